What follows belongs to an exercise in optimizing a design on an open flow for small area and a short achievable clock period; a production flow would make more cautious choices. RTL that was checked went through simulation tests only; none was proved equivalent to the original. Order is by start time. A run may have started before the one above it ended, and the first run may already hold edits. The series may have gaps, and a smaller design here may also do less where the tests do not look. No functional check of the RTL was part of run 1.

$ cat flow/constraint.sdc
create_clock -name core_clock -period 92.0 [get_ports {clk}]
set_input_delay 18.4000 -clock core_clock [delete_from_list [all_inputs] [get_ports {clk}]]
set_output_delay 18.4000 -clock core_clock [all_outputs]
set_load 0.01 [all_outputs]
$ cat flow/design.v
module alu (
    data1,
    data2,
    data3,
    data4,
    shift_amount,
    alu_select,
    result,
    result2
);
    input [31:0] data1;
    input [31:0] data2;
    input [31:0] data3;
    input [31:0] data4;
    input [4:0] shift_amount;
    input [5:0] alu_select;
    output reg [31:0] result;
    output reg [31:0] result2;
    wire signed [31:0] signed_data1;
    wire signed [31:0] signed_data2;
    wire signed [31:0] signed_data3;
    wire signed [31:0] signed_data4;
    assign signed_data1 = data1;
    assign signed_data2 = data2;
    assign signed_data3 = data3;
    assign signed_data4 = data4;
    always @(*) begin
        result = 0;
        result2 = 0;
        case(alu_select)
            6'b000000 : result = data1 ^ data2;                        
            6'b000001 : result = data1 | data2;                        
            6'b000010 : result = ~(data1 | data2);                      
            6'b000011 : result = data1 & data2;                        
            6'b000100 : result = signed_data1 + signed_data2;          
            6'b000101 : result = signed_data1 - signed_data2;          
            6'b000110 : result = data2 + data1;                        
            6'b000111 : result = data1 - data2;                        
            6'b001000 : result = signed_data1 * signed_data2;          
            6'b001001 : begin                                        
                if (data2 == 32'b0)
                    result = 32'b0;
                else if (data1 == 32'h80000000 && data2 == 32'hffffffff)
                    result = 32'h80000000;
                else
                    result = signed_data1 / signed_data2;
            end
            6'b001010 : result = data2 << shift_amount;                
            6'b001011 : result = data2 << data1;                       
            6'b001100 : result = data2 >> shift_amount;                
            6'b001101 : result = data2 >> data1;                       
            6'b001110 : result = signed_data2 >>> shift_amount;                      
            6'b001111 : result = {31'b0, signed_data1 < signed_data2};                        
            6'b010000 : result = 1;                                    
            6'b010001 : result = 1;                                    
            6'b010010 : result = {31'b0, signed_data1 < signed_data2};                    
            6'b010011 : result = data2 << 16;                        
            6'b010100 : result = 32'b0;                                  
            6'b010101 : result = data1;                              
            default: ;
        endcase
    end
endmodule
module alu_ctrl (
    funct,
    alu_op,
    alu_select
);
    input [5:0] funct;
    input [4:0] alu_op;
    output reg [5:0] alu_select;
    always @(*) begin
        case(alu_op)
        5'b00000 : begin
            case(funct)
                6'b100110 : alu_select = 6'b000000;  
                6'b100101 : alu_select = 6'b000001;  
                6'b100111 : alu_select = 6'b000010;  
                6'b100100 : alu_select = 6'b000011;  
                6'b100000 : alu_select = 6'b000100;  
                6'b100010 : alu_select = 6'b000101;  
                6'b100001 : alu_select = 6'b000110;  
                6'b100011 : alu_select = 6'b000111;  
                6'b011000 : alu_select = 6'b001000;  
                6'b011010 : alu_select = 6'b001001;  
                6'b000000 : alu_select = 6'b001010;  
                6'b000100 : alu_select = 6'b001011;  
                6'b000010 : alu_select = 6'b001100;  
                6'b000110 : alu_select = 6'b001101;  
                6'b000011 : alu_select = 6'b001110;  
                6'b101010 : alu_select = 6'b001111;  
                6'b001100 : alu_select = 6'b010000;  
                6'b001000 : alu_select = 6'b010001;  
                default : alu_select = 6'b000000;
            endcase
        end
        5'b00001 : alu_select = 6'b000100;  
        5'b00010 : alu_select = 6'b000110;  
        5'b00011 : alu_select = 6'b000011;  
        5'b00100 : alu_select = 6'b000000;  
        5'b00101 : alu_select = 6'b000001;  
        5'b00110 : alu_select = 6'b010110;  
        5'b00111 : alu_select = 6'b010111;  
        5'b01000 : alu_select = 6'b011000;  
        5'b01001 : alu_select = 6'b011001;  
        5'b01010 : alu_select = 6'b011010;  
        5'b01011 : alu_select = 6'b000100;  
        5'b01100 : alu_select = 6'b000100;  
        5'b01101 : alu_select = 6'b000100;  
        5'b01110 : alu_select = 6'b000100;  
        5'b01111 : alu_select = 6'b010010;  
        5'b10000 : alu_select = 6'b010011;  
        5'b10001 : alu_select = 6'b010100;  
        5'b10010 : alu_select = 6'b010101;  
        5'b10011 : alu_select = 6'b010110;  
        5'b10100 : alu_select = 6'b010111;  
        5'b10101 : alu_select = 6'b011000;  
        5'b10110 : alu_select = 6'b011001;  
        5'b10111 : alu_select = 6'b011010;  
        5'b11000 : alu_select = 6'b011011;  
        5'b11001 : alu_select = 6'b011100;  
        5'b11010 : alu_select = 6'b011101;  
        5'b11011 : alu_select = 6'b011110;  
        5'b11100 : alu_select = 6'b010110;  
        5'b11101 : alu_select = 6'b010110;  
        5'b11110 : alu_select = 6'b010110;  
        default : alu_select = 6'b000000;
        endcase
    end
endmodule
module comparison_control (
    compare_op,
    compare_select
);
    input [4:0] compare_op;
    output reg [5:0] compare_select;
    always @(*) begin
        case(compare_op)
            5'b00110 : compare_select = 6'b010110;  
            5'b00111 : compare_select = 6'b010111;  
            5'b01000 : compare_select = 6'b011000;  
            5'b01001 : compare_select = 6'b011001;  
            5'b01010 : compare_select = 6'b011010;  
            default : compare_select = 6'b000000;
        endcase
    end
endmodule
module comparison_unit (
    compare_select,
    data1,
    data2,
    zero
);
    input [5:0] compare_select;
    input [31:0] data1, data2;
    output reg zero;
    wire signed [31:0] signed_data1;
    wire signed [31:0] signed_data2;
    assign signed_data1 = data1;
    assign signed_data2 = data2;
    always @(*) begin
        zero = 1'b0;
        case(compare_select)
            6'b010110 : zero = (signed_data1 == signed_data2);       
            6'b010111 : zero = (signed_data1 != signed_data2);       
            6'b011000 : zero = (signed_data1 <= 0);                  
            6'b011001 : zero = (signed_data1 > 0);                   
            6'b011010 : zero = (signed_data1 >= 0);                  
            default: ;
        endcase
    end
endmodule
module control_unit(
    is_hazard_detected,
    opcode,
    funct,
    reg_write_en,
    reg_dst,
    alu_src,
    alu_op,
    mem_write_en,
    mem_read_en,
    mem_to_reg,
    branch,
    halted,
    jr,
    jal,
    b,
    jump,
    unsign,
    load,
    cache_en,
    complex,
    reg_write_en_C,
    forwarding_en,
    complex_forwarding_en,
    complex_reg_dst,
    alu_src_C,
    mem_write_en_C,
    mem_to_reg_C
);
    input is_hazard_detected;
    input [5:0] opcode;
    input [5:0] funct;
    output reg reg_write_en;
    output reg [1:0] reg_dst;
    output reg alu_src;
    output reg [4:0] alu_op;
    output reg mem_write_en;
    output reg mem_read_en;
    output reg mem_to_reg;
    output reg branch;
    output reg halted;
    output reg b;
    output reg jr;
    output reg jal;
    output reg jump;
    output reg unsign;
    output reg load;
    output reg cache_en;
    output reg complex;
    output reg reg_write_en_C;
    output reg forwarding_en;
    output reg complex_forwarding_en;
    output reg complex_reg_dst;
    output reg alu_src_C;
    output reg mem_write_en_C;
    output reg mem_to_reg_C;
    always @(*) begin
        reg_write_en = 1'b0;
        reg_dst = 2'b00; 
        alu_src = 1'b0;
        alu_op = 5'b00000;
        mem_write_en = 1'b0;
        mem_read_en = 1'b0;
        mem_to_reg = 1'b0;
        branch = 1'b0;
        halted = 1'b0;
        b = 1'b0;
        jr = 1'b0;
        jal = 1'b0;
        jump = 1'b0;
        unsign = 1'b0;
        load = 1'b0;
        cache_en = 1'b0;
        complex = 1'b0;
        reg_write_en_C = 1'b0;
        complex_forwarding_en = 1'b0;
        forwarding_en = 1'b1;
        alu_src_C = 1'b0;
        mem_write_en_C = 1'b0;
        mem_to_reg_C = 1'b0;
        complex_reg_dst = 1'b0;
        if (is_hazard_detected == 1'b0) begin
            case(opcode)
                6'b000000 :  
                    case(funct)
                        6'b001100 :  
                            begin
                                reg_dst = 2'b01;
                                halted = 1'b1;
                            end
                        6'b001000 :  
                            begin
                                jr = 1'b1;
                            end
                        default : 
                            begin 
                                reg_write_en = 1'b1;
                                reg_dst = 2'b01;
                            end
                    endcase
                6'b001000 :  
                begin
                    reg_write_en = 1'b1;
                    alu_src = 1'b1;
                    alu_op = 5'b00001;
                end
                6'b001001 :  
                begin 
                    reg_write_en = 1'b1;
                    alu_src = 1'b1;
                    alu_op = 5'b00010;
                    unsign = 1'b1;
                end
                6'b001100 :  
                begin
                    reg_write_en = 1'b1;
                    alu_src = 1'b1;
                    alu_op = 5'b00011;
                end
                6'b001110 :  
                begin
                    reg_write_en = 1'b1;
                    alu_src = 1'b1;
                    alu_op = 5'b00100;
                end
                6'b001101 :  
                begin
                    reg_write_en = 1'b1;
                    alu_src = 1'b1;
                    alu_op = 5'b00101;
                    unsign = 1'b1;
                end
                6'b000100 :  
                begin
                    alu_src = 1'b0;
                    alu_op = 5'b00110;        
                    branch = 1'b1;
                end
                6'b000101 :  
                begin
                    alu_src = 1'b0;
                    alu_op = 5'b00111;        
                    branch = 1'b1;
                end
                6'b000110 :  
                begin
                    alu_src = 1'b1;
                    alu_op = 5'b01000;        
                    branch = 1'b1;
                end
                6'b000111 :  
                begin
                    alu_src = 1'b1;
                    alu_op = 5'b01001;        
                    branch = 1'b1;
                end
                6'b000001 :  
                begin
                    alu_src = 1'b1;
                    alu_op = 5'b01010;        
                    branch = 1'b1;
                end
                6'b100011 :  
                begin
                    reg_write_en = 1'b1;
                    reg_dst = 2'b00;
                    alu_src = 1'b1;
                    alu_op = 5'b01011;
                    mem_read_en = 1'b1;
                    mem_to_reg = 1'b1;
                    load = 1'b1;
                    cache_en = 1'b1;
                end
                6'b101011 :  
                begin
                    alu_src = 1'b1;
                    alu_op = 5'b01100;
                    cache_en = 1'b1;
                end
                6'b100000 :  
                begin
                    reg_write_en = 1'b1;
                    alu_src = 1'b1;
                    alu_op = 5'b01101;
                    mem_read_en = 1'b1;
                    mem_to_reg = 1'b1;
                    b = 1'b1;
                    load = 1'b1;
                    cache_en = 1'b1;
                end
                6'b101000 :  
                begin
                    alu_src = 1'b1;
                    alu_op = 5'b01110;
                    b = 1'b1;
                    cache_en = 1'b1;
                end
                6'b001010 :  
                begin
                    reg_write_en = 1'b1;
                    alu_src = 1'b1;
                    alu_op = 5'b01111;
                end
                6'b001111 :  
                begin
                    reg_write_en = 1'b1;
                    alu_src = 1'b1;
                    alu_op = 5'b10000;
                end
                6'b000010 :  
                begin
                    alu_src = 1'b1;
                    jump = 1'b1;
                end
                6'b000011 :  
                begin
                    reg_write_en = 1'b1;
                    reg_dst = 2'b10; 
                    alu_op = 5'b10010;
                    jal = 1'b1;
                    jump = 1'b1;
                end
                default : ;
            endcase
        end
    end
endmodule
module hazard_detection (
    src1_ID,
    src2_ID,
    write_reg_EXE,
    write_reg_MEM,
    reg_write_en_EXE,
    reg_write_en_MEM,
    mem_to_reg_EXE,
    opcode_ID,
    opcode_EXE,
    funct,
    is_hazard_detected
);
    input [4:0] src1_ID, src2_ID;
    input [4:0] write_reg_EXE, write_reg_MEM;
    input reg_write_en_EXE, reg_write_en_MEM, mem_to_reg_EXE;
    input [5:0] opcode_ID, funct, opcode_EXE;
    output is_hazard_detected;
    wire src1_is_valid, src2_is_valid, exe_has_hazard, mem_has_hazard, hazard, inst_is_branch, inst_is_store_or_beq_or_bne;
    assign inst_is_store_or_beq_or_bne = (opcode_ID == 6'b000100) || (opcode_ID == 6'b000101) ||  
    (opcode_ID == 6'b101011) || (opcode_ID == 6'b101000);  
    assign src2_is_valid = inst_is_store_or_beq_or_bne ||
    ((opcode_ID == 6'b000000) && (funct != 6'b001100) && (funct != 6'b001000));
    assign src1_is_valid = (opcode_ID != 6'b000010) && (opcode_ID != 6'b000011) && 
    ((opcode_ID == 6'b000000) && (funct != 6'b001100));
    assign inst_is_branch = (opcode_ID == 6'b000100) || (opcode_ID == 6'b000101) || 
    (opcode_ID == 6'b000110) || (opcode_ID == 6'b000111) || (opcode_ID == 6'b000001);
    assign exe_has_hazard = reg_write_en_EXE && write_reg_EXE != 5'b00000 && ((src1_is_valid && (src1_ID == write_reg_EXE)) || (src2_is_valid && (src2_ID == write_reg_EXE)));
    assign mem_has_hazard = reg_write_en_MEM && write_reg_MEM != 5'b00000 && ((src1_is_valid && (src1_ID == write_reg_MEM)) || (src2_is_valid && (src2_ID == write_reg_MEM)));
    assign hazard = exe_has_hazard || mem_has_hazard;
    assign is_hazard_detected = (inst_is_branch && hazard) || (mem_to_reg_EXE && mem_has_hazard);
endmodule
module Forwarding_EXE (
    src1_EXE,
    src2_EXE,
    store_src_EXE,
    write_reg_MEM,
    write_reg_WB,
    reg_write_en_MEM,
    reg_write_en_WB,
    alu_input1_sel,
    alu_input2_sel,
    store_val_sel
);
    input [4:0] src1_EXE, src2_EXE, store_src_EXE;
    input [4:0] write_reg_MEM, write_reg_WB;
    input reg_write_en_MEM, reg_write_en_WB;
    output reg [1:0] alu_input1_sel, alu_input2_sel, store_val_sel;
    always @(*) begin
        {alu_input1_sel, alu_input2_sel, store_val_sel} = 0;
        if ((store_src_EXE != 5'b00000) && reg_write_en_MEM && (store_src_EXE == write_reg_MEM)) begin
            store_val_sel = 2'b01;
        end
        else if ((store_src_EXE != 5'b00000) && reg_write_en_WB && (store_src_EXE == write_reg_WB)) begin
            store_val_sel = 2'b10;
        end
        if ((src1_EXE != 5'b00000) && reg_write_en_MEM && (src1_EXE == write_reg_MEM)) begin
            alu_input1_sel = 2'b01;
        end
        else if ((src1_EXE != 5'b00000) && reg_write_en_WB && (src1_EXE == write_reg_WB)) begin
            alu_input1_sel = 2'b10;
        end
        if ((src2_EXE != 5'b00000) && reg_write_en_MEM && (src2_EXE == write_reg_MEM)) begin
            alu_input2_sel = 2'b01;
        end
        else if ((src2_EXE != 5'b00000) && reg_write_en_WB && (src2_EXE == write_reg_WB)) begin
            alu_input2_sel = 2'b10;
        end
    end
endmodule
module complex_forwarding_EXE (
    src1_EXE,
    src2_EXE,
    src3_EXE,
    src4_EXE,
    store_src_EXE,
    store_src2_EXE,
    write_reg_MEM,
    write_reg2_MEM,
    write_reg_WB,
    write_reg2_WB,
    reg_write_en_MEM,
    reg_write_en_WB,
    alu_input1_sel,
    alu_input2_sel,
    alu_input3_sel,
    alu_input4_sel,
    store_val_sel,
    store_val2_sel  
);
    input [3:0] src1_EXE, src2_EXE, src3_EXE, src4_EXE, store_src_EXE, store_src2_EXE;
    input [3:0] write_reg_MEM, write_reg2_MEM, write_reg_WB, write_reg2_WB;
    input reg_write_en_MEM, reg_write_en_WB;
    output reg [2:0] alu_input1_sel, alu_input2_sel, alu_input3_sel, alu_input4_sel, store_val_sel, store_val2_sel;
    always @(*) begin
        {alu_input1_sel, alu_input2_sel, alu_input3_sel, alu_input4_sel, store_val_sel, store_val2_sel} = 0;
        if ((store_src_EXE != 4'b0000) && reg_write_en_MEM && (store_src_EXE == write_reg_MEM)) begin
            store_val_sel = 3'b001;
        end
        else if ((store_src_EXE != 4'b0000) && reg_write_en_WB && (store_src_EXE == write_reg_WB)) begin
            store_val_sel = 3'b010;
        end 
        if ((store_src2_EXE != 4'b0000) && reg_write_en_MEM && (store_src2_EXE == write_reg_MEM)) begin
            store_val2_sel = 3'b001;
        end
        else if ((store_src2_EXE != 4'b0000) && reg_write_en_WB && (store_src2_EXE == write_reg_WB)) begin
            store_val2_sel = 3'b010;
        end 
        if ((store_src_EXE != 4'b0000) && reg_write_en_MEM && (store_src_EXE == write_reg2_MEM)) begin
            store_val_sel = 3'b011;
        end
        else if ((store_src_EXE != 4'b0000) && reg_write_en_WB && (store_src_EXE == write_reg2_WB)) begin
            store_val_sel = 3'b100;
        end 
        if ((store_src2_EXE != 4'b0000) && reg_write_en_MEM && (store_src2_EXE == write_reg2_MEM)) begin
            store_val2_sel = 3'b011;
        end
        else if ((store_src2_EXE != 4'b0000) && reg_write_en_WB && (store_src2_EXE == write_reg2_WB)) begin
            store_val2_sel = 3'b100;
        end
        if ((src1_EXE != 4'b0000) && reg_write_en_MEM && (src1_EXE == write_reg_MEM)) begin
            alu_input1_sel = 3'b001;
        end
        else if ((src1_EXE != 4'b0000) && reg_write_en_WB && (src1_EXE == write_reg_WB)) begin
            alu_input1_sel = 3'b010;
        end 
        if ((src2_EXE != 4'b0000) && reg_write_en_MEM && (src2_EXE == write_reg_MEM)) begin
            alu_input2_sel = 3'b001;
        end
        else if ((src2_EXE != 4'b0000) && reg_write_en_WB && (src2_EXE == write_reg_WB)) begin
            alu_input2_sel = 3'b010;
        end 
        if ((src1_EXE != 4'b0000) && reg_write_en_MEM && (src1_EXE == write_reg2_MEM)) begin
            alu_input1_sel = 3'b011;
        end
        else if ((src1_EXE != 4'b0000) && reg_write_en_WB && (src1_EXE == write_reg2_WB)) begin
            alu_input1_sel = 3'b100;
        end 
        if ((src2_EXE != 4'b0000) && reg_write_en_MEM && (src2_EXE == write_reg2_MEM)) begin
            alu_input2_sel = 3'b011;
        end
        else if ((src2_EXE != 4'b0000) && reg_write_en_WB && (src2_EXE == write_reg2_WB)) begin
            alu_input2_sel = 3'b100;
        end
        if ((src3_EXE != 4'b0000) && reg_write_en_MEM && (src3_EXE == write_reg_MEM)) begin
            alu_input3_sel = 3'b001;
        end
        else if ((src3_EXE != 4'b0000) && reg_write_en_WB && (src3_EXE == write_reg_WB)) begin
            alu_input3_sel = 3'b010;
        end 
        if ((src4_EXE != 4'b0000) && reg_write_en_MEM && (src4_EXE == write_reg_MEM)) begin
            alu_input4_sel = 3'b001;
        end
        else if ((src4_EXE != 4'b0000) && reg_write_en_WB && (src4_EXE == write_reg_WB)) begin
            alu_input4_sel = 3'b010;
        end 
        if ((src3_EXE != 4'b0000) && reg_write_en_MEM && (src3_EXE == write_reg2_MEM)) begin
            alu_input3_sel = 3'b011;
        end
        else if ((src3_EXE != 4'b0000) && reg_write_en_WB && (src3_EXE == write_reg2_WB)) begin
            alu_input3_sel = 3'b100;
        end 
        if ((src4_EXE != 4'b0000) && reg_write_en_MEM && (src4_EXE == write_reg2_MEM)) begin
            alu_input4_sel = 3'b011;
        end
        else if ((src4_EXE != 4'b0000) && reg_write_en_WB && (src4_EXE == write_reg2_WB)) begin
            alu_input4_sel = 3'b100;
        end
    end
endmodule
module regfile(
    rs_data,
    rt_data,
    rs_num,
    rt_num,
    rd_num,
    rd_data,
    rd_we,
    clk,
    rst_b,
    halted
);
    parameter XLEN=32, size=32;
    output [XLEN-1:0] rs_data;
    output [XLEN-1:0] rt_data;
    input       [4:0] rs_num;
    input       [4:0] rt_num;
    input       [4:0] rd_num;
    input  [XLEN-1:0] rd_data;
    input             rd_we;
    input             clk;
    input             rst_b;
    input             halted;
    reg [XLEN-1:0] data[0:size-1];
    assign rs_data = data[rs_num];
    assign rt_data = data[rt_num];
    always_ff @(posedge clk, negedge rst_b) begin
        if (rst_b == 0) begin
            integer i;
            for (i = 0; i < size; i++)
                data[i] <= 0;
        end else begin
            if (rd_we && (rd_num != 0))
                data[rd_num] <= rd_data;
        end
    end
endmodule
module cache(
    clk,
    rst_b,
    hit,
    cache_addr,
    cache_data_out,
    cache_data_in,
    mem_write_en,
    mem_addr,
    mem_data_in,
    mem_data_out,
    load,
    cache_en
);
    input clk;
    input rst_b;
    output hit;
    input [31:0] cache_addr;
    output reg [31:0] cache_data_out;
    input [31:0] cache_data_in;
    output mem_write_en;
    output reg [31:0] mem_addr;
    output reg [31:0] mem_data_in;
    input [31:0] mem_data_out;
    input load;
    input cache_en;
    reg [31:0] cache_memory[0:15];
    reg [25:0] tag_array[0:15];
    reg valid_array[0:15];
    reg dirty_array[0:15];
    reg [3:0] cycle;
    wire [25:0] address_tag;
    wire [3:0] address_block;
    wire [1:0] address_byte;
    reg temp_hit;
    reg temp_write_en;
    assign address_tag = cache_addr[31:6];
    assign address_block = cache_addr[5:2];
    assign address_byte = cache_addr[1:0];
    assign hit = (address_tag == tag_array[address_block]) && valid_array[address_block] || temp_hit;
    assign mem_write_en = temp_write_en;
    integer j;
    always @(posedge clk, negedge rst_b) begin
        if (!rst_b) begin
            cycle <= 4'b0;
            temp_hit <= 1'b0;
            temp_write_en <= 1'b0;
            cache_data_out <= 32'b0;
            mem_addr <= 32'b0;
            mem_data_in <= 32'b0;
            for (j = 0; j < 16; j = j + 1) begin
                cache_memory[j] <= 32'b0;
                tag_array[j] <= 26'b0;
                valid_array[j] <= 1'b0;
                dirty_array[j] <= 1'b0;
            end
        end 
        else begin
            if (cache_en) begin
                case(cycle)
                    4'b0: begin
                        temp_hit <= 1'b0;
                        if (hit) begin
                            if (load) 
                                cache_data_out <= cache_memory[address_block];
                            else begin
                                cache_memory[address_block] <= cache_data_in;
                                dirty_array[address_block] <= 1'b1;
                            end 
                        end 
                        else
                            cycle <= 4'b0001;
                    end
                    4'b0001: begin
                        if (address_tag != tag_array[address_block] && valid_array[address_block]) begin
                            if (dirty_array[address_block]) begin
                                mem_data_in <= cache_memory[address_block];
                                mem_addr <= {tag_array[address_block], address_block, 2'b0};
                                temp_write_en <= 1'b1;
                                cycle <= 4'b0010;  
                            end
                            else
                                cycle <= 4'b0101;
                        end
                        else cycle <= 4'b0101;
                    end
                    4'b0010: cycle <= 4'b0011;
                    4'b0011: cycle <= 4'b0100;
                    4'b0100: cycle <= 4'b0101;
                    4'b0101: begin  
                        temp_hit <= 1'b1;
                        if (load) begin
                            temp_write_en <= 1'b0;
                            mem_addr <= cache_addr;
                            cycle <= 4'b0110;  
                        end
                        else begin
                            cache_memory[address_block] <= cache_data_in;
                            tag_array[address_block] <= address_tag;
                            valid_array[address_block] <= 1'b1;
                            dirty_array[address_block] <= 1'b1;
                            cycle <= 4'b1010;
                        end
                    end
                    4'b0110: cycle <= 4'b0111;
                    4'b0111: cycle <= 4'b1000;
                    4'b1000: cycle <= 4'b1001;
                    4'b1001: begin
                        cache_memory[address_block] <= mem_data_out;
                        valid_array[address_block] <= 1'b1;
                        tag_array[address_block] <= address_tag;
                        cycle <= 4'b1010;
                    end
                    4'b1010: begin
                        temp_hit <= 1'b0;
                        cycle <= 4'b0;
                    end
                default: cycle <= 4'b0;
                endcase
            end
        end
    end 
endmodule
module IFStage (
    clk,
    rst_b,
    is_hazard_detected,
    is_cache_missed,
    new_PC,
    PC
);
    input clk, rst_b, is_hazard_detected, is_cache_missed;
    input [31:0] new_PC;
    output reg [31:0] PC;
    always @(posedge clk, negedge rst_b) begin
        if (rst_b == 1'b0)
            PC <= 32'b0;
        else if (is_hazard_detected)
            PC <= PC;
        else
            PC <= new_PC;
    end
endmodule
module IF2ID (
    clk,
    rst_b,
    freeze,
    flush,
    PC_in,
    inst_in,
    inst,
    PC
);
    input clk, rst_b, freeze, flush;
    input [31:0] PC_in, inst_in;
    output reg [31:0] inst, PC;
    always @(posedge clk, negedge rst_b) begin
        if (rst_b == 1'b0) begin
            PC <= 32'b0;
            inst <= 32'b0;
        end
        else if (freeze == 1'b0) begin
            if (flush) begin
                PC <= PC_in - 4;
                inst <= 32'b0;
            end
            else begin
                PC <= PC_in;
                inst <= inst_in;
            end
        end
        else begin
            PC <= PC;
            inst <= inst;
        end
    end
endmodule
module IDStage (
    is_hazard_detected,
    inst,
    PC,
    rs_data,
    rt_data,
    rs1_data_C, 
    rs2_data_C, 
    rt1_data_C, 
    rt2_data_C,
    halted,
    mem_read_en,
    mem_to_reg,
    reg_write_en,
    b,
    jal,
    is_load,
    cache_en,
    program_flow_change_taken,
    alu_op,
    rs_num,
    rt_num,
    src2_forwarding,
    opcode,
    val1,
    val2,
    new_PC,
    write_register,
    shift_amount,
    func,
    rs1_num_C, 
    rs2_num_C, 
    rt1_num_C, 
    rt2_num_C, 
    rd1_num_C, 
    rd2_num_C,
    complex_write_register,
    complex_write_register2,
    complex,
    complex_forwarding_en,
    forwarding_en,
    reg_write_en_C,
    mem_write_en_C,
    mem_to_reg_C,
    val3,
    val4,
    src3_forwarding_C,
    src4_forwarding_C,
    input_format_C,
    output_format_C
);
    input is_hazard_detected;
    input [31:0] inst, PC, rs_data, rt_data;
    output reg halted;
    output mem_read_en, mem_to_reg, reg_write_en, b, jal, is_load, cache_en, program_flow_change_taken;
    output [4:0] alu_op;
    output [5:0] opcode, func;
    output [31:0] new_PC;
    output [4:0] shift_amount;
    output [4:0] rs_num, rt_num, src2_forwarding;
    output reg [4:0] write_register;
    output reg [31:0] val1, val2;
    input [31:0] rs1_data_C, rs2_data_C, rt1_data_C, rt2_data_C;
    output [3:0] rs1_num_C, rs2_num_C, rt1_num_C, rt2_num_C, rd1_num_C, rd2_num_C;
    output reg [3:0] complex_write_register, complex_write_register2;
    output complex, forwarding_en, complex_forwarding_en, reg_write_en_C;
    output mem_write_en_C, mem_to_reg_C;
    output reg [31:0] val3,val4;
    output [3:0] src3_forwarding_C, src4_forwarding_C;
    output input_format_C, output_format_C;
    assign rs1_num_C = inst[25:22];
    assign rs2_num_C = inst[21:18];
    assign rt1_num_C = inst[17:14];
    assign rt2_num_C = inst[13:10];
    assign rd1_num_C = inst[9:6];
    assign rd2_num_C = inst[5:2];
    assign signed_extend_immediate_C = {{28{inst[9]}}, inst[9:6]};
    assign signed_extend2_immediate_C = {{28{inst[5]}}, inst[5:2]};
    assign src3_forwarding_C = alu_src_C == 1'b0 ? rt1_num_C : 4'b0000;
    assign src4_forwarding_C = alu_src_C == 1'b0 ? rt2_num_C : 4'b0000;
    assign input_format_C = 1'b0;
    assign output_format_C = 1'b0;
    wire [4:0] rd_num;
    wire [15:0] immediate;
    wire [31:0] signed_extend_immediate;
    wire [31:0] zero_extend_immediate;
    wire [31:0] shifted_immediate;
    wire [27:0] jump_shifted;
    wire [31:0] jump_address;
    wire [31:0] PC_add_4;
    wire [31:0] PC_4_immediate;
    wire [31:0] extended_immediate;
    assign opcode = inst[31:26];
    assign rs_num = inst[25:21];
    assign rt_num = inst[20:16];
    assign rd_num = inst[15:11];
    assign shift_amount = inst[10:6];
    assign func = inst[5:0];
    assign immediate = inst[15:0];
    assign signed_extend_immediate = {{16{inst[15]}}, inst[15:0]};
    assign zero_extend_immediate = {16'b0, inst[15:0]};
    assign extended_immediate = unsign ? zero_extend_immediate : signed_extend_immediate;
    assign shifted_immediate = signed_extend_immediate << 2;
    assign PC_add_4 = PC + 4;
    assign PC_4_immediate = PC_add_4 + shifted_immediate;
    assign jump_shifted = {inst[25:0], 2'b0};
    assign jump_address = {PC_add_4[31:28], jump_shifted};
    assign program_flow_change_taken = (branch && zero) || jump || jr;
    wire branch;
    wire alu_src;
    wire jr;
    wire jump;
    wire unsign;
    wire mem_write_en;
    wire [1:0] reg_dst;
    wire complex_reg_dst;
    wire [5:0] compare_select;
    wire zero;
    wire [31:0] PC_temp1, PC_temp2;
    wire [31:0] signed_extend_immediate_C;
    wire [31:0] signed_extend2_immediate_C;
    wire alu_src_C;
    control_unit controlUnit(
        .is_hazard_detected(is_hazard_detected),
        .opcode(opcode),
        .funct(func),
        .reg_write_en(reg_write_en),
        .reg_dst(reg_dst),
        .alu_src(alu_src),
        .alu_op(alu_op),
        .mem_write_en(mem_write_en),
        .mem_read_en(mem_read_en),
        .mem_to_reg(mem_to_reg),
        .branch(branch),
        .halted(halted),
        .b(b),
        .jr(jr),
        .jal(jal),
        .jump(jump),
        .unsign(unsign),
        .load(is_load),
        .cache_en(cache_en),
        .complex(complex),
        .forwarding_en(forwarding_en),
        .complex_forwarding_en(complex_forwarding_en),
        .complex_reg_dst(complex_reg_dst),
        .reg_write_en_C(reg_write_en_C),
        .alu_src_C(alu_src_C),
        .mem_write_en_C(mem_write_en_C),
        .mem_to_reg_C(mem_to_reg_C)
    );
    comparison_control compare_ctrl(
        .compare_op(alu_op),
        .compare_select(compare_select)
    );
    comparison_unit compare_unit(
        .compare_select(compare_select),
        .data1(rs_data),
        .data2(rt_data),
        .zero(zero)
    );
    assign PC_temp1 = (branch && zero) ? PC_4_immediate : PC_add_4;
    assign PC_temp2 = (jump) ? jump_address : PC_temp1;
    assign new_PC = (jr) ? rs_data : PC_temp2;
    always @(*) begin
        if (complex)
            write_register = 5'b0;
        else begin
            case (reg_dst) 
                2'b0 : write_register = rt_num;
                2'b01 : write_register = rd_num;
                2'b10 : write_register = 5'b11111;
                default : write_register = 5'b00000;
            endcase
            end
    end
    always @(*) begin
        if (~complex) begin
            complex_write_register = 4'b0;
            complex_write_register2 = 4'b0;
        end
        else if (complex_reg_dst == 1'b0) begin
            complex_write_register = rt1_num_C;
            complex_write_register2 = rt2_num_C;
        end
        else begin
            complex_write_register = rd1_num_C;
            complex_write_register2 = rd2_num_C;
        end
    end
    always @(*) begin
        if(~complex) begin
            val3 = 32'b0;
            val4 = 32'b0;
        end
        else if(alu_src_C == 1'b0) begin
            val3 = rt1_data_C;
            val4 = rt2_data_C;
        end 
        else begin
            val3 = signed_extend_immediate_C;
            val4 = signed_extend2_immediate_C;
        end
    end
    always @(*) begin
        if(~complex) begin
            val1 = rs_data;
            if (alu_src == 1'b0)
                val2 = rt_data;
            else 
                val2 = extended_immediate;
        end
        else begin
            val1 = rs1_data_C;
            val2 = rs2_data_C;
        end 
    end
    assign src2_forwarding = ((alu_src == 1'b0) || (opcode == 6'b101011) || (opcode == 6'b101000)) ? rt_num : 5'b00000;
endmodule
module ID2EXE (
    clk,
    rst_b,
    mem_read_en_in,
    mem_to_reg_in,
    reg_write_en_in,
    write_register_in,
    val1_in,
    val2_in,
    val3_in,
    val4_in,
    store_val_in,
    store_val2_in,
    rt_data_in,
    inst_func_in,
    shift_amount_in,
    jal_in,
    b_in,
    alu_op_in,
    PC_in,
    is_load_in,
    cache_en_in,
    src1_in,
    src2_in,
    halted_in,
    complex_in,
    forwarding_en_in,
    complex_forwarding_en_in,
    complex_write_register_in,
    complex_write_register2_in,
    reg_write_en_C_in,
    src1_C_in,
    src2_C_in,
    src3_C_in,
    src4_C_in,
    mem_to_reg_C_in,
    mem_write_en_C_in,
    output_format_C_in,
    input_format_C_in,
    mem_read_en,
    mem_to_reg,
    reg_write_en,
    write_register,
    val1_out,
    val2_out,
    val3_out,
    val4_out,
    store_value,
    store_value2,
    rt_data,
    inst_func,
    shift_amount,
    jal,
    b,
    alu_op,
    PC,
    is_load,
    cache_en,
    src1_out,
    src2_out,
    halted,
    complex,
    forwarding_en,
    complex_forwarding_en,
    complex_write_register,
    complex_write_register2,
    reg_write_en_C,
    src1_C_out,
    src2_C_out,
    src3_C_out,
    src4_C_out,
    mem_to_reg_C,
    mem_write_en_C,
    output_format_C,
    input_format_C
);
    input clk, rst_b, mem_read_en_in, mem_to_reg_in, reg_write_en_in, jal_in, b_in, is_load_in, cache_en_in, halted_in;
    input [4:0] write_register_in, alu_op_in, src1_in, src2_in, shift_amount_in;
    input [5:0] inst_func_in;
    input [31:0] val1_in, val2_in, val3_in, val4_in, store_val_in, store_val2_in, rt_data_in, PC_in;
    input complex_in;
    input forwarding_en_in;
    input complex_forwarding_en_in;
    input [3:0] complex_write_register_in, complex_write_register2_in;
    input reg_write_en_C_in;
    input [3:0] src1_C_in, src2_C_in, src3_C_in, src4_C_in;
    input mem_to_reg_C_in, mem_write_en_C_in;
    input output_format_C_in, input_format_C_in;
    output reg mem_read_en, mem_to_reg, reg_write_en, jal, b, is_load, cache_en, halted;
    output reg [4:0] write_register, alu_op, src1_out, src2_out, shift_amount;
    output reg [5:0] inst_func;
    output reg [31:0] val1_out, val2_out, val3_out, val4_out, store_value, store_value2, rt_data, PC;
    output reg complex;
    output reg forwarding_en;
    output reg complex_forwarding_en;
    output reg [3:0] complex_write_register, complex_write_register2;
    output reg reg_write_en_C;
    output reg [3:0] src1_C_out, src2_C_out, src3_C_out, src4_C_out;
    output reg mem_to_reg_C, mem_write_en_C;
    output reg output_format_C, input_format_C;
    always @(posedge clk, negedge rst_b) begin
        if (rst_b == 1'b0) begin
            {mem_read_en, mem_to_reg, reg_write_en, jal, b, is_load, cache_en, write_register, alu_op, inst_func,
             src1_out, src2_out, shift_amount, val1_out, val2_out, val3_out, val4_out, 
             store_value, store_value2, rt_data, PC, halted, complex, forwarding_en, complex_forwarding_en, complex_write_register,
             complex_write_register2, reg_write_en_C, src1_C_out, src2_C_out, src3_C_out, src4_C_out,
             mem_to_reg_C, mem_write_en_C, output_format_C, input_format_C} <= 0;
        end
        else begin
            mem_read_en <= mem_read_en_in;
            mem_to_reg <= mem_to_reg_in;
            reg_write_en <= reg_write_en_in;
            jal <= jal_in;
            b <= b_in;
            is_load <= is_load_in;
            cache_en <= cache_en_in;
            write_register <= write_register_in;
            alu_op <= alu_op_in;
            inst_func <= inst_func_in;
            val1_out <= val1_in;
            val2_out <= val2_in;
            val3_out <= val3_in;
            val4_out <= val4_in;
            store_value <= store_val_in;
            store_value2 <= store_val2_in;
            PC <= PC_in;
            src1_out <= src1_in;
            src2_out <= src2_in;
            shift_amount <= shift_amount_in;
            rt_data <= rt_data_in;
            halted <= halted_in;
            complex <= complex_in;
            forwarding_en <= forwarding_en_in;
            complex_forwarding_en <= complex_forwarding_en_in;
            complex_write_register <= complex_write_register_in;
            complex_write_register2 <= complex_write_register2_in;
            reg_write_en_C <= reg_write_en_C_in;
            src1_C_out <= src1_C_in;
            src2_C_out <= src2_C_in;
            src3_C_out <= src3_C_in;
            src4_C_out <= src4_C_in;
            mem_to_reg_C <= mem_to_reg_C_in;
            mem_write_en_C <= mem_write_en_C_in;
            output_format_C <= output_format_C_in;
            input_format_C <= input_format_C_in;
        end
    end
endmodule
module EXEStage (
    val1,
    val2,
    val3,
    val4,
    alu_result_MEM,
    alu_result2_MEM,
    rd_data_WB,
    store_val_in,
    store_val2_in,
    rd_data_forwarding_C_WB,
    rd_data2_forwarding_C_WB,
    alu_input1_sel,
    alu_input2_sel,
    alu_input3_sel_C,
    alu_input4_sel_C,
    store_val_sel,
    store_val2_sel,
    alu_op,
    func,
    shift_amount,
    alu_result,
    alu_result2,
    store_val_out,
    store_val2_out,
    alu_input1_sel_C,
    alu_input2_sel_C,
    complex,
    store_val_sel_C
);
    input [31:0] val1, val2, val3, val4, alu_result_MEM, alu_result2_MEM, rd_data_WB, rd_data2_forwarding_C_WB, store_val_in, store_val2_in;
    input [1:0] alu_input1_sel, alu_input2_sel, store_val_sel;
    input [2:0] alu_input3_sel_C, alu_input4_sel_C, store_val2_sel;
    input [4:0] alu_op, shift_amount;
    input [5:0] func;
    input [2:0] alu_input1_sel_C, alu_input2_sel_C, store_val_sel_C;
    input complex;
    input [31:0] rd_data_forwarding_C_WB;
    output [31:0] alu_result, alu_result2;
    output reg [31:0] store_val_out, store_val2_out;
    wire [5:0] alu_select;
    reg [31:0] alu_input1, alu_input2, alu_input3, alu_input4;
    always @(*) begin
        if(~complex) begin
            case(alu_input1_sel)
            2'b00: alu_input1 = val1;
            2'b01: alu_input1 = alu_result_MEM;
            2'b10: alu_input1 = rd_data_WB;
            default: alu_input1 = 32'b0;
        endcase
        end     
        else begin
            case(alu_input1_sel_C)
            3'b000: alu_input1 = val1;
            3'b001: alu_input1 = alu_result_MEM;
            3'b010: alu_input1 = rd_data_forwarding_C_WB;
            3'b011: alu_input1 = alu_result2_MEM;
            3'b100: alu_input1 = rd_data2_forwarding_C_WB;
            default: alu_input1 = 32'b0;
            endcase
        end
    end
    always @(*) begin
        if(~complex) begin
            case(alu_input2_sel)
            2'b00: alu_input2 = val2;
            2'b01: alu_input2 = alu_result_MEM;
            2'b10: alu_input2 = rd_data_WB;
            default: alu_input2 = 32'b0;
        endcase
        end     
        else begin
            case(alu_input2_sel_C)
            3'b000: alu_input2 = val2;
            3'b001: alu_input2 = alu_result_MEM;
            3'b010: alu_input2 = rd_data_forwarding_C_WB;
            3'b011: alu_input2 = alu_result2_MEM;
            3'b100: alu_input2 = rd_data2_forwarding_C_WB;
            default: alu_input2 = 32'b0;
            endcase
        end
    end
    always @(*) begin
        case(alu_input3_sel_C)
            3'b000: alu_input3 = val3;
            3'b001: alu_input3 = alu_result_MEM;
            3'b010: alu_input3 = rd_data_forwarding_C_WB;
            3'b011: alu_input3 = alu_result2_MEM;
            3'b100: alu_input3 = rd_data2_forwarding_C_WB;
            default: alu_input3 = 32'b0;
        endcase
    end
    always @(*) begin
        case(alu_input4_sel_C)
            3'b000: alu_input4 = val4;
            3'b001: alu_input4 = alu_result_MEM;
            3'b010: alu_input4 = rd_data_forwarding_C_WB;
            3'b011: alu_input4 = alu_result2_MEM;
            3'b100: alu_input4 = rd_data2_forwarding_C_WB;
            default: alu_input4 = 32'b0;
        endcase
    end
    always @(*) begin
        if (~complex) begin
            case(store_val_sel)
            2'b00: store_val_out = store_val_in;
            2'b01: store_val_out = alu_result_MEM;
            2'b10: store_val_out = rd_data_WB;
            default: store_val_out = 32'b0;
            endcase
        end
        else begin
            case(store_val_sel_C)
            3'b000: store_val_out = store_val_in;
            3'b001: store_val_out = alu_result_MEM;
            3'b010: store_val_out = rd_data_forwarding_C_WB;
            3'b011: store_val_out = alu_result2_MEM;
            3'b100: store_val_out = rd_data2_forwarding_C_WB;
            default: store_val_out = 32'b0;
            endcase
        end  
    end
    always @(*) begin
        case(store_val2_sel)
            3'b000: store_val2_out = store_val2_in;
            3'b001: store_val2_out = alu_result_MEM;
            3'b010: store_val2_out = rd_data_forwarding_C_WB;
            3'b011: store_val2_out = alu_result2_MEM;
            3'b100: store_val2_out = rd_data2_forwarding_C_WB;
            default: store_val2_out = 32'b0;
        endcase
    end
    alu_ctrl aluControl(
        .funct(func),
        .alu_op(alu_op),
        .alu_select(alu_select)
    );
    alu alu(
        .data1(alu_input1),
        .data2(alu_input2),
        .data3(alu_input3),
        .data4(alu_input4),
        .shift_amount(shift_amount),
        .alu_select(alu_select),
        .result(alu_result),
        .result2(alu_result2)
    );
endmodule
module EXE2MEM (
    clk,
    rst_b,
    mem_to_reg_in,
    mem_read_en_in,
    reg_write_en_in,
    is_load_in,
    cache_en_in,
    jal_in,
    b_in,
    write_register_in,
    store_val_in,
    store_val2_in,
    rt_data_in,
    PC_in,
    alu_result_in,
    alu_result2_in,
    halted_in,
    complex_in,
    forwarding_en_in,
    complex_forwarding_en_in,
    complex_write_register_in,
    complex_write_register2_in,
    reg_write_en_C_in,
    mem_to_reg_C_in,
    mem_write_en_C_in,
    output_format_C_in,
    input_format_C_in,
    mem_to_reg,
    mem_read_en,
    reg_write_en,
    is_load,
    cache_en,
    jal,
    b,
    write_register,
    store_val,
    store_val2,
    rt_data,
    PC,
    alu_result,
    alu_result2,
    halted,
    complex,
    forwarding_en,
    complex_forwarding_en,
    reg_write_en_C,
    complex_write_register,
    complex_write_register2,
    mem_to_reg_C,
    mem_write_en_C,
    output_format_C,
    input_format_C
);
    input clk, rst_b, mem_to_reg_in, mem_read_en_in, reg_write_en_in, is_load_in, cache_en_in, jal_in, b_in, halted_in;
    input [4:0] write_register_in;
    input [31:0] store_val_in, PC_in, alu_result_in, alu_result2_in, rt_data_in;
    input complex_in, forwarding_en_in, complex_forwarding_en_in, reg_write_en_C_in;
    input [3:0] complex_write_register_in, complex_write_register2_in;
    input [31:0] store_val2_in;
    input mem_to_reg_C_in, mem_write_en_C_in;
    input output_format_C_in, input_format_C_in;
    output reg mem_to_reg, mem_read_en, reg_write_en, is_load, cache_en, jal, b, halted;
    output reg [4:0] write_register;
    output reg [31:0] store_val, PC, alu_result, alu_result2, rt_data;
    output reg complex, forwarding_en, complex_forwarding_en, reg_write_en_C;
    output reg [3:0] complex_write_register, complex_write_register2;
    output reg [31:0] store_val2;
    output reg mem_to_reg_C, mem_write_en_C;
    output reg output_format_C, input_format_C;
    always @(posedge clk, negedge rst_b) begin
        if (rst_b == 1'b0) begin
            {mem_to_reg, mem_read_en, reg_write_en, is_load, cache_en, jal, b, 
            write_register, store_val, PC, alu_result, alu_result2, rt_data, halted,
            complex, forwarding_en, complex_forwarding_en, reg_write_en_C,
            complex_write_register, complex_write_register2, store_val2,
            mem_to_reg_C, mem_write_en_C, output_format_C, input_format_C} <= 0;
        end
        else begin
            mem_to_reg <= mem_to_reg_in;
            mem_read_en <= mem_read_en_in;
            reg_write_en <= reg_write_en_in;
            is_load <= is_load_in;
            cache_en <= cache_en_in;
            jal <= jal_in;
            b <= b_in;
            write_register <= write_register_in;
            store_val <= store_val_in;
            PC <= PC_in;
            alu_result <= alu_result_in;
            alu_result2 <= alu_result2_in;
            rt_data <= rt_data_in;
            halted <= halted_in;
            complex <= complex_in;
            forwarding_en <= forwarding_en_in;
            complex_forwarding_en <= complex_forwarding_en_in;
            reg_write_en_C <= reg_write_en_C_in;
            complex_write_register <= complex_write_register_in;
            complex_write_register2 <= complex_write_register2_in;
            store_val2 <= store_val2_in;
            mem_to_reg_C <= mem_to_reg_C_in;
            mem_write_en_C <= mem_write_en_C_in;
            output_format_C <= output_format_C_in;
            input_format_C <= input_format_C_in;
        end
    end
endmodule
module MEMStage (
    clk,
    rst_b,
    cache_addr,
    store_val,
    cache_en,
    is_load,
    mem_write_en,
    b,
    mem_data_out,
    mem_addr,
    hit,
    cache_data_out,
    mem_data_in
);
    input clk, rst_b, cache_en, is_load, b;
    input [31:0] cache_addr, store_val;
    input [31:0] mem_data_out;
    output [31:0] mem_data_in;
    output [31:0] mem_addr, cache_data_out;
    output hit, mem_write_en;
    wire [31:0] cache_data_in;
    assign cache_data_in[7:0] = b ? (cache_addr % 4 == 3 ? store_val[7:0] : cache_data_out[7:0]) : store_val[7:0];
    assign cache_data_in[15:8] = b ? (cache_addr % 4 == 2 ? store_val[7:0] : cache_data_out[15:8]) : store_val[15:8];
    assign cache_data_in[23:16] = b ? (cache_addr % 4 == 1 ? store_val[7:0] : cache_data_out[23:16]) : store_val[23:16];
    assign cache_data_in[31:24] = b ? (cache_addr % 4 == 0 ? store_val[7:0] : cache_data_out[31:24]) : store_val[31:24];
    cache cache_memory(
        .clk(clk),
        .rst_b(rst_b),
        .hit(hit),
        .cache_addr(cache_addr),
        .cache_data_out(cache_data_out),
        .cache_data_in(cache_data_in),
        .mem_write_en(mem_write_en),
        .mem_addr(mem_addr),
        .mem_data_in(mem_data_in),
        .mem_data_out(mem_data_out),
        .load(is_load),
        .cache_en(cache_en)
    );
endmodule
module MEM2WB (
    clk,
    rst_b,
    mem_to_reg_in,
    reg_write_en_in,
    b_in,
    jal_in,
    write_register_in,
    cache_data_out_in,
    alu_result_in,
    rt_data_in,
    PC_in,
    reg_write_en_C_in,
    complex_write_register_in,
    complex_write_register2_in,
    mem_data1_out_C_in,
    mem_data2_out_C_in,
    mem_to_reg_C_in,
    alu_result2_in,
    complex_in,
    output_format_C_in,
    input_format_C_in,
    mem_to_reg,
    reg_write_en,
    b,
    jal,
    write_register,
    cache_data_out,
    alu_result,
    rt_data,
    PC,
    reg_write_en_C,
    complex_write_register,
    complex_write_register2,
    mem_data1_out_C,
    mem_data2_out_C,
    mem_to_reg_C,
    alu_result2,
    complex,
    output_format_C,
    input_format_C
);
    input clk, rst_b, mem_to_reg_in, b_in, jal_in, reg_write_en_in;
    input [4:0] write_register_in;
    input [31:0] cache_data_out_in, alu_result_in, rt_data_in, PC_in;
    input reg_write_en_C_in;
    input [3:0] complex_write_register_in, complex_write_register2_in;
    input [31:0] mem_data1_out_C_in, mem_data2_out_C_in;
    input mem_to_reg_C_in, complex_in;
    input [31:0] alu_result2_in;
    input output_format_C_in, input_format_C_in;
    output reg mem_to_reg, b, jal, reg_write_en;
    output reg [4:0] write_register;
    output reg [31:0] cache_data_out, alu_result, rt_data, PC;
    output reg reg_write_en_C;
    output reg [3:0] complex_write_register, complex_write_register2;
    output reg [31:0] mem_data1_out_C, mem_data2_out_C;
    output reg mem_to_reg_C, complex;
    output reg [31:0] alu_result2;
    output reg output_format_C, input_format_C;
    always @(posedge clk, negedge rst_b) begin
        if (rst_b == 1'b0) begin
            {mem_to_reg, b, jal, reg_write_en, write_register, cache_data_out, alu_result, 
            rt_data, PC, reg_write_en_C, complex_write_register, complex_write_register2,
            mem_data1_out_C, mem_data2_out_C, mem_to_reg_C, alu_result2, complex, output_format_C,
            input_format_C} <= 0;
        end
        else begin
            mem_to_reg <= mem_to_reg_in;
            b <= b_in;
            jal <= jal_in;
            reg_write_en <= reg_write_en_in;
            write_register <= write_register_in;
            cache_data_out <= cache_data_out_in;
            alu_result <= alu_result_in;
            rt_data <= rt_data_in;
            PC <= PC_in;
            reg_write_en_C <= reg_write_en_C_in;
            complex_write_register <= complex_write_register_in;
            complex_write_register2 <= complex_write_register2_in;
            mem_data1_out_C <= mem_data1_out_C_in;
            mem_data2_out_C <= mem_data2_out_C_in;
            mem_to_reg_C <= mem_to_reg_C_in;
            alu_result2 <= alu_result2_in;
            complex <= complex_in;
            output_format_C <= output_format_C_in;
            input_format_C <= input_format_C_in;
        end
    end
endmodule
module WBStage (
    mem_to_reg,
    b,
    jal,
    cache_data_out,
    alu_result,
    PC,
    rt_data,
    mem_to_reg_C,
    complex,
    mem_data1_out_C,
    mem_data2_out_C,
    alu_result2,
    output_format_C,
    rd_data,
    rd_data2,
    rd_data_forwarding_C,
    rd_data2_forwarding_C
);
    input mem_to_reg, b, jal;
    input [31:0] cache_data_out, alu_result, PC, rt_data;
    input mem_to_reg_C, complex;
    input [31:0] mem_data1_out_C, mem_data2_out_C, alu_result2;
    input output_format_C;
    output reg [31:0] rd_data, rd_data2;
    output reg [31:0] rd_data_forwarding_C, rd_data2_forwarding_C;
    reg [31:0] byte_word;
    reg [31:0] bw_result;
    wire signed [31:0] signed_alu_result, signed_alu_result2;
    assign signed_alu_result = alu_result;
    assign signed_alu_result2 = alu_result2;
    always @(*) begin
        if(~complex) begin
            rd_data_forwarding_C = 32'b0;
            rd_data2_forwarding_C = 32'b0;
        end
        else if(mem_to_reg_C) begin
            rd_data_forwarding_C = mem_data1_out_C; 
            rd_data2_forwarding_C = mem_data2_out_C;
        end
        else begin
            rd_data_forwarding_C = alu_result;
            rd_data2_forwarding_C = alu_result2;
        end
    end
    always @(*) begin
        if (~complex) begin
            if (mem_to_reg) begin
                byte_word = cache_data_out;
                if (b) begin
                    case (alu_result % 4)
                        0: byte_word[7:0] = cache_data_out[31:24];
                        1: byte_word[7:0] = cache_data_out[23:16];
                        2: byte_word[7:0] = cache_data_out[15:8];
                        3: byte_word[7:0] = cache_data_out[7:0];
                    endcase
                end
            end
            else begin
                byte_word = alu_result;
            end
            bw_result[7:0] = byte_word[7:0];
            bw_result[31:8] = b ? rt_data[31:8] : byte_word[31:8];
            rd_data = jal ? PC : bw_result;
            rd_data2 = 32'b0;
        end
        else begin
            if (mem_to_reg_C) begin
                rd_data = mem_data1_out_C;
                rd_data2 = mem_data2_out_C;
            end
            else begin
                rd_data = alu_result;
                rd_data2 = alu_result2;
            end
        end
    end
endmodule
module mips_core(
    inst_addr,
    inst,
    mem_addr,
    mem_data_out,
    mem_data_in,
    mem_write_en,
    halted,
    clk,
    rst_b
);
    output  [31:0] inst_addr;
    input   [31:0] inst;
    output  [31:0] mem_addr;
    input   [31:0] mem_data_out;
    output  [31:0] mem_data_in;
    output         mem_write_en;
    output         halted;
    input          clk;
    input          rst_b;
    wire [5:0] opcode;
    wire [4:0] rd_num;
    wire [4:0] shift_amount;
    wire [5:0] func;
    wire [15:0] immediate;
    wire [31:0] signed_extend_immediate;
    wire [31:0] zero_extend_immediate;
    wire [31:0] alu_input2_immediate;
    wire [31:0] shifted_immediate;
    wire [27:0] jump_shifted;
    wire [31:0] jump_address;
    wire [31:0] byte_number;
    wire reg_write_en;
    wire [1:0] reg_dst;
    wire alu_src;
    wire [4:0] alu_op;
    wire mem_read_en;
    wire mem_to_reg;
    wire branch;
    wire b;
    wire jr;
    wire jal;
    wire jump;
    wire unsign;
    wire [31:0] bw_result;
    wire [5:0] alu_select;
    wire zero;
    wire [31:0] alu_result;
    reg [31:0] PC;
    reg [31:0] alu_input2;
    wire [31:0] byte_word;
    wire [31:0] PC_add_4;
    wire [31:0] PC_4_immediate;
    reg [31:0] PC_4_immediate_branch;
    reg [31:0] PC_jump;
    reg [31:0] PC_next;
    wire hit;
    reg [31:0] cache_addr;
    wire [31:0] cache_data_in;
    wire load;
    wire cache_en;
    assign rd_num = inst[15:11];
    assign shift_amount = inst[10:6];
    assign func = inst[5:0];
    assign immediate = inst[15:0];
    assign signed_extend_immediate = {{16{inst[15]}}, inst[15:0]};
    assign zero_extend_immediate = {16'b0, inst[15:0]};
    assign alu_input2_immediate = unsign ? zero_extend_immediate : signed_extend_immediate;
    assign shifted_immediate = signed_extend_immediate << 2;
    assign jump_shifted = {inst[25:0], 2'b0};
    assign PC_add_4 = PC + 4;
    assign PC_4_immediate = PC_add_4 + shifted_immediate;
    assign jump_address = {PC_add_4[31:28], jump_shifted};
    wire is_hazard_detected;
    wire [31:0] PC_IF, PC_ID, new_PC_ID, PC_EXE, PC_MEM, PC_WB;
    assign inst_addr = PC_IF;
    wire [31:0] inst_IF, inst_ID;
    wire prog_fl_chg_tkn_ID, flush_IF;
    wire mem_read_en_ID, mem_read_en_EXE, mem_read_en_MEM;
    wire mem_to_reg_ID, mem_to_reg_EXE, mem_to_reg_MEM, mem_to_reg_WB;
    wire reg_write_en_ID, reg_write_en_EXE, reg_write_en_MEM, reg_write_en_WB;
    wire b_ID, b_EXE, b_MEM, b_WB;
    wire jal_ID, jal_EXE, jal_MEM, jal_WB;
    wire is_load_ID, is_load_EXE, is_load_MEM;
    wire cache_en_ID, cache_en_EXE, cache_en_MEM;
    wire [4:0] alu_op_ID, alu_op_EXE;
    wire [4:0] rs_num_ID, rt_num_ID, src2_forwarding_ID, src1_forwarding_EXE, src2_forwarding_EXE;
    wire [5:0] opcode_ID;
    wire [5:0] opcode_EXE = 6'b0;
    wire [31:0] val1_ID, val1_EXE;
    wire [31:0] val2_ID, val2_EXE;
    wire [31:0] rs_data_ID;
    wire [31:0] rt_data_ID, rt_data_EXE, rt_data_MEM, rt_data_WB;
    wire [4:0] write_register_ID, write_register_EXE, write_register_MEM, write_register_WB;
    wire [5:0] inst_func_ID, inst_func_EXE;
    wire [31:0] alu_result_EXE, alu_result_MEM, alu_result_WB;
    wire [31:0] alu_result2_EXE, alu_result2_MEM, alu_result2_WB;
    wire [31:0] rd_data_WB;
    wire [31:0] store_val_MEM;
    wire [31:0] store_val_EXE, store_val_EXE2MEM;
    wire [1:0] alu_input1_sel, alu_input2_sel, store_val_sel;
    wire [4:0] shift_amount_ID, shift_amount_EXE;
    wire [31:0] cache_data_out_MEM, cache_data_out_WB;
    wire halted_ID, halted_EXE, halted_MEM;
    reg [31:0] store_val_ID;
    wire [31:0] rs1_data_C_ID, rs2_data_C_ID;
    wire [31:0] rt1_data_C_ID, rt2_data_C_ID;
    wire [31:0] rd_data2_WB;
    wire [31:0] store_val2_EXE, store_val2_EXE2MEM;
    wire [31:0] store_val2_MEM;
    wire [31:0] val3_ID, val3_EXE;
    wire [31:0] val4_ID, val4_EXE;
    wire [3:0] complex_write_register_ID, complex_write_register_EXE, complex_write_register_MEM, complex_write_register_WB;
    wire [3:0] complex_write_register2_ID, complex_write_register2_EXE, complex_write_register2_MEM, complex_write_register2_WB;
    wire [3:0] rs1_num_C_ID, rs2_num_C_ID, rt1_num_C_ID, rt2_num_C_ID;
    wire [3:0] rd1_num_C_ID, rd2_num_C_ID;
    wire [2:0] store_val2_sel = 3'b0;
    wire mem_write_en_C_ID, mem_write_en_C_EXE, mem_write_en_C_MEM;
    wire complex_ID, complex_EXE, complex_MEM, complex_WB;
    wire forwarding_en_ID, forwarding_en_EXE, forwarding_en_MEM;
    wire complex_forwarding_en_ID, complex_forwarding_en_EXE, complex_forwarding_en_MEM;
    wire reg_write_en_C_ID, reg_write_en_C_EXE, reg_write_en_C_MEM, reg_write_en_C_WB;
    wire [3:0] src3_forwarding_C_ID, src3_forwarding_C_EXE;
    wire [3:0] src4_forwarding_C_ID, src4_forwarding_C_EXE;
    wire [3:0] src1_forwarding_C_EXE, src2_forwarding_C_EXE;
    wire [2:0] alu_input1_sel_C_EXE, alu_input2_sel_C_EXE, alu_input3_sel_C_EXE, alu_input4_sel_C_EXE;
    wire [2:0] store_val_sel_C_EXE, store_val2_sel_C_EXE;
    wire [31:0] mem_data1_out_C_MEM = 32'b0;
    wire [31:0] mem_data2_out_C_MEM = 32'b0;
    wire [31:0] mem_data1_out_C_WB, mem_data2_out_C_WB;
    wire mem_to_reg_C_ID, mem_to_reg_C_EXE, mem_to_reg_C_MEM, mem_to_reg_C_WB;
    wire input_format_C_ID, input_format_C_EXE, input_format_C_MEM, input_format_C_WB;
    wire output_format_C_ID, output_format_C_EXE, output_format_C_MEM, output_format_C_WB;
    wire [31:0] rd_data_forwarding_C_WB, rd_data2_forwarding_C_WB;
    wire [31:0] mem_data1_out_C_P_WB, mem_data2_out_C_P_WB;
    reg [31:0] store_val2_ID;
    assign mem_data1_out_C_P_WB = mem_data1_out_C_WB;
    assign mem_data2_out_C_P_WB = mem_data2_out_C_WB;
    assign rs1_data_C_ID = 32'b0;
    assign rs2_data_C_ID = 32'b0;
    assign rt1_data_C_ID = 32'b0;
    assign rt2_data_C_ID = 32'b0;
    always @(*) begin
        store_val_ID = rt_data_ID;
        store_val2_ID = 32'b0;
    end
    IFStage ifstage(
        .clk(clk),
        .rst_b(rst_b),
        .is_hazard_detected(is_hazard_detected),
        .is_cache_missed(~hit),
        .new_PC(new_PC_ID),
        .PC(PC_IF)
    );
    assign flush_IF = prog_fl_chg_tkn_ID;
    assign inst_IF = inst;
    IF2ID if2id(
        .clk(clk),
        .rst_b(rst_b),
        .freeze(is_hazard_detected),
        .flush(flush_IF),
        .PC_in(PC_IF),
        .inst_in(inst_IF),
        .inst(inst_ID),
        .PC(PC_ID)
    );
    IDStage idstage(
        .is_hazard_detected(is_hazard_detected),
        .inst(inst_ID),
        .PC(PC_ID),
        .rs_data(rs_data_ID),
        .rt_data(rt_data_ID),
        .rs1_data_C(rs1_data_C_ID), 
        .rs2_data_C(rs2_data_C_ID), 
        .rt1_data_C(rt1_data_C_ID), 
        .rt2_data_C(rt2_data_C_ID),
        .halted(halted_ID),
        .mem_read_en(mem_read_en_ID),
        .mem_to_reg(mem_to_reg_ID),
        .reg_write_en(reg_write_en_ID),
        .b(b_ID),
        .jal(jal_ID),
        .is_load(is_load_ID),
        .cache_en(cache_en_ID),
        .program_flow_change_taken(prog_fl_chg_tkn_ID),
        .alu_op(alu_op_ID),
        .rs_num(rs_num_ID),
        .rt_num(rt_num_ID),
        .src2_forwarding(src2_forwarding_ID),
        .opcode(opcode_ID),
        .val1(val1_ID),
        .val2(val2_ID),
        .new_PC(new_PC_ID),
        .write_register(write_register_ID),
        .shift_amount(shift_amount_ID),
        .func(inst_func_ID),
        .rs1_num_C(rs1_num_C_ID), 
        .rs2_num_C(rs2_num_C_ID), 
        .rt1_num_C(rt1_num_C_ID), 
        .rt2_num_C(rt2_num_C_ID), 
        .rd1_num_C(rd1_num_C_ID), 
        .rd2_num_C(rd2_num_C_ID),
        .complex_write_register(complex_write_register_ID),
        .complex_write_register2(complex_write_register2_ID),
        .complex(complex_ID),
        .complex_forwarding_en(complex_forwarding_en_ID),
        .forwarding_en(forwarding_en_ID),
        .reg_write_en_C(reg_write_en_C_ID),
        .val3(val3_ID),
        .val4(val4_ID),
        .src3_forwarding_C(src3_forwarding_C_ID),
        .src4_forwarding_C(src4_forwarding_C_ID),
        .mem_to_reg_C(mem_to_reg_C_ID),
        .mem_write_en_C(mem_write_en_C_ID),
        .input_format_C(input_format_C_ID),
        .output_format_C(output_format_C_ID)
    );
    ID2EXE id2exe(
        .clk(clk),
        .rst_b(rst_b),
        .mem_read_en_in(mem_read_en_ID),
        .mem_to_reg_in(mem_to_reg_ID),
        .reg_write_en_in(reg_write_en_ID),
        .write_register_in(write_register_ID),
        .val1_in(val1_ID),
        .val2_in(val2_ID),
        .val3_in(val3_ID),
        .val4_in(val4_ID),
        .store_val_in(store_val_ID),
        .store_val2_in(store_val2_ID),
        .rt_data_in(rt_data_ID),
        .inst_func_in(inst_func_ID),
        .jal_in(jal_ID),
        .b_in(b_ID),
        .alu_op_in(alu_op_ID),
        .PC_in(new_PC_ID),
        .is_load_in(is_load_ID),
        .cache_en_in(cache_en_ID),
        .src1_in(rs_num_ID),
        .src2_in(src2_forwarding_ID),
        .shift_amount_in(shift_amount_ID),
        .halted_in(halted_ID),
        .complex_in(complex_ID),
        .complex_forwarding_en_in(complex_forwarding_en_ID),
        .forwarding_en_in(forwarding_en_ID),
        .complex_write_register_in(complex_write_register_ID),
        .complex_write_register2_in(complex_write_register2_ID),
        .reg_write_en_C_in(reg_write_en_C_ID),
        .src1_C_in(rs1_num_C_ID),
        .src2_C_in(rs2_num_C_ID),
        .src3_C_in(src3_forwarding_C_ID),
        .src4_C_in(src4_forwarding_C_ID),
        .mem_to_reg_C_in(mem_to_reg_C_ID),
        .mem_write_en_C_in(mem_write_en_C_ID),
        .output_format_C_in(output_format_C_ID),
        .input_format_C_in(input_format_C_ID),
        .mem_read_en(mem_read_en_EXE),
        .mem_to_reg(mem_to_reg_EXE),
        .reg_write_en(reg_write_en_EXE),
        .write_register(write_register_EXE),
        .val1_out(val1_EXE),
        .val2_out(val2_EXE),
        .val3_out(val3_EXE),
        .val4_out(val4_EXE),
        .store_value(store_val_EXE),
        .store_value2(store_val2_EXE),
        .rt_data(rt_data_EXE),
        .inst_func(inst_func_EXE),
        .jal(jal_EXE),
        .b(b_EXE),
        .alu_op(alu_op_EXE),
        .PC(PC_EXE),
        .is_load(is_load_EXE),
        .cache_en(cache_en_EXE),
        .src1_out(src1_forwarding_EXE),
        .src2_out(src2_forwarding_EXE),
        .shift_amount(shift_amount_EXE),
        .halted(halted_EXE),
        .complex(complex_EXE),
        .complex_forwarding_en(complex_forwarding_en_EXE),
        .forwarding_en(forwarding_en_EXE),
        .complex_write_register(complex_write_register_EXE),
        .complex_write_register2(complex_write_register2_EXE),
        .reg_write_en_C(reg_write_en_C_EXE),
        .src1_C_out(src1_forwarding_C_EXE),
        .src2_C_out(src2_forwarding_C_EXE),
        .src3_C_out(src3_forwarding_C_EXE),
        .src4_C_out(src4_forwarding_C_EXE),
        .mem_to_reg_C(mem_to_reg_C_EXE),
        .mem_write_en_C(mem_write_en_C_EXE),
        .output_format_C(output_format_C_EXE),
        .input_format_C(input_format_C_EXE)
    );
    EXEStage exestage(
        .val1(val1_EXE),
        .val2(val2_EXE),
        .val3(val3_EXE),
        .val4(val4_EXE),
        .alu_result_MEM(alu_result_MEM),
        .alu_result2_MEM(alu_result2_MEM),
        .rd_data_WB(rd_data_WB),
        .rd_data_forwarding_C_WB(rd_data_forwarding_C_WB),
        .rd_data2_forwarding_C_WB(rd_data2_forwarding_C_WB),
        .store_val_in(store_val_EXE),
        .store_val2_in(store_val2_EXE),
        .alu_input1_sel(alu_input1_sel),
        .alu_input2_sel(alu_input2_sel),
        .store_val_sel(store_val_sel),
        .store_val2_sel(store_val2_sel),
        .alu_op(alu_op_EXE),
        .func(inst_func_EXE),
        .shift_amount(shift_amount_EXE),
        .alu_input1_sel_C(alu_input1_sel_C_EXE),
        .alu_input2_sel_C(alu_input2_sel_C_EXE),
        .alu_input3_sel_C(alu_input3_sel_C_EXE),
        .alu_input4_sel_C(alu_input4_sel_C_EXE),
        .complex(complex_EXE),
        .store_val_sel_C(store_val_sel_C_EXE),
        .alu_result(alu_result_EXE),
        .alu_result2(alu_result2_EXE),
        .store_val_out(store_val_EXE2MEM),
        .store_val2_out(store_val2_EXE2MEM)
    );
    EXE2MEM exe2mem(
        .clk(clk),
        .rst_b(rst_b),
        .mem_to_reg_in(mem_to_reg_EXE),
        .mem_read_en_in(mem_read_en_EXE),
        .reg_write_en_in(reg_write_en_EXE),
        .is_load_in(is_load_EXE),
        .cache_en_in(cache_en_EXE),
        .jal_in(jal_EXE),
        .b_in(b_EXE),
        .write_register_in(write_register_EXE),
        .store_val_in(store_val_EXE2MEM),
        .store_val2_in(store_val2_EXE2MEM),
        .rt_data_in(rt_data_EXE),
        .PC_in(PC_EXE),
        .alu_result_in(alu_result_EXE),
        .alu_result2_in(alu_result2_EXE),
        .halted_in(halted_EXE),
        .complex_in(complex_EXE),
        .complex_forwarding_en_in(complex_forwarding_en_EXE),
        .forwarding_en_in(forwarding_en_EXE),
        .reg_write_en_C_in(reg_write_en_C_EXE),
        .complex_write_register_in(complex_write_register_EXE),
        .complex_write_register2_in(complex_write_register2_EXE),
        .mem_to_reg_C_in(mem_to_reg_C_EXE),
        .mem_write_en_C_in(mem_write_en_C_EXE),
        .output_format_C_in(output_format_C_EXE),
        .input_format_C_in(input_format_C_EXE),
        .mem_to_reg(mem_to_reg_MEM),
        .mem_read_en(mem_read_en_MEM),
        .reg_write_en(reg_write_en_MEM),
        .is_load(is_load_MEM),
        .cache_en(cache_en_MEM),
        .jal(jal_MEM),
        .b(b_MEM),
        .write_register(write_register_MEM),
        .store_val(store_val_MEM),
        .store_val2(store_val2_MEM),
        .rt_data(rt_data_MEM),
        .PC(PC_MEM),
        .alu_result(alu_result_MEM),
        .alu_result2(alu_result2_MEM),
        .halted(halted),
        .complex(complex_MEM),
        .complex_forwarding_en(complex_forwarding_en_MEM),
        .forwarding_en(forwarding_en_MEM),
        .reg_write_en_C(reg_write_en_C_MEM),
        .complex_write_register(complex_write_register_MEM),
        .complex_write_register2(complex_write_register2_MEM),
        .mem_to_reg_C(mem_to_reg_C_MEM),
        .mem_write_en_C(mem_write_en_C_MEM),
        .output_format_C(output_format_C_MEM),
        .input_format_C(input_format_C_MEM)
    );
    MEMStage memstage(
        .clk(clk),
        .rst_b(rst_b),
        .cache_addr(alu_result_MEM),
        .store_val(store_val_MEM),
        .cache_en(cache_en_MEM),
        .is_load(is_load_MEM),
        .b(b_MEM),
        .mem_data_out(mem_data_out),
        .mem_addr(mem_addr),
        .hit(hit),
        .mem_write_en(mem_write_en),
        .cache_data_out(cache_data_out_MEM),
        .mem_data_in(mem_data_in)
    );
    MEM2WB mem2wb(
        .clk(clk),
        .rst_b(rst_b),
        .mem_to_reg_in(mem_to_reg_MEM),
        .reg_write_en_in(reg_write_en_MEM),
        .b_in(b_MEM),
        .jal_in(jal_MEM),
        .write_register_in(write_register_MEM),
        .cache_data_out_in(cache_data_out_MEM),
        .alu_result_in(alu_result_MEM),
        .rt_data_in(rt_data_MEM),
        .PC_in(PC_MEM),
        .reg_write_en_C_in(reg_write_en_C_MEM),
        .complex_write_register_in(complex_write_register_MEM),
        .complex_write_register2_in(complex_write_register2_MEM),
        .mem_data1_out_C_in(mem_data1_out_C_MEM),
        .mem_data2_out_C_in(mem_data2_out_C_MEM),
        .mem_to_reg_C_in(mem_to_reg_C_MEM),
        .complex_in(complex_MEM),
        .alu_result2_in(alu_result2_MEM),
        .output_format_C_in(output_format_C_MEM),
        .input_format_C_in(input_format_C_MEM),
        .mem_to_reg(mem_to_reg_WB),
        .reg_write_en(reg_write_en_WB),
        .b(b_WB),
        .jal(jal_WB),
        .write_register(write_register_WB),
        .cache_data_out(cache_data_out_WB),
        .alu_result(alu_result_WB),
        .rt_data(rt_data_WB),
        .PC(PC_WB),
        .reg_write_en_C(reg_write_en_C_WB),
        .complex_write_register(complex_write_register_WB),
        .complex_write_register2(complex_write_register2_WB),
        .mem_data1_out_C(mem_data1_out_C_WB),
        .mem_data2_out_C(mem_data2_out_C_WB),
        .mem_to_reg_C(mem_to_reg_C_WB),
        .complex(complex_WB),
        .alu_result2(alu_result2_WB),
        .output_format_C(output_format_C_WB),
        .input_format_C(input_format_C_WB)
    );
    WBStage wbstage(
        .mem_to_reg(mem_to_reg_WB),
        .b(b_WB),
        .jal(jal_WB),
        .cache_data_out(cache_data_out_WB),
        .alu_result(alu_result_WB),
        .PC(PC_WB),
        .rt_data(rt_data_WB),
        .complex(complex_WB),
        .mem_to_reg_C(mem_to_reg_C_WB),
        .mem_data1_out_C(mem_data1_out_C_P_WB),
        .mem_data2_out_C(mem_data2_out_C_P_WB),
        .alu_result2(alu_result2_WB),
        .output_format_C(output_format_C_WB),
        .rd_data(rd_data_WB),
        .rd_data2(rd_data2_WB),
        .rd_data_forwarding_C(rd_data_forwarding_C_WB),
        .rd_data2_forwarding_C(rd_data2_forwarding_C_WB)
    );
    regfile RegisterFile(
        .rs_data(rs_data_ID),
        .rt_data(rt_data_ID),
        .rs_num(rs_num_ID),
        .rt_num(rt_num_ID),
        .rd_num(write_register_WB),
        .rd_data(rd_data_WB),
        .rd_we(reg_write_en_WB),
        .clk(clk),
        .rst_b(rst_b),
        .halted(halted)
    );
    Forwarding_EXE forwarding_EXE(
        .src1_EXE(src1_forwarding_EXE),
        .src2_EXE(src2_forwarding_EXE),
        .store_src_EXE(write_register_EXE),
        .write_reg_MEM(write_register_MEM),
        .write_reg_WB(write_register_WB),
        .reg_write_en_MEM(reg_write_en_MEM),
        .reg_write_en_WB(reg_write_en_WB),
        .alu_input1_sel(alu_input1_sel),
        .alu_input2_sel(alu_input2_sel),
        .store_val_sel(store_val_sel)
    );
    hazard_detection hazard_detection_unit(
        .src1_ID(rs_num_ID),
        .src2_ID(rt_num_ID),
        .write_reg_EXE(write_register_EXE),
        .write_reg_MEM(write_register_MEM),
        .reg_write_en_EXE(reg_write_en_EXE),
        .reg_write_en_MEM(reg_write_en_MEM),
        .mem_to_reg_EXE(mem_to_reg_EXE),
        .opcode_ID(opcode_ID),
        .opcode_EXE(opcode_EXE),
        .funct(inst_func_ID),
        .is_hazard_detected(is_hazard_detected)
    );
    complex_forwarding_EXE C_forwarding_EXE(
        .src1_EXE(src1_forwarding_C_EXE),
        .src2_EXE(src2_forwarding_C_EXE),
        .src3_EXE(src3_forwarding_C_EXE),
        .src4_EXE(src4_forwarding_C_EXE),
        .store_src_EXE(complex_write_register_EXE),
        .store_src2_EXE(complex_write_register2_EXE),
        .write_reg_MEM(complex_write_register_MEM),
        .write_reg2_MEM(complex_write_register2_MEM),
        .write_reg_WB(complex_write_register_WB),
        .write_reg2_WB(complex_write_register2_WB),
        .reg_write_en_MEM(reg_write_en_C_MEM),
        .reg_write_en_WB(reg_write_en_C_WB),
        .alu_input1_sel(alu_input1_sel_C_EXE),
        .alu_input2_sel(alu_input2_sel_C_EXE),
        .alu_input3_sel(alu_input3_sel_C_EXE),
        .alu_input4_sel(alu_input4_sel_C_EXE),
        .store_val_sel(store_val_sel_C_EXE),
        .store_val2_sel (store_val2_sel_C_EXE)
    );
endmodule
$ cat flow/run.sh
#!/bin/bash
# synth_recipe.tcl (not shown) runs the flow's synth.tcl, then flattens the netlist and writes it again
# the make line also repeats each setting of config.mk as NAME=value (left out here)
make -C /OpenROAD-flow-scripts/flow DESIGN_CONFIG=/design/flow/config.mk WORK_HOME=/design/flow/orfs CLKGATE_MAP_FILE= SYNTH_SCRIPT=/design/flow/synth_recipe.tcl finish
$ cat flow/config.mk
export PLATFORM = sky130hd
export DESIGN_NAME = mips_core
export DESIGN_NICKNAME = mips_core
export VERILOG_FILES = /design/flow/design.v
export SDC_FILE = /design/flow/constraint.sdc
export NUM_CORES = 4
export LEC_CHECK = 0
export CAP_MARGIN = 20
export CORE_MARGIN = 2
export CORE_UTILIZATION = 40
export PLACE_DENSITY = 0.6
export SLEW_MARGIN = 20
==> results.txt, run 1 <==
- Least-Margin Pin Slew: 1.349 ns
- Hpwl dp: 590.2 mm
- Post-synthesis compound-gate area fraction: 22.87%
- RePlAce Congestion: 1.098
- Flop-to-flop setup slack: 5.26 ns
- Largest net degree at the start of global routing: 182
- Hold-fix buffers, CTS: 0
- Port bufs: 163
- Die area: 435800 µm²
- Share of flip-flops with an asynchronous set or reset: 100.0%
- Proportion of synthesized area in mux cells: 5.266%
- Number of buffers created by CTS: 293
- Most used DFF post-synth: dfrtp_1
- Worst setup SP type: flop
- Largest family of logic cells by synthesized area: compound AO/OA/AOI/OAI gates
- Die height: 660.2 µm
- FF-to-FF End: exe2mem.alu_result[19]
- Reg clk slew, reported paths: 0.06 ns
- Tcrit/Tclk final: 94.29%
- Final instance area: 194900 µm²
- Setup WS pre-CTS: -0.4983 ns
- Clock Sinks: 2607
- Worst Slack Setup Final: 5.257 ns
- Total GRT Usage: 39.02%
- Syn Std Cell Area: 172200 µm²
- Setup CP Type: flop to flop
- Cells after Synth: 19380
- Total Wirelength: 874.8 mm
- Setup TNS: 0 ns
- Maxcap violations: 0
- Via count: 164600
- Final core occ: 45.55%
- Gr ovfl total: 0
- Hold Crit Depth: 0
- NumNets Final: 20640
- Register area share after synthesis: 37.88%
- CTS tree: yes
- CP Buf/Inv Count: 15
- H-tree levels: 5
- Crit-path max FO: 30
- Initial antenna violation count: 62
- Biggest regs: RegisterFile.data x1024, memstage.cache_memory.cache_memory x512, memstage.cache_memory.tag_array x416
- Max Slew Vio Count: 0
- First-pass DRT Iterations: 12
- Worst setup path start: mem2wb.alu_result[1]
- Root Buffer: clkbuf_16
- Vias/cell: 6.513
- Post-synth top cells: dfrtp_1, nand2_1, nor2_1
- Fmax achieved: 11.53 MHz
- Number of flip-flops under the largest register name: 1024
- Post-DRT Antenna Nets: 0
- Area Overhead vs Synth: 13.18%
- Top-area cell type share of the netlist area: 37.88%
- Slew headroom: 9.092%
- First-pass GRT wire length: 1216 mm
- EDFF count, synth: 0
- Share of cells above drive strength 1: 13.03%
- Critical Path Sink Type: flop
- Fill count: 41290
- Max incr delay on CP: 0.71 ns
- Worst r2r src: mem2wb.alu_result[1]
- Critical path's top delay family: compound AO/OA/AOI/OAI gates
- Synth warn: 23
- Area after DPL: 183900 µm²
- Top cells by area, synth: dfrtp_1, ha_1, a21oi_1, fa_1, nand2_1
- Worst hold start: exe2mem.PC[12]
- Rows: 240
- I/O pins: 164
- Core Footprint: 427900 µm²
- Hold Fails Final Rpt: 0
- Max stage delay cell, worst path: nor4_1
- Post-Synth Adder-Cell Area: 10.91%
- Count leader, synth: dfrtp_1
- Worst-Skew Late Latency: 0.98 ns
- Final setup violating endpoints: 0
- Clock buffer depth: 4
- Post-Synth XOR/XNOR Area: 3.301%
- Post-Syn Area per Cell: 8.888 µm²
- Initial Utilization: 40.25%
- Outcome: finished clean
- Chip width: 660.2 µm
- CP Data Required Time: 92.77 ns
- Synth area leader: dfrtp_1
- Data arrival, critical path: 87.51 ns
- Syn nets: 20700
- Most used cell, CP: o21a_1
- Drt wl/cell: 34.62 µm
- Biggest register: RegisterFile.data
- DR iter-0 viols: 22520
- Worst Hold End: mem2wb.PC[12]
- Post-layout min period: 86.74 ns
- Worst R2R Path Depth: 430
- Residual DRC count: 0
- Synth Register Bits: 2607
- Hold Path Class: flop to flop
- Vias in the first global route: 156300
- Worst Skew: 0.07712 ns
- Simple-gate area share of the yosys netlist: 14.66%
- Library cells used by synthesis: 122
## area by class of cell
cell class / count / area, µm² / share of cell area, %
Multi-Input combinational cell: 14470 / 100600 / 51.63
Sequential cell: 2607 / 65250 / 33.48
Timing Repair Buffer: 1078 / 8851 / 4.541
Clock buffer: 412 / 8454 / 4.337
Tap cell: 5687 / 7116 / 3.651
Inverter: 868 / 3263 / 1.674
Clock inverter: 100 / 1237 / 0.6348
Antenna cell: 45 / 112.6 / 0.05777
Timing Repair inverter: 1 / 5.005 / 0.002568
## through the flow
stage	hold WS (ns)	instances
after floorplan	0.3312	19380
after CTS	0.3235	25180
after global placement	0.3320	24660
after global routing	0.3342	25230
after detailed placement	0.3347	24660
final	0.3234	25270
## worst register-to-register path, delay by kind of cell (launching register included)
kind | cells | cell delay, ns
buffers and inverters | 15 | 2.60
adders and majority gates | 32 | 9.41
muxes | 6 | 1.74
AOI/OAI and AO/OA | 284 | 54.80
DFF | 1 | 0.54
and+or+nand+nor | 93 | 17.47
## worst max-delay path by stage
| stage | to | depth (start not counted) |
|---|---|---|
| global placement | exe2mem.alu_result[26] | 423 |
| floorplan | exe2mem.alu_result[26] | 452 |
| detailed placement | exe2mem.alu_result[26] | 425 |
| finish | exe2mem.alu_result[19] | 430 |
| CTS | exe2mem.alu_result[26] | 435 |
| global route | exe2mem.alu_result[26] | 443 |
## cells by family after synthesis
group           Yosys count
flops                  2607
compound gates         6039
buf+inv                2303
simple gates           5715
mux                     808
xor+xnor                649
fa+ha+maj              1255
## repair_timing
item                       in CTS  in global routing
setup endpoints to repair      20                 32
gates cloned                    0                  3
resized for setup               5                196
pin swaps                       2                 43
buffers inserted                4                 36
## metal layers
metal / track usage [%] / vias to the layer above / wire length [µm]
li1: - / 69360 / -
met1: 49.22 / 80910 / 333900
met4: 26.40 / 52 / 74860
met3: 13.04 / 3377 / 104300
met5: 0.3435 / - / 1029
met2: 56.46 / 10860 / 360700
## placed cells by master (no fill, tap or decap), types with 373 or more instances in the layout
cell      instances
xnor2_1         469
inv_1           834
a221oi_1        413
nor2_1         1890
ha_1            842
nand2_1        2003
buf_4           885
dfrtp_1        2599
fa_1            412
a22o_1          373
a22oi_1         681
a21oi_1        1671
o21ai_0        1316
mux2_2          584
Power of run 1 is not shown: default switching activity piles up to over one toggle a cycle in this logic, so the estimate is an artifact.
==> run 2, diff against run 1 <==
--- a/flow/design.v
+++ b/flow/design.v
@@ -24,6 +24,8 @@
     assign signed_data2 = data2;
     assign signed_data3 = data3;
     assign signed_data4 = data4;
+    wire [31:0] quotient;
+    rdiv divider(.a(data1), .b(data2), .q(quotient));
     always @(*) begin
         result = 0;
         result2 = 0;
@@ -37,14 +39,7 @@
             6'b000110 : result = data2 + data1;                        
             6'b000111 : result = data1 - data2;                        
             6'b001000 : result = signed_data1 * signed_data2;          
-            6'b001001 : begin                                        
-                if (data2 == 32'b0)
-                    result = 32'b0;
-                else if (data1 == 32'h80000000 && data2 == 32'hffffffff)
-                    result = 32'h80000000;
-                else
-                    result = signed_data1 / signed_data2;
-            end
+            6'b001001 : result = quotient;                          
             6'b001010 : result = data2 << shift_amount;                
             6'b001011 : result = data2 << data1;                       
             6'b001100 : result = data2 >> shift_amount;                
@@ -61,6 +56,51 @@
         endcase
     end
 endmodule
+module rdiv (
+    input  [31:0] a,
+    input  [31:0] b,
+    output [31:0] q
+);
+    wire an = a[31], bn = b[31];
+    wire [31:0] ua = an ? -a : a;
+    wire [31:0] ub = bn ? -b : b;
+    wire [33:0] D1 = {2'b0, ub};
+    wire [33:0] D2 = {1'b0, ub, 1'b0};
+    wire [33:0] D3 = D1 + D2;
+    wire [31:0] uq;
+    genvar j;
+    generate
+        for (j = 15; j >= 0; j = j - 1) begin : st
+            localparam integer WR = 32 - 2 * j;            
+            wire [WR-1:0] R4;
+            wire [WR-1:0] rn;                             
+            if (j == 15) begin : f
+                assign R4 = ua[31:30];
+            end else begin : n
+                assign R4 = {st[j+1].rn, ua[2*j+1:2*j]};
+            end
+            wire f1, f2, f3;
+            if (WR >= 34) begin : wide
+                assign f1 = 1'b1; assign f2 = 1'b1; assign f3 = 1'b1;
+            end else begin : narrow
+                assign f1 = (D1[33:WR] == 0);
+                assign f2 = (D2[33:WR] == 0);
+                assign f3 = (D3[33:WR] == 0);
+            end
+            wire [WR:0] d1 = {1'b0, R4} - {1'b0, D1[WR-1:0]};
+            wire [WR:0] d2 = {1'b0, R4} - {1'b0, D2[WR-1:0]};
+            wire [WR:0] d3 = {1'b0, R4} - {1'b0, D3[WR-1:0]};
+            wire c1 = f1 & ~d1[WR];
+            wire c2 = f2 & ~d2[WR];
+            wire c3 = f3 & ~d3[WR];
+            assign rn = c3 ? d3[WR-1:0] : c2 ? d2[WR-1:0] : c1 ? d1[WR-1:0] : R4;
+            assign uq[2*j+1] = c2;
+            assign uq[2*j] = c3 | (c1 & ~c2);
+        end
+    endgenerate
+    wire bz = (b == 32'b0);
+    assign q = bz ? 32'b0 : (an ^ bn) ? -uq : uq;
+endmodule
 module alu_ctrl (
     funct,
     alu_op,
==> results.txt, run 2 <==
- Share of flip-flops with an asynchronous set or reset: 100.0% (unchanged)
- Count leader, synth: dfrtp_1
- Worst r2r src: mem2wb.write_register[1]
- Gr ovfl total: 0 (unchanged)
- First-pass DRT Iterations: 10 (-2)
- Fmax achieved: 13.92 MHz (+21%)
- Worst setup SP type: flop
- Worst R2R Path Depth: 281 (-35%)
- Hold Path Class: flop to flop
- Flop-to-flop setup slack: 20.17 ns (+14.92 ns)
- Number of flip-flops under the largest register name: 1024 (unchanged)
- Core Footprint: 460200 µm² (+7.5%)
- CTS tree: yes
- Register area share after synthesis: 35.26% (-2.6 points)
- Initial antenna violation count: 99 (+60%)
- Synth area leader: dfrtp_1
- CP Data Required Time: 92.83 ns (+0.06 ns)
- Post-DRT Antenna Nets: 0 (unchanged)
- Maxcap violations: 0 (unchanged)
- Die height: 684.1 µm (+3.6%)
- Most used DFF post-synth: dfrtp_1
- Syn nets: 22740 (+9.9%)
- Biggest regs: RegisterFile.data x1024, memstage.cache_memory.cache_memory x512, memstage.cache_memory.tag_array x416
- Max incr delay on CP: 0.95 ns (+0.24 ns)
- Worst-Skew Late Latency: 0.97 ns (about the same)
- Initial Utilization: 40.20% (-0.042 points)
- Tcrit/Tclk final: 78.07% (-16 points)
- Synth Register Bits: 2607 (unchanged)
- Biggest register: RegisterFile.data
- Post-Syn Area per Cell: 8.767 µm² (-1.4%)
- Cells after Synth: 21100 (+8.9%)
- First-pass GRT wire length: 1268 mm (+4.3%)
- Top-area cell type share of the netlist area: 35.26% (-2.6 points)
- RePlAce Congestion: 1.064 (-3.1%)
- Max stage delay cell, worst path: a2111oi_0
- Share of cells above drive strength 1: 10.21% (-2.8 points)
- Post-synth top cells: dfrtp_1, nand2_1, nor2_1
- Critical Path Sink Type: flop
- Vias/cell: 6.512 (about the same)
- End of the critical path: exe2mem.alu_result[23]
- Setup CP Type: flop to flop
- DR iter-0 viols: 24190 (+7.4%)
- Via count: 177300 (+7.7%)
- Hold Fails Final Rpt: 0 (unchanged)
- Die area: 468000 µm² (+7.4%)
- Leading cell types in the layout, fill and taps excluded: dfrtp_1, nand2_1, a21oi_1
- Slew headroom: 9.456% (+0.36 points)
- Chip width: 684.1 µm (+3.6%)
- Final setup violating endpoints: 0 (unchanged)
- Fill count: 44950 (+8.9%)
- Post-layout min period: 71.83 ns (-14.92 ns)
- Hpwl dp: 605.4 mm (+2.6%)
- Port bufs: 163 (unchanged)
- RSZ-0062 raised after global routing: false
- Setup TNS: 0 ns (unchanged)
- Area Overhead vs Synth: 11.05%
- H-tree levels: 5 (unchanged)
- Largest net degree at the start of global routing: 146 (-20%)
- Number of buffers created by CTS: 285 (-2.7%)
- Rows: 249 (+3.8%)
- Syn Std Cell Area: 185000 µm² (+7.4%)
- Most common cell after layout, fill and taps aside: dfrtp_1
- Total Wirelength: 904.5 mm (+3.4%)
- Total GRT Usage: 37.38% (-1.6 points)
- Clock buffer depth: 4 (unchanged)
- Drt wl/cell: 33.23 µm (-4.0%)
- Data arrival, critical path: 72.65 ns (-14.86 ns)
- Post-CTS resize count: 0 (-5)
- Worst setup path start: mem2wb.write_register[1]
- Max Slew Vio Count: 0 (unchanged)
- EDFF count, synth: 0 (unchanged)
- Clock Sinks: 2607 (unchanged)
- FF-to-FF End: exe2mem.alu_result[23]
- Synth warn: 23 (unchanged)
- Reg clk slew, reported paths: 0.06 ns (about the same)
- Crit-path max FO: 43 (+43%)
- Post-CTS setup buffers: 0 (-4)
- NumNets Final: 22410 (+8.6%)
- Hold-fix buffers, CTS: 0 (unchanged)
- Vias in the first global route: 167600 (+7.2%)
- Worst Skew: 0.08504 ns (+0.007922 ns)
- I/O pins: 164 (unchanged)
- Most used cell, CP: o21ai_0
- Residual DRC count: 0 (unchanged)
- Outcome: finished clean
- Top cells by area, synth: dfrtp_1, ha_1, a21oi_1, fa_1, nand2_1
- Library cells used by synthesis: 128 (+4.9%)
- Least-Margin Pin Slew: 1.344 ns (-0.005408 ns)
- Root Buffer: clkbuf_16
-- run 2: changes by cell type after synthesis, moves of 121 or more --
cell / delta
a21oi_1: +278
a21o_1: +150
xnor2_1: +155
inv_1: +173
nand2_1: +158
nor3_1: -140
o21a_1: -121
o21ai_0: +187
ha_1: +275
-- run 2: final cells by class --
cell class | instances | area (µm²) | area share, %
Inverter | 1063 | 3990 | 1.942
Sequential cell | 2607 | 65240 | 31.76
Clock inverter | 103 | 1483 | 0.7217
Timing Repair Buffer | 831 | 6802 | 3.311
Tap cell | 6149 | 7694 | 3.745
Clock buffer | 395 | 8203 | 3.993
Antenna cell | 93 | 232.7 | 0.1133
Multi-Input combinational cell | 15980 | 111800 | 54.42
-- run 2: kinds of logic (layout without fill, tap and decap cells) --
group / Yosys count / in the layout / synth area share, %
compound gates: 6895 / 6895 / 24.23
buf+inv: 2516 / 2392 / 5.260
fa+ha+maj: 1577 / 1577 / 12.52
xor+xnor: 881 / 881 / 4.215
mux: 735 / 735 / 4.412
other cells: 0 / 93 / 0
simple gates: 5892 / 5892 / 14.10
flops: 2607 / 2607 / 35.26
-- run 2: through the flow --
| stage | std cells | hold WS (ns) | util [%] | cell area (µm²) | setup slack, ns |
|---|---|---|---|---|---|
| global placement | 26620 | 0.3322 | 42.43 | 195200 | 22.79 |
| detailed placement | 26620 | 0.3347 | 42.44 | 195300 | 22.05 |
| finish | 27220 | 0.3320 | 44.65 | 205400 | 20.17 |
| CTS | 27120 | 0.2955 | 44.55 | 205000 | 21.66 |
| global route | 27160 | 0.3169 | 44.61 | 205300 | 14.28 |
| floorplan | 21100 | 0.3312 | - | 185000 | 33.97 |
-- run 2: critical path: cells and delay by family, from the launching register on --
| kind | cells | cell delay [ns] |
|---|---|---|
| and+or+nand+nor | 58 | 14.09 |
| AOI/OAI and AO/OA | 172 | 39.68 |
| xor gates and xnor gates | 4 | 0.50 |
| muxes | 10 | 5.37 |
| DFF | 1 | 0.72 |
| adders and majority gates | 17 | 5.75 |
| buffers and inverters | 20 | 5.31 |
-- run 2: metal layers --
metal	vias to the layer above	wire, µm	track usage [%]
met2	12130	378700	55.11
met4	40	90010	29.64
met3	4004	102900	11.37
met5	-	469	0.1327
met1	86210	332400	45.36
li1	74890	-	-
-- run 2: worst min-delay path by stage --
stage | startpoint | end | cells past startpoint
after floorplan | id2exe.PC[0] | exe2mem.PC[0] | 0
after global placement | exe2mem.rt_data[9] | mem2wb.rt_data[9] | 0
after detailed placement | id2exe.PC[25] | exe2mem.PC[25] | 0
after CTS | exe2mem.rt_data[24] | mem2wb.rt_data[24] | 0
after global routing | exe2mem.rt_data[24] | mem2wb.rt_data[24] | 0
final | exe2mem.rt_data[14] | mem2wb.rt_data[14] | 0
Power of run 2 is left out for the same reason.
==> run 3, diff against run 2 <==
==> flow/design.v (replaced) <==
module alu (
    data1,
    data2,
    shift_amount,
    alu_select,
    result
);
    input [31:0] data1;
    input [31:0] data2;
    input [4:0] shift_amount;
    input [5:0] alu_select;
    output reg [31:0] result;
    wire signed [31:0] signed_data1 = data1;
    wire signed [31:0] signed_data2 = data2;
    wire [31:0] quotient;
    rdiv divider(.a(data1), .b(data2), .q(quotient));
    always @(*) begin
        result = 0;
        case(alu_select)
            6'b000000 : result = data1 ^ data2;                        
            6'b000001 : result = data1 | data2;                        
            6'b000010 : result = ~(data1 | data2);                      
            6'b000011 : result = data1 & data2;                        
            6'b000100 : result = signed_data1 + signed_data2;          
            6'b000101 : result = signed_data1 - signed_data2;          
            6'b000110 : result = data2 + data1;                        
            6'b000111 : result = data1 - data2;                        
            6'b001000 : result = signed_data1 * signed_data2;          
            6'b001001 : result = quotient;                          
            6'b001010 : result = data2 << shift_amount;                
            6'b001011 : result = data2 << data1;                       
            6'b001100 : result = data2 >> shift_amount;                
            6'b001101 : result = data2 >> data1;                       
            6'b001110 : result = signed_data2 >>> shift_amount;                      
            6'b001111 : result = {31'b0, signed_data1 < signed_data2};                        
            6'b010000 : result = 1;                                    
            6'b010001 : result = 1;                                    
            6'b010010 : result = {31'b0, signed_data1 < signed_data2};                    
            6'b010011 : result = data2 << 16;                        
            6'b010100 : result = 32'b0;                                  
            6'b010101 : result = data1;                              
            default: ;
        endcase
    end
endmodule
module rdiv (
    input  [31:0] a,
    input  [31:0] b,
    output [31:0] q
);
    wire an = a[31], bn = b[31];
    wire [31:0] ua = an ? -a : a;
    wire [31:0] ub = bn ? -b : b;
    wire [33:0] D1 = {2'b0, ub};
    wire [33:0] D2 = {1'b0, ub, 1'b0};
    wire [33:0] D3 = D1 + D2;
    wire [31:0] uq;
    genvar j;
    generate
        for (j = 15; j >= 0; j = j - 1) begin : st
            localparam integer WR = 32 - 2 * j;            
            wire [WR-1:0] R4;
            wire [WR-1:0] rn;                             
            if (j == 15) begin : f
                assign R4 = ua[31:30];
            end else begin : n
                assign R4 = {st[j+1].rn, ua[2*j+1:2*j]};
            end
            wire f1, f2, f3;
            if (WR >= 34) begin : wide
                assign f1 = 1'b1; assign f2 = 1'b1; assign f3 = 1'b1;
            end else begin : narrow
                assign f1 = (ub < (34'd1 << WR));
                assign f2 = (ub < (34'd1 << (WR - 1)));
                assign f3 = (ub < ((34'd1 << WR) + 34'd2) / 3);
            end
            wire [WR:0] d1 = {1'b0, R4} - {1'b0, D1[WR-1:0]};
            wire [WR:0] d2 = {1'b0, R4} - {1'b0, D2[WR-1:0]};
            wire [WR:0] d3 = {1'b0, R4} - {1'b0, D3[WR-1:0]};
            wire c1 = f1 & ~d1[WR];
            wire c2 = f2 & ~d2[WR];
            wire c3 = f3 & ~d3[WR];
            assign rn = c3 ? d3[WR-1:0] : c2 ? d2[WR-1:0] : c1 ? d1[WR-1:0] : R4;
            assign uq[2*j+1] = c2;
            assign uq[2*j] = c3 | (c1 & ~c2);
        end
    endgenerate
    wire [29:0] nhi = -uq[31:2];
    wire [1:0] m = uq[1:0];
    wire [31:0] nq = (m == 2'd0) ? {nhi, 2'b00} : {~uq[31:2], 2'd0 - m};
    wire bz = (b == 32'b0);
    assign q = bz ? 32'b0 : (an ^ bn) ? nq : uq;
endmodule
module alu_ctrl (
    funct,
    alu_op,
    alu_select
);
    input [5:0] funct;
    input [4:0] alu_op;
    output reg [5:0] alu_select;
    always @(*) begin
        case(alu_op)
        5'b00000 : begin
            case(funct)
                6'b100110 : alu_select = 6'b000000;  
                6'b100101 : alu_select = 6'b000001;  
                6'b100111 : alu_select = 6'b000010;  
                6'b100100 : alu_select = 6'b000011;  
                6'b100000 : alu_select = 6'b000100;  
                6'b100010 : alu_select = 6'b000101;  
                6'b100001 : alu_select = 6'b000110;  
                6'b100011 : alu_select = 6'b000111;  
                6'b011000 : alu_select = 6'b001000;  
                6'b011010 : alu_select = 6'b001001;  
                6'b000000 : alu_select = 6'b001010;  
                6'b000100 : alu_select = 6'b001011;  
                6'b000010 : alu_select = 6'b001100;  
                6'b000110 : alu_select = 6'b001101;  
                6'b000011 : alu_select = 6'b001110;  
                6'b101010 : alu_select = 6'b001111;  
                6'b001100 : alu_select = 6'b010000;  
                6'b001000 : alu_select = 6'b010001;  
                default : alu_select = 6'b000000;
            endcase
        end
        5'b00001 : alu_select = 6'b000100;  
        5'b00010 : alu_select = 6'b000110;  
        5'b00011 : alu_select = 6'b000011;  
        5'b00100 : alu_select = 6'b000000;  
        5'b00101 : alu_select = 6'b000001;  
        5'b00110 : alu_select = 6'b010110;  
        5'b00111 : alu_select = 6'b010111;  
        5'b01000 : alu_select = 6'b011000;  
        5'b01001 : alu_select = 6'b011001;  
        5'b01010 : alu_select = 6'b011010;  
        5'b01011 : alu_select = 6'b000100;  
        5'b01100 : alu_select = 6'b000100;  
        5'b01101 : alu_select = 6'b000100;  
        5'b01110 : alu_select = 6'b000100;  
        5'b01111 : alu_select = 6'b010010;  
        5'b10000 : alu_select = 6'b010011;  
        5'b10001 : alu_select = 6'b010100;  
        5'b10010 : alu_select = 6'b010101;  
        5'b10011 : alu_select = 6'b010110;  
        5'b10100 : alu_select = 6'b010111;  
        5'b10101 : alu_select = 6'b011000;  
        5'b10110 : alu_select = 6'b011001;  
        5'b10111 : alu_select = 6'b011010;  
        5'b11000 : alu_select = 6'b011011;  
        5'b11001 : alu_select = 6'b011100;  
        5'b11010 : alu_select = 6'b011101;  
        5'b11011 : alu_select = 6'b011110;  
        5'b11100 : alu_select = 6'b010110;  
        5'b11101 : alu_select = 6'b010110;  
        5'b11110 : alu_select = 6'b010110;  
        default : alu_select = 6'b000000;
        endcase
    end
endmodule
module comparison_control (
    compare_op,
    compare_select
);
    input [4:0] compare_op;
    output reg [5:0] compare_select;
    always @(*) begin
        case(compare_op)
            5'b00110 : compare_select = 6'b010110;  
            5'b00111 : compare_select = 6'b010111;  
            5'b01000 : compare_select = 6'b011000;  
            5'b01001 : compare_select = 6'b011001;  
            5'b01010 : compare_select = 6'b011010;  
            default : compare_select = 6'b000000;
        endcase
    end
endmodule
module comparison_unit (
    compare_select,
    data1,
    data2,
    zero
);
    input [5:0] compare_select;
    input [31:0] data1, data2;
    output reg zero;
    wire signed [31:0] signed_data1;
    wire signed [31:0] signed_data2;
    assign signed_data1 = data1;
    assign signed_data2 = data2;
    always @(*) begin
        zero = 1'b0;
        case(compare_select)
            6'b010110 : zero = (signed_data1 == signed_data2);       
            6'b010111 : zero = (signed_data1 != signed_data2);       
            6'b011000 : zero = (signed_data1 <= 0);                  
            6'b011001 : zero = (signed_data1 > 0);                   
            6'b011010 : zero = (signed_data1 >= 0);                  
            default: ;
        endcase
    end
endmodule
module control_unit(
    is_hazard_detected,
    opcode,
    funct,
    reg_write_en,
    reg_dst,
    alu_src,
    alu_op,
    mem_write_en,
    mem_read_en,
    mem_to_reg,
    branch,
    halted,
    jr,
    jal,
    b,
    jump,
    unsign,
    load,
    cache_en
);
    input is_hazard_detected;
    input [5:0] opcode;
    input [5:0] funct;
    output reg reg_write_en;
    output reg [1:0] reg_dst;
    output reg alu_src;
    output reg [4:0] alu_op;
    output reg mem_write_en;
    output reg mem_read_en;
    output reg mem_to_reg;
    output reg branch;
    output reg halted;
    output reg b;
    output reg jr;
    output reg jal;
    output reg jump;
    output reg unsign;
    output reg load;
    output reg cache_en;
    always @(*) begin
        reg_write_en = 1'b0;
        reg_dst = 2'b00; 
        alu_src = 1'b0;
        alu_op = 5'b00000;
        mem_write_en = 1'b0;
        mem_read_en = 1'b0;
        mem_to_reg = 1'b0;
        branch = 1'b0;
        halted = 1'b0;
        b = 1'b0;
        jr = 1'b0;
        jal = 1'b0;
        jump = 1'b0;
        unsign = 1'b0;
        load = 1'b0;
        cache_en = 1'b0;
        if (is_hazard_detected == 1'b0) begin
            case(opcode)
                6'b000000 :  
                    case(funct)
                        6'b001100 :  
                            begin
                                reg_dst = 2'b01;
                                halted = 1'b1;
                            end
                        6'b001000 :  
                            begin
                                jr = 1'b1;
                            end
                        default : 
                            begin 
                                reg_write_en = 1'b1;
                                reg_dst = 2'b01;
                            end
                    endcase
                6'b001000 :  
                begin
                    reg_write_en = 1'b1;
                    alu_src = 1'b1;
                    alu_op = 5'b00001;
                end
                6'b001001 :  
                begin 
                    reg_write_en = 1'b1;
                    alu_src = 1'b1;
                    alu_op = 5'b00010;
                    unsign = 1'b1;
                end
                6'b001100 :  
                begin
                    reg_write_en = 1'b1;
                    alu_src = 1'b1;
                    alu_op = 5'b00011;
                end
                6'b001110 :  
                begin
                    reg_write_en = 1'b1;
                    alu_src = 1'b1;
                    alu_op = 5'b00100;
                end
                6'b001101 :  
                begin
                    reg_write_en = 1'b1;
                    alu_src = 1'b1;
                    alu_op = 5'b00101;
                    unsign = 1'b1;
                end
                6'b000100 :  
                begin
                    alu_src = 1'b0;
                    alu_op = 5'b00110;        
                    branch = 1'b1;
                end
                6'b000101 :  
                begin
                    alu_src = 1'b0;
                    alu_op = 5'b00111;        
                    branch = 1'b1;
                end
                6'b000110 :  
                begin
                    alu_src = 1'b1;
                    alu_op = 5'b01000;        
                    branch = 1'b1;
                end
                6'b000111 :  
                begin
                    alu_src = 1'b1;
                    alu_op = 5'b01001;        
                    branch = 1'b1;
                end
                6'b000001 :  
                begin
                    alu_src = 1'b1;
                    alu_op = 5'b01010;        
                    branch = 1'b1;
                end
                6'b100011 :  
                begin
                    reg_write_en = 1'b1;
                    reg_dst = 2'b00;
                    alu_src = 1'b1;
                    alu_op = 5'b01011;
                    mem_read_en = 1'b1;
                    mem_to_reg = 1'b1;
                    load = 1'b1;
                    cache_en = 1'b1;
                end
                6'b101011 :  
                begin
                    alu_src = 1'b1;
                    alu_op = 5'b01100;
                    cache_en = 1'b1;
                end
                6'b100000 :  
                begin
                    reg_write_en = 1'b1;
                    alu_src = 1'b1;
                    alu_op = 5'b01101;
                    mem_read_en = 1'b1;
                    mem_to_reg = 1'b1;
                    b = 1'b1;
                    load = 1'b1;
                    cache_en = 1'b1;
                end
                6'b101000 :  
                begin
                    alu_src = 1'b1;
                    alu_op = 5'b01110;
                    b = 1'b1;
                    cache_en = 1'b1;
                end
                6'b001010 :  
                begin
                    reg_write_en = 1'b1;
                    alu_src = 1'b1;
                    alu_op = 5'b01111;
                end
                6'b001111 :  
                begin
                    reg_write_en = 1'b1;
                    alu_src = 1'b1;
                    alu_op = 5'b10000;
                end
                6'b000010 :  
                begin
                    alu_src = 1'b1;
                    jump = 1'b1;
                end
                6'b000011 :  
                begin
                    reg_write_en = 1'b1;
                    reg_dst = 2'b10; 
                    alu_op = 5'b10010;
                    jal = 1'b1;
                    jump = 1'b1;
                end
                default : ;
            endcase
        end
    end
endmodule
module hazard_detection (
    src1_ID,
    src2_ID,
    write_reg_EXE,
    write_reg_MEM,
    reg_write_en_EXE,
    reg_write_en_MEM,
    mem_to_reg_EXE,
    opcode_ID,
    opcode_EXE,
    funct,
    is_hazard_detected
);
    input [4:0] src1_ID, src2_ID;
    input [4:0] write_reg_EXE, write_reg_MEM;
    input reg_write_en_EXE, reg_write_en_MEM, mem_to_reg_EXE;
    input [5:0] opcode_ID, funct, opcode_EXE;
    output is_hazard_detected;
    wire src1_is_valid, src2_is_valid, exe_has_hazard, mem_has_hazard, hazard, inst_is_branch, inst_is_store_or_beq_or_bne;
    assign inst_is_store_or_beq_or_bne = (opcode_ID == 6'b000100) || (opcode_ID == 6'b000101) ||  
    (opcode_ID == 6'b101011) || (opcode_ID == 6'b101000);  
    assign src2_is_valid = inst_is_store_or_beq_or_bne ||
    ((opcode_ID == 6'b000000) && (funct != 6'b001100) && (funct != 6'b001000));
    assign src1_is_valid = (opcode_ID != 6'b000010) && (opcode_ID != 6'b000011) && 
    ((opcode_ID == 6'b000000) && (funct != 6'b001100));
    assign inst_is_branch = (opcode_ID == 6'b000100) || (opcode_ID == 6'b000101) || 
    (opcode_ID == 6'b000110) || (opcode_ID == 6'b000111) || (opcode_ID == 6'b000001);
    assign exe_has_hazard = reg_write_en_EXE && write_reg_EXE != 5'b00000 && ((src1_is_valid && (src1_ID == write_reg_EXE)) || (src2_is_valid && (src2_ID == write_reg_EXE)));
    assign mem_has_hazard = reg_write_en_MEM && write_reg_MEM != 5'b00000 && ((src1_is_valid && (src1_ID == write_reg_MEM)) || (src2_is_valid && (src2_ID == write_reg_MEM)));
    assign hazard = exe_has_hazard || mem_has_hazard;
    assign is_hazard_detected = (inst_is_branch && hazard) || (mem_to_reg_EXE && mem_has_hazard);
endmodule
module Forwarding_EXE (
    src1_EXE,
    src2_EXE,
    store_src_EXE,
    write_reg_MEM,
    write_reg_WB,
    reg_write_en_MEM,
    reg_write_en_WB,
    alu_input1_sel,
    alu_input2_sel,
    store_val_sel
);
    input [4:0] src1_EXE, src2_EXE, store_src_EXE;
    input [4:0] write_reg_MEM, write_reg_WB;
    input reg_write_en_MEM, reg_write_en_WB;
    output reg [1:0] alu_input1_sel, alu_input2_sel, store_val_sel;
    always @(*) begin
        {alu_input1_sel, alu_input2_sel, store_val_sel} = 0;
        if ((store_src_EXE != 5'b00000) && reg_write_en_MEM && (store_src_EXE == write_reg_MEM)) begin
            store_val_sel = 2'b01;
        end
        else if ((store_src_EXE != 5'b00000) && reg_write_en_WB && (store_src_EXE == write_reg_WB)) begin
            store_val_sel = 2'b10;
        end
        if ((src1_EXE != 5'b00000) && reg_write_en_MEM && (src1_EXE == write_reg_MEM)) begin
            alu_input1_sel = 2'b01;
        end
        else if ((src1_EXE != 5'b00000) && reg_write_en_WB && (src1_EXE == write_reg_WB)) begin
            alu_input1_sel = 2'b10;
        end
        if ((src2_EXE != 5'b00000) && reg_write_en_MEM && (src2_EXE == write_reg_MEM)) begin
            alu_input2_sel = 2'b01;
        end
        else if ((src2_EXE != 5'b00000) && reg_write_en_WB && (src2_EXE == write_reg_WB)) begin
            alu_input2_sel = 2'b10;
        end
    end
endmodule
module complex_forwarding_EXE (
    src1_EXE,
    src2_EXE,
    src3_EXE,
    src4_EXE,
    store_src_EXE,
    store_src2_EXE,
    write_reg_MEM,
    write_reg2_MEM,
    write_reg_WB,
    write_reg2_WB,
    reg_write_en_MEM,
    reg_write_en_WB,
    alu_input1_sel,
    alu_input2_sel,
    alu_input3_sel,
    alu_input4_sel,
    store_val_sel,
    store_val2_sel  
);
    input [3:0] src1_EXE, src2_EXE, src3_EXE, src4_EXE, store_src_EXE, store_src2_EXE;
    input [3:0] write_reg_MEM, write_reg2_MEM, write_reg_WB, write_reg2_WB;
    input reg_write_en_MEM, reg_write_en_WB;
    output reg [2:0] alu_input1_sel, alu_input2_sel, alu_input3_sel, alu_input4_sel, store_val_sel, store_val2_sel;
    always @(*) begin
        {alu_input1_sel, alu_input2_sel, alu_input3_sel, alu_input4_sel, store_val_sel, store_val2_sel} = 0;
        if ((store_src_EXE != 4'b0000) && reg_write_en_MEM && (store_src_EXE == write_reg_MEM)) begin
            store_val_sel = 3'b001;
        end
        else if ((store_src_EXE != 4'b0000) && reg_write_en_WB && (store_src_EXE == write_reg_WB)) begin
            store_val_sel = 3'b010;
        end 
        if ((store_src2_EXE != 4'b0000) && reg_write_en_MEM && (store_src2_EXE == write_reg_MEM)) begin
            store_val2_sel = 3'b001;
        end
        else if ((store_src2_EXE != 4'b0000) && reg_write_en_WB && (store_src2_EXE == write_reg_WB)) begin
            store_val2_sel = 3'b010;
        end 
        if ((store_src_EXE != 4'b0000) && reg_write_en_MEM && (store_src_EXE == write_reg2_MEM)) begin
            store_val_sel = 3'b011;
        end
        else if ((store_src_EXE != 4'b0000) && reg_write_en_WB && (store_src_EXE == write_reg2_WB)) begin
            store_val_sel = 3'b100;
        end 
        if ((store_src2_EXE != 4'b0000) && reg_write_en_MEM && (store_src2_EXE == write_reg2_MEM)) begin
            store_val2_sel = 3'b011;
        end
        else if ((store_src2_EXE != 4'b0000) && reg_write_en_WB && (store_src2_EXE == write_reg2_WB)) begin
            store_val2_sel = 3'b100;
        end
        if ((src1_EXE != 4'b0000) && reg_write_en_MEM && (src1_EXE == write_reg_MEM)) begin
            alu_input1_sel = 3'b001;
        end
        else if ((src1_EXE != 4'b0000) && reg_write_en_WB && (src1_EXE == write_reg_WB)) begin
            alu_input1_sel = 3'b010;
        end 
        if ((src2_EXE != 4'b0000) && reg_write_en_MEM && (src2_EXE == write_reg_MEM)) begin
            alu_input2_sel = 3'b001;
        end
        else if ((src2_EXE != 4'b0000) && reg_write_en_WB && (src2_EXE == write_reg_WB)) begin
            alu_input2_sel = 3'b010;
        end 
        if ((src1_EXE != 4'b0000) && reg_write_en_MEM && (src1_EXE == write_reg2_MEM)) begin
            alu_input1_sel = 3'b011;
        end
        else if ((src1_EXE != 4'b0000) && reg_write_en_WB && (src1_EXE == write_reg2_WB)) begin
            alu_input1_sel = 3'b100;
        end 
        if ((src2_EXE != 4'b0000) && reg_write_en_MEM && (src2_EXE == write_reg2_MEM)) begin
            alu_input2_sel = 3'b011;
        end
        else if ((src2_EXE != 4'b0000) && reg_write_en_WB && (src2_EXE == write_reg2_WB)) begin
            alu_input2_sel = 3'b100;
        end
        if ((src3_EXE != 4'b0000) && reg_write_en_MEM && (src3_EXE == write_reg_MEM)) begin
            alu_input3_sel = 3'b001;
        end
        else if ((src3_EXE != 4'b0000) && reg_write_en_WB && (src3_EXE == write_reg_WB)) begin
            alu_input3_sel = 3'b010;
        end 
        if ((src4_EXE != 4'b0000) && reg_write_en_MEM && (src4_EXE == write_reg_MEM)) begin
            alu_input4_sel = 3'b001;
        end
        else if ((src4_EXE != 4'b0000) && reg_write_en_WB && (src4_EXE == write_reg_WB)) begin
            alu_input4_sel = 3'b010;
        end 
        if ((src3_EXE != 4'b0000) && reg_write_en_MEM && (src3_EXE == write_reg2_MEM)) begin
            alu_input3_sel = 3'b011;
        end
        else if ((src3_EXE != 4'b0000) && reg_write_en_WB && (src3_EXE == write_reg2_WB)) begin
            alu_input3_sel = 3'b100;
        end 
        if ((src4_EXE != 4'b0000) && reg_write_en_MEM && (src4_EXE == write_reg2_MEM)) begin
            alu_input4_sel = 3'b011;
        end
        else if ((src4_EXE != 4'b0000) && reg_write_en_WB && (src4_EXE == write_reg2_WB)) begin
            alu_input4_sel = 3'b100;
        end
    end
endmodule
module regfile(
    rs_data,
    rt_data,
    rs_num,
    rt_num,
    rd_num,
    rd_data,
    rd_we,
    clk,
    rst_b
);
    parameter XLEN=32, size=32;
    output [XLEN-1:0] rs_data;
    output [XLEN-1:0] rt_data;
    input       [4:0] rs_num;
    input       [4:0] rt_num;
    input       [4:0] rd_num;
    input  [XLEN-1:0] rd_data;
    input             rd_we;
    input             clk;
    input             rst_b;
    reg [XLEN-1:0] data[1:size-1];
    reg [size-1:1] valid;
    assign rs_data = (rs_num != 0 && valid[rs_num]) ? data[rs_num] : {XLEN{1'b0}};
    assign rt_data = (rt_num != 0 && valid[rt_num]) ? data[rt_num] : {XLEN{1'b0}};
    always @(posedge clk, negedge rst_b) begin
        if (rst_b == 0)
            valid <= 0;
        else if (rd_we && (rd_num != 0))
            valid[rd_num] <= 1'b1;
    end
    always @(posedge clk) begin
        if (rd_we && (rd_num != 0))
            data[rd_num] <= rd_data;
    end
endmodule
module cache(
    clk,
    rst_b,
    cache_addr,
    cache_data_out,
    cache_data_in,
    mem_write_en,
    mem_addr,
    mem_data_in,
    mem_data_out,
    load,
    cache_en
);
    input clk;
    input rst_b;
    input [31:0] cache_addr;
    output reg [31:0] cache_data_out;
    input [31:0] cache_data_in;
    output reg mem_write_en;
    output reg [31:0] mem_addr;
    output reg [31:0] mem_data_in;
    input [31:0] mem_data_out;
    input load;
    input cache_en;
    reg [31:0] cache_memory[0:15];
    reg [25:0] tag_array[0:15];
    reg [15:0] valid_array;
    reg [15:0] dirty_array;
    reg [3:0] cycle;
    wire [25:0] address_tag = cache_addr[31:6];
    wire [3:0] address_block = cache_addr[5:2];
    wire [25:0] line_tag = tag_array[address_block];
    wire line_valid = valid_array[address_block];
    wire tag_match = (address_tag == line_tag);
    wire hit = tag_match && line_valid;
    wire st0 = (cycle == 4'd0);
    wire st1 = (cycle == 4'd1);
    wire st5 = (cycle == 4'd5);
    wire st9 = (cycle == 4'd9);
    wire wr_data = cache_en && ((st0 && hit && !load) || (st5 && !load) || st9);
    wire [31:0] wdata = st9 ? mem_data_out : cache_data_in;
    wire wr_tag = cache_en && ((st5 && !load) || st9);
    wire set_dirty = cache_en && ((st0 && hit && !load) || (st5 && !load));
    always @(posedge clk) begin
        if (wr_data)
            cache_memory[address_block] <= wdata;
        if (wr_tag)
            tag_array[address_block] <= address_tag;
    end
    always @(posedge clk, negedge rst_b) begin
        if (!rst_b) begin
            valid_array <= 16'b0;
            dirty_array <= 16'b0;
        end else begin
            if (wr_tag)
                valid_array[address_block] <= 1'b1;
            if (set_dirty)
                dirty_array[address_block] <= 1'b1;
        end
    end
    always @(posedge clk, negedge rst_b) begin
        if (!rst_b) begin
            cycle <= 4'b0;
            mem_write_en <= 1'b0;
            cache_data_out <= 32'b0;
            mem_addr <= 32'b0;
            mem_data_in <= 32'b0;
        end
        else begin
            if (cache_en) begin
                case(cycle)
                    4'b0: begin
                        if (hit) begin
                            if (load)
                                cache_data_out <= cache_memory[address_block];
                        end
                        else
                            cycle <= 4'b0001;
                    end
                    4'b0001: begin
                        if (!tag_match && line_valid) begin
                            if (dirty_array[address_block]) begin
                                mem_data_in <= cache_memory[address_block];
                                mem_addr <= {line_tag, address_block, 2'b0};
                                mem_write_en <= 1'b1;
                                cycle <= 4'b0010;  
                            end
                            else
                                cycle <= 4'b0101;
                        end
                        else cycle <= 4'b0101;
                    end
                    4'b0010: cycle <= 4'b0011;
                    4'b0011: cycle <= 4'b0100;
                    4'b0100: cycle <= 4'b0101;
                    4'b0101: begin
                        if (load) begin
                            mem_write_en <= 1'b0;
                            mem_addr <= cache_addr;
                            cycle <= 4'b0110;
                        end
                        else
                            cycle <= 4'b1010;
                    end
                    4'b0110: cycle <= 4'b0111;
                    4'b0111: cycle <= 4'b1000;
                    4'b1000: cycle <= 4'b1001;
                    4'b1001: cycle <= 4'b1010;
                    4'b1010: cycle <= 4'b0;
                    default: cycle <= 4'b0;
                endcase
            end
        end
    end
endmodule
module IFStage (
    clk,
    rst_b,
    is_hazard_detected,
    new_PC,
    PC
);
    input clk, rst_b, is_hazard_detected;
    input [31:0] new_PC;
    output reg [31:0] PC;
    always @(posedge clk, negedge rst_b) begin
        if (rst_b == 1'b0)
            PC <= 32'b0;
        else if (is_hazard_detected)
            PC <= PC;
        else
            PC <= new_PC;
    end
endmodule
module IF2ID (
    clk,
    rst_b,
    freeze,
    flush,
    PC_in,
    inst_in,
    inst,
    PC
);
    input clk, rst_b, freeze, flush;
    input [31:0] PC_in, inst_in;
    output reg [31:0] inst, PC;
    always @(posedge clk, negedge rst_b) begin
        if (rst_b == 1'b0) begin
            PC <= 32'b0;
            inst <= 32'b0;
        end
        else if (freeze == 1'b0) begin
            if (flush) begin
                PC <= PC_in - 4;
                inst <= 32'b0;
            end
            else begin
                PC <= PC_in;
                inst <= inst_in;
            end
        end
        else begin
            PC <= PC;
            inst <= inst;
        end
    end
endmodule
module IDStage (
    is_hazard_detected,
    inst,
    PC,
    rs_data,
    rt_data,
    halted,
    mem_to_reg,
    reg_write_en,
    b,
    jal,
    is_load,
    cache_en,
    program_flow_change_taken,
    alu_select,
    rs_num,
    rt_num,
    src2_forwarding,
    opcode,
    val1,
    val2,
    new_PC,
    write_register,
    shift_amount,
    func
);
    input is_hazard_detected;
    input [31:0] inst, PC, rs_data, rt_data;
    output halted;
    output mem_to_reg, reg_write_en, b, jal, is_load, cache_en, program_flow_change_taken;
    output [5:0] alu_select;
    output [5:0] opcode, func;
    output [31:0] new_PC;
    output [4:0] shift_amount;
    output [4:0] rs_num, rt_num, src2_forwarding;
    output reg [4:0] write_register;
    output [31:0] val1;
    output [31:0] val2;
    wire [4:0] rd_num;
    wire [31:0] signed_extend_immediate;
    wire [31:0] zero_extend_immediate;
    wire [31:0] shifted_immediate;
    wire [27:0] jump_shifted;
    wire [31:0] jump_address;
    wire [31:0] PC_add_4;
    wire [31:0] PC_4_immediate;
    wire [31:0] extended_immediate;
    assign opcode = inst[31:26];
    assign rs_num = inst[25:21];
    assign rt_num = inst[20:16];
    assign rd_num = inst[15:11];
    assign shift_amount = inst[10:6];
    assign func = inst[5:0];
    assign signed_extend_immediate = {{16{inst[15]}}, inst[15:0]};
    assign zero_extend_immediate = {16'b0, inst[15:0]};
    assign extended_immediate = unsign ? zero_extend_immediate : signed_extend_immediate;
    assign shifted_immediate = signed_extend_immediate << 2;
    assign PC_add_4 = PC + 4;
    assign PC_4_immediate = PC_add_4 + shifted_immediate;
    assign jump_shifted = {inst[25:0], 2'b0};
    assign jump_address = {PC_add_4[31:28], jump_shifted};
    assign program_flow_change_taken = (branch && zero) || jump || jr;
    wire branch;
    wire alu_src;
    wire jr;
    wire jump;
    wire unsign;
    wire mem_write_en;
    wire mem_read_en;
    wire [1:0] reg_dst;
    wire [4:0] alu_op;
    wire [5:0] compare_select;
    wire zero;
    wire [31:0] PC_temp1, PC_temp2;
    control_unit controlUnit(
        .is_hazard_detected(is_hazard_detected),
        .opcode(opcode),
        .funct(func),
        .reg_write_en(reg_write_en),
        .reg_dst(reg_dst),
        .alu_src(alu_src),
        .alu_op(alu_op),
        .mem_write_en(mem_write_en),
        .mem_read_en(mem_read_en),
        .mem_to_reg(mem_to_reg),
        .branch(branch),
        .halted(halted),
        .b(b),
        .jr(jr),
        .jal(jal),
        .jump(jump),
        .unsign(unsign),
        .load(is_load),
        .cache_en(cache_en)
    );
    alu_ctrl aluControl(
        .funct(func),
        .alu_op(alu_op),
        .alu_select(alu_select)
    );
    comparison_control compare_ctrl(
        .compare_op(alu_op),
        .compare_select(compare_select)
    );
    comparison_unit compare_unit(
        .compare_select(compare_select),
        .data1(rs_data),
        .data2(rt_data),
        .zero(zero)
    );
    assign PC_temp1 = (branch && zero) ? PC_4_immediate : PC_add_4;
    assign PC_temp2 = (jump) ? jump_address : PC_temp1;
    assign new_PC = (jr) ? rs_data : PC_temp2;
    always @(*) begin
        case (reg_dst) 
            2'b0 : write_register = rt_num;
            2'b01 : write_register = rd_num;
            2'b10 : write_register = 5'b11111;
            default : write_register = 5'b00000;
        endcase
    end
    assign val1 = rs_data;
    assign val2 = jal ? new_PC : (alu_src ? extended_immediate : rt_data);
    assign src2_forwarding = ((alu_src == 1'b0) || (opcode == 6'b101011) || (opcode == 6'b101000)) ? rt_num : 5'b00000;
endmodule
module ID2EXE (
    clk,
    rst_b,
    mem_to_reg_in,
    reg_write_en_in,
    write_register_in,
    val1_in,
    val2_in,
    rt_data_in,
    alu_select_in,
    shift_amount_in,
    jal_in,
    b_in,
    is_load_in,
    cache_en_in,
    halted_in,
    fwd1_in,
    fwd2_in,
    fwds_in,
    mem_to_reg,
    reg_write_en,
    write_register,
    val1_out,
    val2_out,
    rt_data,
    alu_select,
    shift_amount,
    jal,
    b,
    is_load,
    cache_en,
    halted,
    fwd1,
    fwd2,
    fwds
);
    input clk, rst_b, mem_to_reg_in, reg_write_en_in, jal_in, b_in, is_load_in, cache_en_in, halted_in;
    input [4:0] write_register_in, shift_amount_in;
    input [5:0] alu_select_in;
    input [31:0] val1_in, val2_in, rt_data_in;
    input [1:0] fwd1_in, fwd2_in, fwds_in;
    output reg mem_to_reg, reg_write_en, jal, b, is_load, cache_en, halted;
    output reg [4:0] write_register, shift_amount;
    output reg [5:0] alu_select;
    output reg [31:0] val1_out, val2_out, rt_data;
    output reg [1:0] fwd1, fwd2, fwds;
    always @(posedge clk, negedge rst_b) begin
        if (rst_b == 1'b0) begin
            {mem_to_reg, reg_write_en, jal, b, is_load, cache_en, halted, write_register, shift_amount,
             alu_select, val1_out, val2_out, rt_data, fwd1, fwd2, fwds} <= 0;
        end
        else begin
            mem_to_reg <= mem_to_reg_in;
            reg_write_en <= reg_write_en_in;
            jal <= jal_in;
            b <= b_in;
            is_load <= is_load_in;
            cache_en <= cache_en_in;
            halted <= halted_in;
            write_register <= write_register_in;
            shift_amount <= shift_amount_in;
            alu_select <= alu_select_in;
            val1_out <= val1_in;
            val2_out <= val2_in;
            rt_data <= rt_data_in;
            fwd1 <= fwd1_in;
            fwd2 <= fwd2_in;
            fwds <= fwds_in;
        end
    end
endmodule
module EXEStage (
    val1,
    val2,
    rt_data,
    alu_result_MEM,
    rd_data_WB,
    fwd1,
    fwd2,
    fwds,
    jal,
    is_load,
    alu_select,
    shift_amount,
    alu_result,
    aux
);
    input [31:0] val1, val2, rt_data, alu_result_MEM, rd_data_WB;
    input [1:0] fwd1, fwd2, fwds;
    input jal, is_load;
    input [5:0] alu_select;
    input [4:0] shift_amount;
    output [31:0] alu_result;
    output [31:0] aux;
    reg [31:0] alu_input1, alu_input2, store_val;
    always @(*) begin
        case (fwd1)
            2'b01: alu_input1 = alu_result_MEM;
            2'b10: alu_input1 = rd_data_WB;
            default: alu_input1 = val1;
        endcase
        case (fwd2)
            2'b01: alu_input2 = alu_result_MEM;
            2'b10: alu_input2 = rd_data_WB;
            default: alu_input2 = val2;
        endcase
        case (fwds)
            2'b01: store_val = alu_result_MEM;
            2'b10: store_val = rd_data_WB;
            default: store_val = rt_data;
        endcase
    end
    assign aux = jal ? val2 : (is_load ? rt_data : store_val);
    alu alu(
        .data1(alu_input1),
        .data2(alu_input2),
        .shift_amount(shift_amount),
        .alu_select(alu_select),
        .result(alu_result)
    );
endmodule
module EXE2MEM (
    clk,
    rst_b,
    mem_to_reg_in,
    reg_write_en_in,
    is_load_in,
    cache_en_in,
    jal_in,
    b_in,
    write_register_in,
    aux_in,
    alu_result_in,
    halted_in,
    mem_to_reg,
    reg_write_en,
    is_load,
    cache_en,
    jal,
    b,
    write_register,
    aux,
    alu_result,
    halted
);
    input clk, rst_b, mem_to_reg_in, reg_write_en_in, is_load_in, cache_en_in, jal_in, b_in, halted_in;
    input [4:0] write_register_in;
    input [31:0] aux_in, alu_result_in;
    output reg mem_to_reg, reg_write_en, is_load, cache_en, jal, b, halted;
    output reg [4:0] write_register;
    output reg [31:0] aux, alu_result;
    always @(posedge clk, negedge rst_b) begin
        if (rst_b == 1'b0) begin
            {mem_to_reg, reg_write_en, is_load, cache_en, jal, b, halted, write_register, aux, alu_result} <= 0;
        end
        else begin
            mem_to_reg <= mem_to_reg_in;
            reg_write_en <= reg_write_en_in;
            is_load <= is_load_in;
            cache_en <= cache_en_in;
            jal <= jal_in;
            b <= b_in;
            halted <= halted_in;
            write_register <= write_register_in;
            aux <= aux_in;
            alu_result <= alu_result_in;
        end
    end
endmodule
module MEMStage (
    clk,
    rst_b,
    cache_addr,
    store_val,
    cache_en,
    is_load,
    mem_write_en,
    b,
    mem_data_out,
    mem_addr,
    cache_data_out,
    mem_data_in
);
    input clk, rst_b, cache_en, is_load, b;
    input [31:0] cache_addr, store_val;
    input [31:0] mem_data_out;
    output [31:0] mem_data_in;
    output [31:0] mem_addr, cache_data_out;
    output mem_write_en;
    wire [31:0] cache_data_in;
    assign cache_data_in[7:0] = b ? (cache_addr[1:0] == 2'd3 ? store_val[7:0] : cache_data_out[7:0]) : store_val[7:0];
    assign cache_data_in[15:8] = b ? (cache_addr[1:0] == 2'd2 ? store_val[7:0] : cache_data_out[15:8]) : store_val[15:8];
    assign cache_data_in[23:16] = b ? (cache_addr[1:0] == 2'd1 ? store_val[7:0] : cache_data_out[23:16]) : store_val[23:16];
    assign cache_data_in[31:24] = b ? (cache_addr[1:0] == 2'd0 ? store_val[7:0] : cache_data_out[31:24]) : store_val[31:24];
    cache cache_memory(
        .clk(clk),
        .rst_b(rst_b),
        .cache_addr(cache_addr),
        .cache_data_out(cache_data_out),
        .cache_data_in(cache_data_in),
        .mem_write_en(mem_write_en),
        .mem_addr(mem_addr),
        .mem_data_in(mem_data_in),
        .mem_data_out(mem_data_out),
        .load(is_load),
        .cache_en(cache_en)
    );
endmodule
module MEM2WB (
    clk,
    rst_b,
    reg_write_en_in,
    write_register_in,
    rd_data_in,
    reg_write_en,
    write_register,
    rd_data
);
    input clk, rst_b, reg_write_en_in;
    input [4:0] write_register_in;
    input [31:0] rd_data_in;
    output reg reg_write_en;
    output reg [4:0] write_register;
    output reg [31:0] rd_data;
    always @(posedge clk, negedge rst_b) begin
        if (rst_b == 1'b0) begin
            {reg_write_en, write_register, rd_data} <= 0;
        end
        else begin
            reg_write_en <= reg_write_en_in;
            write_register <= write_register_in;
            rd_data <= rd_data_in;
        end
    end
endmodule
module WBStage (
    mem_to_reg,
    b,
    jal,
    cache_data_out,
    alu_result,
    aux,
    rd_data
);
    input mem_to_reg, b, jal;
    input [31:0] cache_data_out, alu_result;
    input [31:0] aux;             
    output [31:0] rd_data;
    reg [7:0] low;
    always @(*) begin
        if (mem_to_reg) begin
            if (b) begin
                case (alu_result[1:0])
                    2'd0: low = cache_data_out[31:24];
                    2'd1: low = cache_data_out[23:16];
                    2'd2: low = cache_data_out[15:8];
                    default: low = cache_data_out[7:0];
                endcase
            end
            else low = cache_data_out[7:0];
        end
        else low = alu_result[7:0];
    end
    wire [31:8] high = b ? aux[31:8] : (mem_to_reg ? cache_data_out[31:8] : alu_result[31:8]);
    assign rd_data = jal ? aux : {high, low};
endmodule
module mips_core(
    inst_addr,
    inst,
    mem_addr,
    mem_data_out,
    mem_data_in,
    mem_write_en,
    halted,
    clk,
    rst_b
);
    output  [31:0] inst_addr;
    input   [31:0] inst;
    output  [31:0] mem_addr;
    input   [31:0] mem_data_out;
    output  [31:0] mem_data_in;
    output         mem_write_en;
    output         halted;
    input          clk;
    input          rst_b;
    wire is_hazard_detected;
    wire [31:0] PC_IF, PC_ID, new_PC_ID;
    assign inst_addr = PC_IF;
    wire [31:0] inst_ID;
    wire prog_fl_chg_tkn_ID;
    wire mem_to_reg_ID, reg_write_en_ID, b_ID, jal_ID, is_load_ID, cache_en_ID, halted_ID;
    wire [5:0] alu_select_ID, opcode_ID, inst_func_ID;
    wire [4:0] rs_num_ID, rt_num_ID, src2_forwarding_ID, write_register_ID, shift_amount_ID;
    wire [31:0] val1_ID, val2_ID, rs_data_ID, rt_data_ID;
    wire [1:0] fwd1_ID, fwd2_ID, fwds_ID;
    wire mem_to_reg_EXE, reg_write_en_EXE, b_EXE, jal_EXE, is_load_EXE, cache_en_EXE, halted_EXE;
    wire [5:0] alu_select_EXE;
    wire [4:0] write_register_EXE, shift_amount_EXE;
    wire [31:0] val1_EXE, val2_EXE, rt_data_EXE;
    wire [1:0] fwd1_EXE, fwd2_EXE, fwds_EXE;
    wire [31:0] alu_result_EXE, aux_EXE;
    wire mem_to_reg_MEM, reg_write_en_MEM, b_MEM, jal_MEM, is_load_MEM, cache_en_MEM;
    wire [4:0] write_register_MEM;
    wire [31:0] alu_result_MEM, aux_MEM, cache_data_out_MEM, rd_data_MEM;
    wire reg_write_en_WB;
    wire [4:0] write_register_WB;
    wire [31:0] rd_data_WB;
    IFStage ifstage(
        .clk(clk),
        .rst_b(rst_b),
        .is_hazard_detected(is_hazard_detected),
        .new_PC(new_PC_ID),
        .PC(PC_IF)
    );
    IF2ID if2id(
        .clk(clk),
        .rst_b(rst_b),
        .freeze(is_hazard_detected),
        .flush(prog_fl_chg_tkn_ID),
        .PC_in(PC_IF),
        .inst_in(inst),
        .inst(inst_ID),
        .PC(PC_ID)
    );
    IDStage idstage(
        .is_hazard_detected(is_hazard_detected),
        .inst(inst_ID),
        .PC(PC_ID),
        .rs_data(rs_data_ID),
        .rt_data(rt_data_ID),
        .halted(halted_ID),
        .mem_to_reg(mem_to_reg_ID),
        .reg_write_en(reg_write_en_ID),
        .b(b_ID),
        .jal(jal_ID),
        .is_load(is_load_ID),
        .cache_en(cache_en_ID),
        .program_flow_change_taken(prog_fl_chg_tkn_ID),
        .alu_select(alu_select_ID),
        .rs_num(rs_num_ID),
        .rt_num(rt_num_ID),
        .src2_forwarding(src2_forwarding_ID),
        .opcode(opcode_ID),
        .val1(val1_ID),
        .val2(val2_ID),
        .new_PC(new_PC_ID),
        .write_register(write_register_ID),
        .shift_amount(shift_amount_ID),
        .func(inst_func_ID)
    );
    Forwarding_EXE forwarding_EXE(
        .src1_EXE(rs_num_ID),
        .src2_EXE(src2_forwarding_ID),
        .store_src_EXE(write_register_ID),
        .write_reg_MEM(write_register_EXE),
        .write_reg_WB(write_register_MEM),
        .reg_write_en_MEM(reg_write_en_EXE),
        .reg_write_en_WB(reg_write_en_MEM),
        .alu_input1_sel(fwd1_ID),
        .alu_input2_sel(fwd2_ID),
        .store_val_sel(fwds_ID)
    );
    ID2EXE id2exe(
        .clk(clk),
        .rst_b(rst_b),
        .mem_to_reg_in(mem_to_reg_ID),
        .reg_write_en_in(reg_write_en_ID),
        .write_register_in(write_register_ID),
        .val1_in(val1_ID),
        .val2_in(val2_ID),
        .rt_data_in(rt_data_ID),
        .alu_select_in(alu_select_ID),
        .shift_amount_in(shift_amount_ID),
        .jal_in(jal_ID),
        .b_in(b_ID),
        .is_load_in(is_load_ID),
        .cache_en_in(cache_en_ID),
        .halted_in(halted_ID),
        .fwd1_in(fwd1_ID),
        .fwd2_in(fwd2_ID),
        .fwds_in(fwds_ID),
        .mem_to_reg(mem_to_reg_EXE),
        .reg_write_en(reg_write_en_EXE),
        .write_register(write_register_EXE),
        .val1_out(val1_EXE),
        .val2_out(val2_EXE),
        .rt_data(rt_data_EXE),
        .alu_select(alu_select_EXE),
        .shift_amount(shift_amount_EXE),
        .jal(jal_EXE),
        .b(b_EXE),
        .is_load(is_load_EXE),
        .cache_en(cache_en_EXE),
        .halted(halted_EXE),
        .fwd1(fwd1_EXE),
        .fwd2(fwd2_EXE),
        .fwds(fwds_EXE)
    );
    EXEStage exestage(
        .val1(val1_EXE),
        .val2(val2_EXE),
        .rt_data(rt_data_EXE),
        .alu_result_MEM(alu_result_MEM),
        .rd_data_WB(rd_data_WB),
        .fwd1(fwd1_EXE),
        .fwd2(fwd2_EXE),
        .fwds(fwds_EXE),
        .jal(jal_EXE),
        .is_load(is_load_EXE),
        .alu_select(alu_select_EXE),
        .shift_amount(shift_amount_EXE),
        .alu_result(alu_result_EXE),
        .aux(aux_EXE)
    );
    EXE2MEM exe2mem(
        .clk(clk),
        .rst_b(rst_b),
        .mem_to_reg_in(mem_to_reg_EXE),
        .reg_write_en_in(reg_write_en_EXE),
        .is_load_in(is_load_EXE),
        .cache_en_in(cache_en_EXE),
        .jal_in(jal_EXE),
        .b_in(b_EXE),
        .write_register_in(write_register_EXE),
        .aux_in(aux_EXE),
        .alu_result_in(alu_result_EXE),
        .halted_in(halted_EXE),
        .mem_to_reg(mem_to_reg_MEM),
        .reg_write_en(reg_write_en_MEM),
        .is_load(is_load_MEM),
        .cache_en(cache_en_MEM),
        .jal(jal_MEM),
        .b(b_MEM),
        .write_register(write_register_MEM),
        .aux(aux_MEM),
        .alu_result(alu_result_MEM),
        .halted(halted)
    );
    MEMStage memstage(
        .clk(clk),
        .rst_b(rst_b),
        .cache_addr(alu_result_MEM),
        .store_val(aux_MEM),
        .cache_en(cache_en_MEM),
        .is_load(is_load_MEM),
        .b(b_MEM),
        .mem_data_out(mem_data_out),
        .mem_addr(mem_addr),
        .mem_write_en(mem_write_en),
        .cache_data_out(cache_data_out_MEM),
        .mem_data_in(mem_data_in)
    );
    WBStage wbstage(
        .mem_to_reg(mem_to_reg_MEM),
        .b(b_MEM),
        .jal(jal_MEM),
        .cache_data_out(cache_data_out_MEM),
        .alu_result(alu_result_MEM),
        .aux(aux_MEM),
        .rd_data(rd_data_MEM)
    );
    MEM2WB mem2wb(
        .clk(clk),
        .rst_b(rst_b),
        .reg_write_en_in(reg_write_en_MEM),
        .write_register_in(write_register_MEM),
        .rd_data_in(rd_data_MEM),
        .reg_write_en(reg_write_en_WB),
        .write_register(write_register_WB),
        .rd_data(rd_data_WB)
    );
    regfile RegisterFile(
        .rs_data(rs_data_ID),
        .rt_data(rt_data_ID),
        .rs_num(rs_num_ID),
        .rt_num(rt_num_ID),
        .rd_num(write_register_WB),
        .rd_data(rd_data_WB),
        .rd_we(reg_write_en_WB),
        .clk(clk),
        .rst_b(rst_b)
    );
    hazard_detection hazard_detection_unit(
        .src1_ID(rs_num_ID),
        .src2_ID(rt_num_ID),
        .write_reg_EXE(write_register_EXE),
        .write_reg_MEM(write_register_MEM),
        .reg_write_en_EXE(reg_write_en_EXE),
        .reg_write_en_MEM(reg_write_en_MEM),
        .mem_to_reg_EXE(mem_to_reg_EXE),
        .opcode_ID(opcode_ID),
        .opcode_EXE(6'b0),
        .funct(inst_func_ID),
        .is_hazard_detected(is_hazard_detected)
    );
endmodule
--- a/flow/config.mk
+++ b/flow/config.mk
@@ -5,6 +5,7 @@
 export SDC_FILE = /design/flow/constraint.sdc
 export NUM_CORES = 4
 export LEC_CHECK = 0
+export ABC_AREA = 1
 export CAP_MARGIN = 20
 export CORE_MARGIN = 2
 export CORE_UTILIZATION = 40
==> results.txt, run 3 <==
- Outcome: finished clean
- Initial Utilization: 40.20% (about the same)
- EDFF count, synth: 1920 (+1920)
- Top-area cell type share of the netlist area: 32.44% (-2.8 points)
- Port bufs: 163 (unchanged)
- Vias/cell: 6.073 (-6.8%)
- H-tree levels: 5 (unchanged)
- Worst r2r src: id2exe.fwd2[0]
- DR iter-0 viols: 20920 (-13%)
- Largest net degree at the start of global routing: 188 (+29%)
- Leading cell types in the layout, fill and taps excluded: nand2_1, a21oi_1, o21ai_0
- Data arrival, critical path: 67.16 ns (-5.49 ns)
- Clock buffer depth: 4 (unchanged)
- Total Wirelength: 785.4 mm (-13%)
- Max stage delay cell, worst path: nor4_1
- Flop-to-flop setup slack: 25.74 ns (+5.57 ns)
- Syn nets: 22860 (+0.50%)
- Post-CTS setup buffers: 0 (unchanged)
- Most used DFF post-synth: edfxtp_1
- Post-layout min period: 66.26 ns (-5.565 ns)
- Hpwl dp: 533.1 mm (-12%)
- Worst setup SP type: flop
- Via count: 164900 (-7.0%)
- Worst Skew: 0.1061 ns (+0.02106 ns)
- First-pass GRT wire length: 1110 mm (-13%)
- Post-Syn Area per Cell: 8.402 µm² (-4.2%)
- Least-Margin Pin Slew: 1.323 ns (-0.02141 ns)
- CP Data Required Time: 92.90 ns (+0.07 ns)
- Biggest register: RegisterFile.data
- Root Buffer: clkbuf_16
- Register area share after synthesis: 39.43% (+4.2 points)
- Clock Sinks: 2416 (-7.3%)
- First-pass DRT Iterations: 9 (-1)
- Top cells by area, synth: edfxtp_1, nand2_1, ha_1, dfrtp_1, a21oi_1
- Synth Register Bits: 2416 (-7.3%)
- Synth area leader: edfxtp_1
- Area of the multi-input gates: 96170 µm² (-14%)
- Reg clk slew, reported paths: 0.07 ns (about the same)
- Number of flip-flops under the largest register name: 992 (-3.1%)
- Drt wl/cell: 28.92 µm (-13%)
- Final setup violating endpoints: 0 (unchanged)
- Post-CTS resize count: 0 (unchanged)
- Setup CP Type: flop to flop
- Number of buffers created by CTS: 267 (-6.3%)
- Die area: 449600 µm² (-3.9%)
- Post-DRT Antenna Nets: 0 (unchanged)
- Count leader, synth: nand2_1
- Hold Fails Final Rpt: 0 (unchanged)
- Slew headroom: 10.90% (+1.4 points)
- Worst R2R Path Depth: 346 (+23%)
- Total GRT Usage: 33.67% (-3.7 points)
- Fill count: 43480 (-3.3%)
- Library cells used by synthesis: 88 (-31%)
- Max Slew Vio Count: 0 (unchanged)
- Chip width: 670.5 µm (-2.0%)
- Crit-path max FO: 46 (+7.0%)
- Share of flip-flops with an asynchronous set or reset: 20.53% (-79 points)
- NumNets Final: 22710 (+1.3%)
- Area Overhead vs Synth: 10.41%
- End of the critical path: exe2mem.alu_result[29]
- Gr ovfl total: 0 (unchanged)
- FF-to-FF End: exe2mem.alu_result[29]
- Post-synth top cells: nand2_1, a21oi_1, o21ai_0
- Biggest regs: RegisterFile.data x992, memstage.cache_memory.cache_memory x512, memstage.cache_memory.tag_array x416
- Residual DRC count: 0 (unchanged)
- Core Footprint: 442100 µm² (-3.9%)
- Critical Path Sink Type: flop
- Die height: 670.5 µm (-2.0%)
- RePlAce Congestion: 1.056 (-0.76%)
- Initial antenna violation count: 83 (-16%)
- Cells after Synth: 21150 (+0.23%)
- Vias in the first global route: 154500 (-7.8%)
- Syn Std Cell Area: 177700 µm² (-3.9%)
- Reg area: 70110 µm² (+7.5%)
- Setup TNS: 0 ns (unchanged)
- Most used cell, CP: a21oi_1
- Synth warn: 16 (-30%)
- Rows: 244 (-2.0%)
- Worst setup path start: id2exe.fwd2[0]
- Hold Path Class: flop to flop
- Hold-fix buffers, CTS: 0 (unchanged)
- CTS tree: yes
- I/O pins: 164 (unchanged)
- Tcrit/Tclk final: 72.02% (-6.0 points)
- Most common cell after layout, fill and taps aside: nand2_1
- Max incr delay on CP: 0.78 ns (-0.17 ns)
- Hold Crit Depth: 0 (unchanged)
- Worst-Skew Late Latency: 0.97 ns (about the same)
- Maxcap violations: 0 (unchanged)
- Share of cells above drive strength 1: 6.744% (-3.5 points)
- RSZ-0062 raised after global routing: false
- Fmax achieved: 15.09 MHz (+8.4%)
==> run 3: changes by cell type in the layout (fill, tap and decap cells not counted), sizes merged, moves of 576 or more <==
| cell | change |
|---|---|
| inv | +1036 |
| dfrtp | -2111 |
| o21ai | +576 |
| edfxtp | +1920 |
| nand2 | +1888 |
| a22oi | -637 |
==> run 3: per-stage QoR <==
step	util [%]	instance area [µm²]	setup slack [ns]	hold slack [ns]	std cells
floorplan	-	177700	44.26	0.3312	21150
global placement	42.37	187300	28.32	0.3413	26630
detailed placement	42.39	187400	27.57	0.3530	26640
CTS	44.35	196000	27.21	0.3663	27120
global route	44.37	196100	19.29	0.3702	27130
finish	44.39	196200	25.74	0.3676	27160
==> run 3: layout make-up <==
type | instances | area share (%)
Antenna cell | 39 | 0.04974
Clock inverter | 142 | 0.7282
Clock buffer | 343 | 3.676
Timing Repair Buffer | 695 | 2.940
Multi-Input combinational cell | 15500 | 49.01
Tap cell | 5904 | 3.765
Sequential cell | 2416 | 35.73
Inverter | 2123 | 4.097
==> run 3: cells by family (layout without fill, tap and decap cells) <==
kind of cell / after synthesis / count (layout) / share of synthesized area (%)
buf+inv: 3235 / 3303 / 6.996
simple gates: 7045 / 7045 / 16.42
compound gates: 6064 / 6064 / 19.96
fa+ha+maj: 1640 / 1640 / 13.48
other cells: 0 / 39 / 0
mux: 31 / 31 / 0.1746
flops: 2416 / 2416 / 39.43
xor+xnor: 720 / 720 / 3.548
==> run 3: how the worst min path moves through the flow <==
stage / start / endpoint / slack [ns]
floorplan: id2exe.b / exe2mem.b / 0.33
global placement: id2exe.halted / exe2mem.halted / 0.34
detailed placement: id2exe.halted / exe2mem.halted / 0.35
CTS: id2exe.halted / exe2mem.halted / 0.37
global route: id2exe.halted / exe2mem.halted / 0.37
finish: id2exe.halted / exe2mem.halted / 0.37
==> run 3: per-layer routing <==
| layer | track usage (%) | wire length (µm) | part of all wire (%) | vias up |
|---|---|---|---|---|
| met5 | 0.09566 | 253 | 0.032 | - |
| met4 | 23.08 | 66140 | 8.4 | 30 |
| met3 | 7.152 | 81920 | 10 | 2331 |
| met2 | 51.57 | 340200 | 43 | 9476 |
| met1 | 42.62 | 296900 | 38 | 79760 |
| li1 | - | - | - | 73350 |
==> run 3: critical path, delay by kind of cell (launching register included) <==
kind / cells / cell delay, ns
compound gates: 151 / 28.64
xor+xnor: 1 / 0.25
fa+ha+maj: 19 / 6.67
buf+inv: 48 / 9.39
flops: 1 / 0.35
simple gates: 127 / 20.70
Power of run 3 is left out for the same reason.
==> run 4, diff against run 3 <==
--- a/flow/design.v
+++ b/flow/design.v
@@ -12,6 +12,8 @@
     output reg [31:0] result;
     wire signed [31:0] signed_data1 = data1;
     wire signed [31:0] signed_data2 = data2;
+    wire [31:0] product;
+    bmul multiplier(.a(data1), .b(data2), .p(product));
     wire [31:0] quotient;
     rdiv divider(.a(data1), .b(data2), .q(quotient));
     always @(*) begin
@@ -25,7 +27,7 @@
             6'b000101 : result = signed_data1 - signed_data2;          
             6'b000110 : result = data2 + data1;                        
             6'b000111 : result = data1 - data2;                        
-            6'b001000 : result = signed_data1 * signed_data2;          
+            6'b001000 : result = product;                              
             6'b001001 : result = quotient;                          
             6'b001010 : result = data2 << shift_amount;                
             6'b001011 : result = data2 << data1;                       
@@ -51,46 +53,103 @@
     wire an = a[31], bn = b[31];
     wire [31:0] ua = an ? -a : a;
     wire [31:0] ub = bn ? -b : b;
-    wire [33:0] D1 = {2'b0, ub};
-    wire [33:0] D2 = {1'b0, ub, 1'b0};
-    wire [33:0] D3 = D1 + D2;
+    wire [34:0] M [0:7];
+    assign M[0] = 35'd0;
+    assign M[1] = {3'b0, ub};
+    assign M[2] = {2'b0, ub, 1'b0};
+    assign M[4] = {1'b0, ub, 2'b0};
+    assign M[3] = M[1] + M[2];
+    assign M[5] = M[1] + M[4];
+    assign M[6] = {M[3][33:0], 1'b0};
+    assign M[7] = M[4] + M[3];
     wire [31:0] uq;
-    genvar j;
+    wire [1:0] R0 = ua[31:30];
+    wire f01 = (ub < 32'd4);
+    wire f02 = (ub < 32'd2);
+    wire f03 = (ub < 32'd2);
+    wire c01 = f01 & (R0 >= M[1][1:0]);
+    wire c02 = f02 & (R0 >= M[2][1:0]);
+    wire c03 = f03 & (R0 >= M[3][1:0]);
+    wire [1:0] r0n = c03 ? R0 - M[3][1:0] : c02 ? R0 - M[2][1:0] : c01 ? R0 - M[1][1:0] : R0;
+    assign uq[31] = c02;
+    assign uq[30] = c03 | (c01 & ~c02);
+    genvar t, k;
     generate
-        for (j = 15; j >= 0; j = j - 1) begin : st
-            localparam integer WR = 32 - 2 * j;            
-            wire [WR-1:0] R4;
-            wire [WR-1:0] rn;                             
-            if (j == 15) begin : f
-                assign R4 = ua[31:30];
+        for (t = 9; t >= 0; t = t - 1) begin : st
+            localparam integer WR = 32 - 3 * t;            
+            wire [WR-1:0] R8;
+            wire [WR-1:0] rn;
+            if (t == 9) begin : f
+                assign R8 = {r0n, ua[29:27]};
             end else begin : n
-                assign R4 = {st[j+1].rn, ua[2*j+1:2*j]};
+                assign R8 = {st[t+1].rn, ua[3*t+2:3*t]};
             end
-            wire f1, f2, f3;
-            if (WR >= 34) begin : wide
-                assign f1 = 1'b1; assign f2 = 1'b1; assign f3 = 1'b1;
-            end else begin : narrow
-                assign f1 = (ub < (34'd1 << WR));
-                assign f2 = (ub < (34'd1 << (WR - 1)));
-                assign f3 = (ub < ((34'd1 << WR) + 34'd2) / 3);
+            wire [7:0] c;
+            wire [WR:0] d [0:7];
+            assign c[0] = 1'b1;
+            assign d[0] = {1'b0, R8};
+            for (k = 1; k < 8; k = k + 1) begin : cmp
+                wire fk;
+                if (WR >= 35) begin : wide
+                    assign fk = 1'b1;
+                end else begin : narrow
+                    assign fk = ({3'b0, ub} < ((35'd1 << WR) + k - 1) / k);
+                end
+                assign d[k] = {1'b0, R8} - {1'b0, M[k][WR-1:0]};
+                assign c[k] = fk & ~d[k][WR];
+            end
+            wire [7:0] s = c & ~{1'b0, c[7:1]};
+            reg [WR-1:0] rsel;
+            integer m;
+            always @(*) begin
+                rsel = {WR{1'b0}};
+                for (m = 0; m < 8; m = m + 1)
+                    rsel = rsel | ({WR{s[m]}} & d[m][WR-1:0]);
             end
-            wire [WR:0] d1 = {1'b0, R4} - {1'b0, D1[WR-1:0]};
-            wire [WR:0] d2 = {1'b0, R4} - {1'b0, D2[WR-1:0]};
-            wire [WR:0] d3 = {1'b0, R4} - {1'b0, D3[WR-1:0]};
-            wire c1 = f1 & ~d1[WR];
-            wire c2 = f2 & ~d2[WR];
-            wire c3 = f3 & ~d3[WR];
-            assign rn = c3 ? d3[WR-1:0] : c2 ? d2[WR-1:0] : c1 ? d1[WR-1:0] : R4;
-            assign uq[2*j+1] = c2;
-            assign uq[2*j] = c3 | (c1 & ~c2);
+            assign rn = rsel;
+            assign uq[3*t+2] = c[4];
+            assign uq[3*t+1] = (c[2] & ~c[4]) | c[6];
+            assign uq[3*t] = (c[1] & ~c[2]) | (c[3] & ~c[4]) | (c[5] & ~c[6]) | c[7];
         end
     endgenerate
-    wire [29:0] nhi = -uq[31:2];
-    wire [1:0] m = uq[1:0];
-    wire [31:0] nq = (m == 2'd0) ? {nhi, 2'b00} : {~uq[31:2], 2'd0 - m};
+    wire [28:0] nhi = -uq[31:3];
+    wire [2:0] m3 = uq[2:0];
+    wire [31:0] nq = (m3 == 3'd0) ? {nhi, 3'b000} : {~uq[31:3], 3'd0 - m3};
     wire bz = (b == 32'b0);
     assign q = bz ? 32'b0 : (an ^ bn) ? nq : uq;
 endmodule
+module bmul (
+    input  [31:0] a,
+    input  [31:0] b,
+    output [31:0] p
+);
+    wire [32:0] bx = {b, 1'b0};
+    wire [31:0] pp [0:15];
+    wire [31:0] negs;
+    genvar i;
+    generate
+        for (i = 0; i < 16; i = i + 1) begin : row
+            wire [2:0] t = bx[2*i+2:2*i];
+            wire one = t[0] ^ t[1];
+            wire two = (t == 3'b011) | (t == 3'b100);
+            wire neg = t[2] & ~(t[1] & t[0]);
+            localparam integer WI = 32 - 2 * i;
+            wire [WI-1:0] ax = a[WI-1:0];
+            wire [WI-1:0] a2 = {a[WI-2:0], 1'b0};
+            wire [WI-1:0] mag = ({WI{one}} & ax) | ({WI{two}} & a2);
+            wire [WI-1:0] sel = mag ^ {WI{neg}};
+            if (i == 0) begin : r0
+                assign pp[i] = sel;
+            end else begin : rn
+                assign pp[i] = {sel, {(2*i){1'b0}}};
+            end
+            assign negs[2*i] = neg;
+            assign negs[2*i+1] = 1'b0;
+        end
+    endgenerate
+    assign p = pp[0] + pp[1] + pp[2] + pp[3] + pp[4] + pp[5] + pp[6] + pp[7]
+             + pp[8] + pp[9] + pp[10] + pp[11] + pp[12] + pp[13] + pp[14] + pp[15] + negs;
+endmodule
 module alu_ctrl (
     funct,
     alu_op,
@@ -751,28 +810,28 @@
     PC_in,
     inst_in,
     inst,
-    PC
+    PC_add_4
 );
     input clk, rst_b, freeze, flush;
     input [31:0] PC_in, inst_in;
-    output reg [31:0] inst, PC;
+    output reg [31:0] inst, PC_add_4;    
     always @(posedge clk, negedge rst_b) begin
         if (rst_b == 1'b0) begin
-            PC <= 32'b0;
+            PC_add_4 <= 32'd4;
             inst <= 32'b0;
         end
         else if (freeze == 1'b0) begin
             if (flush) begin
-                PC <= PC_in - 4;
+                PC_add_4 <= PC_in;
                 inst <= 32'b0;
             end
             else begin
-                PC <= PC_in;
+                PC_add_4 <= PC_in + 4;
                 inst <= inst_in;
             end
         end
         else begin
-            PC <= PC;
+            PC_add_4 <= PC_add_4;
             inst <= inst;
         end
     end
@@ -780,7 +839,7 @@
 module IDStage (
     is_hazard_detected,
     inst,
-    PC,
+    PC_add_4,
     rs_data,
     rt_data,
     halted,
@@ -804,7 +863,7 @@
     func
 );
     input is_hazard_detected;
-    input [31:0] inst, PC, rs_data, rt_data;
+    input [31:0] inst, PC_add_4, rs_data, rt_data;
     output halted;
     output mem_to_reg, reg_write_en, b, jal, is_load, cache_en, program_flow_change_taken;
     output [5:0] alu_select;
@@ -821,7 +880,6 @@
     wire [31:0] shifted_immediate;
     wire [27:0] jump_shifted;
     wire [31:0] jump_address;
-    wire [31:0] PC_add_4;
     wire [31:0] PC_4_immediate;
     wire [31:0] extended_immediate;
     assign opcode = inst[31:26];
@@ -834,7 +892,6 @@
     assign zero_extend_immediate = {16'b0, inst[15:0]};
     assign extended_immediate = unsign ? zero_extend_immediate : signed_extend_immediate;
     assign shifted_immediate = signed_extend_immediate << 2;
-    assign PC_add_4 = PC + 4;
     assign PC_4_immediate = PC_add_4 + shifted_immediate;
     assign jump_shifted = {inst[25:0], 2'b0};
     assign jump_address = {PC_add_4[31:28], jump_shifted};
@@ -950,8 +1007,7 @@
     output reg [1:0] fwd1, fwd2, fwds;
     always @(posedge clk, negedge rst_b) begin
         if (rst_b == 1'b0) begin
-            {mem_to_reg, reg_write_en, jal, b, is_load, cache_en, halted, write_register, shift_amount,
-             alu_select, val1_out, val2_out, rt_data, fwd1, fwd2, fwds} <= 0;
+            {mem_to_reg, reg_write_en, jal, b, is_load, cache_en, halted, fwd1, fwd2, fwds} <= 0;
         end
         else begin
             mem_to_reg <= mem_to_reg_in;
@@ -961,17 +1017,19 @@
             is_load <= is_load_in;
             cache_en <= cache_en_in;
             halted <= halted_in;
-            write_register <= write_register_in;
-            shift_amount <= shift_amount_in;
-            alu_select <= alu_select_in;
-            val1_out <= val1_in;
-            val2_out <= val2_in;
-            rt_data <= rt_data_in;
             fwd1 <= fwd1_in;
             fwd2 <= fwd2_in;
             fwds <= fwds_in;
         end
     end
+    always @(posedge clk) begin
+        write_register <= write_register_in;
+        shift_amount <= shift_amount_in;
+        alu_select <= alu_select_in;
+        val1_out <= val1_in;
+        val2_out <= val2_in;
+        rt_data <= rt_data_in;
+    end
 endmodule
 module EXEStage (
     val1,
@@ -1055,7 +1113,7 @@
     output reg [31:0] aux, alu_result;
     always @(posedge clk, negedge rst_b) begin
         if (rst_b == 1'b0) begin
-            {mem_to_reg, reg_write_en, is_load, cache_en, jal, b, halted, write_register, aux, alu_result} <= 0;
+            {mem_to_reg, reg_write_en, is_load, cache_en, jal, b, halted} <= 0;
         end
         else begin
             mem_to_reg <= mem_to_reg_in;
@@ -1065,11 +1123,13 @@
             jal <= jal_in;
             b <= b_in;
             halted <= halted_in;
-            write_register <= write_register_in;
-            aux <= aux_in;
-            alu_result <= alu_result_in;
         end
     end
+    always @(posedge clk) begin
+        write_register <= write_register_in;
+        aux <= aux_in;
+        alu_result <= alu_result_in;
+    end
 endmodule
 module MEMStage (
     clk,
@@ -1128,14 +1188,16 @@
     output reg [31:0] rd_data;
     always @(posedge clk, negedge rst_b) begin
         if (rst_b == 1'b0) begin
-            {reg_write_en, write_register, rd_data} <= 0;
+            reg_write_en <= 1'b0;
         end
         else begin
             reg_write_en <= reg_write_en_in;
-            write_register <= write_register_in;
-            rd_data <= rd_data_in;
         end
     end
+    always @(posedge clk) begin
+        write_register <= write_register_in;
+        rd_data <= rd_data_in;
+    end
 endmodule
 module WBStage (
     mem_to_reg,
@@ -1225,12 +1287,12 @@
         .PC_in(PC_IF),
         .inst_in(inst),
         .inst(inst_ID),
-        .PC(PC_ID)
+        .PC_add_4(PC_ID)
     );
     IDStage idstage(
         .is_hazard_detected(is_hazard_detected),
         .inst(inst_ID),
-        .PC(PC_ID),
+        .PC_add_4(PC_ID),
         .rs_data(rs_data_ID),
         .rt_data(rt_data_ID),
         .halted(halted_ID),
==> flow/flow/run.sh (new file) <==
#!/bin/bash
# The standard layout (standard.sh), with timing repair asked to overfix
# setup by a margin: the divider paths already meet the clock, and without a
# margin repair_timing leaves them at minimum size.
set -e
export SETUP_SLACK_MARGIN=56
bash standard.sh > standard.log 2>&1
==> flow/standard.sh (new file) <==
#!/bin/bash
# synth_recipe.tcl (not shown) runs the flow's synth.tcl, then flattens the netlist and writes it again
# the make line also repeats each setting of config.mk as NAME=value (left out here)
make -C /OpenROAD-flow-scripts/flow DESIGN_CONFIG=/design/flow/config.mk WORK_HOME=/design/flow/orfs CLKGATE_MAP_FILE= SYNTH_SCRIPT=/design/flow/synth_recipe.tcl "${@:-finish}"
--- a/flow/config.mk
+++ b/flow/config.mk
@@ -6,8 +6,8 @@
 export NUM_CORES = 4
 export LEC_CHECK = 0
 export ABC_AREA = 1
-export CAP_MARGIN = 20
+export CAP_MARGIN = 35
 export CORE_MARGIN = 2
 export CORE_UTILIZATION = 40
 export PLACE_DENSITY = 0.6
-export SLEW_MARGIN = 20
+export SLEW_MARGIN = 30
removed: flow/run.sh
==> results.txt, run 4 <==
- Most common cell after layout, fill and taps aside: nand2_1
- Syn Std Cell Area: 188900 µm² (+6.3%)
- Root Buffer: clkbuf_16
- Cells after Synth: 23150 (+9.5%)
- Port bufs: 163 (unchanged)
- Crit-path max FO: 11 (-76%)
- Share of flip-flops with an asynchronous set or reset: 11.55% (-9.0 points)
- I/O pins: 164 (unchanged)
- RePlAce Congestion: 1.078 (+2.1%)
- Outcome: finished clean
- Total Wirelength: 927.3 mm (+18%)
- Number of flip-flops under the largest register name: 992 (unchanged)
- Post-synth top cells: nand2_1, a21oi_1, o21ai_0
- RSZ-0062 raised after global routing: true
- Leading cell types in the layout, fill and taps excluded: nand2_1, a21oi_1, o21ai_0
- Most used routing layer in global routing: met2
- Setup CP Type: flop to flop
- Register area share after synthesis: 36.52% (-2.9 points)
- Worst hold start: id2exe.cache_en
- Die area: 477700 µm² (+6.3%)
- Slew headroom: 22.89% (+12 points)
- Syn nets: 25100 (+9.8%)
- Clock Sinks: 2416 (unchanged)
- Area Overhead vs Synth: 19.38%
- Worst r2r src: id2exe.fwd2[1]
- Initial Utilization: 40.13% (-0.075 points)
- Most used cell, CP: buf_4
- Critical Path Sink Type: flop
- Top cells by area, synth: edfxtp_1, ha_1, nand2_1, a21oi_1, o21ai_0
- Library cells used by synthesis: 94 (+6.8%)
- Tcrit/Tclk final: 40.15% (-32 points)
- Hpwl dp: 637.4 mm (+20%)
- Post-layout min period: 36.93 ns (-29.33 ns)
- Drt wl/cell: 30.22 µm (+4.5%)
- DR iter-0 viols: 27090 (+29%)
- Rows: 252 (+3.3%)
- Residual DRC count: 0 (unchanged)
- Share of cells above drive strength 1: 15.07% (+8.3 points)
- Fmax achieved: 27.07 MHz (+79%)
- Clock buffer depth: 4 (unchanged)
- First-pass GRT wire length: 1290 mm (+16%)
- Biggest regs: RegisterFile.data x992, memstage.cache_memory.cache_memory x512, memstage.cache_memory.tag_array x416
- Largest net degree at the start of global routing: 155 (-18%)
- Hold Path Class: flop to flop
- NumNets Final: 26160 (+15%)
- Least-Margin Pin Slew: 1.157 ns (-0.1659 ns)
- Most used DFF post-synth: edfxtp_1
- Chip width: 691.2 µm (+3.1%)
- First-pass DRT Iterations: 9 (unchanged)
- Total GRT Usage: 36.90% (+3.2 points)
- Count leader, synth: nand2_1
- Reg clk slew, reported paths: 0.07 ns (about the same)
- H-tree levels: 5 (unchanged)
- Worst-Skew Late Latency: 0.95 ns (-0.02 ns)
- Synth area leader: edfxtp_1
- GR met1 Demand/Resource: 50.69% (+8.1 points)
- Final setup violating endpoints: 0 (unchanged)
- Initial antenna violation count: 84 (+1.2%)
- CTS tree: yes
- Die height: 691.2 µm (+3.1%)
- Vias in the first global route: 176600 (+14%)
- Data arrival, critical path: 37.70 ns (-29.46 ns)
- Worst Skew: 0.07636 ns (-0.02973 ns)
- Synth Register Bits: 2416 (unchanged)
- CP Data Required Time: 92.77 ns (-0.13 ns)
- Synth warn: 18 (+2)
- Setup TNS: 0 ns (unchanged)
- Number of buffers created by CTS: 263 (-1.5%)
- Hold Fails Final Rpt: 0 (unchanged)
- GR Layer Usage met2: 53.74% (+2.2 points)
- GR Layer Usage met3: 9.099% (+1.9 points)
- Max incr delay on CP: 0.73 ns (-0.05 ns)
- Maxcap violations: 0 (unchanged)
- Max stage delay cell, worst path: o211ai_1
- Worst setup SP type: flop
- Worst setup path start: id2exe.fwd2[1]
- Via count: 191900 (+16%)
- Post-Syn Area per Cell: 8.158 µm² (-2.9%)
- Vias/cell: 6.253 (+3.0%)
- Core Footprint: 470700 µm² (+6.5%)
- EDFF count, synth: 1920 (unchanged)
- Max Slew Vio Count: 0 (unchanged)
- Biggest register: RegisterFile.data
- Top-area cell type share of the netlist area: 30.52% (-1.9 points)
- Post-DRT Antenna Nets: 0 (unchanged)
- Gr ovfl total: 0 (unchanged)
-- run 4: cell types whose count changed in the layout (fill, tap and decap cells not counted), sizes merged, moves of 120 or more --
cell / change
o22ai: +314
dfrtp: -218
nor2: +218
ha: +457
a21oi: +565
xor2: +325
fa: -216
dfxtp: +217
buf: +1182
o21ai: +120
-- run 4: kinds of logic after synthesis --
family,share of synthesized area (%)
muxes,0.3815
and+or+nand+nor,16.20
adders and majority gates,13.42
xor gates and xnor gates,4.989
DFF,36.52
buffers and inverters,6.526
AOI/OAI and AO/OA,21.96
-- run 4: per-stage QoR --
step,setup WS [ns],cells,hold WS (ns),instance area [µm²],utilization [%]
2_1_floorplan,56.00,23150,0.3290,189000,-
6_report,55.07,30690,0.3470,225500,47.90
3_5_place_dp,39.99,29130,0.3347,200600,42.62
5_1_grt,53.57,30640,0.3496,225400,47.88
3_3_place_gp,40.66,29090,0.3361,200000,42.49
4_1_cts,55.75,30350,0.3485,219800,46.70
-- run 4: per-layer routing --
layer | vias to the layer above | wire length [µm]
li1 | 84400 | -
met3 | 2678 | 111600
met2 | 12220 | 382200
met4 | 40 | 57690
met5 | - | 267
met1 | 92520 | 375400
-- run 4: path summary, 6_finish.rpt --
path / to / slack (ns) / cells after the start
setup / recovery: exe2mem.alu_result[19] / 55.07 / 249
hold / removal: exe2mem.cache_en / 0.35 / 0
setup reg to reg: exe2mem.alu_result[19] / 55.07 / 249
hold reg to reg: exe2mem.cache_en / 0.35 / 0
max in group asynchronous: if2id.inst[19] / 71.69 / 4
min in group asynchronous: memstage.cache_memory.mem_addr[13] / 17.41 / 1
-- run 4: worst max-delay path, delay by kind of cell, from the launching register on --
family / cells / cell delay [ns]
XOR/XNOR: 2 / 0.54
flip-flops: 1 / 0.41
adder cells (fa/ha/maj): 15 / 4.19
AO/OA/AOI/OAI: 52 / 9.54
AND/OR/NAND/NOR: 86 / 10.36
buffers and inverters: 94 / 11.52
-- run 4: cell type report --
| type | instances | area [µm²] |
|---|---|---|
| clock buffers | 351 | 7159 |
| fillers | 45220 | 245300 |
| diodes | 45 | 112.6 |
| repair buffers | 1881 | 16390 |
| multi-input cells | 17530 | 115700 |
| well taps | 6223 | 7786 |
| inverters | 2118 | 8303 |
| flip-flops and latches | 2416 | 69030 |
| repair inverters | 1 | 16.27 |
| clock inverters | 120 | 992.2 |
-- run 4: repair_timing --
item,CTS,global route
gates cloned,9,1
pin swaps,470,610
setup endpoints to repair,32,32
resized for setup,1118,674
hold buffers,0,0
buffers inserted,736,283
hold endpoints to repair,0,0
Power of run 4 is left out for the same reason.
==> run 5, diff against run 4 <==
==> flow/flow/run.sh (replaced) <==
#!/bin/bash
# The standard layout (standard.sh), with timing repair asked to overfix
# setup by a margin: the divider paths already meet the clock, and without a
# margin repair_timing leaves them at minimum size.
set -e
export SETUP_SLACK_MARGIN=58
bash standard.sh > standard.log 2>&1
--- a/flow/config.mk
+++ b/flow/config.mk
@@ -8,6 +8,6 @@
 export ABC_AREA = 1
 export CAP_MARGIN = 35
 export CORE_MARGIN = 2
-export CORE_UTILIZATION = 40
-export PLACE_DENSITY = 0.6
+export CORE_UTILIZATION = 55
+export PLACE_DENSITY = 0.7
 export SLEW_MARGIN = 30
==> results.txt, run 5 <==
- Post-layout min period: 37.33 ns (+0.3983 ns)
- H-tree levels: 4 (-1)
- Clock buffer depth: 4 (unchanged)
- Core Footprint: 342400 µm² (-27%)
- Area Overhead vs Synth: 16.17%
- Data arrival, critical path: 38.15 ns (+0.45 ns)
- Rows: 215 (-15%)
- CTS tree: yes
- Die area: 348100 µm² (-27%)
- Vias in the first global route: 178600 (+1.1%)
- Share of flip-flops with an asynchronous set or reset: 11.55% (unchanged)
- Library cells used by synthesis: 94 (unchanged)
- Least-Margin Pin Slew: 1.258 ns (+0.1011 ns)
- Residual DRC count: 0 (unchanged)
- Fill count: 28650 (-37%)
- Number of flip-flops under the largest register name: 992 (unchanged)
- Maxcap violations: 0 (unchanged)
- Chip width: 590.0 µm (-15%)
- Tcrit/Tclk final: 40.58% (+0.43 points)
- EDFF count, synth: 1920 (unchanged)
- Count leader, synth: nand2_1
- Register area share after synthesis: 36.52% (unchanged)
- I/O pins: 164 (unchanged)
- Synth Register Bits: 2416 (unchanged)
- Hold Path Class: flop to flop
- Top cells by area, synth: edfxtp_1, ha_1, nand2_1, a21oi_1, o21ai_0
- Max Slew Vio Count: 0 (unchanged)
- Hold-fix buffers, CTS: 0 (unchanged)
- Syn nets: 25100 (unchanged)
- Synth area leader: edfxtp_1
- Max incr delay on CP: 0.59 ns (-0.14 ns)
- Final setup violating endpoints: 0 (unchanged)
- Critical Path Sink Type: flop
- Total Wirelength: 930.3 mm (+0.33%)
- Most common cell after layout, fill and taps aside: nand2_1
- Worst setup SP type: flop
- Worst Skew: 0.1344 ns (+0.05802 ns)
- Die height: 590.0 µm (-15%)
- Most used cell, CP: nand2_1
- Initial antenna violation count: 105 (+25%)
- Worst r2r src: exe2mem.alu_result[13]
- Post-DRT Antenna Nets: 0 (unchanged)
- Hold Fails Final Rpt: 0 (unchanged)
- Number of buffers created by CTS: 244 (-7.2%)
- Port bufs: 163 (unchanged)
- Reg clk slew, reported paths: 0.07 ns (about the same)
- First-pass GRT wire length: 1280 mm (-0.73%)
- RSZ-0062 raised after global routing: true
- Worst-Skew Late Latency: 1.04 ns (+0.09 ns)
- Worst R2R Path Depth: 255 (+2.4%)
- Gr ovfl total: 0 (unchanged)
- Cells after Synth: 23150 (unchanged)
- Vias/cell: 6.813 (+9.0%)
- Fmax achieved: 26.79 MHz (-1.1%)
- Worst Hold End: exe2mem.halted
- First-pass DRT Iterations: 7 (-2)
- Setup WS pre-CTS: 42.94 ns (+2.949 ns)
- FF-to-FF End: exe2mem.alu_result[19]
- Top-area cell type share of the netlist area: 30.52% (unchanged)
- Most used DFF post-synth: edfxtp_1
- RePlAce Congestion: 1.158 (+7.4%)
- Post-Syn Area per Cell: 8.158 µm² (unchanged)
- Largest net degree at the start of global routing: 232 (+50%)
- Syn Std Cell Area: 188900 µm² (unchanged)
- Clock Sinks: 2416 (unchanged)
- Post-synth top cells: nand2_1, a21oi_1, o21ai_0
- Synth warn: 18 (unchanged)
- Total GRT Usage: 50.98% (+14 points)
- Crit-path max FO: 21 (+10)
- Max stage delay cell, worst path: ha_1
- Biggest regs: RegisterFile.data x992, memstage.cache_memory.cache_memory x512, memstage.cache_memory.tag_array x416
- Leading cell types in the layout, fill and taps excluded: nand2_1, a21oi_1, o21ai_0
- CP Data Required Time: 92.82 ns (+0.05 ns)
- Setup CP Type: flop to flop
- Biggest register: RegisterFile.data
- Share of cells above drive strength 1: 13.27% (-1.8 points)
- Slew headroom: 15.84% (-7.0 points)
- Via count: 196500 (+2.4%)
- Setup TNS: 0 ns (unchanged)
- Hpwl dp: 641.2 mm (+0.60%)
- Initial Utilization: 55.16% (+15 points)
- Drt wl/cell: 32.26 µm (+6.8%)
- Root Buffer: clkbuf_16
- NumNets Final: 25790 (-1.4%)
- Worst hold start: id2exe.halted
- DR iter-0 viols: 32150 (+19%)
- Worst Slack Setup Final: 54.67 ns (-0.3983 ns)
- Flop-to-flop setup slack: 54.67 ns (-0.40 ns)
- Hold Crit Depth: 0 (unchanged)
- Outcome: finished clean
[run 5: kinds of logic after synthesis]
| kind of cell | synth area share (%) |
|---|---|
| XOR/XNOR | 4.989 |
| adder cells (fa/ha/maj) | 13.42 |
| AO/OA/AOI/OAI | 21.96 |
| buffers and inverters | 6.526 |
| flip-flops | 36.52 |
| AND/OR/NAND/NOR | 16.20 |
| multiplexers | 0.3815 |
[run 5: worst max-delay path by stage]
stage / start / end / slack (ns)
4_1_cts: id2exe.fwd2[0] / exe2mem.alu_result[19] / 54.62
2_1_floorplan: id2exe.fwd2[1] / exe2mem.alu_result[27] / 57.98
3_5_place_dp: id2exe.fwd2[1] / exe2mem.alu_result[19] / 42.94
5_1_grt: id2exe.fwd2[1] / exe2mem.alu_result[19] / 53.07
6_report: exe2mem.alu_result[13] / exe2mem.alu_result[19] / 54.67
3_3_place_gp: id2exe.fwd2[1] / exe2mem.alu_result[19] / 43.39
[run 5: worst max-delay path: cells and delay by family (launching register included)]
family	cells	cell delay, ns
flip-flops	1	0.49
buffers and inverters	43	6.19
AO/OA/AOI/OAI	93	14.43
adder cells (fa/ha/maj)	13	3.81
AND/OR/NAND/NOR	106	12.02
[run 5: area by class of cell]
type	instances	area [µm²]	share of cell area, %
Clock inverter	134	1328	0.6050
Sequential cell	2416	69030	31.46
Antenna cell	227	568.0	0.2589
Tap cell	4557	5702	2.598
Multi-Input combinational cell	17530	114600	52.24
Timing Repair Buffer	1523	13070	5.956
Timing Repair inverter	3	43.79	0.01996
Clock buffer	326	6723	3.064
Inverter	2118	8341	3.801
[run 5: stage by stage]
| stage | util [%] | instance area (µm²) | hold WS (ns) | instances |
|---|---|---|---|---|
| after floorplan | - | 189800 | 0.3290 | 23150 |
| after global placement | 58.03 | 198700 | 0.3397 | 27430 |
| after detailed placement | 58.16 | 199200 | 0.3403 | 27460 |
| after CTS | 62.06 | 212500 | 0.3522 | 28260 |
| after global routing | 64.01 | 219200 | 0.3659 | 28750 |
| final | 64.08 | 219400 | 0.3491 | 28840 |
[run 5: metal layers]
metal,vias up,wire (µm),part of all wire (%),GRT usage (%)
met5,-,362,0.039,0
li1,83800,-,-,-
met4,40,94950,10,42.90
met3,4020,144100,15,17.99
met2,16590,369100,40,70.77
met1,92020,321800,35,63.18
[run 5: what timing repair did]
action                     4_1_cts  5_1_grt
pin swaps                      169      479
setup buffers                  329      317
cloned                           8        6
setup endpoints to repair       32       32
gates resized for setup        581      776
Power of run 5 is left out for the same reason.
==> run 6, diff against run 5 <==
--- a/flow/design.v
+++ b/flow/design.v
@@ -3,47 +3,49 @@
     data2,
     shift_amount,
     alu_select,
+    is_div,
     result
 );
     input [31:0] data1;
     input [31:0] data2;
     input [4:0] shift_amount;
     input [5:0] alu_select;
-    output reg [31:0] result;
+    input is_div;                 
+    output [31:0] result;
+    reg [31:0] other;
     wire signed [31:0] signed_data1 = data1;
     wire signed [31:0] signed_data2 = data2;
-    wire [31:0] product;
-    bmul multiplier(.a(data1), .b(data2), .p(product));
+    wire [31:0] product = signed_data1 * signed_data2;
     wire [31:0] quotient;
     rdiv divider(.a(data1), .b(data2), .q(quotient));
     always @(*) begin
-        result = 0;
+        other = 0;
         case(alu_select)
-            6'b000000 : result = data1 ^ data2;                        
-            6'b000001 : result = data1 | data2;                        
-            6'b000010 : result = ~(data1 | data2);                      
-            6'b000011 : result = data1 & data2;                        
-            6'b000100 : result = signed_data1 + signed_data2;          
-            6'b000101 : result = signed_data1 - signed_data2;          
-            6'b000110 : result = data2 + data1;                        
-            6'b000111 : result = data1 - data2;                        
-            6'b001000 : result = product;                              
-            6'b001001 : result = quotient;                          
-            6'b001010 : result = data2 << shift_amount;                
-            6'b001011 : result = data2 << data1;                       
-            6'b001100 : result = data2 >> shift_amount;                
-            6'b001101 : result = data2 >> data1;                       
-            6'b001110 : result = signed_data2 >>> shift_amount;                      
-            6'b001111 : result = {31'b0, signed_data1 < signed_data2};                        
-            6'b010000 : result = 1;                                    
-            6'b010001 : result = 1;                                    
-            6'b010010 : result = {31'b0, signed_data1 < signed_data2};                    
-            6'b010011 : result = data2 << 16;                        
-            6'b010100 : result = 32'b0;                                  
-            6'b010101 : result = data1;                              
+            6'b000000 : other = data1 ^ data2;                        
+            6'b000001 : other = data1 | data2;                        
+            6'b000010 : other = ~(data1 | data2);                      
+            6'b000011 : other = data1 & data2;                        
+            6'b000100 : other = signed_data1 + signed_data2;          
+            6'b000101 : other = signed_data1 - signed_data2;          
+            6'b000110 : other = data2 + data1;                        
+            6'b000111 : other = data1 - data2;                        
+            6'b001000 : other = product;                              
+            6'b001010 : other = data2 << shift_amount;                
+            6'b001011 : other = data2 << data1;                       
+            6'b001100 : other = data2 >> shift_amount;                
+            6'b001101 : other = data2 >> data1;                       
+            6'b001110 : other = signed_data2 >>> shift_amount;                      
+            6'b001111 : other = {31'b0, signed_data1 < signed_data2};                        
+            6'b010000 : other = 1;                                    
+            6'b010001 : other = 1;                                    
+            6'b010010 : other = {31'b0, signed_data1 < signed_data2};                    
+            6'b010011 : other = data2 << 16;                        
+            6'b010100 : other = 32'b0;                                  
+            6'b010101 : other = data1;                              
             default: ;
         endcase
     end
+    assign result = is_div ? quotient : other;
 endmodule
 module rdiv (
     input  [31:0] a,
@@ -118,38 +120,6 @@
     wire bz = (b == 32'b0);
     assign q = bz ? 32'b0 : (an ^ bn) ? nq : uq;
 endmodule
-module bmul (
-    input  [31:0] a,
-    input  [31:0] b,
-    output [31:0] p
-);
-    wire [32:0] bx = {b, 1'b0};
-    wire [31:0] pp [0:15];
-    wire [31:0] negs;
-    genvar i;
-    generate
-        for (i = 0; i < 16; i = i + 1) begin : row
-            wire [2:0] t = bx[2*i+2:2*i];
-            wire one = t[0] ^ t[1];
-            wire two = (t == 3'b011) | (t == 3'b100);
-            wire neg = t[2] & ~(t[1] & t[0]);
-            localparam integer WI = 32 - 2 * i;
-            wire [WI-1:0] ax = a[WI-1:0];
-            wire [WI-1:0] a2 = {a[WI-2:0], 1'b0};
-            wire [WI-1:0] mag = ({WI{one}} & ax) | ({WI{two}} & a2);
-            wire [WI-1:0] sel = mag ^ {WI{neg}};
-            if (i == 0) begin : r0
-                assign pp[i] = sel;
-            end else begin : rn
-                assign pp[i] = {sel, {(2*i){1'b0}}};
-            end
-            assign negs[2*i] = neg;
-            assign negs[2*i+1] = 1'b0;
-        end
-    endgenerate
-    assign p = pp[0] + pp[1] + pp[2] + pp[3] + pp[4] + pp[5] + pp[6] + pp[7]
-             + pp[8] + pp[9] + pp[10] + pp[11] + pp[12] + pp[13] + pp[14] + pp[15] + negs;
-endmodule
 module alu_ctrl (
     funct,
     alu_op,
@@ -969,6 +939,7 @@
     val2_in,
     rt_data_in,
     alu_select_in,
+    is_div_in,
     shift_amount_in,
     jal_in,
     b_in,
@@ -985,6 +956,7 @@
     val2_out,
     rt_data,
     alu_select,
+    is_div,
     shift_amount,
     jal,
     b,
@@ -998,11 +970,13 @@
     input clk, rst_b, mem_to_reg_in, reg_write_en_in, jal_in, b_in, is_load_in, cache_en_in, halted_in;
     input [4:0] write_register_in, shift_amount_in;
     input [5:0] alu_select_in;
+    input is_div_in;
     input [31:0] val1_in, val2_in, rt_data_in;
     input [1:0] fwd1_in, fwd2_in, fwds_in;
     output reg mem_to_reg, reg_write_en, jal, b, is_load, cache_en, halted;
     output reg [4:0] write_register, shift_amount;
     output reg [5:0] alu_select;
+    output reg is_div;
     output reg [31:0] val1_out, val2_out, rt_data;
     output reg [1:0] fwd1, fwd2, fwds;
     always @(posedge clk, negedge rst_b) begin
@@ -1026,6 +1000,7 @@
         write_register <= write_register_in;
         shift_amount <= shift_amount_in;
         alu_select <= alu_select_in;
+        is_div <= is_div_in;
         val1_out <= val1_in;
         val2_out <= val2_in;
         rt_data <= rt_data_in;
@@ -1043,6 +1018,7 @@
     jal,
     is_load,
     alu_select,
+    is_div,
     shift_amount,
     alu_result,
     aux
@@ -1051,6 +1027,7 @@
     input [1:0] fwd1, fwd2, fwds;
     input jal, is_load;
     input [5:0] alu_select;
+    input is_div;
     input [4:0] shift_amount;
     output [31:0] alu_result;
     output [31:0] aux;
@@ -1078,6 +1055,7 @@
         .data2(alu_input2),
         .shift_amount(shift_amount),
         .alu_select(alu_select),
+        .is_div(is_div),
         .result(alu_result)
     );
 endmodule
@@ -1262,6 +1240,7 @@
     wire [1:0] fwd1_ID, fwd2_ID, fwds_ID;
     wire mem_to_reg_EXE, reg_write_en_EXE, b_EXE, jal_EXE, is_load_EXE, cache_en_EXE, halted_EXE;
     wire [5:0] alu_select_EXE;
+    wire is_div_EXE;
     wire [4:0] write_register_EXE, shift_amount_EXE;
     wire [31:0] val1_EXE, val2_EXE, rt_data_EXE;
     wire [1:0] fwd1_EXE, fwd2_EXE, fwds_EXE;
@@ -1337,6 +1316,7 @@
         .val2_in(val2_ID),
         .rt_data_in(rt_data_ID),
         .alu_select_in(alu_select_ID),
+        .is_div_in(alu_select_ID == 6'b001001),
         .shift_amount_in(shift_amount_ID),
         .jal_in(jal_ID),
         .b_in(b_ID),
@@ -1353,6 +1333,7 @@
         .val2_out(val2_EXE),
         .rt_data(rt_data_EXE),
         .alu_select(alu_select_EXE),
+        .is_div(is_div_EXE),
         .shift_amount(shift_amount_EXE),
         .jal(jal_EXE),
         .b(b_EXE),
@@ -1375,6 +1356,7 @@
         .jal(jal_EXE),
         .is_load(is_load_EXE),
         .alu_select(alu_select_EXE),
+        .is_div(is_div_EXE),
         .shift_amount(shift_amount_EXE),
         .alu_result(alu_result_EXE),
         .aux(aux_EXE)
--- a/flow/config.mk
+++ b/flow/config.mk
@@ -8,6 +8,6 @@
 export ABC_AREA = 1
 export CAP_MARGIN = 35
 export CORE_MARGIN = 2
-export CORE_UTILIZATION = 55
-export PLACE_DENSITY = 0.7
+export CORE_UTILIZATION = 40
+export PLACE_DENSITY = 0.6
 export SLEW_MARGIN = 30
==> results.txt, run 6 <==
- Outcome: finished clean
- CTS tree: yes
- Syn Std Cell Area: 197200 µm² (+4.4%)
- Share of cells above drive strength 1: 12.43% (-0.84 points)
- Via count: 197400 (+0.49%)
- Leading cell types in the layout, fill and taps excluded: nand2_1, a21oi_1, inv_1
- Max stage delay cell, worst path: o211ai_1
- Syn nets: 26880 (+7.1%)
- Synth Register Bits: 2417 (+0.041%)
- Hpwl dp: 651.7 mm (+1.6%)
- Most common cell after layout, fill and taps aside: nand2_1
- RSZ-0062 raised after global routing: true
- Root Buffer: clkbuf_16
- Maxcap violations: 0 (unchanged)
- Worst Skew: 0.09284 ns (-0.04154 ns)
- Setup CP Type: flop to flop
- Library cells used by synthesis: 102 (+8.5%)
- Vias in the first global route: 181200 (+1.5%)
- Total GRT Usage: 35.89% (-15 points)
- Port bufs: 163 (unchanged)
- Fmax achieved: 30.11 MHz (+12%)
- Hold Fails Final Rpt: 0 (unchanged)
- Crit-path max FO: 17 (-19%)
- Tcrit/Tclk final: 36.10% (-4.5 points)
- Vias/cell: 6.165 (-9.5%)
- Reg clk slew, reported paths: 0.09 ns (+0.02 ns)
- EDFF count, synth: 1920 (unchanged)
- Synth area leader: edfxtp_1
- Critical Path Sink Type: flop
- Number of buffers created by CTS: 244 (unchanged)
- CP Data Required Time: 92.87 ns (+0.05 ns)
- Initial Utilization: 40.20% (-15 points)
- Top-area cell type share of the netlist area: 29.24% (-1.3 points)
- H-tree levels: 4 (unchanged)
- Final setup violating endpoints: 0 (unchanged)
- Rows: 257 (+20%)
- NumNets Final: 27500 (+6.7%)
- Area Overhead vs Synth: 15.93%
- Max Slew Vio Count: 0 (unchanged)
- Top cells by area, synth: edfxtp_1, ha_1, nand2_1, a21oi_1, o21ai_0
- Post-Syn Area per Cell: 7.987 µm² (-2.1%)
- Post-Synth Adder-Cell Area: 15.28% (+1.9 points)
- Post-synth top cells: nand2_1, a21oi_1, inv_1
- I/O pins: 164 (unchanged)
- First-pass DRT Iterations: 7 (unchanged)
- Data arrival, critical path: 34.08 ns (-4.07 ns)
- Clock buffer depth: 4 (unchanged)
- Fill count: 47750 (+67%)
- Post-layout min period: 33.21 ns (-4.121 ns)
- Proportion of synthesized area in mux cells: 0.3300% (-0.052 points)
- Gr ovfl total: 0 (unchanged)
- Final core occ: 46.61% (-17 points)
- Die height: 706.1 µm (+20%)
- Largest net degree at the start of global routing: 174 (-25%)
- First-pass GRT wire length: 1311 mm (+2.4%)
- Largest family of logic cells by synthesized area: compound AO/OA/AOI/OAI gates
- Biggest register: RegisterFile.data
- Least-Margin Pin Slew: 1.149 ns (-0.1087 ns)
- CP Buf/Inv Count: 39 (-9.3%)
- Worst setup SP type: flop
- Worst-Skew Late Latency: 1.00 ns (-0.04 ns)
- Simple-gate area share of the yosys netlist: 18.62% (+2.4 points)
- Chip width: 706.1 µm (+20%)
- DR iter-0 viols: 27600 (-14%)
- Most used DFF post-synth: edfxtp_1
- Drt wl/cell: 29.40 µm (-8.9%)
- Hold Path Class: flop to flop
- Total Wirelength: 941.4 mm (+1.2%)
- Die area: 498500 µm² (+43%)
- Hold Slack: 0.3646 ns (+0.01550 ns)
- Initial antenna violation count: 84 (-20%)
- Cells after Synth: 24690 (+6.6%)
- Residual DRC count: 0 (unchanged)
- Post-DRT Antenna Nets: 0 (unchanged)
- Number of flip-flops under the largest register name: 992 (unchanged)
- Biggest regs: RegisterFile.data x992, memstage.cache_memory.cache_memory x512, memstage.cache_memory.tag_array x416
- Share of flip-flops with an asynchronous set or reset: 11.54% (about the same)
- Hold Crit Depth: 0 (unchanged)
- Clock Sinks: 2417 (+0.041%)
- Non-Filler Instances: 32030 (+11%)
- Worst R2R Path Depth: 198 (-22%)
- Core Footprint: 490400 µm² (+43%)
- Critical path's top delay family: compound AO/OA/AOI/OAI gates
- Post-synthesis compound-gate area fraction: 20.20% (-1.8 points)
- Synth warn: 17 (-1)
- Critical path depth: 198 (-22%)
- Register area share after synthesis: 35.00% (-1.5 points)
- Slew headroom: 22.75% (+6.9 points)
- Count leader, synth: nand2_1
- Max incr delay on CP: 0.80 ns (+0.21 ns)
- Setup TNS: 0 ns (unchanged)
- Placed cells: 30890 (+12%)
- Post-Synth XOR/XNOR Area: 3.532% (-1.5 points)
- RePlAce Congestion: 1.054 (-9.0%)
run 6: cell count changes after synthesis, sizes merged, moves of 39 or more:
cell / before / now
nand2: 3959 / 4949
fa: 241 / 462
o21bai: 195 / 142
o22ai: 641 / 390
a221oi: 242 / 133
o31ai: 114 / 75
nand3: 858 / 972
o21ai: 2295 / 2468
a21oi: 2658 / 2539
clkbuf: 792 / 636
nor2: 1790 / 2099
inv: 2079 / 2454
buf: 301 / 436
xor2: 780 / 517
run 6: per-layer routing:
layer | global-route usage (%) | vias to the layer above | part of all wire (%)
li1 | - | 87390 | -
met1 | 48.50 | 94930 | 39
met2 | 52.59 | 12320 | 41
met3 | 9.163 | 2722 | 13
met4 | 19.12 | 50 | 6.6
met5 | 0 | - | 0.040
run 6: final timing paths:
| kind | from | end | slack (ns) |
|---|---|---|---|
| worst max register to register | id2exe.fwd2[1] | exe2mem.alu_result[12] | 58.79 |
| worst min-delay path | id2exe.cache_en | exe2mem.cache_en | 0.36 |
| worst min register to register | id2exe.cache_en | exe2mem.cache_en | 0.36 |
| worst max-delay path | id2exe.fwd2[1] | exe2mem.alu_result[12] | 58.79 |
| min in group asynchronous | rst_b | ifstage.PC[24] | 17.29 |
| max in group asynchronous | rst_b | memstage.cache_memory.mem_addr[20] | 73.27 |
run 6: cells by family (layout without fill, tap and decap cells):
kind of cell             after synthesis  count (layout)
AND/OR/NAND/NOR                     8816            8818
AO/OA/AOI/OAI                       6890            6890
buffers and inverters               3573            4404
flip-flops                          2417            2417
adder cells (fa/ha/maj)             2130            2130
XOR/XNOR                             795             795
multiplexers                          64              64
other                                  0              32
run 6: cell type report:
class / instances / area, µm² / area share (%)
diodes: 32 / 80.08 / 0.03504
clock inverters: 144 / 1338 / 0.5852
inverters: 2501 / 9768 / 4.274
repair inverters: 2 / 16.27 / 0.007117
clock buffers: 313 / 6603 / 2.889
well taps: 6475 / 8102 / 3.545
repair buffers: 1444 / 12800 / 5.601
flip-flops and latches: 2417 / 69060 / 30.21
multi-input cells: 18700 / 120800 / 52.85
run 6: metrics by stage:
| step | setup slack, ns | instance area (µm²) |
|---|---|---|
| after floorplan | 58.04 | 197200 |
| after global placement | 46.27 | 208100 |
| after detailed placement | 46.12 | 208800 |
| after CTS | 58.00 | 221100 |
| after global routing | 57.56 | 228500 |
| final | 58.79 | 228600 |
run 6: repair_timing:
| item | CTS | global route |
|---|---|---|
| pin swaps | 149 | 399 |
| buffers inserted | 252 | 367 |
| gates resized for setup | 568 | 893 |
| gates cloned | 4 | 11 |
| hold buffers | 0 | 0 |
| endpoints found under the setup margin | 32 | 32 |
Power of run 6 is left out for the same reason.
==> run 7, diff against run 6 <==
--- a/flow/design.v
+++ b/flow/design.v
@@ -15,7 +15,8 @@
     reg [31:0] other;
     wire signed [31:0] signed_data1 = data1;
     wire signed [31:0] signed_data2 = data2;
-    wire [31:0] product = signed_data1 * signed_data2;
+    wire [31:0] product;
+    bmul multiplier(.a(data1), .b(data2), .p(product));
     wire [31:0] quotient;
     rdiv divider(.a(data1), .b(data2), .q(quotient));
     always @(*) begin
@@ -120,6 +121,38 @@
     wire bz = (b == 32'b0);
     assign q = bz ? 32'b0 : (an ^ bn) ? nq : uq;
 endmodule
+module bmul (
+    input  [31:0] a,
+    input  [31:0] b,
+    output [31:0] p
+);
+    wire [32:0] bx = {b, 1'b0};
+    wire [31:0] pp [0:15];
+    wire [31:0] negs;
+    genvar i;
+    generate
+        for (i = 0; i < 16; i = i + 1) begin : row
+            wire [2:0] t = bx[2*i+2:2*i];
+            wire one = t[0] ^ t[1];
+            wire two = (t == 3'b011) | (t == 3'b100);
+            wire neg = t[2] & ~(t[1] & t[0]);
+            localparam integer WI = 32 - 2 * i;
+            wire [WI-1:0] ax = a[WI-1:0];
+            wire [WI-1:0] a2 = {a[WI-2:0], 1'b0};
+            wire [WI-1:0] mag = ({WI{one}} & ax) | ({WI{two}} & a2);
+            wire [WI-1:0] sel = mag ^ {WI{neg}};
+            if (i == 0) begin : r0
+                assign pp[i] = sel;
+            end else begin : rn
+                assign pp[i] = {sel, {(2*i){1'b0}}};
+            end
+            assign negs[2*i] = neg;
+            assign negs[2*i+1] = 1'b0;
+        end
+    endgenerate
+    assign p = pp[0] + pp[1] + pp[2] + pp[3] + pp[4] + pp[5] + pp[6] + pp[7]
+             + pp[8] + pp[9] + pp[10] + pp[11] + pp[12] + pp[13] + pp[14] + pp[15] + negs;
+endmodule
 module alu_ctrl (
     funct,
     alu_op,
==> flow/run.sh (new file) <==
#!/bin/bash
# synth_recipe.tcl (not shown) runs the flow's synth.tcl, then flattens the netlist and writes it again
# the make line also repeats each setting of config.mk as NAME=value (left out here)
make -C /OpenROAD-flow-scripts/flow DESIGN_CONFIG=/design/flow/config.mk WORK_HOME=/design/flow/orfs CLKGATE_MAP_FILE= SYNTH_SCRIPT=/design/flow/synth_recipe.tcl finish
removed: flow/flow/run.sh
removed: flow/standard.sh
==> results.txt, run 7 <==
- Proportion of synthesized area in mux cells: 0.3496% (+0.020 points)
- EDFF count, synth: 1920 (unchanged)
- Share of cells above drive strength 1: 6.788% (-5.6 points)
- End of the critical path: exe2mem.alu_result[25]
- First-pass DRT Iterations: 10 (+3)
- Worst Slack Setup Final: 39.11 ns (-19.68 ns)
- Synth area leader: edfxtp_1
- Placed cells: 29180 (-5.5%)
- Synth warn: 18 (+1)
- Hpwl dp: 610.1 mm (-6.4%)
- Max incr delay on CP: 0.95 ns (+0.15 ns)
- FF-to-FF End: exe2mem.alu_result[25]
- Non-Filler Instances: 29680 (-7.3%)
- Post-Synth XOR/XNOR Area: 4.797% (+1.3 points)
- Total Wirelength: 881.3 mm (-6.4%)
- Hold Crit Depth: 0 (unchanged)
- Cells after Synth: 23230 (-5.9%)
- Chip width: 691.3 µm (-2.1%)
- Root Buffer: clkbuf_16
- Worst r2r src: id2exe.fwd2[0]
- Most common cell after layout, fill and taps aside: nand2_1
- Via count: 185000 (-6.3%)
- Fmax achieved: 18.91 MHz (-37%)
- Maxcap violations: 0 (unchanged)
- Critical path's top delay family: compound AO/OA/AOI/OAI gates
- CP Data Required Time: 92.81 ns (-0.06 ns)
- Port bufs: 163 (unchanged)
- Data arrival, critical path: 53.70 ns (+19.62 ns)
- Core Footprint: 470700 µm² (-4.0%)
- Slew headroom: 22.37% (-0.38 points)
- Initial Utilization: 40.14% (-0.064 points)
- Clock Sinks: 2417 (unchanged)
- Simple-gate area share of the yosys netlist: 16.50% (-2.1 points)
- H-tree levels: 4 (unchanged)
- Critical Path Sink Type: flop
- Worst Skew: 0.08378 ns (-0.009063 ns)
- Setup WS pre-CTS: 40.61 ns (-5.506 ns)
- Largest net degree at the start of global routing: 184 (+5.7%)
- Final setup violating endpoints: 0 (unchanged)
- Hold Fails Final Rpt: 0 (unchanged)
- Vias in the first global route: 171300 (-5.5%)
- Worst setup SP type: flop
- Number of buffers created by CTS: 245 (+0.41%)
- Max Slew Vio Count: 0 (unchanged)
- Fill count: 46390 (-2.9%)
- Post-DRT Antenna Nets: 0 (unchanged)
- RSZ-0062 raised after global routing: false
- Worst R2R Path Depth: 253 (+28%)
- Most used cell, CP: nand2_1
- Post-Syn Area per Cell: 8.136 µm² (+1.9%)
- Reg clk slew, reported paths: 0.08 ns (about the same)
- Largest family of logic cells by synthesized area: compound AO/OA/AOI/OAI gates
- Register area share after synthesis: 36.52% (+1.5 points)
- Hold Path Class: flop to flop
- Residual DRC count: 0 (unchanged)
- Syn nets: 25170 (-6.4%)
- Reg area: 69050 µm² (about the same)
- Top-area cell type share of the netlist area: 30.51% (+1.3 points)
- Rows: 252 (-1.9%)
- Synth Register Bits: 2417 (unchanged)
- DR iter-0 viols: 26850 (-2.7%)
- Total GRT Usage: 35.27% (-0.63 points)
- Top cells by area, synth: edfxtp_1, ha_1, nand2_1, a21oi_1, o21ai_0
- Setup TNS: 0 ns (unchanged)
- Share of flip-flops with an asynchronous set or reset: 11.54% (unchanged)
- Post-CTS resize count: 0 (-100%)
- Post-Synth Adder-Cell Area: 13.41% (-1.9 points)
- Area of the multi-input gates: 108800 µm² (-9.9%)
- Outcome: finished clean
- Biggest regs: RegisterFile.data x992, memstage.cache_memory.cache_memory x512, memstage.cache_memory.tag_array x416
- Library cells used by synthesis: 92 (-9.8%)
- Hold-fix buffers, CTS: 0 (unchanged)
- Flop-to-flop setup slack: 39.11 ns (-19.68 ns)
- Setup CP Type: flop to flop
- Worst setup path start: id2exe.fwd2[0]
- Hold Slack: 0.4022 ns (+0.03757 ns)
- Most used DFF post-synth: edfxtp_1
- CTS tree: yes
- Max stage delay cell, worst path: o2111ai_1
- Vias/cell: 6.232 (+1.1%)
- NumNets Final: 25170 (-8.5%)
- Worst-Skew Late Latency: 0.98 ns (-0.02 ns)
- CP Buf/Inv Count: 40 (+2.6%)
- RePlAce Congestion: 1.047 (-0.68%)
- Leading cell types in the layout, fill and taps excluded: nand2_1, a21oi_1, o21ai_0
- Drt wl/cell: 29.69 µm (+1.0%)
- I/O pins: 164 (unchanged)
- Gr ovfl total: 0 (unchanged)
- Syn Std Cell Area: 189000 µm² (-4.2%)
- Biggest register: RegisterFile.data
- First-pass GRT wire length: 1239 mm (-5.5%)
- Post-synthesis compound-gate area fraction: 21.90% (+1.7 points)
- Post-layout min period: 52.89 ns (+19.68 ns)
- Area Overhead vs Synth: 10.49%
- Number of flip-flops under the largest register name: 992 (unchanged)
- Least-Margin Pin Slew: 1.155 ns (+0.005646 ns)
- Post-CTS setup buffers: 0 (-100%)
- Post-synth top cells: nand2_1, a21oi_1, o21ai_0
- Initial antenna violation count: 75 (-11%)
- Die height: 691.3 µm (-2.1%)
- Critical path depth: 253 (+28%)
- Count leader, synth: nand2_1
- Die area: 477900 µm² (-4.1%)
- Crit-path max FO: 48 (+31)
- Clock buffer depth: 4 (unchanged)
- Tcrit/Tclk final: 57.49% (+21 points)
-- run 7: cell types whose count changed in the layout (fill, tap and decap cells not counted), moves of 221 or more --
cell     previous run  this run
fa_1              461       240
inv_1            2288      2056
o22ai_1           386       625
xor2_1            503       738
buf_4            1092       625
nand2_1          4727      3972
-- run 7: cells by family after synthesis --
logic type | after synthesis
XOR/XNOR | 1035
AO/OA/AOI/OAI | 7090
buffers and inverters | 3254
multiplexers | 65
flip-flops | 2417
AND/OR/NAND/NOR | 7483
adder cells (fa/ha/maj) | 1881
-- run 7: worst min path at each step --
stage / slack [ns] / startpoint / to
6_report: 0.40 / id2exe.b / exe2mem.b
5_1_grt: 0.42 / id2exe.b / exe2mem.b
4_1_cts: 0.40 / if2id.inst[8] / id2exe.shift_amount[2]
3_5_place_dp: 0.39 / if2id.inst[8] / id2exe.shift_amount[2]
3_3_place_gp: 0.40 / if2id.inst[8] / id2exe.shift_amount[2]
2_1_floorplan: 0.33 / id2exe.b / exe2mem.b
-- run 7: through the flow --
stage          instance area, µm²  utilization, %
3_3_place_gp               200100           42.52
6_report                   208800           44.35
2_1_floorplan              189000               -
4_1_cts                    208500           44.29
3_5_place_dp               200600           42.62
5_1_grt                    208700           44.33
-- run 7: metal layers --
metal  track usage, %  wire length (µm)
met1            47.78            354700
met2            51.59            363800
met3            10.03            111400
met4            16.87             50910
met5                0               391
-- run 7: cell type report --
| class | count | area share [%] |
|---|---|---|
| antenna | 37 | 0.04435 |
| sequential | 2417 | 33.07 |
| clock buffer | 319 | 3.185 |
| clock inverter | 130 | 0.5783 |
| timing repair buffer | 840 | 3.351 |
| multi-input combinational | 17550 | 52.12 |
| tap | 6223 | 3.729 |
| inverter | 2163 | 3.922 |
Power of run 7 is left out for the same reason.
==> run 8, diff against run 7 <==
==> flow/flow/run.sh (new file) <==
#!/bin/bash
# The standard layout (standard.sh), with timing repair asked to overfix
# setup by a margin, using gate sizing only (no buffering, cloning or pin
# swaps), so the netlist keeps the synthesized structure.
set -e
export SETUP_SLACK_MARGIN=58
export SETUP_MOVE_SEQUENCE=sizeup
export SKIP_GATE_CLONING=1
export SKIP_PIN_SWAP=1
export SKIP_BUFFER_REMOVAL=1
export SKIP_LAST_GASP=1
bash standard.sh > standard.log 2>&1
==> flow/standard.sh (new file) <==
#!/bin/bash
# synth_recipe.tcl (not shown) runs the flow's synth.tcl, then flattens the netlist and writes it again
# the make line also repeats each setting of config.mk as NAME=value (left out here)
make -C /OpenROAD-flow-scripts/flow DESIGN_CONFIG=/design/flow/config.mk WORK_HOME=/design/flow/orfs CLKGATE_MAP_FILE= SYNTH_SCRIPT=/design/flow/synth_recipe.tcl "${@:-finish}"
removed: flow/run.sh
==> results.txt, run 8 <==
- Area Overhead vs Synth: 13.35%
- Worst hold start: id2exe.halted
- Worst Hold End: exe2mem.halted
- Least-Margin Pin Slew: 1.127 ns (-0.02777 ns)
- Worst Skew: 0.1032 ns (+0.01943 ns)
- Synth area leader: edfxtp_1
- Via count: 186100 (+0.60%)
- Worst setup SP type: flop
- Clock Sinks: 2417 (unchanged)
- Hold Crit Depth: 0 (unchanged)
- Hold Fails Final Rpt: 0 (unchanged)
- Top cells by area, synth: edfxtp_1, ha_1, nand2_1, a21oi_1, o21ai_0
- Synth Register Bits: 2417 (unchanged)
- Setup TNS: 0 ns (unchanged)
- Port bufs: 163 (unchanged)
- Hold-fix buffers, CTS: 0 (unchanged)
- Final setup violating endpoints: 0 (unchanged)
- Number of flip-flops under the largest register name: 992 (unchanged)
- Max Slew Vio Count: 0 (unchanged)
- Drt wl/cell: 30.34 µm (+2.2%)
- Post-layout min period: 42.38 ns (-10.52 ns)
- Hpwl dp: 621.3 mm (+1.8%)
- Die height: 691.3 µm (unchanged)
- Share of flip-flops with an asynchronous set or reset: 11.54% (unchanged)
- Leading cell types in the layout, fill and taps excluded: nand2_1, a21oi_1, o21ai_0
- Count leader, synth: nand2_1
- Hold Path Class: flop to flop
- I/O pins: 164 (unchanged)
- Vias in the first global route: 171800 (+0.30%)
- EDFF count, synth: 1920 (unchanged)
- Post-Syn Area per Cell: 8.136 µm² (unchanged)
- Share of cells above drive strength 1: 9.731% (+2.9 points)
- Total Wirelength: 900.8 mm (+2.2%)
- Critical path's top delay family: compound AO/OA/AOI/OAI gates
- Initial Utilization: 40.14% (unchanged)
- H-tree levels: 5 (+1)
- Worst r2r src: id2exe.fwd2[0]
- Syn nets: 25170 (unchanged)
- Flop-to-flop setup slack: 49.62 ns (+10.52 ns)
- Maxcap violations: 0 (unchanged)
- First-pass GRT wire length: 1263 mm (+2.0%)
- Most common cell after layout, fill and taps aside: nand2_1
- Max incr delay on CP: 0.88 ns (-0.07 ns)
- CP Buf/Inv Count: 44 (+10%)
- Fmax achieved: 23.60 MHz (+25%)
- CP Data Required Time: 92.85 ns (+0.04 ns)
- Slew headroom: 24.65% (+2.3 points)
- Post-DRT Antenna Nets: 0 (unchanged)
- Biggest register: RegisterFile.data
- Most used cell, CP: nand2_2
- Core Footprint: 470700 µm² (unchanged)
- CTS tree: yes
- Register area share after synthesis: 36.52% (unchanged)
- Gr ovfl total: 0 (unchanged)
- Tcrit/Tclk final: 46.06% (-11 points)
- Syn Std Cell Area: 189000 µm² (unchanged)
- RSZ-0062 raised after global routing: true
- DR iter-0 viols: 25590 (-4.7%)
- Largest net degree at the start of global routing: 166 (-9.8%)
- Critical Path Sink Type: flop
- FF-to-FF End: exe2mem.alu_result[25]
- Root Buffer: clkbuf_16
- Max stage delay cell, worst path: nand4_1
- Worst R2R Path Depth: 257 (+1.6%)
- Library cells used by synthesis: 92 (unchanged)
- Biggest regs: RegisterFile.data x992, memstage.cache_memory.cache_memory x512, memstage.cache_memory.tag_array x416
- Residual DRC count: 0 (unchanged)
- Total GRT Usage: 36.09% (+0.82 points)
- Critical path depth: 257 (+1.6%)
- Number of buffers created by CTS: 266 (+8.6%)
- Worst-Skew Late Latency: 1.01 ns (+0.03 ns)
- First-pass DRT Iterations: 9 (-1)
- Clock buffer depth: 4 (unchanged)
- Post-synth top cells: nand2_1, a21oi_1, o21ai_0
- Die area: 477900 µm² (unchanged)
- Outcome: finished clean
- Synth warn: 18 (unchanged)
- Setup CP Type: flop to flop
- Top-area cell type share of the netlist area: 30.51% (unchanged)
- NumNets Final: 25190 (+0.072%)
- Cells after Synth: 23230 (unchanged)
- Crit-path max FO: 48 (unchanged)
- Data arrival, critical path: 43.22 ns (-10.48 ns)
- Rows: 252 (unchanged)
- Chip width: 691.3 µm (unchanged)
- Reg clk slew, reported paths: 0.06 ns (-0.02 ns)
- Initial antenna violation count: 75 (unchanged)
- Most used DFF post-synth: edfxtp_1
- Vias/cell: 6.268 (+0.57%)
- RePlAce Congestion: 1.040 (-0.72%)
[run 8: layer usage]
layer | vias to the layer above | GRT usage (%) | share of wire (%)
met2 | 11320 | 52.70 | 41
li1 | 82430 | - | -
met3 | 2118 | 8.661 | 12
met1 | 90220 | 50.47 | 41
met5 | - | 0 | 0.020
met4 | 24 | 15.98 | 5.3
[run 8: cell families (layout without fill, tap and decap cells)]
| logic type | count (synthesis) | in the layout | share of synthesized area, % |
|---|---|---|---|
| compound gates | 7090 | 7090 | 21.90 |
| mux | 65 | 65 | 0.3496 |
| other cells | 0 | 20 | 0 |
| simple gates | 7483 | 7483 | 16.50 |
| xor+xnor | 1035 | 1035 | 4.797 |
| fa+ha+maj | 1881 | 1881 | 13.41 |
| buf+inv | 3254 | 3479 | 6.525 |
| flops | 2417 | 2417 | 36.52 |
[run 8: how the worst max path moves through the flow]
stage | from | to | slack, ns
6_report | id2exe.fwd2[0] | exe2mem.alu_result[25] | 49.62
5_1_grt | id2exe.fwd2[0] | exe2mem.alu_result[25] | 47.83
4_1_cts | id2exe.fwd2[0] | exe2mem.alu_result[25] | 50.78
3_5_place_dp | id2exe.fwd2[0] | exe2mem.alu_result[25] | 41.87
3_3_place_gp | id2exe.fwd2[0] | exe2mem.alu_result[27] | 42.41
2_1_floorplan | id2exe.fwd2[0] | exe2mem.alu_result[25] | 58.01
[run 8: layout make-up]
| class | count | area [µm²] |
|---|---|---|
| Inverter | 2163 | 8413 |
| Clock inverter | 127 | 1346 |
| Sequential cell | 2417 | 69050 |
| Antenna cell | 20 | 50.05 |
| Fill cell | 46160 | 256600 |
| Timing Repair Buffer | 837 | 7172 |
| Tap cell | 6223 | 7786 |
| Clock buffer | 352 | 7318 |
| Multi-Input combinational cell | 17550 | 113000 |
[run 8: worst register-to-register path, delay by kind of cell, from the launching register on]
family	cells	cell delay, ns
adder cells (fa/ha/maj)	14	5.03
AO/OA/AOI/OAI	90	15.18
multiplexers	1	0.55
flip-flops	1	0.39
AND/OR/NAND/NOR	107	14.84
buffers and inverters	44	6.12
XOR/XNOR	1	0.20
[run 8: repair_timing]
| item | CTS | global route |
|---|---|---|
| endpoints found under the setup margin | 32 | 32 |
| resized for setup | 664 | 250 |
| buffers inserted | 0 | 0 |
| pin swaps | 0 | 0 |
[run 8: per-stage QoR]
| stage | setup WS, ns | hold slack, ns | std cells | instance area (µm²) | utilization, % |
|---|---|---|---|---|---|
| after floorplan | 58.01 | 0.3312 | 23230 | 189700 | - |
| after global placement | 42.41 | 0.3359 | 29140 | 200700 | 42.64 |
| after detailed placement | 41.87 | 0.3347 | 29180 | 201200 | 42.73 |
| after CTS | 50.78 | 0.3479 | 29650 | 212800 | 45.20 |
| after global routing | 47.83 | 0.3586 | 29680 | 214100 | 45.49 |
| final | 49.62 | 0.3461 | 29690 | 214200 | 45.50 |
Power of run 8 is left out for the same reason.

-- separate check: timing with driven ports --
The results above use ideal ports. As a check the final layouts listed here were re-extracted and re-timed, cells and wires unchanged. Step 1, drivers: a clkbuf_16 drives clk and a buf_2 each remaining input, both assumed. Step 2, shift: input delay + t, output delay - t, t = (earliest + latest rising clock arrival at the registers) / 2. This alone moves slack from input paths to output paths. Slacks: ideal ports / drivers / drivers and shift; pairs: ideal ports / drivers.
run	shift t [ns]	setup WS [ns]	worst hold slack (ns)	worst data-port slew with drivers (ns)
run 1	1.051	5.257 / 5.257 / 5.257	0.323 / 0.323 / 0.323	0.13
run 2	1.061	20.173 / 20.173 / 20.173	0.332 / 0.332 / 0.332	0.20
run 3	1.018	25.738 / 25.738 / 25.738	0.368 / 0.368 / 0.368	0.16
run 4	1.028	55.065 / 55.065 / 55.065	0.347 / 0.347 / 0.347	0.12
run 5	1.100	54.667 / 54.667 / 54.667	0.349 / 0.349 / 0.349	0.17
run 6	1.053	58.788 / 58.788 / 58.788	0.365 / 0.365 / 0.365	0.11
run 7	1.060	39.105 / 39.105 / 39.105	0.402 / 0.402 / 0.402	0.15
run 8	1.070	49.624 / 49.624 / 49.624	0.346 / 0.346 / 0.346	0.18
After both steps setup and hold are still met in every run listed.
